Background: an optimization exercise with open tools, aiming at a short achievable clock period. Do not read the settings as production practice.
RTL that was checked went through simulation tests only; none was proved equivalent to the original.
Order is by start time. A run may have started before the one above it ended, and the first run may already hold edits.
Not every run is shown, and edits may drop behaviour that the tests do not exercise.
The RTL of runs 3 to 5, 11, 16 and 17 was laid out without a check of its function.
No driver is modelled on the clock port, so clocking that relies on it looks cheaper here than on a real chip.
Power figures rest on the tool's default switching activity, not on a simulated workload.

===== design.v =====
module sync_fifo #(parameter WIDTH=32, ADDR=4) (
  input clk, rst,clr,
  input wr_en,
  input [WIDTH-1:0] wdata,
  input rd_en,
  output reg [WIDTH-1:0] rdata,
  output reg fifo_empty, fifo_full
);
  localparam DEPTH = 1<<ADDR ;
  reg [WIDTH-1:0] mem [0:DEPTH-1];
  reg [DEPTH-1:0] wp, rp;        
  reg [DEPTH:0]   cnt;           
  wire wa  = wr_en & ~fifo_full;
  wire ra  = rd_en & ~fifo_empty;
  wire inc = wa & ~ra;
  wire dec = ra & ~wa;
  wire [DEPTH:0] cnt_up = {cnt[DEPTH-1:0], 1'b0};
  wire [DEPTH:0] cnt_dn = {1'b0, cnt[DEPTH:1]};
  wire [DEPTH:0] cnt_nxt = inc ? cnt_up : dec ? cnt_dn : cnt;
  always @(posedge clk, negedge rst)
    if (~rst) begin
      fifo_empty <= 1'b1;
      fifo_full  <= 1'b0;
      cnt        <= {{DEPTH{1'b0}}, 1'b1};
      wp         <= {{(DEPTH-1){1'b0}}, 1'b1};
      rp         <= {{(DEPTH-1){1'b0}}, 1'b1};
    end else if (clr) begin
      fifo_empty <= 1'b1;
      fifo_full  <= 1'b0;
      cnt        <= {{DEPTH{1'b0}}, 1'b1};
      wp         <= {{(DEPTH-1){1'b0}}, 1'b1};
      rp         <= {{(DEPTH-1){1'b0}}, 1'b1};
    end else begin
      fifo_empty <= cnt_nxt[0];
      fifo_full  <= cnt_nxt[DEPTH];
      cnt        <= cnt_nxt;
      if (wa) wp <= {wp[DEPTH-2:0], wp[DEPTH-1]};
      if (ra) rp <= {rp[DEPTH-2:0], rp[DEPTH-1]};
    end
  integer i;
  always @(posedge clk)
    for (i = 0; i < DEPTH; i = i + 1)
      if (wp[i] & ~fifo_full)
        mem[i] <= wdata;
  reg [WIDTH-1:0] head;
  always @* begin
    head = {WIDTH{1'b0}};
    for (i = 0; i < DEPTH; i = i + 1)
      head = head | (mem[i] & {WIDTH{rp[i]}});
  end
  always @(posedge clk, negedge rst)
    if (~rst)
      rdata <= {WIDTH{1'b0}};
    else if (ra)
      rdata <= head;
endmodule

===== run.sh =====
#!/bin/bash
# synth_recipe.tcl (not shown) runs the flow's synth.tcl, then flattens the netlist and writes it again
# the make line also repeats each setting of config.mk as NAME=value (left out here)
make -C /OpenROAD-flow-scripts/flow DESIGN_CONFIG=/design/flow/config.mk WORK_HOME=/design/flow/orfs CLKGATE_MAP_FILE= SYNTH_SCRIPT=/design/flow/synth_recipe.tcl finish

===== config.mk =====
export PLATFORM = sky130hd
export DESIGN_NAME = sync_fifo
export DESIGN_NICKNAME = sync_fifo
export VERILOG_FILES = /design/flow/design.v
export SDC_FILE = /design/flow/constraint.sdc
export NUM_CORES = 4
export LEC_CHECK = 0
export CAP_MARGIN = 20
export CORE_MARGIN = 2
export CORE_UTILIZATION = 40
export SLEW_MARGIN = 20

===== constraint.sdc =====
create_clock -name core_clock -period 4.0 [get_ports {clk}]
set_input_delay 0.8000 -clock core_clock [delete_from_list [all_inputs] [get_ports {clk}]]
set_output_delay 0.8000 -clock core_clock [all_outputs]
set_load 0.01 [all_outputs]

==> results of run 1 <==
-- cells in the final DEF (no fill, tap or decap), types with 2 or more instances in the layout --
cell             instances
edfxtp_1               512
a221oi_1                97
a22o_1                  96
nand2_1                 92
dfrtp_1                 77
clkdlybuf4s50_1         69
a22oi_1                 65
clkbuf_16               59
and3_1                  45
buf_4                   40
a21oi_1                 33
nor2_1                  33
a41oi_1                 32
clkbuf_1                18
nor2b_4                 16
a311oi_1                11
clkinv_2                10
clkinv_1                 7
bufinv_16                5
clkbuf_8                 5
dfstp_2                  3
nand3b_1                 2
inv_1                    2
a211oi_1                 2
-- cell families (layout without fill, tap and decap cells) --
group,Yosys count,after routing,synth area share [%]
DFF,593,593,80.9
AOI/OAI and AO/OA,339,339,12.8
and+or+nand+nor,193,193,4.18
buffers and inverters,93,218,2.03
muxes,1,1,0.0465
-- worst paths after layout --
check / to / cells after the start
setup / recovery: fifo_full / 1
hold / removal: cnt[11] / 1
setup reg to reg: cnt[11] / 4
hold reg to reg: wp[0] / 2
max in group asynchronous: wp[0] / 2
min in group core_clock: wp[0] / 2
-- power by group --
group / switching [uW] / total (uW) / internal, uW / leakage (uW)
registers: 111 / 7000 / 6890 / 0.00566
clock network: 2250 / 5360 / 3110 / 0.000910
logic: 330 / 600 / 270 / 0.00140
total: 2690 / 13000 / 10300 / 0.00798
-- Yosys cell counts --
master    instances
edfxtp_1        512
a221oi_1         97
a22o_1           96
nand2_1          92
dfrtp_1          78
a22oi_1          65
and3_1           45
buf_2            45
clkbuf_1         37
a21oi_1          33
nor2_1           33
a41oi_1          32
nor2b_1          17
a311oi_1         11
buf_4             6
dfstp_2           3
a211oi_1          2
inv_1             2
nand3b_1          2
a21o_1            1
a221o_1           1
and2b_1           1
buf_1             1
buf_6             1
clkbuf_2          1
mux2i_1           1
nand2b_1          1
nor3_1            1
o21bai_1          1
or2b_1            1
-- through the flow --
stage / cells / setup slack (ns)
finish: 2032 / 0.955
CTS: 2032 / 0.919
global route: 2032 / 0.886
detailed placement: 1926 / 1.17
global placement: 1926 / 1.24
floorplan: 1219 / 1.33
-- layer usage --
metal	share of wire (%)	track usage, %	vias to the layer above	wire (um)
met1	42	27.1	6230	23000
met2	49	32.6	457	26600
met5	0.053	0	-	29
met3	7.0	2.87	82	3800
met4	1.8	5.23	4	986
li1	-	-	5144	-
-- registers in the layout (all words and copies together) (netlist names) --
signal,cells
cnt,17
mem,512
rp,16
wp,16
rdata,32
-- layout make-up --
cell class / instances / area (um2) / share of cell area (%)
sequential: 593 / 17400 / 69.8
multi-input combinational: 533 / 3790 / 15.2
clock buffer: 82 / 1610 / 6.47
timing repair buffer: 110 / 1010 / 4.05
tap: 688 / 861 / 3.45
clock inverter: 24 / 243 / 0.973
inverter: 2 / 7.51 / 0.0301
==> impl_metrics.py, run 1 <==
metrics = {
    "run_status": {
        "status": "no timing/DRC/antenna violations",
    },
    "critical_path": {
        "startpoint": "cnt[16]",
        "cp_num_buf_inv": 1,
        "cp_max_fo": 21,
        "regToRegSetupSlack_ns": 1.44,
        "cpLargestDelayFamily": "flip-flops",
        "cp_cell_sequence": "clkdlybuf4s50_1",
        "cp.required_ns": 3.20,
        "timing.rr.start": "cnt[16]",
        "end_kind": "primary output",
        "worstSetupPathType": "reg2out",
        "slowest_stage": "dfrtp_2",
        "max_stage_delay_ns": 0.94,
        "cp-start-kind": "flop",
        "arrival_ns": 2.25,
    },
    "pwr": {
        "p_leak_uw": 0.00798,
        "power.density_mw_per_mm2": 520,
        "power_uw": 13000,
        "ir_drop_mv": 0.341,
    },
    "route": {
        "wire_per_inst_um": 26.8,
        "drt_iter0_markers": 1220,
        "ant_nets": 0,
        "first_pass_iters": 5,
        "wirelength_um": 54400,
        "drt-vias-per-instance": 5.86,
        "route.detailed.drc": 0,
        "route.vias.total": 11917,
    },
    "place": {
        "dpl.hpwl_um": 29800,
        "gp_congestion": 0.754,
        "port_buffers": 70,
        "place_area_mm2": 0.0231,
    },
    "global_routing": {
        "grt-ovfl-total": 0,
        "grt_pass1_wl_um": 81000,
        "grt_max_degree": 64,
        "antenna_found_initial": 2,
        "grt.total_usage_pct": 19.6,
        "grt_pass1_vias": 12124,
    },
    "layout": {
        "nets": 1335,
        "fin_area_mm2": 0.0249,
        "layout-drive-gt1-share_pct": 10.7,
        "diodes": 0,
        "fillers": 4449,
        "synthToLayoutAreaGrowth_pct": 15.9,
        "utilization_pct": 47.2,
    },
    "clocking": {
        "postCtsSetupBuffers": 0,
        "hold_buffers": 0,
        "clockBufferDepth": 3,
        "cts_max_level": 2,
        "cts-root-buf": "clkbuf_16",
        "cts.sinks": 593,
        "cts_resized": 0,
        "cts.clk_slew.worst_paths_ns": 0.06,
        "clock_latency_ns": 0.61,
        "numCtsBuffers": 58,
        "cts_tree": "done",
    },
    "floorplanning": {
        "die_h_um": 236,
        "ios": 71,
        "dieArea_mm2": 0.0556,
        "fp.dieW_um": 236,
        "rows": 84,
        "initial_core_util_pct": 40.7,
        "core_mm2": 0.0529,
    },
    "logic_synthesis": {
        "synth_area_leaders": "edfxtp_1, dfrtp_1, a221oi_1",
        "seq_area_frac_synth_pct": 80.9,
        "ys_warn_count": 2,
        "syn_area_mm2": 0.0215,
        "syn-num-nets": 1256,
        "yosysUniqueCellTypes": 30,
        "syn_area_per_cell_um2": 17.6,
        "syn-instance-count": 1219,
        "yosys.area.top_type": "edfxtp_1",
        "ys_ff_latch": 593,
        "synth_top_area_share_pct": 71.5,
    },
    "worst_hold_path": {
        "worstHoldPathType": "in2async",
    },
    "sta": {
        "holdWs_ns": 0.341,
        "min_period_ns": 3.05,
        "setup_violations": 0,
        "worstMarginPinSlew_ns": 1.22,
        "max_freq_ghz": 0.328,
        "clock_skew_ns": 0.0150,
        "setup_tns_ns": 0,
        "rsz0062_at_grt": "no",
        "period_share_pct": 76.1,
        "relSlewSlack_pct": 18.4,
        "finalHoldViolCount": 0,
        "drv_slew": 0,
    },
    "flow_run": {
        "cap_violations": 0,
    },
}
==> inputs of run 2 (changes only) <==
--- a/config.mk
+++ b/config.mk
@@ -5,7 +5,9 @@
 export SDC_FILE = /design/flow/constraint.sdc
 export NUM_CORES = 4
 export LEC_CHECK = 0
+export ABC_CLOCK_PERIOD_IN_PS = 1200
 export CAP_MARGIN = 20
 export CORE_MARGIN = 2
 export CORE_UTILIZATION = 40
+export SETUP_SLACK_MARGIN = 2.7
 export SLEW_MARGIN = 20
==> impl_metrics.py, run 2 <==
metrics = {
    "critical_path": {
        "max_stage_delay_ns": 0.43,
        "r2r_cells": 9,
        "timing.rr.start": "cnt[16]",
        "slowest_stage": "dfrtp_1",
        "cp_num_buf_inv": 1,
        "cpLargestDelayFamily": "flip-flops",
        "end_kind": "primary output",
        "arrival_ns": 1.26,
        "cp_cell_sequence": "buf_2",
        "cp_max_fo": 2,
        "worstSetupPathType": "reg2out",
        "cp-start-kind": "flop",
        "regToRegSetupSlack_ns": 2.13,
        "r2r-end": "cnt[7]",
        "cp.required_ns": 3.20,
    },
    "floorplanning": {
        "ios": 71,
        "die_h_um": 236,
        "core_mm2": 0.0529,
        "initial_core_util_pct": 40.7,
        "fp.dieW_um": 236,
        "rows": 84,
        "dieArea_mm2": 0.0556,
    },
    "place": {
        "placedCellCount": 1928,
        "port_buffers": 70,
        "gp_congestion": 0.744,
        "dpl.hpwl_um": 29900,
    },
    "route": {
        "route.vias.total": 14403,
        "drt_iter0_markers": 1997,
        "route.detailed.drc": 0,
        "wire_per_inst_um": 32.4,
        "drt-vias-per-instance": 6.29,
        "wirelength_um": 74100,
        "first_pass_iters": 6,
        "ant_nets": 0,
    },
    "pwr": {
        "pwr-share-comb_pct": 7.4,
        "power.density_mw_per_mm2": 436,
        "sw_frac_of_total_pct": 22.8,
        "clock_power_share_pct": 39.6,
        "ir_drop_mv": 0.372,
        "power.internal_uw": 10200,
        "seqPwrFrac_pct": 53.0,
        "p_switching_uw": 3020,
        "p_leak_uw": 0.0104,
    },
    "logic_synthesis": {
        "synth_top_area_share_pct": 71.5,
        "ys_ff_latch": 593,
        "syn-num-nets": 1256,
        "ys_warn_count": 2,
        "seq_area_frac_synth_pct": 80.9,
        "synth_area_leaders": "edfxtp_1, dfrtp_1, a221oi_1",
        "syn_area_mm2": 0.0215,
        "synthTopCellsByCount": "edfxtp_1, a221oi_1, a22o_1, nand2_1, dfrtp_1",
        "synth_edf_count": 512,
        "async_reset_ff_share_pct": 13.7,
        "syn_area_per_cell_um2": 17.6,
        "synth_top_flop_cell": "edfxtp_1",
        "yosys.area.top_type": "edfxtp_1",
        "synth.most_common_cell": "edfxtp_1",
        "yosysUniqueCellTypes": 30,
        "syn-instance-count": 1219,
    },
    "global_routing": {
        "antenna_found_initial": 0,
        "grt_pass1_vias": 13480,
        "grt.total_usage_pct": 23.7,
        "grt-ovfl-total": 0,
        "grt_pass1_wl_um": 95200,
        "grt_max_degree": 50,
    },
    "sta": {
        "setup_violations": 0,
        "relSlewSlack_pct": 53.9,
        "clock_skew_ns": 0.0551,
        "finalHoldViolCount": 0,
        "period_share_pct": 51.5,
        "worstMarginPinSlew_ns": 0.691,
        "setup_tns_ns": 0,
        "drv_slew": 0,
        "max_freq_ghz": 0.486,
        "rsz0062_at_grt": "yes",
        "min_period_ns": 2.06,
    },
    "layout": {
        "mostFrequentLayoutCells": "edfxtp_1, a22o_1, buf_12",
        "fin_cells": 2289,
        "top_register": "mem",
        "synthToLayoutAreaGrowth_pct": 40.7,
        "largest_reg_flops": 512,
        "top_regs": "mem x512, rdata x32, cnt x17",
        "layout-drive-gt1-share_pct": 37.6,
        "nets": 1588,
        "final_common_cell": "edfxtp_1",
    },
    "flow_run": {
        "cap_violations": 0,
    },
    "clocking": {
        "cts.clk_slew.worst_paths_ns": 0.07,
        "numCtsBuffers": 58,
        "cts_max_level": 2,
        "cts.sinks": 593,
        "cts-root-buf": "clkbuf_16",
        "clock_latency_ns": 0.67,
        "cts_tree": "done",
        "clockBufferDepth": 3,
    },
    "run_status": {
        "status": "no timing/DRC/antenna violations",
    },
    "worst_hold_path": {
        "worstHoldPathType": "in2async",
    },
}
-- run 2: how the worst max path moves through the flow --
| stage | from | to | slack (ns) | cells after the start |
|---|---|---|---|---|
| floorplan | wr_en | cnt[15] | 2.23 | 6 |
| global placement | rd_en | rp[1] | 1.36 | 5 |
| detailed placement | rd_en | rdata[22] | 1.32 | 5 |
| CTS | rdata[25] | rdata[25] | 1.93 | 1 |
| global route | rdata[25] | rdata[25] | 1.93 | 1 |
| finish | rdata[25] | rdata[25] | 1.94 | 1 |
-- run 2: per-layer routing --
layer  up-vias  part of all wire, %  GRT usage [%]
met5         -                    0              0
met1      7451                   38           33.2
met2       996                   46           36.8
met3       239                   11           4.10
met4         0                  5.1           9.75
li1       5717                    -              -
-- run 2: repair_timing --
action	CTS	global route
endpoints found under the hold margin	0	0
setup endpoints to repair	627	832
pin swaps	22	88
setup buffers	121	59
gates cloned	44	27
hold buffers	0	0
resized for setup	416	226
-- run 2: cell families after synthesis --
kind of cell | Yosys count | share of synthesized area (%)
flip-flops | 593 | 80.9
buffers and inverters | 93 | 2.03
multiplexers | 1 | 0.0465
AO/OA/AOI/OAI | 339 | 12.8
AND/OR/NAND/NOR | 193 | 4.18
-- run 2: area by class of cell --
type | instances | area (um2)
clock inverter | 27 | 190
clock buffer | 82 | 1620
tap | 688 | 861
antenna | 1 | 2.50
sequential | 593 | 17500
inverter | 2 | 7.51
timing repair buffer | 347 | 5210
fill | 3748 | 22600
multi-input combinational | 549 | 4900
-- run 2: metrics by stage --
stage,util [%],hold WS (ns),cell area [um2],setup slack (ns),total power [uW]
3_5_place_dp,43.8,0.492,23100,1.32,7760
3_3_place_gp,43.8,0.485,23100,1.36,7740
6_report,57.2,0.186,30300,1.94,13200
5_1_grt,57.2,0.223,30300,1.93,13500
4_1_cts,53.0,0.180,28000,1.93,13000
2_1_floorplan,-,0.472,21800,2.23,7360
-- run 2: power by group through the flow --
stage / sequential, uW / combinational, uW / clock (uW)
after global placement: 7130 / 607 / 0
after CTS: 7000 / 773 / 5210
after floorplan: 7110 / 251 / 0
after detailed placement: 7140 / 622 / 0
final: 7000 / 977 / 5220
after global routing: 7010 / 1020 / 5480
==> inputs of run 3 (changes only) <==
==> design.v (replaced) <==
module sync_fifo #(parameter WIDTH=32, ADDR=4) (
  input clk, rst,clr,
  input wr_en,
  input [WIDTH-1:0] wdata,
  input rd_en,
  output reg [WIDTH-1:0] rdata,
  output reg fifo_empty, fifo_full
);
  localparam DEPTH = 1<<ADDR ;
  reg [WIDTH-1:0] mem [0:DEPTH-1];
  reg [DEPTH-1:0] wp, rp;        
  reg [DEPTH-1:1] cnt;           
  reg             ne, nf;        
  wire wa  = wr_en & nf;
  wire ra  = rd_en & ne;
  wire inc = wa & ~ra;
  wire dec = ra & ~wa;
  wire [DEPTH:0] c      = {~nf, cnt, ~ne};
  wire [DEPTH:0] c_up   = {c[DEPTH-1:0], 1'b0};
  wire [DEPTH:0] c_dn   = {1'b0, c[DEPTH:1]};
  wire [DEPTH:0] c_nxt  = inc ? c_up : dec ? c_dn : c;
  always @(posedge clk, negedge rst)
    if (~rst) begin
      fifo_empty <= 1'b1;
      fifo_full  <= 1'b0;
      ne         <= 1'b0;
      nf         <= 1'b1;
      cnt        <= {(DEPTH-1){1'b0}};
      wp         <= {{(DEPTH-1){1'b0}}, 1'b1};
      rp         <= {{(DEPTH-1){1'b0}}, 1'b1};
    end else if (clr) begin
      fifo_empty <= 1'b1;
      fifo_full  <= 1'b0;
      ne         <= 1'b0;
      nf         <= 1'b1;
      cnt        <= {(DEPTH-1){1'b0}};
      wp         <= {{(DEPTH-1){1'b0}}, 1'b1};
      rp         <= {{(DEPTH-1){1'b0}}, 1'b1};
    end else begin
      fifo_empty <= c_nxt[0];
      fifo_full  <= c_nxt[DEPTH];
      ne         <= ~c_nxt[0];
      nf         <= ~c_nxt[DEPTH];
      cnt        <= c_nxt[DEPTH-1:1];
      if (wa) wp <= {wp[DEPTH-2:0], wp[DEPTH-1]};
      if (ra) rp <= {rp[DEPTH-2:0], rp[DEPTH-1]};
    end
  integer i;
  always @(posedge clk)
    for (i = 0; i < DEPTH; i = i + 1)
      if (wp[i] & nf)
        mem[i] <= wdata;
  reg [WIDTH-1:0] head;
  always @* begin
    head = {WIDTH{1'b0}};
    for (i = 0; i < DEPTH; i = i + 1)
      head = head | (mem[i] & {WIDTH{rp[i]}});
  end
  always @(posedge clk, negedge rst)
    if (~rst)
      rdata <= {WIDTH{1'b0}};
    else if (ra)
      rdata <= head;
endmodule
==> impl_metrics.py, run 3 <==
metrics = {
    "critical_path": {
        "startpoint": "fifo_empty",
        "cp_max_fo": 1,
        "path_depth": 1,
        "end_kind": "primary output",
        "worstSetupPathType": "reg2out",
        "slowest_stage": "dfstp_2",
        "timing.rr.start": "nf",
        "max_stage_delay_ns": 0.53,
        "cp_num_buf_inv": 1,
        "cp.required_ns": 3.20,
        "cp-start-kind": "flop",
        "r2r_cells": 7,
        "regToRegSetupSlack_ns": 2.15,
        "arrival_ns": 1.25,
        "cpLargestDelayFamily": "flip-flops",
        "r2r-end": "mem[13][20]",
        "cp_cell_sequence": "buf_6",
        "setup.worst_path.end": "fifo_empty",
    },
    "pwr": {
        "ir_drop_mv": 0.337,
        "power.density_mw_per_mm2": 455,
        "p_leak_uw": 0.0101,
    },
    "layout": {
        "mostFrequentLayoutCells": "edfxtp_1, buf_12, a22o_1",
        "fillers": 3867,
        "top_regs": "mem x512, rdata x32",
        "seqCellArea_mm2": 0.0175,
        "largest_reg_flops": 512,
        "fin_cells": 2287,
        "synthToLayoutAreaGrowth_pct": 38.1,
        "final_common_cell": "edfxtp_1",
        "layout-drive-gt1-share_pct": 40.0,
        "nets": 1577,
        "multi_input_area_mm2": 0.00527,
        "top_register": "mem",
    },
    "floorplanning": {
        "core_mm2": 0.0539,
        "ios": 71,
        "initial_core_util_pct": 40.5,
        "dieArea_mm2": 0.0564,
        "rows": 85,
        "die_h_um": 238,
        "fp.dieW_um": 238,
    },
    "global_routing": {
        "grt.total_usage_pct": 26.1,
        "grt_pass1_vias": 14154,
        "grt_max_degree": 68,
        "grt-ovfl-total": 0,
        "antenna_found_initial": 3,
        "grt_pass1_wl_um": 104000,
    },
    "logic_synthesis": {
        "syn_area_per_cell_um2": 17.8,
        "syn-instance-count": 1224,
        "synthTopCellsByCount": "edfxtp_1, a22o_1, dfrtp_1, a221oi_1, nand2_1",
        "synth_area_leaders": "edfxtp_1, dfrtp_1, a22o_1",
        "seq_area_frac_synth_pct": 80.0,
        "yosysUniqueCellTypes": 32,
        "syn-num-nets": 1261,
        "synth_edf_count": 512,
        "synth_top_flop_cell": "edfxtp_1",
        "async_reset_ff_share_pct": 13.9,
        "syn_area_mm2": 0.0218,
        "ys_ff_latch": 595,
        "synth_top_area_share_pct": 70.5,
        "yosys.area.top_type": "edfxtp_1",
        "ys_warn_count": 2,
        "synth.most_common_cell": "edfxtp_1",
    },
    "sta": {
        "worstMarginPinSlew_ns": 0.842,
        "relSlewSlack_pct": 43.9,
        "min_period_ns": 2.05,
        "setup_violations": 0,
        "rsz0062_at_grt": "yes",
        "drv_slew": 0,
        "period_share_pct": 51.2,
        "finalHoldViolCount": 0,
        "setup_tns_ns": 0,
        "max_freq_ghz": 0.488,
        "clock_skew_ns": 0.0310,
    },
    "flow_run": {
        "cap_violations": 0,
    },
    "clocking": {
        "cts_tree": "done",
        "hold_buffers": 0,
        "numCtsBuffers": 58,
        "clock_latency_ns": 0.64,
        "cts.clk_slew.worst_paths_ns": 0.06,
        "cts_max_level": 2,
        "clockBufferDepth": 3,
        "cts-root-buf": "clkbuf_16",
        "cts.sinks": 595,
    },
    "route": {
        "ant_nets": 0,
        "wire_per_inst_um": 33.2,
        "wirelength_um": 75900,
        "route.detailed.drc": 0,
        "first_pass_iters": 7,
        "drt-vias-per-instance": 6.35,
        "drt_iter0_markers": 2020,
        "route.vias.total": 14528,
    },
    "place": {
        "gp_congestion": 0.739,
        "placedCellCount": 1913,
        "dpl.hpwl_um": 26200,
        "port_buffers": 70,
    },
    "worst_hold_path": {
        "worstHoldPathType": "in2async",
    },
    "run_status": {
        "status": "no timing/DRC/antenna violations",
    },
}
## run 3: changes by cell type in the layout (fill, tap and decap cells not counted), moves of 17 or more
cell	change
buf_16	-17
a211oi_2	+18
nor2b_4	-22
clkbuf_16	-23
buf_12	+25
nand2_1	-27
and2_4	+42
## run 3: cells by family (layout without fill, tap and decap cells)
logic type,after synthesis,in the layout,share of synthesized area [%]
buffers and inverters,97,430,2.46
multiplexers,1,1,0.0459
other,0,2,0
flip-flops,595,595,80.0
AND/OR/NAND/NOR,179,211,3.90
AO/OA/AOI/OAI,352,352,13.6
## run 3: cell type report
class                   instances  share of cell area, %
clock buffers                  77                   5.19
diodes                          2                 0.0166
inverters                       4                 0.0498
well taps                     696                   2.89
clock inverters                32                   1.34
repair buffers                317                   14.9
flip-flops and latches        595                   58.2
multi-input cells             564                   17.5
## run 3: how the worst min path moves through the flow
stage	startpoint	slack, ns	to	cells after the start
after floorplan	wp[0]	0.48	wp[0]	2
after global placement	wp[0]	0.49	wp[0]	2
after detailed placement	wp[0]	0.50	wp[0]	2
after CTS	rst	0.39	rdata[17]	1
after global routing	rst	0.25	rdata[17]	1
final	rst	0.21	rdata[17]	1
## run 3: metrics by stage
step,util (%),area (um2),setup slack [ns],total power (uW),hold WS [ns]
after detailed placement,42.8,23100,1.04,7760,0.495
final,55.9,30100,1.95,13700,0.214
after global placement,42.8,23100,1.06,7740,0.489
after global routing,55.9,30100,1.93,14000,0.253
after CTS,54.4,29300,1.94,13500,0.385
after floorplan,-,22000,2.45,7380,0.476
## run 3: repair_timing
action | 4_1_cts | 5_1_grt
pin swaps | 120 | 77
gates resized for setup | 408 | 118
gates cloned | 44 | 2
setup buffers | 195 | 22
endpoints found under the setup margin | 629 | 719
## run 3: routing by layer
layer,track usage (%),share of wire [%]
met1,34.8,36
met2,40.5,46
met4,11.8,5.2
met3,6.87,13
met5,0.346,0.030
## run 3: power by group
| group | leakage, uW | switching, uW | internal [uW] |
|---|---|---|---|
| Clock | 0.000961 | 2420 | 3340 |
| Combinational | 0.00353 | 500 | 427 |
| Sequential | 0.00566 | 117 | 6910 |
| Total | 0.0101 | 3040 | 10700 |
==> inputs of run 4 (changes only) <==
==> design.v (replaced) <==
module sync_fifo #(parameter WIDTH=32, ADDR=4) (
  input clk, rst,clr,
  input wr_en,
  input [WIDTH-1:0] wdata,
  input rd_en,
  output reg [WIDTH-1:0] rdata,
  output fifo_empty,
  output reg fifo_full
);
  localparam DEPTH = 1<<ADDR ;
  reg [WIDTH-1:0] mem [0:DEPTH-1];
  reg [DEPTH-1:0] wp, rp;        
  reg [DEPTH-1:1] cnt;           
  reg             emp, nf;       
  reg             ne_o;          
  reg [DEPTH-1:0] wen;           
  assign fifo_empty = ~ne_o;
  wire wa  = wr_en & nf;
  wire ra  = rd_en & ~emp;
  wire inc = wa & ~ra;
  wire dec = ra & ~wa;
  wire [DEPTH:0] c      = {~nf, cnt, emp};
  wire [DEPTH:0] c_up   = {c[DEPTH-1:0], 1'b0};
  wire [DEPTH:0] c_dn   = {1'b0, c[DEPTH:1]};
  wire [DEPTH:0] c_nxt  = inc ? c_up : dec ? c_dn : c;
  wire [DEPTH-1:0] wp_nxt = wa ? {wp[DEPTH-2:0], wp[DEPTH-1]} : wp;
  always @(posedge clk, negedge rst)
    if (~rst) begin
      ne_o       <= 1'b0;
      fifo_full  <= 1'b0;
      emp        <= 1'b1;
      nf         <= 1'b1;
      cnt        <= {(DEPTH-1){1'b0}};
      wp         <= {{(DEPTH-1){1'b0}}, 1'b1};
      rp         <= {{(DEPTH-1){1'b0}}, 1'b1};
      wen        <= {{(DEPTH-1){1'b0}}, 1'b1};
    end else if (clr) begin
      ne_o       <= 1'b0;
      fifo_full  <= 1'b0;
      emp        <= 1'b1;
      nf         <= 1'b1;
      cnt        <= {(DEPTH-1){1'b0}};
      wp         <= {{(DEPTH-1){1'b0}}, 1'b1};
      rp         <= {{(DEPTH-1){1'b0}}, 1'b1};
      wen        <= {{(DEPTH-1){1'b0}}, 1'b1};
    end else begin
      ne_o       <= ~c_nxt[0];
      fifo_full  <= c_nxt[DEPTH];
      emp        <= c_nxt[0];
      nf         <= ~c_nxt[DEPTH];
      cnt        <= c_nxt[DEPTH-1:1];
      wp         <= wp_nxt;
      wen        <= wp_nxt & {DEPTH{~c_nxt[DEPTH]}};
      if (ra) rp <= {rp[DEPTH-2:0], rp[DEPTH-1]};
    end
  integer i;
  always @(posedge clk)
    for (i = 0; i < DEPTH; i = i + 1)
      if (wen[i])
        mem[i] <= wdata;
  reg [WIDTH-1:0] head;
  always @* begin
    head = {WIDTH{1'b0}};
    for (i = 0; i < DEPTH; i = i + 1)
      head = head | (mem[i] & {WIDTH{rp[i]}});
  end
  always @(posedge clk, negedge rst)
    if (~rst)
      rdata <= {WIDTH{1'b0}};
    else if (ra)
      rdata <= head;
endmodule
==> flow/run.sh (new file) <==
#!/bin/bash
# Own flow: the standard layout, but the resizer may change a cell's footprint
# (so flip-flops driving ports can be upsized).
set -e
bash standard.sh MATCH_CELL_FOOTPRINT=0 finish > standard.log 2>&1
==> standard.sh (new file) <==
#!/bin/bash
# synth_recipe.tcl (not shown) runs the flow's synth.tcl, then flattens the netlist and writes it again
# the make line also repeats each setting of config.mk as NAME=value (left out here)
make -C /OpenROAD-flow-scripts/flow DESIGN_CONFIG=/design/flow/config.mk WORK_HOME=/design/flow/orfs CLKGATE_MAP_FILE= SYNTH_SCRIPT=/design/flow/synth_recipe.tcl "${@:-finish}"
--- a/config.mk
+++ b/config.mk
@@ -8,6 +8,8 @@
 export ABC_CLOCK_PERIOD_IN_PS = 1200
 export CAP_MARGIN = 20
 export CORE_MARGIN = 2
-export CORE_UTILIZATION = 40
+export CORE_UTILIZATION = 60
+export CTS_CLUSTER_DIAMETER = 100
+export CTS_CLUSTER_SIZE = 25
 export SETUP_SLACK_MARGIN = 2.7
 export SLEW_MARGIN = 20
removed: run.sh
==> impl_metrics.py, run 4 <==
metrics = {
    "place": {
        "port_buffers": 70,
        "dpl.hpwl_um": 27200,
        "place_ws_ns": 1.15,
        "gp_congestion": 0.730,
        "place_area_mm2": 0.0232,
    },
    "layout": {
        "seqCellArea_mm2": 0.0180,
        "top_regs": "mem x512, rdata x32",
        "final_common_cell": "edfxtp_1",
        "synthToLayoutAreaGrowth_pct": 22.9,
        "fin_area_mm2": 0.0272,
        "diodes": 0,
        "multi_input_area_mm2": 0.00507,
        "mostFrequentLayoutCells": "edfxtp_1, a22o_1, a221oi_2",
        "nets": 1435,
        "layout-drive-gt1-share_pct": 34.3,
        "largest_reg_flops": 512,
        "top_register": "mem",
        "fillers": 2097,
    },
    "clocking": {
        "cts_max_level": 1,
        "clockBufferDepth": 3,
        "numCtsBuffers": 28,
        "cts-root-buf": "clkbuf_16",
        "cts_tree": "done",
        "cts.sinks": 611,
        "clock_latency_ns": 0.60,
        "cts.clk_slew.worst_paths_ns": 0.11,
    },
    "floorplanning": {
        "initial_core_util_pct": 60.7,
        "die_h_um": 196,
        "dieArea_mm2": 0.0384,
        "core_mm2": 0.0364,
        "ios": 71,
        "fp.dieW_um": 196,
        "rows": 70,
    },
    "global_routing": {
        "grt_pass1_vias": 12754,
        "grt.total_usage_pct": 33.2,
        "grt-ovfl-total": 0,
        "antenna_found_initial": 0,
        "grt_max_degree": 60,
        "grt_pass1_wl_um": 89500,
    },
    "critical_path": {
        "cpLargestDelayFamily": "flip-flops",
        "cp.required_ns": 3.20,
        "cp-start-kind": "flop",
        "max_stage_delay_ns": 0.44,
        "cp_num_buf_inv": 1,
        "arrival_ns": 1.18,
        "worstSetupPathType": "reg2out",
        "cp_max_fo": 2,
        "slowest_stage": "dfrtp_1",
        "cp_cell_sequence": "clkbuf_2",
        "end_kind": "primary output",
    },
    "route": {
        "drt_iter0_markers": 1827,
        "drt-vias-per-instance": 6.90,
        "first_pass_iters": 6,
        "route.vias.total": 13023,
        "wire_per_inst_um": 33.9,
        "route.detailed.drc": 0,
        "ant_nets": 0,
        "wirelength_um": 63900,
    },
    "logic_synthesis": {
        "async_reset_ff_share_pct": 16.2,
        "ys_warn_count": 2,
        "synth_edf_count": 512,
        "syn-instance-count": 1210,
        "syn_area_per_cell_um2": 18.3,
        "synth_top_area_share_pct": 69.5,
        "synth.most_common_cell": "edfxtp_1",
        "yosys.area.top_type": "edfxtp_1",
        "synth_top_flop_cell": "edfxtp_1",
        "seq_area_frac_synth_pct": 80.7,
        "synthTopCellsByCount": "edfxtp_1, a22o_1, dfrtp_1, a221oi_1, buf_2",
        "syn-num-nets": 1247,
        "yosysUniqueCellTypes": 35,
        "ys_ff_latch": 611,
        "syn_area_mm2": 0.0221,
        "synth_area_leaders": "edfxtp_1, dfrtp_1, a22o_1",
    },
    "flow_run": {
        "cap_violations": 0,
    },
    "sta": {
        "drv_slew": 0,
        "setup_tns_ns": 0,
        "setup_violations": 0,
        "rsz0062_at_grt": "yes",
        "clock_skew_ns": 0.0186,
        "holdWs_ns": 0.314,
        "period_share_pct": 49.4,
        "timing.final.ws_setup_ns": 2.02,
        "max_freq_ghz": 0.506,
        "worstMarginPinSlew_ns": 0.883,
        "min_period_ns": 1.98,
        "finalHoldViolCount": 0,
        "relSlewSlack_pct": 41.1,
    },
    "pwr": {
        "p_leak_uw": 0.00911,
        "ir_drop_mv": 0.500,
        "power.density_mw_per_mm2": 413,
    },
    "run_status": {
        "status": "no timing/DRC/antenna violations",
    },
    "worst_hold_path": {
        "worstHoldPathType": "in2async",
    },
}
==> run 4: kinds of logic (layout without fill, tap and decap cells) <==
family                 Yosys count  count (layout)  share of synthesized area [%]
buffers and inverters           93             294                           2.23
flip-flops                     611             611                           80.7
multiplexers                    36              36                           1.68
AND/OR/NAND/NOR                153             161                           3.18
AO/OA/AOI/OAI                  317             317                           12.2
==> run 4: metrics by stage <==
| stage | utilization (%) | cells | power, uW |
|---|---|---|---|
| after floorplan | - | 1210 | 7530 |
| after global placement | 63.8 | 1688 | 7880 |
| after detailed placement | 63.8 | 1688 | 7900 |
| after CTS | 72.4 | 1860 | 11200 |
| after global routing | 74.7 | 1887 | 11600 |
| final | 74.7 | 1887 | 11200 |
==> run 4: layer usage <==
layer / share of wire, % / up-vias / GRT usage, % / wire length (um)
met1: 39 / 6762 / 47.4 / 25000
met3: 9.8 / 146 / 5.66 / 6250
met5: 0 / - / 0 / 0
li1: - / 5352 / - / -
met2: 47 / 763 / 53.0 / 30200
met4: 3.8 / 0 / 11.3 / 2430
==> run 4: power breakdown <==
group / switching (uW) / leakage [uW] / internal [uW] / total, uW
combinational: 441 / 0.00286 / 362 / 803
sequential: 109 / 0.00586 / 7060 / 7170
clock: 1890 / 0.000389 / 1380 / 3270
==> run 4: area by class of cell <==
class | instances | share of cell area (%)
sequential | 611 | 66.0
multi-input combinational | 514 | 18.6
timing repair buffer | 238 | 10.1
clock buffer | 50 | 2.96
tap | 468 | 2.15
inverter | 5 | 0.0690
clock inverter | 1 | 0.0598
==> run 4: final timing paths <==
kind / end / cells past startpoint / slack [ns] / start
max: rdata[17] / 1 / 2.02 / rdata[17]
min: rp[1] / 1 / 0.31 / rst
max reg2reg: rdata[12] / 5 / 2.38 / rp[9]
min in group core_clock: mem[7][22] / 0 / 0.50 / wen[7]
max in group asynchronous: rp[4] / 2 / 2.89 / rst
min reg2reg: mem[7][22] / 0 / 0.50 / wen[7]
==> run 4: repair_timing <==
item / CTS / global route
gates resized for setup: 302 / 121
hold buffers: 0 / 0
endpoints found under the setup margin: 574 / 232
buffers inserted: 100 / 25
pin swaps: 64 / 64
cloned: 21 / 2
==> inputs of run 5 (changes only) <==
==> run.sh (new file) <==
#!/bin/bash
# synth_recipe.tcl (not shown) runs the flow's synth.tcl, then flattens the netlist and writes it again
# the make line also repeats each setting of config.mk as NAME=value (left out here)
make -C /OpenROAD-flow-scripts/flow DESIGN_CONFIG=/design/flow/config.mk WORK_HOME=/design/flow/orfs CLKGATE_MAP_FILE= SYNTH_SCRIPT=/design/flow/synth_recipe.tcl finish
removed: flow/run.sh
removed: standard.sh
==> impl_metrics.py, run 5 <==
metrics = {
    "run_status": {
        "status": "no timing/DRC/antenna violations",
    },
    "clocking": {
        "clockBufferDepth": 3,
        "cts_max_level": 1,
        "cts.sinks": 611,
        "clock_latency_ns": 0.60,
        "numCtsBuffers": 28,
        "hold_buffers": 0,
        "cts_tree": "done",
        "cts-root-buf": "clkbuf_16",
        "cts.clk_slew.worst_paths_ns": 0.10,
    },
    "logic_synthesis": {
        "seq_area_frac_synth_pct": 80.7,
        "syn-instance-count": 1210,
        "synth_top_flop_cell": "edfxtp_1",
        "synth.most_common_cell": "edfxtp_1",
        "synth_area_leaders": "edfxtp_1, dfrtp_1, a22o_1",
        "yosys.area.top_type": "edfxtp_1",
        "synthTopCellsByCount": "edfxtp_1, a22o_1, dfrtp_1, a221oi_1, buf_2",
        "syn_area_per_cell_um2": 18.3,
        "syn-num-nets": 1247,
        "ys_ff_latch": 611,
        "yosysUniqueCellTypes": 35,
        "async_reset_ff_share_pct": 16.2,
        "synth_top_area_share_pct": 69.5,
        "syn_area_mm2": 0.0221,
        "synth_edf_count": 512,
        "ys_warn_count": 2,
    },
    "layout": {
        "fin_cells": 1918,
        "synthToLayoutAreaGrowth_pct": 26.0,
        "seqCellArea_mm2": 0.0180,
        "top_register": "mem",
        "layout-drive-gt1-share_pct": 35.8,
        "largest_reg_flops": 512,
        "mostFrequentLayoutCells": "edfxtp_1, a22o_1, buf_4",
        "nets": 1465,
        "multi_input_area_mm2": 0.00514,
        "final_common_cell": "edfxtp_1",
        "fillers": 2011,
        "fin_area_mm2": 0.0279,
        "top_regs": "mem x512, rdata x32",
    },
    "sta": {
        "relSlewSlack_pct": 40.1,
        "rsz0062_at_grt": "yes",
        "worstMarginPinSlew_ns": 0.898,
        "finalHoldViolCount": 0,
        "period_share_pct": 49.8,
        "setup_tns_ns": 0,
        "drv_slew": 0,
        "clock_skew_ns": 0.0224,
        "setup_violations": 0,
        "max_freq_ghz": 0.502,
        "min_period_ns": 1.99,
    },
    "route": {
        "ant_nets": 0,
        "drt-vias-per-instance": 6.92,
        "route.vias.total": 13264,
        "route.detailed.drc": 0,
        "drt_iter0_markers": 1695,
        "first_pass_iters": 5,
        "wirelength_um": 65900,
        "wire_per_inst_um": 34.4,
    },
    "floorplanning": {
        "fp.dieW_um": 196,
        "core_mm2": 0.0364,
        "initial_core_util_pct": 60.7,
        "ios": 71,
        "dieArea_mm2": 0.0384,
        "die_h_um": 196,
        "rows": 70,
    },
    "critical_path": {
        "startpoint": "rdata[5]",
        "max_stage_delay_ns": 0.44,
        "worstSetupPathType": "reg2out",
        "slowest_stage": "dfrtp_1",
        "end_kind": "primary output",
        "path_depth": 1,
        "arrival_ns": 1.19,
        "timing.rr.start": "rp[9]",
        "cp.required_ns": 3.20,
        "cp_num_buf_inv": 1,
        "cp_cell_sequence": "buf_2",
        "cpLargestDelayFamily": "flip-flops",
        "r2r_cells": 6,
        "cp_max_fo": 2,
        "cp-start-kind": "flop",
    },
    "global_routing": {
        "grt_max_degree": 56,
        "grt_pass1_wl_um": 89300,
        "grt_pass1_vias": 12824,
        "antenna_found_initial": 0,
        "grt-ovfl-total": 0,
        "grt.total_usage_pct": 33.2,
    },
    "place": {
        "port_buffers": 70,
        "gp_congestion": 0.728,
        "place_area_mm2": 0.0233,
        "dpl.hpwl_um": 27300,
        "placedCellCount": 1690,
    },
    "pwr": {
        "power.density_mw_per_mm2": 405,
        "seqPwrFrac_pct": 63.6,
        "ir_drop_mv": 0.385,
        "clock_power_share_pct": 29.2,
        "p_leak_uw": 0.00934,
        "sw_frac_of_total_pct": 21.9,
        "pwr-share-comb_pct": 7.2,
        "p_switching_uw": 2470,
        "power.internal_uw": 8810,
        "power_uw": 11300,
    },
    "worst_hold_path": {
        "worstHoldPathType": "in2async",
    },
    "flow_run": {
        "cap_violations": 0,
    },
}
## run 5: cell counts after synthesis
Identical to the previous run, type by type.
## run 5: metal layers
layer | vias to the layer above | track usage [%] | wire length [um]
met5 | - | 0 | 0
met1 | 6865 | 46.1 | 25000
met3 | 170 | 5.84 | 6420
met4 | 0 | 12.9 | 2890
met2 | 820 | 53.6 | 31700
li1 | 5409 | - | -
## run 5: worst paths after layout
path	end	slack, ns
min in group core_clock	rdata[4]	0.58
max in group asynchronous	rp[0]	2.92
min reg2reg	rdata[4]	0.58
max reg2reg	rdata[21]	2.33
max	rdata[5]	2.01
min	rdata[6]	0.27
## run 5: per-stage QoR
step / setup slack (ns) / util (%) / hold WS [ns]
3_5_place_dp: 1.15 / 63.9 / 0.542
2_1_floorplan: 2.39 / - / 0.502
3_3_place_gp: 1.23 / 63.9 / 0.531
4_1_cts: 1.99 / 72.8 / 0.294
5_1_grt: 1.97 / 76.5 / 0.325
6_report: 2.01 / 76.5 / 0.273
## run 5: final cells by class
cell class              count  share of cell area, %
flip-flops and latches    611                   64.4
multi-input cells         512                   18.4
repair buffers            270                   12.0
clock buffers              50                   2.89
well taps                 468                   2.10
inverters                   5                 0.0673
clock inverters             1                 0.0583
diodes                      1                0.00897
## run 5: power groups by stage
stage               clock [uW]  sequential (uW)  combinational (uW)
finish                    3290             7180                 810
global route              3500             7190                 855
CTS                       3300             7170                 687
detailed placement           0             7340                 566
global placement             0             7340                 551
floorplan                    0             7310                 215
## run 5: what timing repair did
item | 4_1_cts | 5_1_grt
gates cloned | 16 | 8
setup buffers | 109 | 43
pin swaps | 74 | 90
gates resized for setup | 388 | 156
setup endpoints to repair | 510 | 355
## run 5: kinds of logic after synthesis
| group | share of synthesized area (%) |
|---|---|
| mux | 1.68 |
| compound gates | 12.2 |
| simple gates | 3.18 |
| buf+inv | 2.23 |
| flops | 80.7 |
==> inputs of run 6 (changes only) <==
==> design.v (replaced) <==
module sync_fifo #(parameter WIDTH=32, ADDR=4) (
  input clk, rst,clr,
  input wr_en,
  input [WIDTH-1:0] wdata,
  input rd_en,
  output reg [WIDTH-1:0] rdata,
  output fifo_empty,
  output reg fifo_full
);
  localparam DEPTH = 1<<ADDR ;
  reg [WIDTH-1:0] mem [0:DEPTH-1];
  reg [DEPTH-1:0] wp_q, rp_q, wen_q;
  wire [DEPTH-1:0] flip = {{(DEPTH-1){1'b0}}, 1'b1};
  wire [DEPTH-1:0] wp  = wp_q  ^ flip;
  wire [DEPTH-1:0] rp  = rp_q  ^ flip;
  wire [DEPTH-1:0] wen = wen_q ^ flip;    
  reg [DEPTH-1:1] cnt;           
  reg             ne;            
  assign fifo_empty = ~ne;
  wire wa  = wr_en & ~fifo_full;
  wire ra  = rd_en & ne;
  wire inc = wa & ~ra;
  wire dec = ra & ~wa;
  wire [DEPTH:0] c      = {fifo_full, cnt, ~ne};
  wire [DEPTH:0] c_up   = {c[DEPTH-1:0], 1'b0};
  wire [DEPTH:0] c_dn   = {1'b0, c[DEPTH:1]};
  wire [DEPTH:0] c_nxt  = inc ? c_up : dec ? c_dn : c;
  wire [DEPTH-1:0] wp_nxt = wa ? {wp[DEPTH-2:0], wp[DEPTH-1]} : wp;
  wire [DEPTH-1:0] rp_nxt = ra ? {rp[DEPTH-2:0], rp[DEPTH-1]} : rp;
  always @(posedge clk, negedge rst)
    if (~rst) begin
      ne         <= 1'b0;
      fifo_full  <= 1'b0;
      cnt        <= {(DEPTH-1){1'b0}};
      wp_q       <= {DEPTH{1'b0}};
      rp_q       <= {DEPTH{1'b0}};
      wen_q      <= {DEPTH{1'b0}};
    end else if (clr) begin
      ne         <= 1'b0;
      fifo_full  <= 1'b0;
      cnt        <= {(DEPTH-1){1'b0}};
      wp_q       <= {DEPTH{1'b0}};
      rp_q       <= {DEPTH{1'b0}};
      wen_q      <= {DEPTH{1'b0}};
    end else begin
      ne         <= ~c_nxt[0];
      fifo_full  <= c_nxt[DEPTH];
      cnt        <= c_nxt[DEPTH-1:1];
      wp_q       <= wp_nxt ^ flip;
      rp_q       <= rp_nxt ^ flip;
      wen_q      <= (wp_nxt & {DEPTH{~c_nxt[DEPTH]}}) ^ flip;
    end
  integer i;
  always @(posedge clk)
    for (i = 0; i < DEPTH; i = i + 1)
      if (wen[i])
        mem[i] <= wdata;
  reg [WIDTH-1:0] head;
  always @* begin
    head = {WIDTH{1'b0}};
    for (i = 0; i < DEPTH; i = i + 1)
      head = head | (mem[i] & {WIDTH{rp[i]}});
  end
  always @(posedge clk, negedge rst)
    if (~rst)
      rdata <= {WIDTH{1'b0}};
    else if (ra)
      rdata <= head;
endmodule
--- a/config.mk
+++ b/config.mk
@@ -8,8 +8,6 @@
 export ABC_CLOCK_PERIOD_IN_PS = 1200
 export CAP_MARGIN = 20
 export CORE_MARGIN = 2
-export CORE_UTILIZATION = 60
-export CTS_CLUSTER_DIAMETER = 100
-export CTS_CLUSTER_SIZE = 25
+export CORE_UTILIZATION = 40
 export SETUP_SLACK_MARGIN = 2.7
 export SLEW_MARGIN = 20
==> impl_metrics.py, run 6 <==
metrics = {
    "layout": {
        "final_common_cell": "edfxtp_1",
        "mostFrequentLayoutCells": "edfxtp_1, nand2_1, buf_4",
        "synthToLayoutAreaGrowth_pct": 28.3,
        "nets": 1538,
        "top_register": "mem",
        "top_regs": "mem x512, rdata x32",
        "layout-drive-gt1-share_pct": 32.8,
        "fin_area_mm2": 0.0283,
        "largest_reg_flops": 512,
    },
    "floorplanning": {
        "rows": 86,
        "die_h_um": 239,
        "fp.dieW_um": 239,
        "initial_core_util_pct": 40.3,
        "core_mm2": 0.0548,
        "ios": 71,
        "dieArea_mm2": 0.0570,
    },
    "global_routing": {
        "grt-ovfl-total": 0,
        "grt_max_degree": 65,
        "grt_pass1_wl_um": 86900,
        "antenna_found_initial": 1,
        "grt_pass1_vias": 12958,
        "grt.total_usage_pct": 21.1,
    },
    "route": {
        "drt-vias-per-instance": 5.85,
        "wirelength_um": 62700,
        "route.vias.total": 13189,
        "first_pass_iters": 5,
        "drt_iter0_markers": 1359,
        "wire_per_inst_um": 27.8,
        "ant_nets": 0,
        "route.detailed.drc": 0,
    },
    "logic_synthesis": {
        "synth_top_flop_cell": "edfxtp_1",
        "async_reset_ff_share_pct": 15.9,
        "syn-num-nets": 1340,
        "syn-instance-count": 1303,
        "syn_area_mm2": 0.0221,
        "yosys.area.top_type": "edfxtp_1",
        "synth_top_area_share_pct": 69.7,
        "syn_area_per_cell_um2": 16.9,
        "synthTopCellsByCount": "edfxtp_1, nand2_1, a221oi_1, dfrtp_1",
        "synth.most_common_cell": "edfxtp_1",
        "synth_area_leaders": "edfxtp_1, dfrtp_1, a221oi_1",
        "yosysUniqueCellTypes": 27,
        "synth_edf_count": 512,
        "seq_area_frac_synth_pct": 80.7,
        "ys_ff_latch": 609,
        "ys_warn_count": 2,
    },
    "sta": {
        "finalHoldViolCount": 0,
        "worstMarginPinSlew_ns": 0.822,
        "clock_skew_ns": 0.0242,
        "rsz0062_at_grt": "yes",
        "period_share_pct": 50.6,
        "setup_violations": 0,
        "relSlewSlack_pct": 45.2,
        "drv_slew": 0,
        "max_freq_ghz": 0.494,
        "setup_tns_ns": 0,
        "min_period_ns": 2.02,
    },
    "place": {
        "dpl.hpwl_um": 27700,
        "port_buffers": 70,
        "place_area_mm2": 0.0235,
        "gp_congestion": 0.709,
    },
    "critical_path": {
        "cp_num_buf_inv": 1,
        "worstSetupPathType": "reg2out",
        "cp_cell_sequence": "buf_2",
        "cp.required_ns": 3.20,
        "max_stage_delay_ns": 0.44,
        "path_depth": 1,
        "cpLargestDelayFamily": "flip-flops",
        "slowest_stage": "dfrtp_1",
        "cp-start-kind": "flop",
        "r2r_cells": 6,
        "regToRegSetupSlack_ns": 2.33,
        "timing.rr.start": "rp_q[8]",
        "r2r-end": "rdata[12]",
        "startpoint": "rdata[10]",
        "arrival_ns": 1.22,
        "setup.worst_path.end": "rdata[10]",
        "cp_max_fo": 2,
        "end_kind": "primary output",
    },
    "clocking": {
        "clock_latency_ns": 0.62,
        "cts.clk_slew.worst_paths_ns": 0.06,
        "cts_max_level": 2,
        "cts_tree": "done",
        "cts.sinks": 609,
        "cts-root-buf": "clkbuf_16",
        "clockBufferDepth": 3,
        "hold_buffers": 0,
        "numCtsBuffers": 57,
    },
    "flow_run": {
        "cap_violations": 0,
    },
    "pwr": {
        "ir_drop_mv": 0.311,
        "power.density_mw_per_mm2": 476,
        "p_leak_uw": 0.00968,
    },
    "worst_hold_path": {
        "worstHoldPathType": "in2async",
    },
    "run_status": {
        "status": "no timing/DRC/antenna violations",
    },
}
-- run 6: changes by cell type after synthesis, sizes merged, moves of 14 or more --
cell and delta:
nor3 -15, a22o -33, buf -22, o21ai +32, clkbuf +24, nor2 -22, nand2 +87, inv +30
mux2i -26, a21oi +14, and2 +14
-- run 6: how the worst min path moves through the flow --
stage             start   endpoint  slack [ns]  depth (start not counted)
2_1_floorplan  wp_q[15]    wp_q[0]        0.44                          1
4_1_cts             rst  rdata[17]        0.20                          1
3_5_place_dp    wp_q[0]    wp_q[1]        0.49                          1
6_report            rst  rdata[17]        0.18                          1
5_1_grt             rst  rdata[30]        0.22                          1
3_3_place_gp   wp_q[15]    wp_q[0]        0.48                          1
-- run 6: final cells by class --
type / instances / area, um2
clock buffers: 75 / 1590
flip-flops and latches: 609 / 17900
fillers: 4202 / 26500
multi-input cells: 577 / 4880
well taps: 704 / 881
diodes: 1 / 2.50
clock inverters: 32 / 329
inverters: 35 / 135
repair buffers: 221 / 2590
-- run 6: repair_timing --
action	4_1_cts	5_1_grt
pin swaps	63	125
resized for setup	344	173
cloned	17	6
setup endpoints to repair	642	318
setup buffers	77	36
-- run 6: through the flow --
| step | cells | setup slack [ns] | hold WS, ns | power, uW | util [%] |
|---|---|---|---|---|---|
| floorplan | 1303 | 2.33 | 0.440 | 7500 | - |
| global placement | 2009 | 1.26 | 0.483 | 7860 | 42.8 |
| detailed placement | 2010 | 1.21 | 0.494 | 7880 | 42.8 |
| CTS | 2211 | 1.96 | 0.197 | 13400 | 49.5 |
| global route | 2253 | 1.96 | 0.221 | 13800 | 51.7 |
| finish | 2254 | 1.98 | 0.185 | 13500 | 51.7 |
-- run 6: cell families after synthesis --
group / synth area share (%)
AND/OR/NAND/NOR: 4.63
AO/OA/AOI/OAI: 12.0
flip-flops: 80.7
buffers and inverters: 2.60
-- run 6: power breakdown --
group / leakage (uW) / switching, uW / internal [uW]
Sequential: 0.00584 / 127 / 7040
Clock: 0.000936 / 2350 / 3180
Combinational: 0.00291 / 424 / 351
-- run 6: metal layers --
layer	vias up	share of wire (%)	track usage, %
met5	-	0	0
met4	0	3.2	8.16
met3	111	6.6	2.91
met2	522	51	36.3
met1	6955	39	27.2
li1	5601	-	-
==> inputs of run 7 (changes only) <==
--- a/config.mk
+++ b/config.mk
@@ -8,6 +8,8 @@
 export ABC_CLOCK_PERIOD_IN_PS = 1200
 export CAP_MARGIN = 20
 export CORE_MARGIN = 2
-export CORE_UTILIZATION = 40
+export CORE_UTILIZATION = 60
+export CTS_CLUSTER_DIAMETER = 60
+export CTS_CLUSTER_SIZE = 20
 export SETUP_SLACK_MARGIN = 2.7
 export SLEW_MARGIN = 20
==> impl_metrics.py, run 7 <==
metrics = {
    "layout": {
        "mostFrequentLayoutCells": "edfxtp_1, nand2_1, dfrtp_1",
        "top_regs": "mem x512, rdata x32",
        "utilization_pct": 75.3,
        "top_register": "mem",
        "fillers": 2103,
        "largest_reg_flops": 512,
        "layout-drive-gt1-share_pct": 31.6,
        "fin_cells": 1982,
        "final_common_cell": "edfxtp_1",
        "synthToLayoutAreaGrowth_pct": 24.4,
        "diodes": 0,
        "nets": 1526,
    },
    "route": {
        "wire_per_inst_um": 31.3,
        "drt-vias-per-instance": 6.77,
        "route.detailed.drc": 0,
        "drt_iter0_markers": 1493,
        "wirelength_um": 62000,
        "first_pass_iters": 7,
        "ant_nets": 0,
        "route.vias.total": 13411,
    },
    "logic_synthesis": {
        "async_reset_ff_share_pct": 15.9,
        "syn-num-nets": 1340,
        "seq_area_frac_synth_pct": 80.7,
        "synth_top_area_share_pct": 69.7,
        "synth_top_flop_cell": "edfxtp_1",
        "synth.most_common_cell": "edfxtp_1",
        "synth_area_leaders": "edfxtp_1, dfrtp_1, a221oi_1",
        "syn_area_mm2": 0.0221,
        "yosysUniqueCellTypes": 27,
        "syn_area_per_cell_um2": 16.9,
        "yosys.area.top_type": "edfxtp_1",
        "synth_edf_count": 512,
        "ys_warn_count": 2,
        "synthTopCellsByCount": "edfxtp_1, nand2_1, a221oi_1, dfrtp_1",
        "ys_ff_latch": 609,
        "syn-instance-count": 1303,
    },
    "critical_path": {
        "path_depth": 1,
        "worstSetupPathType": "reg2out",
        "cpLargestDelayFamily": "flip-flops",
        "cp.required_ns": 3.20,
        "r2r_cells": 10,
        "slowest_stage": "dfrtp_1",
        "cp_max_fo": 2,
        "cp_cell_sequence": "buf_2",
        "arrival_ns": 1.17,
        "max_stage_delay_ns": 0.45,
        "cp_num_buf_inv": 1,
        "cp-start-kind": "flop",
        "end_kind": "primary output",
    },
    "clocking": {
        "hold_buffers": 0,
        "cts-root-buf": "clkbuf_16",
        "cts.sinks": 609,
        "cts_tree": "done",
        "clockBufferDepth": 3,
        "clock_latency_ns": 0.56,
        "cts_max_level": 2,
        "numCtsBuffers": 38,
        "cts.clk_slew.worst_paths_ns": 0.08,
    },
    "pwr": {
        "p_leak_uw": 0.00943,
        "ir_drop_mv": 0.338,
        "power.internal_uw": 9440,
        "pwr-share-comb_pct": 6.8,
        "seqPwrFrac_pct": 59.4,
        "p_switching_uw": 2580,
        "clock_power_share_pct": 33.8,
        "sw_frac_of_total_pct": 21.5,
        "power.density_mw_per_mm2": 438,
    },
    "floorplanning": {
        "dieArea_mm2": 0.0383,
        "initial_core_util_pct": 60.5,
        "fp.dieW_um": 196,
        "rows": 70,
        "ios": 71,
        "die_h_um": 196,
        "core_mm2": 0.0364,
    },
    "global_routing": {
        "antenna_found_initial": 2,
        "grt_pass1_vias": 13024,
        "grt.total_usage_pct": 32.0,
        "grt_pass1_wl_um": 86900,
        "grt-ovfl-total": 0,
        "grt_max_degree": 58,
    },
    "run_status": {
        "status": "no timing/DRC/antenna violations",
    },
    "sta": {
        "setup_tns_ns": 0,
        "worstMarginPinSlew_ns": 0.884,
        "drv_slew": 0,
        "min_period_ns": 1.97,
        "period_share_pct": 49.2,
        "rsz0062_at_grt": "yes",
        "setup_violations": 0,
        "clock_skew_ns": 0.0242,
        "relSlewSlack_pct": 41.1,
        "max_freq_ghz": 0.508,
        "finalHoldViolCount": 0,
    },
    "place": {
        "port_buffers": 70,
        "dpl.hpwl_um": 25900,
        "placedCellCount": 1777,
        "gp_congestion": 0.732,
    },
    "worst_hold_path": {
        "worstHoldPathType": "in2async",
    },
    "flow_run": {
        "cap_violations": 0,
    },
}
[run 7: cell types whose count changed in the layout (fill, tap and decap cells not counted), sizes merged, moves of 3 or more]
cell	delta
buf	+8
bufinv	-3
clkbuf	-25
clkdlybuf4s50	-17
clkinv	-16
dlygate4sd2	+6
dlymetal6s2s	+11
[run 7: per-layer routing]
layer / share of wire, % / vias to the layer above / GRT usage, % / routed length, um
met5: 0.040 / - / 0 / 25
met4: 4.0 / 4 / 11.0 / 2510
met3: 9.9 / 162 / 6.12 / 6120
met2: 47 / 728 / 51.0 / 29400
met1: 39 / 6944 / 45.3 / 23900
li1: - / 5573 / - / -
[run 7: cell families (layout without fill, tap and decap cells)]
kind of cell	Yosys count	count (layout)	share of synthesized area, %
flops	609	609	80.7
compound gates	341	341	12.0
simple gates	228	239	4.63
buf+inv	125	325	2.60
[run 7: through the flow]
stage	setup slack (ns)	power (uW)	hold slack [ns]	area, um2
after floorplan	2.33	7500	0.440	22200
after global placement	1.25	7840	0.471	23200
after detailed placement	1.15	7860	0.470	23200
after CTS	2.01	12000	0.351	26600
after global routing	2.01	12300	0.249	27400
final	2.03	12000	0.204	27400
[run 7: worst paths after layout]
kind / startpoint / to / slack [ns]
setup / recovery: rdata[31] / rdata[31] / 2.03
hold / removal: rst / rdata[5] / 0.20
setup reg to reg: fifo_full / wen_q[1] / 2.23
hold reg to reg: wp_q[15] / wp_q[0] / 0.54
max in group asynchronous: rst / rp_q[10] / 2.98
min in group core_clock: wp_q[15] / wp_q[0] / 0.54
[run 7: power groups by stage]
stage	Sequential [uW]	Clock [uW]	Combinational, uW
CTS	7140	4100	718
global placement	7290	0	553
global route	7160	4310	875
detailed placement	7290	0	568
floorplan	7270	0	223
finish	7140	4060	822
[run 7: cell type report]
| class | count | area [um2] | area share [%] |
|---|---|---|---|
| clock buffers | 54 | 1040 | 3.80 |
| clock inverters | 11 | 145 | 0.529 |
| inverters | 35 | 135 | 0.493 |
| multi-input cells | 580 | 5000 | 18.2 |
| flip-flops and latches | 609 | 17900 | 65.2 |
| well taps | 468 | 586 | 2.13 |
| repair buffers | 225 | 2640 | 9.61 |
[run 7: repair_timing]
action / in CTS / in global routing
cloned: 17 / 6
endpoints found under the hold margin: 0 / 0
setup endpoints to repair: 562 / 588
resized for setup: 425 / 117
setup buffers: 89 / 28
pin swaps: 149 / 63
==> inputs of run 8 (changes only) <==
--- a/design.v
+++ b/design.v
@@ -15,13 +15,15 @@
   wire [DEPTH-1:0] rp  = rp_q  ^ flip;
   wire [DEPTH-1:0] wen = wen_q ^ flip;    
   reg [DEPTH-1:1] cnt;           
-  reg             ne;            
-  assign fifo_empty = ~ne;
-  wire wa  = wr_en & ~fifo_full;
-  wire ra  = rd_en & ne;
+  reg             emp;           
+  reg             ne_o;          
+  reg             nf;            
+  assign fifo_empty = ~ne_o;
+  wire wa  = wr_en & nf;
+  wire ra  = rd_en & ~emp;
   wire inc = wa & ~ra;
   wire dec = ra & ~wa;
-  wire [DEPTH:0] c      = {fifo_full, cnt, ~ne};
+  wire [DEPTH:0] c      = {~nf, cnt, emp};
   wire [DEPTH:0] c_up   = {c[DEPTH-1:0], 1'b0};
   wire [DEPTH:0] c_dn   = {1'b0, c[DEPTH:1]};
   wire [DEPTH:0] c_nxt  = inc ? c_up : dec ? c_dn : c;
@@ -29,21 +31,27 @@
   wire [DEPTH-1:0] rp_nxt = ra ? {rp[DEPTH-2:0], rp[DEPTH-1]} : rp;
   always @(posedge clk, negedge rst)
     if (~rst) begin
-      ne         <= 1'b0;
+      emp        <= 1'b1;
+      ne_o       <= 1'b0;
+      nf         <= 1'b1;
       fifo_full  <= 1'b0;
       cnt        <= {(DEPTH-1){1'b0}};
       wp_q       <= {DEPTH{1'b0}};
       rp_q       <= {DEPTH{1'b0}};
       wen_q      <= {DEPTH{1'b0}};
     end else if (clr) begin
-      ne         <= 1'b0;
+      emp        <= 1'b1;
+      ne_o       <= 1'b0;
+      nf         <= 1'b1;
       fifo_full  <= 1'b0;
       cnt        <= {(DEPTH-1){1'b0}};
       wp_q       <= {DEPTH{1'b0}};
       rp_q       <= {DEPTH{1'b0}};
       wen_q      <= {DEPTH{1'b0}};
     end else begin
-      ne         <= ~c_nxt[0];
+      emp        <= c_nxt[0];
+      ne_o       <= ~c_nxt[0];
+      nf         <= ~c_nxt[DEPTH];
       fifo_full  <= c_nxt[DEPTH];
       cnt        <= c_nxt[DEPTH-1:1];
       wp_q       <= wp_nxt ^ flip;
==> impl_metrics.py, run 8 <==
metrics = {
    "run_status": {
        "status": "no timing/DRC/antenna violations",
    },
    "layout": {
        "final_common_cell": "edfxtp_1",
        "largest_reg_flops": 512,
        "mostFrequentLayoutCells": "edfxtp_1, dfrtp_1, a22o_1, a22oi_1, buf_4",
        "synthToLayoutAreaGrowth_pct": 23.0,
        "diodes": 0,
        "top_regs": "mem x512, rdata x32",
        "top_register": "mem",
        "layout-drive-gt1-share_pct": 30.2,
        "nets": 1483,
    },
    "critical_path": {
        "cp_max_fo": 2,
        "cp.required_ns": 3.20,
        "worstSetupPathType": "reg2out",
        "slowest_stage": "dfrtp_1",
        "cpLargestDelayFamily": "flip-flops",
        "end_kind": "primary output",
        "max_stage_delay_ns": 0.44,
        "startpoint": "rdata[13]",
        "cp-start-kind": "flop",
        "cp_cell_sequence": "buf_2",
        "cp_num_buf_inv": 1,
        "arrival_ns": 1.17,
        "timing.rr.start": "rp_q[15]",
    },
    "clocking": {
        "numCtsBuffers": 38,
        "cts_max_level": 2,
        "clockBufferDepth": 3,
        "cts.sinks": 611,
        "cts.clk_slew.worst_paths_ns": 0.09,
        "clock_latency_ns": 0.56,
        "cts-root-buf": "clkbuf_16",
        "hold_buffers": 0,
        "cts_tree": "done",
    },
    "logic_synthesis": {
        "synth_area_leaders": "edfxtp_1, dfrtp_1, a221oi_1",
        "synth_top_area_share_pct": 69.5,
        "yosys.area.top_type": "edfxtp_1",
        "synth_top_flop_cell": "edfxtp_1",
        "synthTopCellsByCount": "edfxtp_1, dfrtp_1, a221oi_1, nand2_1",
        "synth.most_common_cell": "edfxtp_1",
        "seq_area_frac_synth_pct": 80.7,
        "ys_ff_latch": 611,
        "ys_warn_count": 2,
        "syn_area_mm2": 0.0221,
        "synth_edf_count": 512,
        "syn-instance-count": 1290,
        "syn-num-nets": 1327,
        "syn_area_per_cell_um2": 17.1,
        "yosysUniqueCellTypes": 33,
        "async_reset_ff_share_pct": 16.2,
    },
    "route": {
        "route.vias.total": 13406,
        "wire_per_inst_um": 32.4,
        "route.detailed.drc": 0,
        "drt-vias-per-instance": 6.90,
        "wirelength_um": 63000,
        "drt_iter0_markers": 1600,
        "first_pass_iters": 7,
        "ant_nets": 0,
    },
    "floorplanning": {
        "rows": 70,
        "ios": 71,
        "core_mm2": 0.0364,
        "fp.dieW_um": 196,
        "initial_core_util_pct": 60.7,
        "die_h_um": 196,
        "dieArea_mm2": 0.0384,
    },
    "pwr": {
        "ir_drop_mv": 0.466,
        "power.internal_uw": 9350,
        "p_switching_uw": 2610,
        "p_leak_uw": 0.00920,
        "pwr-share-comb_pct": 7.0,
        "power.density_mw_per_mm2": 440,
        "clock_power_share_pct": 33.1,
        "sw_frac_of_total_pct": 21.8,
        "seqPwrFrac_pct": 60.0,
    },
    "global_routing": {
        "grt_max_degree": 56,
        "grt_pass1_vias": 13092,
        "use_met2_pct": 51.5,
        "grt.total_usage_pct": 33.0,
        "grt-ovfl-total": 0,
        "antenna_found_initial": 1,
        "grt_pass1_wl_um": 89500,
        "top_usage_layer": "met2",
        "grt_util_met3_pct": 5.81,
        "met1_usage_pct": 48.6,
    },
    "worst_hold_path": {
        "worstHoldPathType": "in2async",
    },
    "flow_run": {
        "cap_violations": 0,
    },
    "sta": {
        "setup_tns_ns": 0,
        "max_freq_ghz": 0.508,
        "clock_skew_ns": 0.0163,
        "period_share_pct": 49.2,
        "rsz0062_at_grt": "yes",
        "finalHoldViolCount": 0,
        "relSlewSlack_pct": 42.3,
        "min_period_ns": 1.97,
        "holdWs_ns": 0.347,
        "worstMarginPinSlew_ns": 0.865,
        "drv_slew": 0,
        "setup_violations": 0,
    },
    "place": {
        "gp_congestion": 0.731,
        "dpl.hpwl_um": 26600,
        "port_buffers": 70,
    },
}
[run 8: stage by stage]
step	utilization (%)	std cells	setup WS [ns]	total power [uW]	cell area (um2)
2_1_floorplan	-	1290	2.37	7560	22200
3_3_place_gp	63.9	1764	1.34	7930	23300
3_5_place_dp	63.9	1764	1.30	7940	23300
4_1_cts	72.6	1926	2.01	11900	26400
5_1_grt	74.6	1943	2.01	12300	27200
6_report	74.6	1943	2.03	12000	27200
[run 8: repair_timing]
item	4_1_cts	5_1_grt
gates resized for setup	376	120
gates cloned	18	0
pin swaps	113	58
setup endpoints to repair	740	379
buffers inserted	75	17
[run 8: power groups by stage]
stage | logic, uW | registers [uW] | clock network, uW
2_1_floorplan | 243 | 7320 | 0
5_1_grt | 891 | 7180 | 4230
3_5_place_dp | 619 | 7320 | 0
4_1_cts | 753 | 7170 | 4000
3_3_place_gp | 607 | 7320 | 0
6_report | 836 | 7170 | 3950
[run 8: path summary, 6_finish.rpt]
| check | slack (ns) | end | cells after the start |
|---|---|---|---|
| setup / recovery | 2.03 | rdata[13] | 1 |
| hold / removal | 0.35 | rdata[17] | 1 |
| setup reg to reg | 2.34 | rdata[11] | 6 |
| hold reg to reg | 0.49 | wp_q[1] | 1 |
| max in group asynchronous | 2.82 | emp | 2 |
| min in group core_clock | 0.49 | wp_q[1] | 1 |
[run 8: cell type report]
class                      instances  area, um2
timing repair buffer             205       2470
sequential                       611      18000
tap                              468        586
multi-input combinational        554       4890
clock inverter                     9       63.8
inverter                          36        139
fill                            2176       9240
clock buffer                      60       1100
[run 8: logic make-up after synthesis]
| kind of cell | Yosys count | synth area share, % |
|---|---|---|
| AND/OR/NAND/NOR | 209 | 4.23 |
| AO/OA/AOI/OAI | 328 | 11.7 |
| buffers and inverters | 126 | 2.59 |
| multiplexers | 16 | 0.730 |
| flip-flops | 611 | 80.7 |
[run 8: worst reg2reg max path, stage by stage (launching register included)]
cell      delay [ns]
dfrtp_4         0.57
buf_12          0.16
buf_16          0.15
a22o_1          0.19
a221oi_2        0.17
and3_1          0.18
a41oi_1         0.10
[run 8: metal layers]
layer | share of wire (%) | wire (um)
met5 | 0.013 | 8
met4 | 3.5 | 2200
met1 | 39 | 24700
met2 | 47 | 29500
met3 | 10 | 6570
==> inputs of run 9 (changes only) <==
==> flow/run.sh (new file) <==
#!/bin/bash
# Own flow: the standard layout (standard.sh), with two changes:
#  - the resizer may change a cell's footprint (MATCH_CELL_FOOTPRINT=0);
#  - before detailed placement, flow/pre_dp.tcl puts each output port's buffer
#    at its port and the read data flip-flop that drives it next to the buffer.
# The make output goes to standard.log in this folder.
set -e
bash standard.sh MATCH_CELL_FOOTPRINT=0 PRE_DETAIL_PLACE_TCL="$PWD/flow/pre_dp.tcl" finish > standard.log 2>&1
==> flow/pre_dp.tcl (new file) <==
# Before detailed placement: put each output port's buffer at the port and the
# flip-flop that drives it (when it drives little else) right next to the buffer, so the register-to-output
# wires are short.  Detailed placement then legalizes the moved cells.
set block [ord::get_db_block]
set core [$block getCoreArea]
set cx0 [$core xMin]; set cy0 [$core yMin]; set cx1 [$core xMax]; set cy1 [$core yMax]
set dbu [$block getDbUnitsPerMicron]
proc clampv {v lo hi} { expr {$v < $lo ? $lo : ($v > $hi ? $hi : $v)} }
set moved 0
foreach bterm [$block getBTerms] {
  if {[$bterm getIoType] ne "OUTPUT"} { continue }
  set net [$bterm getNet]
  set buf ""
  foreach it [$net getITerms] { if {[$it isOutputSignal]} { set buf [$it getInst] } }
  if {$buf eq ""} { continue }
  set bb [$bterm getBBox]
  set px [expr {([$bb xMin] + [$bb xMax]) / 2}]
  set py [expr {([$bb yMin] + [$bb yMax]) / 2}]
  # direction from the port into the core
  set m [expr {2 * $dbu}]
  set bx [clampv $px [expr {$cx0 + $m}] [expr {$cx1 - 12 * $dbu}]]
  set by [clampv $py [expr {$cy0 + $m}] [expr {$cy1 - 6 * $dbu}]]
  $buf setLocation $bx $by
  $buf setPlacementStatus PLACED
  # the driver of the buffer's input
  set ff ""
  foreach it [$buf getITerms] {
    if {[$it isInputSignal]} {
      set inet [$it getNet]
      if {$inet eq "NULL"} { continue }
      foreach it2 [$inet getITerms] { if {[$it2 isOutputSignal]} { set ff [$it2 getInst] } }
    }
  }
  if {$ff eq ""} { continue }
  # only a flip-flop whose output feeds little else (the read data registers)
  set q [$ff findITerm Q]
  if {$q eq "NULL" || $q eq ""} { continue }
  if {[llength [[$q getNet] getITerms]] > 3} { continue }
  set dx 0; set dy 0
  if {$px <= $cx0} { set dx 1 } elseif {$px >= $cx1} { set dx -1 } elseif {$py <= $cy0} { set dy 1 } else { set dy -1 }
  set fx [clampv [expr {$bx + $dx * 8 * $dbu}] [expr {$cx0 + $m}] [expr {$cx1 - 12 * $dbu}]]
  set fy [clampv [expr {$by + $dy * 6 * $dbu}] [expr {$cy0 + $m}] [expr {$cy1 - 6 * $dbu}]]
  $ff setLocation $fx $fy
  $ff setPlacementStatus PLACED
  incr moved
}
puts "pre_dp: moved $moved output buffer / flip-flop pairs"
==> standard.sh (new file) <==
#!/bin/bash
# synth_recipe.tcl (not shown) runs the flow's synth.tcl, then flattens the netlist and writes it again
# the make line also repeats each setting of config.mk as NAME=value (left out here)
make -C /OpenROAD-flow-scripts/flow DESIGN_CONFIG=/design/flow/config.mk WORK_HOME=/design/flow/orfs CLKGATE_MAP_FILE= SYNTH_SCRIPT=/design/flow/synth_recipe.tcl "${@:-finish}"
removed: run.sh
==> impl_metrics.py, run 9 <==
metrics = {
    "run_status": {
        "status": "no timing/DRC/antenna violations",
    },
    "clocking": {
        "cts.sinks": 611,
        "cts_tree": "done",
        "clockBufferDepth": 3,
        "cts_max_level": 2,
        "clock_latency_ns": 0.56,
        "cts.clk_slew.worst_paths_ns": 0.08,
        "numCtsBuffers": 38,
        "hold_buffers": 0,
        "cts-root-buf": "clkbuf_16",
    },
    "critical_path": {
        "arrival_ns": 1.09,
        "worstSetupPathType": "reg2out",
        "max_stage_delay_ns": 0.41,
        "cp.required_ns": 3.20,
        "slowest_stage": "dfrtp_1",
        "cp_cell_sequence": "clkbuf_2",
        "cpLargestDelayFamily": "flip-flops",
        "cp-start-kind": "flop",
        "cp_max_fo": 2,
        "end_kind": "primary output",
        "cp_num_buf_inv": 1,
    },
    "logic_synthesis": {
        "synth_top_flop_cell": "edfxtp_1",
        "seq_area_frac_synth_pct": 80.7,
        "synth.most_common_cell": "edfxtp_1",
        "synthMuxAreaShare_pct": 0.730,
        "synthSimpleGateAreaFrac_pct": 4.23,
        "synth_compound_area_share_pct": 11.7,
        "synthTopCellsByCount": "edfxtp_1, dfrtp_1, a221oi_1, nand2_1",
        "ys_ff_latch": 611,
        "synth_area_leaders": "edfxtp_1, dfrtp_1, a221oi_1",
        "syn_area_mm2": 0.0221,
        "synth_top_family_by_area": "compound AO/OA/AOI/OAI gates",
        "syn-num-nets": 1327,
        "syn_area_per_cell_um2": 17.1,
        "async_reset_ff_share_pct": 16.2,
        "synthXorXnorAreaFrac_pct": 0,
        "syn-instance-count": 1290,
        "synthAdderAreaFrac_pct": 0,
        "synth_top_area_share_pct": 69.5,
        "yosysUniqueCellTypes": 33,
        "synth_edf_count": 512,
        "yosys.area.top_type": "edfxtp_1",
        "ys_warn_count": 2,
    },
    "layout": {
        "largest_reg_flops": 512,
        "layout-drive-gt1-share_pct": 34.5,
        "nets": 1526,
        "fillers": 2064,
        "final_common_cell": "edfxtp_1",
        "top_register": "mem",
        "top_regs": "mem x512, rdata x32",
        "synthToLayoutAreaGrowth_pct": 25.3,
        "mostFrequentLayoutCells": "edfxtp_1, buf_4, a221oi_2",
    },
    "pwr": {
        "p_leak_uw": 0.00963,
        "ir_drop_mv": 0.376,
        "power_uw": 12200,
        "power.density_mw_per_mm2": 439,
    },
    "sta": {
        "clock_skew_ns": 0.0270,
        "rsz0062_at_grt": "yes",
        "setup_tns_ns": 0,
        "setup_violations": 0,
        "finalHoldViolCount": 0,
        "max_freq_ghz": 0.529,
        "period_share_pct": 47.3,
        "drv_slew": 0,
        "min_period_ns": 1.89,
        "relSlewSlack_pct": 35.6,
        "worstMarginPinSlew_ns": 0.967,
    },
    "flow_run": {
        "cap_violations": 0,
    },
    "place": {
        "gp_congestion": 0.742,
        "dpl.hpwl_um": 27400,
        "port_buffers": 70,
    },
    "floorplanning": {
        "ios": 71,
        "core_mm2": 0.0364,
        "fp.dieW_um": 196,
        "rows": 70,
        "die_h_um": 196,
        "initial_core_util_pct": 60.7,
        "dieArea_mm2": 0.0384,
    },
    "route": {
        "drt_iter0_markers": 1625,
        "drt-vias-per-instance": 6.83,
        "route.vias.total": 13562,
        "route.detailed.drc": 0,
        "wire_per_inst_um": 32.7,
        "first_pass_iters": 5,
        "wirelength_um": 65000,
        "ant_nets": 0,
    },
    "global_routing": {
        "grt_max_degree": 64,
        "grt.total_usage_pct": 32.9,
        "antenna_found_initial": 2,
        "grt_pass1_vias": 12962,
        "grt-ovfl-total": 0,
        "grt_pass1_wl_um": 89000,
    },
    "worst_hold_path": {
        "worstHoldPathType": "in2async",
    },
}
-- run 9: metrics by stage --
step | setup slack, ns | utilization (%) | std cells | instance area [um2] | hold WS [ns]
4_1_cts | 2.10 | 73.3 | 1947 | 26700 | 0.359
6_report | 2.11 | 76.0 | 1985 | 27700 | 0.229
5_1_grt | 2.07 | 76.0 | 1984 | 27700 | 0.256
3_3_place_gp | 1.30 | 63.9 | 1766 | 23300 | 0.465
2_1_floorplan | 2.37 | - | 1290 | 22200 | 0.445
3_5_place_dp | 1.23 | 63.9 | 1766 | 23300 | 0.467
-- run 9: final cells by class --
class                   count  area [um2]  area share (%)
clock buffers              55        1060            3.82
multi-input cells         558        5160            18.6
flip-flops and latches    611       17900            64.8
inverters                  36         139           0.501
well taps                 468         586            2.11
clock inverters            11         123           0.443
repair buffers            244        2690            9.72
diodes                      2        5.00          0.0181
-- run 9: per-layer routing --
| metal | share of wire, % | vias up | track usage [%] | wire length [um] |
|---|---|---|---|---|
| met5 | 0.022 | - | 0 | 14 |
| met4 | 4.4 | 2 | 11.8 | 2880 |
| met3 | 10 | 170 | 4.97 | 6610 |
| li1 | - | 5552 | - | - |
| met1 | 38 | 7022 | 47.2 | 24900 |
| met2 | 47 | 816 | 52.6 | 30600 |
-- run 9: final timing paths --
path	depth (start not counted)	end	slack (ns)	start
min	1	rdata[21]	0.23	rst
min reg2reg	1	wp_q[1]	0.47	wp_q[0]
max	1	rdata[8]	2.11	rdata[8]
max reg2reg	6	rdata[26]	2.29	rp_q[8]
min in group core_clock	1	wp_q[1]	0.47	wp_q[0]
max in group asynchronous	2	rdata[6]	2.98	rst
-- run 9: where the power goes --
group / switching [uW] / leakage (uW) / total, uW / internal (uW)
logic: 517 / 0.00319 / 933 / 415
clock network: 2060 / 0.000581 / 4060 / 2000
registers: 96.9 / 0.00586 / 7160 / 7070
total: 2680 / 0.00963 / 12200 / 9480
-- run 9: kinds of logic after synthesis --
family / count (synthesis)
flops: 611
compound gates: 328
simple gates: 209
buf+inv: 126
mux: 16
-- run 9: what timing repair did --
action,CTS,global route
gates resized for setup,336,140
cloned,15,1
setup buffers,100,35
pin swaps,83,72
endpoints found under the setup margin,696,451
endpoints found under the hold margin,0,0
==> inputs of run 10 (changes only) <==
==> flow/run.sh (replaced) <==
#!/bin/bash
# Own flow: the standard layout (standard.sh), with these changes:
#  - the resizer may change a cell's footprint (MATCH_CELL_FOOTPRINT=0);
#  - the clock is routed on met4 and met5 only (less capacitance per um);
#  - before detailed placement, flow/pre_dp.tcl puts each output port's buffer
#    at its port and the flip-flop (and inverter) that drives it next to it.
# The make output goes to standard.log in this folder.
set -e
bash standard.sh MATCH_CELL_FOOTPRINT=0 MIN_CLK_ROUTING_LAYER=met4 PRE_DETAIL_PLACE_TCL="$PWD/flow/pre_dp.tcl" finish > standard.log 2>&1
==> flow/pre_dp.tcl (replaced) <==
# Before detailed placement: put each output port's buffer at the port, and the
# cells that drive it (an inverter, then the flip-flop, when they drive little
# else) right next to it, further into the core, so the register-to-output
# wires are short.  Detailed placement then legalizes the moved cells.
set block [ord::get_db_block]
set core [$block getCoreArea]
set cx0 [$core xMin]; set cy0 [$core yMin]; set cx1 [$core xMax]; set cy1 [$core yMax]
set dbu [$block getDbUnitsPerMicron]
set row [expr {int(2.72 * $dbu)}]
proc clampv {v lo hi} { expr {$v < $lo ? $lo : ($v > $hi ? $hi : $v)} }
proc driver_of {inst} {
  foreach it [$inst getITerms] {
    if {[$it isInputSignal]} {
      set n [$it getNet]
      if {$n eq "NULL" || $n eq ""} { continue }
      foreach it2 [$n getITerms] { if {[$it2 isOutputSignal]} { return [$it2 getInst] } }
    }
  }
  return ""
}
proc out_fanout {inst} {
  foreach it [$inst getITerms] {
    if {[$it isOutputSignal]} {
      set n [$it getNet]
      if {$n eq "NULL" || $n eq ""} { return 99 }
      return [expr {[llength [$n getITerms]] - 1}]
    }
  }
  return 99
}
proc width_of {inst} { [$inst getMaster] getWidth }
set moved 0
foreach bterm [$block getBTerms] {
  if {[$bterm getIoType] ne "OUTPUT"} { continue }
  set net [$bterm getNet]
  set buf ""
  foreach it [$net getITerms] { if {[$it isOutputSignal]} { set buf [$it getInst] } }
  if {$buf eq ""} { continue }
  set bb [$bterm getBBox]
  set px [expr {([$bb xMin] + [$bb xMax]) / 2}]
  set py [expr {([$bb yMin] + [$bb yMax]) / 2}]
  set dx 0; set dy 0
  if {$px <= $cx0} { set dx 1 } elseif {$px >= $cx1} { set dx -1 } elseif {$py <= $cy0} { set dy 1 } else { set dy -1 }
  set m [expr {2 * $dbu}]
  set x [clampv $px [expr {$cx0 + $m}] [expr {$cx1 - [width_of $buf] - $m}]]
  set y [clampv $py [expr {$cy0 + $m}] [expr {$cy1 - $row - $m}]]
  $buf setLocation $x $y
  $buf setPlacementStatus PLACED
  set prev $buf
  # walk back: at most an inverter, then the flip-flop
  for {set k 0} {$k < 2} {incr k} {
    set d [driver_of $prev]
    if {$d eq ""} { break }
    if {[out_fanout $d] > 2} { break }
    set isff [expr {[$d findITerm Q] ne "NULL" && [$d findITerm Q] ne ""}]
    if {$dx == 1} { set x [expr {$x + [width_of $prev]}] } elseif {$dx == -1} { set x [expr {$x - [width_of $d]}] } else { set y [expr {$y + $dy * $row}] }
    set x [clampv $x [expr {$cx0 + $m}] [expr {$cx1 - [width_of $d] - $m}]]
    set y [clampv $y [expr {$cy0 + $m}] [expr {$cy1 - $row - $m}]]
    $d setLocation $x $y
    $d setPlacementStatus PLACED
    incr moved
    if {$isff} { break }
    set prev $d
  }
}
puts "pre_dp: moved $moved cells next to output buffers"
==> impl_metrics.py, run 10 <==
metrics = {
    "run_status": {
        "status": "no timing/DRC/antenna violations",
    },
    "worst_hold_path": {
        "worstHoldPathType": "in2async",
    },
    "critical_path": {
        "regToRegSetupSlack_ns": 2.29,
        "cp_num_buf_inv": 2,
        "cp_max_fo": 1,
        "cp_cell_sequence": "inv_1 -> buf_2",
        "slowest_stage": "dfrtp_1",
        "timing.rr.start": "rp_q[8]",
        "cp-start-kind": "flop",
        "arrival_ns": 1.13,
        "cpLargestDelayFamily": "flip-flops",
        "r2r-end": "rdata[28]",
        "end_kind": "primary output",
        "max_stage_delay_ns": 0.38,
        "cp.required_ns": 3.20,
        "worstSetupPathType": "reg2out",
        "r2r_cells": 6,
    },
    "layout": {
        "mostFrequentLayoutCells": "edfxtp_1, buf_4, dfrtp_1",
        "top_regs": "mem x512, rdata x32",
        "nets": 1531,
        "top_register": "mem",
        "fillers": 2074,
        "largest_reg_flops": 512,
        "final_common_cell": "edfxtp_1",
        "layout-drive-gt1-share_pct": 33.7,
        "fin_cells": 1990,
        "synthToLayoutAreaGrowth_pct": 25.2,
    },
    "logic_synthesis": {
        "ys_ff_latch": 611,
        "synthTopCellsByCount": "edfxtp_1, dfrtp_1, a221oi_1, nand2_1",
        "synth_edf_count": 512,
        "syn_area_mm2": 0.0221,
        "yosys.area.top_type": "edfxtp_1",
        "async_reset_ff_share_pct": 16.2,
        "syn-num-nets": 1327,
        "synth_top_area_share_pct": 69.5,
        "synth_area_leaders": "edfxtp_1, dfrtp_1, a221oi_1",
        "synth.most_common_cell": "edfxtp_1",
        "syn_area_per_cell_um2": 17.1,
        "yosysUniqueCellTypes": 33,
        "syn-instance-count": 1290,
        "seq_area_frac_synth_pct": 80.7,
        "synth_top_flop_cell": "edfxtp_1",
        "ys_warn_count": 2,
    },
    "route": {
        "drt-vias-per-instance": 6.76,
        "first_pass_iters": 5,
        "wirelength_um": 66000,
        "route.detailed.drc": 0,
        "drt_iter0_markers": 1534,
        "route.vias.total": 13454,
        "ant_nets": 0,
        "wire_per_inst_um": 33.1,
    },
    "global_routing": {
        "grt.total_usage_pct": 35.3,
        "grt_pass1_vias": 13808,
        "grt_pass1_wl_um": 97200,
        "grt_max_degree": 64,
        "antenna_found_initial": 1,
        "grt-ovfl-total": 0,
    },
    "sta": {
        "relSlewSlack_pct": 55.5,
        "min_period_ns": 1.93,
        "max_freq_ghz": 0.519,
        "period_share_pct": 48.2,
        "clock_skew_ns": 0.0150,
        "rsz0062_at_grt": "yes",
        "drv_slew": 0,
        "worstMarginPinSlew_ns": 0.667,
        "setup_tns_ns": 0,
        "finalHoldViolCount": 0,
        "setup_violations": 0,
    },
    "pwr": {
        "ir_drop_mv": 0.518,
        "p_leak_uw": 0.00959,
        "power.density_mw_per_mm2": 440,
        "pwr-share-comb_pct": 7.8,
        "clock_power_share_pct": 33.5,
        "power_uw": 12200,
        "power.internal_uw": 9500,
        "sw_frac_of_total_pct": 22.1,
        "seqPwrFrac_pct": 58.7,
        "p_switching_uw": 2690,
    },
    "clocking": {
        "cts-root-buf": "clkbuf_16",
        "clock_latency_ns": 0.57,
        "cts.sinks": 611,
        "cts.clk_slew.worst_paths_ns": 0.08,
        "numCtsBuffers": 39,
        "cts_tree": "done",
        "clockBufferDepth": 3,
        "cts_max_level": 2,
    },
    "floorplanning": {
        "fp.dieW_um": 196,
        "die_h_um": 196,
        "rows": 70,
        "dieArea_mm2": 0.0384,
        "core_mm2": 0.0364,
        "ios": 71,
        "initial_core_util_pct": 60.7,
    },
    "place": {
        "port_buffers": 70,
        "placedCellCount": 1766,
        "gp_congestion": 0.742,
        "dpl.hpwl_um": 27200,
    },
    "flow_run": {
        "cap_violations": 0,
    },
}
run 10: what timing repair did:
| item | in CTS | in global routing |
|---|---|---|
| hold buffers | 0 | 0 |
| buffers inserted | 103 | 35 |
| resized for setup | 297 | 154 |
| cloned | 12 | 5 |
| endpoints found under the setup margin | 555 | 767 |
| pin swaps | 92 | 81 |
run 10: layer usage:
| metal | up-vias | wire (um) | GRT usage, % |
|---|---|---|---|
| met4 | 6 | 3260 | 17.7 |
| met5 | - | 158 | 9.96 |
| li1 | 5581 | - | - |
| met1 | 6910 | 25100 | 42.1 |
| met3 | 195 | 6250 | 10.7 |
| met2 | 762 | 31200 | 57.9 |
run 10: power by group through the flow:
stage                     sequential, uW  combinational, uW  clock [uW]
final                               7150                948        4080
after global routing                7170               1000        4310
after CTS                           7150                797        4110
after detailed placement            7330                627           0
after global placement              7320                598           0
after floorplan                     7320                243           0
run 10: logic make-up (layout without fill, tap and decap cells):
family	Yosys count	after routing	synth area share, %
other cells	0	1	0
buf+inv	126	352	2.59
flops	611	611	80.7
compound gates	328	328	11.7
simple gates	209	214	4.23
mux	16	16	0.730
run 10: worst max path at each step:
stage             start    endpoint  slack (ns)  depth (start not counted)
6_report           ne_o  fifo_empty        2.07                          2
5_1_grt            ne_o  fifo_empty        2.04                          2
4_1_cts        rdata[6]    rdata[6]        2.08                          1
3_5_place_dp      wr_en     cnt[11]        1.26                          5
3_3_place_gp      wr_en     cnt[11]        1.30                          5
2_1_floorplan     wr_en      cnt[3]        2.37                          5
run 10: final cells by class:
cell class / instances / area (um2) / share of cell area, %
inverter: 36 / 139 / 0.502
antenna: 1 / 2.50 / 0.00904
clock buffer: 55 / 1100 / 3.97
sequential: 611 / 17900 / 64.8
tap: 468 / 586 / 2.11
timing repair buffer: 248 / 2800 / 10.1
clock inverter: 13 / 116 / 0.420
multi-input combinational: 558 / 5010 / 18.1
run 10: through the flow:
step	cell area (um2)	util [%]	setup WS [ns]	hold slack, ns
finish	27700	76.0	2.07	0.206
global route	27700	76.0	2.04	0.252
CTS	26600	72.9	2.08	0.343
detailed placement	23300	63.9	1.26	0.469
global placement	23300	63.9	1.30	0.465
floorplan	22200	-	2.37	0.445
==> inputs of run 11 (changes only) <==
==> design.v (replaced) <==
module sync_fifo #(parameter WIDTH=32, ADDR=4) (
  input clk, rst,clr,
  input wr_en,
  input [WIDTH-1:0] wdata,
  input rd_en,
  output reg [WIDTH-1:0] rdata,
  output fifo_empty,
  output reg fifo_full
);
  localparam DEPTH = 1<<ADDR ;
  reg [WIDTH-1:0] mem [0:DEPTH-1];
  reg [DEPTH-1:0] wp_q, rp_q, wen_q;
  wire [DEPTH-1:0] flip = {{(DEPTH-1){1'b0}}, 1'b1};
  wire [DEPTH-1:0] wp  = wp_q  ^ flip;
  wire [DEPTH-1:0] rp  = rp_q  ^ flip;
  wire [DEPTH-1:0] wen = wen_q ^ flip;    
  reg [DEPTH-1:1] cnt;           
  reg             emp;           
  reg             nf;            
  reg             ne_o;          
  assign fifo_empty = ~ne_o;
  wire [DEPTH:0] c      = {~nf, cnt, emp};
  wire [DEPTH:0] c_up   = {c[DEPTH-1:0], 1'b0};
  wire [DEPTH:0] c_dn   = {1'b0, c[DEPTH:1]};
  wire [DEPTH-1:0] wp_rot = {wp[DEPTH-2:0], wp[DEPTH-1]};
  wire [DEPTH-1:0] rp_rot = {rp[DEPTH-2:0], rp[DEPTH-1]};
  integer i;
  reg [WIDTH-1:0] head;
  always @* begin
    head = {WIDTH{1'b0}};
    for (i = 0; i < DEPTH; i = i + 1)
      head = head | (mem[i] & {WIDTH{rp[i]}});
  end
  wire [DEPTH:0]   c_w   = nf ? c_up : c;                     
  wire [DEPTH:0]   c_r   = emp ? c : c_dn;                    
  wire [DEPTH:0]   c_wr  = emp ? c_up : (nf ? c : c_dn);      
  wire [DEPTH-1:0] wp_w  = nf ? wp_rot : wp;                  
  wire [DEPTH-1:0] rp_r  = emp ? rp : rp_rot;                 
  wire [WIDTH-1:0] rd_r  = emp ? rdata : head;
  reg [DEPTH:0]   c_nxt;
  reg [DEPTH-1:0] wp_nxt, rp_nxt, wen_nxt;
  reg [WIDTH-1:0] rdata_nxt;
  always @* begin
    case ({wr_en, rd_en})
      2'b00: begin c_nxt = c;    wen_nxt = wp   & {DEPTH{nf}}; end
      2'b10: begin c_nxt = c_w;  wen_nxt = wp_w & {DEPTH{~c_w[DEPTH]}}; end
      2'b01: begin c_nxt = c_r;  wen_nxt = wp   & {DEPTH{~c_r[DEPTH]}}; end
      default: begin c_nxt = c_wr; wen_nxt = wp_w & {DEPTH{~c_wr[DEPTH]}}; end
    endcase
    wp_nxt    = wr_en ? wp_w : wp;
    rp_nxt    = rd_en ? rp_r : rp;
    rdata_nxt = rd_en ? rd_r : rdata;
  end
  always @(posedge clk, negedge rst)
    if (~rst) begin
      emp        <= 1'b1;
      nf         <= 1'b1;
      ne_o       <= 1'b0;
      fifo_full  <= 1'b0;
      cnt        <= {(DEPTH-1){1'b0}};
      wp_q       <= {DEPTH{1'b0}};
      rp_q       <= {DEPTH{1'b0}};
      wen_q      <= {DEPTH{1'b0}};
    end else if (clr) begin
      emp        <= 1'b1;
      nf         <= 1'b1;
      ne_o       <= 1'b0;
      fifo_full  <= 1'b0;
      cnt        <= {(DEPTH-1){1'b0}};
      wp_q       <= {DEPTH{1'b0}};
      rp_q       <= {DEPTH{1'b0}};
      wen_q      <= {DEPTH{1'b0}};
    end else begin
      emp        <= c_nxt[0];
      nf         <= ~c_nxt[DEPTH];
      ne_o       <= ~c_nxt[0];
      fifo_full  <= c_nxt[DEPTH];
      cnt        <= c_nxt[DEPTH-1:1];
      wp_q       <= wp_nxt ^ flip;
      rp_q       <= rp_nxt ^ flip;
      wen_q      <= wen_nxt ^ flip;
    end
  always @(posedge clk)
    for (i = 0; i < DEPTH; i = i + 1)
      if (wen[i])
        mem[i] <= wdata;
  always @(posedge clk, negedge rst)
    if (~rst)
      rdata <= {WIDTH{1'b0}};
    else
      rdata <= rdata_nxt;
endmodule
==> impl_metrics.py, run 11 <==
metrics = {
    "sta": {
        "finalHoldViolCount": 0,
        "max_freq_ghz": 0.519,
        "period_share_pct": 48.1,
        "min_period_ns": 1.93,
        "drv_slew": 0,
        "relSlewSlack_pct": 52.7,
        "worstMarginPinSlew_ns": 0.710,
        "rsz0062_at_grt": "yes",
        "setup_tns_ns": 0,
        "clock_skew_ns": 0.0342,
        "timing.final.ws_setup_ns": 2.07,
        "setup_violations": 0,
    },
    "route": {
        "first_pass_iters": 5,
        "drt-vias-per-instance": 7.18,
        "route.vias.total": 14557,
        "drt_iter0_markers": 1850,
        "route.detailed.drc": 0,
        "wirelength_um": 74100,
        "wire_per_inst_um": 36.5,
        "ant_nets": 0,
    },
    "logic_synthesis": {
        "yosysUniqueCellTypes": 33,
        "synth.most_common_cell": "edfxtp_1",
        "synth_area_leaders": "edfxtp_1, dfrtp_1, a22o_1",
        "synthTopCellsByCount": "edfxtp_1, a22o_1, a221oi_1, nand2_1, dfrtp_1",
        "ys_warn_count": 2,
        "syn_area_mm2": 0.0223,
        "syn_area_per_cell_um2": 17.5,
        "syn-num-nets": 1308,
        "synth_edf_count": 512,
        "synth_top_flop_cell": "edfxtp_1",
        "seq_area_frac_synth_pct": 80.2,
        "ys_ff_latch": 611,
        "syn-instance-count": 1271,
        "synth_top_area_share_pct": 69.1,
        "yosys.area.top_type": "edfxtp_1",
        "async_reset_ff_share_pct": 16.2,
    },
    "global_routing": {
        "grt_pass1_vias": 14677,
        "grt_max_degree": 55,
        "grt-ovfl-total": 0,
        "grt.total_usage_pct": 40.3,
        "grt_pass1_wl_um": 110000,
        "antenna_found_initial": 5,
    },
    "floorplanning": {
        "ios": 71,
        "dieArea_mm2": 0.0387,
        "die_h_um": 197,
        "rows": 70,
        "core_mm2": 0.0366,
        "fp.dieW_um": 197,
        "initial_core_util_pct": 60.8,
    },
    "pwr": {
        "pwr-share-comb_pct": 7.5,
        "sw_frac_of_total_pct": 22.4,
        "clock_power_share_pct": 34.1,
        "power.density_mw_per_mm2": 430,
        "p_switching_uw": 2760,
        "p_leak_uw": 0.0101,
        "power.internal_uw": 9530,
        "seqPwrFrac_pct": 58.4,
        "ir_drop_mv": 0.496,
    },
    "critical_path": {
        "worstSetupPathType": "reg2out",
        "cp_max_fo": 2,
        "end_kind": "primary output",
        "timing.rr.start": "emp",
        "regToRegSetupSlack_ns": 2.22,
        "r2r-end": "cnt[6]",
        "max_stage_delay_ns": 0.41,
        "cp.required_ns": 3.20,
        "cp_num_buf_inv": 1,
        "cp_cell_sequence": "clkbuf_2",
        "r2r_cells": 7,
        "cp-start-kind": "flop",
        "slowest_stage": "dfrtp_1",
        "cpLargestDelayFamily": "flip-flops",
        "arrival_ns": 1.13,
    },
    "worst_hold_path": {
        "worstHoldPathType": "in2async",
    },
    "layout": {
        "final_common_cell": "edfxtp_1",
        "top_register": "mem",
        "largest_reg_flops": 512,
        "nets": 1562,
        "top_regs": "mem x512, rdata x32",
        "layout-drive-gt1-share_pct": 35.0,
        "synthToLayoutAreaGrowth_pct": 28.5,
        "mostFrequentLayoutCells": "edfxtp_1, a22o_1, a221oi_2",
        "fillers": 1950,
    },
    "clocking": {
        "cts.sinks": 611,
        "cts-root-buf": "clkbuf_16",
        "numCtsBuffers": 39,
        "hold_buffers": 0,
        "clock_latency_ns": 0.60,
        "cts.clk_slew.worst_paths_ns": 0.08,
        "clockBufferDepth": 3,
        "cts_max_level": 2,
        "cts_tree": "done",
    },
    "place": {
        "port_buffers": 70,
        "place_ws_ns": 1.02,
        "dpl.hpwl_um": 28400,
        "gp_congestion": 0.728,
    },
    "run_status": {
        "status": "no timing/DRC/antenna violations",
    },
    "flow_run": {
        "cap_violations": 0,
    },
}
run 11: metal layers:
| layer | track usage [%] | share of wire [%] |
|---|---|---|
| met2 | 62.9 | 47 |
| met5 | 11.9 | 0.56 |
| met4 | 20.6 | 5.3 |
| met1 | 48.5 | 35 |
| met3 | 15.4 | 12 |
run 11: cell families (layout without fill, tap and decap cells):
family | after synthesis | in the layout | synth area share [%]
AO/OA/AOI/OAI | 380 | 380 | 14.0
buffers and inverters | 103 | 382 | 1.88
flip-flops | 611 | 611 | 80.2
multiplexers | 1 | 1 | 0.0450
other | 0 | 5 | 0
AND/OR/NAND/NOR | 176 | 181 | 3.82
run 11: final cells by class:
| type | instances | area, um2 | share of cell area (%) |
|---|---|---|---|
| multi-input cells | 562 | 5040 | 17.6 |
| clock buffers | 57 | 1090 | 3.80 |
| clock inverters | 14 | 145 | 0.508 |
| flip-flops and latches | 611 | 18000 | 62.8 |
| well taps | 468 | 586 | 2.05 |
| repair buffers | 303 | 3710 | 13.0 |
| inverters | 8 | 42.5 | 0.149 |
| diodes | 5 | 12.5 | 0.0438 |
run 11: repair_timing:
| action | in CTS | in global routing |
|---|---|---|
| gates cloned | 24 | 4 |
| gates resized for setup | 337 | 106 |
| pin swaps | 74 | 79 |
| endpoints found under the setup margin | 477 | 800 |
| buffers inserted | 140 | 43 |
run 11: how the worst max path moves through the flow:
stage               cells after the start        end  startpoint
finish                                  1  rdata[24]   rdata[24]
CTS                                     1  rdata[16]   rdata[16]
global route                            1  rdata[24]   rdata[24]
global placement                        6    cnt[10]       rd_en
floorplan                               6    cnt[14]       rd_en
detailed placement                      6    cnt[10]       rd_en
run 11: power groups by stage:
| stage | sequential, uW | clock [uW] | combinational [uW] |
|---|---|---|---|
| detailed placement | 7340 | 0 | 652 |
| floorplan | 7330 | 0 | 292 |
| CTS | 7170 | 4180 | 810 |
| global placement | 7330 | 0 | 633 |
| finish | 7180 | 4200 | 923 |
| global route | 7190 | 4390 | 981 |
run 11: per-stage QoR:
step / instance area (um2) / instances / util (%) / hold slack, ns / power (uW)
global placement: 23500 / 1741 / 64.1 / 0.462 / 7970
finish: 28600 / 2028 / 78.1 / 0.180 / 12300
floorplan: 22700 / 1271 / - / 0.447 / 7620
global route: 28600 / 2025 / 78.1 / 0.248 / 12600
CTS: 27700 / 1976 / 75.6 / 0.323 / 12200
detailed placement: 23500 / 1741 / 64.1 / 0.468 / 8000
==> inputs of run 12 (changes only) <==
==> design.v (replaced) <==
module sync_fifo #(parameter WIDTH=32, ADDR=4) (
  input clk, rst,clr,
  input wr_en,
  input [WIDTH-1:0] wdata,
  input rd_en,
  output reg [WIDTH-1:0] rdata,
  output fifo_empty,
  output reg fifo_full
);
  localparam DEPTH = 1<<ADDR ;
  reg [WIDTH-1:0] mem [0:DEPTH-1];
  reg [DEPTH-1:0] wp_q, rp_q, wen_q;
  wire [DEPTH-1:0] flip = {{(DEPTH-1){1'b0}}, 1'b1};
  wire [DEPTH-1:0] wp  = wp_q  ^ flip;
  wire [DEPTH-1:0] rp  = rp_q  ^ flip;
  wire [DEPTH-1:0] wen = wen_q ^ flip;    
  reg [DEPTH-1:1] cnt;           
  reg             emp;           
  reg             ne_o;          
  reg             nf;            
  assign fifo_empty = ~ne_o;
  wire wa  = wr_en & nf;
  wire ra  = rd_en & ~emp;
  wire inc = wa & ~ra;
  wire dec = ra & ~wa;
  wire [DEPTH:0] c      = {~nf, cnt, emp};
  wire [DEPTH:0] c_up   = {c[DEPTH-1:0], 1'b0};
  wire [DEPTH:0] c_dn   = {1'b0, c[DEPTH:1]};
  wire [DEPTH:0] c_nxt  = inc ? c_up : dec ? c_dn : c;
  wire [DEPTH-1:0] wp_nxt = wa ? {wp[DEPTH-2:0], wp[DEPTH-1]} : wp;
  wire [DEPTH-1:0] rp_nxt = ra ? {rp[DEPTH-2:0], rp[DEPTH-1]} : rp;
  always @(posedge clk, negedge rst)
    if (~rst) begin
      emp        <= 1'b1;
      ne_o       <= 1'b0;
      nf         <= 1'b1;
      fifo_full  <= 1'b0;
      cnt        <= {(DEPTH-1){1'b0}};
      wp_q       <= {DEPTH{1'b0}};
      rp_q       <= {DEPTH{1'b0}};
      wen_q      <= {DEPTH{1'b0}};
    end else if (clr) begin
      emp        <= 1'b1;
      ne_o       <= 1'b0;
      nf         <= 1'b1;
      fifo_full  <= 1'b0;
      cnt        <= {(DEPTH-1){1'b0}};
      wp_q       <= {DEPTH{1'b0}};
      rp_q       <= {DEPTH{1'b0}};
      wen_q      <= {DEPTH{1'b0}};
    end else begin
      emp        <= c_nxt[0];
      ne_o       <= ~c_nxt[0];
      nf         <= ~c_nxt[DEPTH];
      fifo_full  <= c_nxt[DEPTH];
      cnt        <= c_nxt[DEPTH-1:1];
      wp_q       <= wp_nxt ^ flip;
      rp_q       <= rp_nxt ^ flip;
      wen_q      <= (wp_nxt & {DEPTH{~c_nxt[DEPTH]}}) ^ flip;
    end
  integer i;
  always @(posedge clk)
    for (i = 0; i < DEPTH; i = i + 1)
      if (wen[i])
        mem[i] <= wdata;
  reg [WIDTH-1:0] head;
  always @* begin
    head = {WIDTH{1'b0}};
    for (i = 0; i < DEPTH; i = i + 1)
      head = head | (mem[i] & {WIDTH{rp[i]}});
  end
  always @(posedge clk, negedge rst)
    if (~rst)
      rdata <= {WIDTH{1'b0}};
    else if (ra)
      rdata <= head;
endmodule
==> flow/run.sh (replaced) <==
#!/bin/bash
# Own flow: the standard layout (standard.sh), with these changes:
#  - the resizer may change a cell's footprint (MATCH_CELL_FOOTPRINT=0);
#  - before detailed placement, flow/pre_dp.tcl puts each output port's buffer
#    at its port and the flip-flop (and inverter) that drives it next to it.
# The make output goes to standard.log in this folder.
set -e
bash standard.sh MATCH_CELL_FOOTPRINT=0 PRE_DETAIL_PLACE_TCL="$PWD/flow/pre_dp.tcl" finish > standard.log 2>&1
--- a/config.mk
+++ b/config.mk
@@ -8,8 +8,8 @@
 export ABC_CLOCK_PERIOD_IN_PS = 1200
 export CAP_MARGIN = 20
 export CORE_MARGIN = 2
-export CORE_UTILIZATION = 60
+export CORE_UTILIZATION = 70
 export CTS_CLUSTER_DIAMETER = 60
-export CTS_CLUSTER_SIZE = 20
+export CTS_CLUSTER_SIZE = 25
 export SETUP_SLACK_MARGIN = 2.7
 export SLEW_MARGIN = 20
==> impl_metrics.py, run 12 <==
metrics = {
    "layout": {
        "top_regs": "mem x512, rdata x32",
        "final_common_cell": "edfxtp_1",
        "fin_area_mm2": 0.0275,
        "utilization_pct": 87.7,
        "mostFrequentLayoutCells": "edfxtp_1, buf_4, dfrtp_1",
        "fillers": 1160,
        "top_register": "mem",
        "synthToLayoutAreaGrowth_pct": 24.2,
        "largest_reg_flops": 512,
        "diodes": 0,
        "layout-drive-gt1-share_pct": 33.6,
        "nets": 1509,
    },
    "logic_synthesis": {
        "yosys.area.top_type": "edfxtp_1",
        "syn_area_mm2": 0.0221,
        "synth.most_common_cell": "edfxtp_1",
        "synth_edf_count": 512,
        "yosysUniqueCellTypes": 33,
        "syn-instance-count": 1290,
        "async_reset_ff_share_pct": 16.2,
        "synthTopCellsByCount": "edfxtp_1, dfrtp_1, a221oi_1, nand2_1",
        "ys_warn_count": 2,
        "synth_top_flop_cell": "edfxtp_1",
        "seq_area_frac_synth_pct": 80.7,
        "syn_area_per_cell_um2": 17.1,
        "ys_ff_latch": 611,
        "syn-num-nets": 1327,
        "synth_top_area_share_pct": 69.5,
        "synth_area_leaders": "edfxtp_1, dfrtp_1, a221oi_1",
    },
    "route": {
        "wire_per_inst_um": 35.6,
        "drt_iter0_markers": 2073,
        "route.detailed.drc": 0,
        "ant_nets": 0,
        "first_pass_iters": 5,
        "wirelength_um": 67600,
        "drt-vias-per-instance": 7.43,
        "route.vias.total": 14116,
    },
    "clocking": {
        "numCtsBuffers": 37,
        "cts.clk_slew.worst_paths_ns": 0.09,
        "cts_max_level": 2,
        "cts_tree": "done",
        "cts.sinks": 611,
        "clockBufferDepth": 3,
        "cts-root-buf": "clkbuf_16",
        "clock_latency_ns": 0.56,
    },
    "global_routing": {
        "grt-ovfl-total": 0,
        "grt_pass1_vias": 13517,
        "grt_pass1_wl_um": 89600,
        "antenna_found_initial": 1,
        "grt_max_degree": 64,
        "grt.total_usage_pct": 38.1,
    },
    "floorplanning": {
        "dieArea_mm2": 0.0330,
        "ios": 71,
        "die_h_um": 182,
        "core_mm2": 0.0313,
        "initial_core_util_pct": 70.6,
        "fp.dieW_um": 182,
        "rows": 65,
    },
    "critical_path": {
        "cp_max_fo": 1,
        "arrival_ns": 1.11,
        "setup.worst_path.end": "fifo_empty",
        "cp.required_ns": 3.20,
        "r2r_cells": 6,
        "end_kind": "primary output",
        "r2r-end": "rdata[18]",
        "worstSetupPathType": "reg2out",
        "regToRegSetupSlack_ns": 2.16,
        "startpoint": "ne_o",
        "cp-start-kind": "flop",
        "timing.rr.start": "rp_q[15]",
    },
    "sta": {
        "min_period_ns": 1.91,
        "clock_skew_ns": 0.0395,
        "rsz0062_at_grt": "yes",
        "holdWs_ns": 0.205,
        "relSlewSlack_pct": 50.0,
        "finalHoldViolCount": 0,
        "max_freq_ghz": 0.525,
        "worstMarginPinSlew_ns": 0.750,
        "period_share_pct": 47.7,
        "setup_tns_ns": 0,
        "drv_slew": 0,
        "setup_violations": 0,
    },
    "pwr": {
        "pwr-share-comb_pct": 7.8,
        "clock_power_share_pct": 33.7,
        "power.density_mw_per_mm2": 448,
        "sw_frac_of_total_pct": 23.1,
        "p_switching_uw": 2840,
        "seqPwrFrac_pct": 58.5,
        "power.internal_uw": 9450,
        "ir_drop_mv": 0.418,
        "p_leak_uw": 0.00946,
    },
    "place": {
        "place_area_mm2": 0.0232,
        "gp_congestion": 0.757,
        "port_buffers": 70,
        "dpl.hpwl_um": 27000,
    },
    "flow_run": {
        "cap_violations": 0,
    },
    "worst_hold_path": {
        "worstHoldPathType": "in2async",
    },
    "run_status": {
        "status": "no timing/DRC/antenna violations",
    },
}
==> run 12: worst min path at each step <==
stage	to	cells after the start	slack, ns	from
after global routing	rdata[18]	1	0.25	rst
after floorplan	wp_q[1]	1	0.45	wp_q[0]
after global placement	wp_q[1]	1	0.47	wp_q[0]
final	rdata[18]	1	0.21	rst
after detailed placement	wp_q[1]	1	0.47	wp_q[0]
after CTS	rdata[18]	1	0.33	rst
==> run 12: kinds of logic after synthesis <==
kind of cell,after synthesis,share of synthesized area (%)
compound gates,328,11.7
buf+inv,126,2.59
flops,611,80.7
mux,16,0.730
simple gates,209,4.23
==> run 12: critical path, stage by stage, from the launching register on <==
cell,delay (ns)
dfrtp_1,0.38
inv_1,0.06
buf_2,0.12
==> run 12: timing repair <==
action	CTS	global route
hold buffers	0	0
resized for setup	334	150
cloned	21	2
hold endpoints to repair	0	0
buffers inserted	85	31
pin swaps	107	76
endpoints found under the setup margin	798	462
==> run 12: power by group through the flow <==
stage	clock [uW]	combinational, uW	sequential (uW)
2_1_floorplan	0	243	7320
3_3_place_gp	0	576	7330
3_5_place_dp	0	618	7340
4_1_cts	4070	804	7170
5_1_grt	4340	1000	7200
6_report	4140	958	7190
==> run 12: cell type report <==
cell class | count | area (um2) | area share (%)
flip-flops and latches | 611 | 18000 | 65.4
multi-input cells | 562 | 5130 | 18.7
repair buffers | 224 | 2510 | 9.13
clock buffers | 41 | 963 | 3.51
well taps | 402 | 503 | 1.83
clock inverters | 24 | 254 | 0.925
inverters | 36 | 139 | 0.506
==> run 12: stage by stage <==
step                      std cells  worst slack [ns]  total power, uW
after CTS                      1867              2.12            12000
after floorplan                1290              2.37             7560
final                          1900              2.09            12300
after detailed placement       1696              1.26             7950
after global routing           1900              2.07            12500
after global placement         1694              1.32             7910
==> run 12: routing by layer <==
layer  track usage (%)  vias to the layer above  routed length [um]
met5                 0                        -                   9
met1              55.3                     7128               23400
met3              6.32                      274                8380
met4              12.5                        2                3560
met2              60.9                     1183               32300
li1                  -                     5529                   -
==> inputs of run 13 (changes only) <==
==> flow/run.sh (replaced) <==
#!/bin/bash
# Own flow: the standard layout (standard.sh), with these changes:
#  - the resizer may change a cell's footprint (MATCH_CELL_FOOTPRINT=0);
#  - the clock may also be routed on met2 (less capacitance per um than met3);
#  - before detailed placement, flow/pre_dp.tcl puts each output port's buffer
#    at its port and the flip-flop (and inverter) that drives it next to it.
# The make output goes to standard.log in this folder.
set -e
bash standard.sh MATCH_CELL_FOOTPRINT=0 MIN_CLK_ROUTING_LAYER=met2 PRE_DETAIL_PLACE_TCL="$PWD/flow/pre_dp.tcl" finish > standard.log 2>&1
--- a/config.mk
+++ b/config.mk
@@ -8,8 +8,8 @@
 export ABC_CLOCK_PERIOD_IN_PS = 1200
 export CAP_MARGIN = 20
 export CORE_MARGIN = 2
-export CORE_UTILIZATION = 70
+export CORE_UTILIZATION = 60
 export CTS_CLUSTER_DIAMETER = 60
-export CTS_CLUSTER_SIZE = 25
+export CTS_CLUSTER_SIZE = 20
 export SETUP_SLACK_MARGIN = 2.7
 export SLEW_MARGIN = 20
==> impl_metrics.py, run 13 <==
metrics = {
    "critical_path": {
        "r2r-end": "rdata[1]",
        "setup.worst_path.end": "rdata[6]",
        "slowest_stage": "dfrtp_1",
        "regToRegSetupSlack_ns": 2.29,
        "path_depth": 1,
        "cp_num_buf_inv": 1,
        "startpoint": "rdata[6]",
        "end_kind": "primary output",
        "cp_cell_sequence": "buf_6",
        "arrival_ns": 1.10,
        "cp-start-kind": "flop",
        "cpLargestDelayFamily": "flip-flops",
        "r2r_cells": 6,
        "worstSetupPathType": "reg2out",
        "max_stage_delay_ns": 0.41,
        "cp.required_ns": 3.20,
        "cp_max_fo": 2,
        "timing.rr.start": "rp_q[8]",
    },
    "logic_synthesis": {
        "synthAdderAreaFrac_pct": 0,
        "yosys.area.top_type": "edfxtp_1",
        "syn-instance-count": 1290,
        "synthMuxAreaShare_pct": 0.730,
        "synth_edf_count": 512,
        "synth_top_area_share_pct": 69.5,
        "synthTopCellsByCount": "edfxtp_1, dfrtp_1, a221oi_1, nand2_1",
        "synth.most_common_cell": "edfxtp_1",
        "async_reset_ff_share_pct": 16.2,
        "seq_area_frac_synth_pct": 80.7,
        "synth_compound_area_share_pct": 11.7,
        "ys_warn_count": 2,
        "syn_area_mm2": 0.0221,
        "syn_area_per_cell_um2": 17.1,
        "synth_area_leaders": "edfxtp_1, dfrtp_1, a221oi_1",
        "synthSimpleGateAreaFrac_pct": 4.23,
        "syn-num-nets": 1327,
        "synthXorXnorAreaFrac_pct": 0,
        "ys_ff_latch": 611,
        "synth_top_flop_cell": "edfxtp_1",
        "synth_top_family_by_area": "compound AO/OA/AOI/OAI gates",
        "yosysUniqueCellTypes": 33,
    },
    "global_routing": {
        "grt_pass1_vias": 12677,
        "top_usage_layer": "met2",
        "grt-ovfl-total": 0,
        "grt_util_met3_pct": 4.99,
        "grt_max_degree": 64,
        "grt_pass1_wl_um": 87500,
        "use_met2_pct": 53.9,
        "antenna_found_initial": 1,
        "grt.total_usage_pct": 32.3,
        "met1_usage_pct": 46.4,
    },
    "route": {
        "first_pass_iters": 5,
        "ant_nets": 0,
        "route.detailed.drc": 0,
        "wirelength_um": 62200,
        "wire_per_inst_um": 31.4,
        "route.vias.total": 13190,
        "drt-vias-per-instance": 6.66,
        "drt_iter0_markers": 1736,
    },
    "sta": {
        "min_period_ns": 1.90,
        "worstMarginPinSlew_ns": 0.905,
        "max_freq_ghz": 0.527,
        "relSlewSlack_pct": 39.7,
        "finalHoldViolCount": 0,
        "setup_violations": 0,
        "drv_slew": 0,
        "setup_tns_ns": 0,
        "clock_skew_ns": 0.0184,
        "rsz0062_at_grt": "yes",
        "period_share_pct": 47.4,
    },
    "pwr": {
        "power_uw": 12100,
        "ir_drop_mv": 0.464,
        "power.density_mw_per_mm2": 443,
        "p_leak_uw": 0.00942,
    },
    "layout": {
        "top_regs": "mem x512, rdata x32",
        "synthToLayoutAreaGrowth_pct": 23.7,
        "final_common_cell": "edfxtp_1",
        "mostFrequentLayoutCells": "edfxtp_1, buf_4, dfrtp_1",
        "top_register": "mem",
        "nets": 1521,
        "largest_reg_flops": 512,
        "layout-drive-gt1-share_pct": 32.6,
    },
    "worst_hold_path": {
        "worstHoldPathType": "in2async",
    },
    "floorplanning": {
        "core_mm2": 0.0364,
        "die_h_um": 196,
        "ios": 71,
        "rows": 70,
        "initial_core_util_pct": 60.7,
        "dieArea_mm2": 0.0384,
        "fp.dieW_um": 196,
    },
    "clocking": {
        "cts.clk_slew.worst_paths_ns": 0.08,
        "cts.sinks": 611,
        "cts_tree": "done",
        "cts_max_level": 2,
        "hold_buffers": 0,
        "cts-root-buf": "clkbuf_16",
        "clockBufferDepth": 3,
        "numCtsBuffers": 39,
        "clock_latency_ns": 0.55,
    },
    "place": {
        "dpl.hpwl_um": 27200,
        "gp_congestion": 0.742,
        "port_buffers": 70,
    },
    "run_status": {
        "status": "no timing/DRC/antenna violations",
    },
    "flow_run": {
        "cap_violations": 0,
    },
}
## run 13: layer usage
layer,routed length (um),share of wire [%],up-vias
met4,1450,2.3,0
met2,30500,49,676
li1,-,-,5555
met5,0,0,-
met3,5430,8.7,84
met1,24800,40,6875
## run 13: worst min path at each step
stage,to,slack [ns],cells past startpoint
3_3_place_gp,wp_q[0],0.47,1
6_report,rdata[18],0.22,1
4_1_cts,rdata[18],0.34,1
3_5_place_dp,wp_q[1],0.47,1
5_1_grt,rdata[18],0.25,1
2_1_floorplan,wp_q[1],0.45,1
## run 13: where the power goes
| group | internal, uW | switching (uW) |
|---|---|---|
| logic | 400 | 495 |
| registers | 7060 | 94.7 |
| clock network | 2020 | 2050 |
| total | 9480 | 2640 |
## run 13: cells by family (layout without fill, tap and decap cells)
family	Yosys count	in the layout
buffers and inverters	126	342
other	0	1
and+or+nand+nor	209	214
muxes	16	16
AOI/OAI and AO/OA	328	328
DFF	611	611
## run 13: area by class of cell
class	count	area, um2
antenna	1	2.50
clock buffer	55	1100
clock inverter	13	116
fill	2120	9080
inverter	36	139
multi-input combinational	558	4940
sequential	611	17900
tap	468	586
timing repair buffer	238	2530
## run 13: through the flow
stage	utilization, %	setup slack, ns	cells	hold WS, ns	cell area [um2]
finish	75.1	2.10	1980	0.216	27400
global placement	63.9	1.30	1766	0.465	23300
detailed placement	63.9	1.26	1766	0.469	23300
CTS	72.9	2.08	1949	0.343	26600
floorplan	-	2.37	1290	0.445	22200
global route	75.1	2.06	1980	0.246	27400
## run 13: repair_timing
| action | CTS | global route |
|---|---|---|
| gates resized for setup | 297 | 122 |
| pin swaps | 92 | 81 |
| endpoints found under the setup margin | 555 | 532 |
| cloned | 12 | 2 |
| buffers inserted | 103 | 28 |
==> inputs of run 14 (changes only) <==
==> flow/run.sh (replaced) <==
#!/bin/bash
# Own flow: the standard layout (standard.sh), with these changes:
#  - the resizer may change a cell's footprint (MATCH_CELL_FOOTPRINT=0);
#  - before detailed placement, flow/pre_dp.tcl puts each output port's buffer
#    at its port and the flip-flop (and inverter) that drives it next to it;
#  - before CTS, flow/pre_cts.tcl builds a two-level clock tree (a root buffer
#    driving one buffer per cluster of about 30 flip-flops), and TritonCTS is
#    left only the clock port's net, which it does not change.
# The make output goes to standard.log in this folder.
set -e
bash standard.sh MATCH_CELL_FOOTPRINT=0 CLK_CLUSTER=30 "CTS_ARGS=-clk_nets clk" \
  PRE_DETAIL_PLACE_TCL="$PWD/flow/pre_dp.tcl" PRE_CTS_TCL="$PWD/flow/pre_cts.tcl" finish > standard.log 2>&1
==> flow/pre_cts.tcl (new file) <==
# Before CTS: a two-level clock tree.  One clkbuf_16 at the centre of the
# flip-flops drives one clkbuf_16 per cluster of about CLK_CLUSTER flip-flops
# (k-means on their positions); each of those drives its cluster.  All clock
# pins are on the same two levels, so the tree stays balanced.
set block [ord::get_db_block]
set clknet [$block findNet clk]
set size 20
if {[info exists ::env(CLK_CLUSTER)]} { set size $::env(CLK_CLUSTER) }
set sinks {}
foreach it [$clknet getITerms] {
  set inst [$it getInst]
  lassign [$inst getLocation] x y
  set m [$inst getMaster]
  lappend sinks [list $it [expr {$x + [$m getWidth] / 2}] [expr {$y + [$m getHeight] / 2}]]
}
set n [llength $sinks]
set k [expr {int(ceil(double($n) / $size))}]
# k-means, seeded along a sorted order
set sorted [lsort -real -index 2 [lsort -real -index 1 $sinks]]
set cents {}
for {set i 0} {$i < $k} {incr i} {
  set s [lindex $sinks [expr {int(($i + 0.5) * $n / $k)}]]
  lappend cents [list [lindex $s 1] [lindex $s 2]]
}
# balanced assignment: each centre takes at most cap sinks (greedy by distance)
set cap [expr {int(ceil(double($n) / $k)) + 2}]
for {set iter 0} {$iter < 15} {incr iter} {
  set pairs {}
  set si 0
  foreach s $sinks {
    set ci 0
    foreach c $cents {
      set d [expr {abs([lindex $s 1] - [lindex $c 0]) + abs([lindex $s 2] - [lindex $c 1])}]
      lappend pairs [list $d $si $ci]
      incr ci
    }
    incr si
  }
  set pairs [lsort -integer -index 0 $pairs]
  array unset asg; array unset cnt
  for {set ci 0} {$ci < $k} {incr ci} { set cnt($ci) 0 }
  set left $n
  foreach p $pairs {
    lassign $p d si ci
    if {[info exists asg($si)]} { continue }
    if {$cnt($ci) >= $cap} { continue }
    set asg($si) $ci; incr cnt($ci); incr left -1
    if {$left == 0} { break }
  }
  set newc {}
  for {set ci 0} {$ci < $k} {incr ci} { set sx($ci) 0; set sy($ci) 0 }
  for {set si 0} {$si < $n} {incr si} {
    set ci $asg($si); set s [lindex $sinks $si]
    set sx($ci) [expr {$sx($ci) + [lindex $s 1]}]; set sy($ci) [expr {$sy($ci) + [lindex $s 2]}]
  }
  for {set ci 0} {$ci < $k} {incr ci} {
    if {$cnt($ci) > 0} { lappend newc [list [expr {$sx($ci) / $cnt($ci)}] [expr {$sy($ci) / $cnt($ci)}]] } else { lappend newc [lindex $cents $ci] }
  }
  set cents $newc
}
set lib [ord::get_db]
set bufm [$lib findMaster sky130_fd_sc_hd__clkbuf_16]
# root at the centroid of the leaf buffers
set rx 0; set ry 0
foreach c $cents { set rx [expr {$rx + [lindex $c 0]}]; set ry [expr {$ry + [lindex $c 1]}] }
set rx [expr {$rx / $k}]; set ry [expr {$ry / $k}]
set root [odb::dbInst_create $block $bufm clktree_root]
$root setLocation [expr {int($rx)}] [expr {int($ry)}]
$root setPlacementStatus PLACED
set rootnet [odb::dbNet_create $block clktree_root_net]
$rootnet setSigType CLOCK
[$root findITerm X] connect $rootnet
for {set ci 0} {$ci < $k} {incr ci} {
  set b [odb::dbInst_create $block $bufm clktree_leaf_$ci]
  set c [lindex $cents $ci]
  $b setLocation [expr {int([lindex $c 0])}] [expr {int([lindex $c 1])}]
  $b setPlacementStatus PLACED
  set ln [odb::dbNet_create $block clktree_leaf_net_$ci]
  $ln setSigType CLOCK
  [$b findITerm A] connect $rootnet
  [$b findITerm X] connect $ln
  set leafnet($ci) $ln
}
for {set si 0} {$si < $n} {incr si} {
  set it [lindex [lindex $sinks $si] 0]
  $it disconnect
  $it connect $leafnet($asg($si))
}
[$root findITerm A] connect $clknet
puts "pre_cts: $n clock sinks, $k leaf buffers, root at [expr {$rx/1000.0}] [expr {$ry/1000.0}]"
for {set ci 0} {$ci < $k} {incr ci} { puts -nonewline "$cnt($ci) " }
puts ""
==> impl_metrics.py, run 14 <==
metrics = {
    "route": {
        "route.vias.total": 13192,
        "route.detailed.drc": 0,
        "wire_per_inst_um": 32.6,
        "drt_iter0_markers": 1410,
        "drt-vias-per-instance": 6.79,
        "wirelength_um": 63400,
        "ant_nets": 0,
        "first_pass_iters": 5,
    },
    "critical_path": {
        "slowest_stage": "dfrtp_1",
        "cp-start-kind": "flop",
        "cp_num_buf_inv": 1,
        "cpLargestDelayFamily": "flip-flops",
        "timing.rr.start": "rp_q[8]",
        "cp.required_ns": 3.20,
        "r2r_cells": 6,
        "startpoint": "rdata[6]",
        "cp_cell_sequence": "buf_6",
        "arrival_ns": 1.16,
        "setup.worst_path.end": "rdata[6]",
        "worstSetupPathType": "reg2out",
        "regToRegSetupSlack_ns": 2.23,
        "max_stage_delay_ns": 0.43,
        "end_kind": "primary output",
        "r2r-end": "rdata[5]",
        "cp_max_fo": 2,
        "path_depth": 1,
    },
    "layout": {
        "synthToLayoutAreaGrowth_pct": 21.9,
        "largest_reg_flops": 512,
        "mostFrequentLayoutCells": "edfxtp_1, buf_4, dfrtp_1",
        "top_regs": "mem x512, rdata x32",
        "multi_input_area_mm2": 0.00516,
        "nets": 1512,
        "seqCellArea_mm2": 0.0179,
        "top_register": "mem",
        "final_common_cell": "edfxtp_1",
        "utilization_pct": 74.0,
        "layout-drive-gt1-share_pct": 35.7,
        "fillers": 2152,
    },
    "logic_synthesis": {
        "synth_top_flop_cell": "edfxtp_1",
        "syn-instance-count": 1290,
        "syn-num-nets": 1327,
        "synth_area_leaders": "edfxtp_1, dfrtp_1, a221oi_1",
        "yosysUniqueCellTypes": 33,
        "synth.most_common_cell": "edfxtp_1",
        "syn_area_mm2": 0.0221,
        "ys_warn_count": 2,
        "seq_area_frac_synth_pct": 80.7,
        "synth_top_area_share_pct": 69.5,
        "async_reset_ff_share_pct": 16.2,
        "synth_edf_count": 512,
        "yosys.area.top_type": "edfxtp_1",
        "synthTopCellsByCount": "edfxtp_1, dfrtp_1, a221oi_1, nand2_1",
        "syn_area_per_cell_um2": 17.1,
        "ys_ff_latch": 611,
    },
    "pwr": {
        "ir_drop_mv": 0.410,
        "power.density_mw_per_mm2": 403,
        "p_leak_uw": 0.00906,
    },
    "flow_run": {
        "cap_violations": 0,
    },
    "global_routing": {
        "antenna_found_initial": 2,
        "grt_pass1_wl_um": 83400,
        "grt_max_degree": 64,
        "grt-ovfl-total": 0,
        "grt.total_usage_pct": 30.2,
        "grt_pass1_vias": 12258,
    },
    "floorplanning": {
        "ios": 71,
        "rows": 70,
        "dieArea_mm2": 0.0384,
        "fp.dieW_um": 196,
        "core_mm2": 0.0364,
        "die_h_um": 196,
        "initial_core_util_pct": 60.7,
    },
    "sta": {
        "period_share_pct": 48.9,
        "worstMarginPinSlew_ns": 0.733,
        "setup_violations": 0,
        "clock_skew_ns": 0.0308,
        "max_freq_ghz": 0.511,
        "drv_slew": 0,
        "finalHoldViolCount": 0,
        "timing.final.ws_setup_ns": 2.04,
        "setup_tns_ns": 0,
        "rsz0062_at_grt": "yes",
        "relSlewSlack_pct": 51.1,
        "min_period_ns": 1.96,
    },
    "place": {
        "port_buffers": 70,
        "dpl.hpwl_um": 27200,
        "gp_congestion": 0.742,
        "place_ws_ns": 1.26,
    },
    "worst_hold_path": {
        "worstHoldPathType": "in2async",
    },
    "run_status": {
        "status": "no timing/DRC/antenna violations",
    },
    "clocking": {
        "cts.clk_slew.worst_paths_ns": 0.11,
        "hold_buffers": 0,
        "clock_latency_ns": 0.60,
    },
}
-- run 14: what timing repair did --
item,in CTS,in global routing
setup buffers,61,67
pin swaps,10,113
gates cloned,10,15
gates resized for setup,345,233
endpoints found under the setup margin,1058,281
-- run 14: layer usage --
metal | vias to the layer above | global-route usage (%) | part of all wire [%]
met5 | - | 0 | 0
met4 | 0 | 7.15 | 3.0
met3 | 106 | 3.11 | 9.0
met2 | 686 | 49.0 | 48
met1 | 6892 | 45.3 | 40
li1 | 5508 | - | -
-- run 14: cell type report --
| type | instances | share of cell area (%) |
|---|---|---|
| multi-input combinational | 559 | 19.1 |
| antenna | 2 | 0.0186 |
| timing repair buffer | 245 | 9.54 |
| tap | 468 | 2.17 |
| sequential | 611 | 66.6 |
| buffer | 22 | 2.04 |
| inverter | 36 | 0.515 |
-- run 14: cells by family (layout without fill, tap and decap cells) --
kind of cell / after synthesis / in the layout / share of synthesized area, %
AOI/OAI and AO/OA: 328 / 328 / 11.7
and+or+nand+nor: 209 / 215 / 4.23
muxes: 16 / 16 / 0.730
other: 0 / 2 / 0
buffers and inverters: 126 / 303 / 2.59
DFF: 611 / 611 / 80.7
-- run 14: stage by stage --
stage,hold slack (ns),cells,cell area (um2),total power [uW]
floorplan,0.445,1290,22200,7560
global placement,0.465,1766,23300,7920
detailed placement,0.469,1766,23300,7950
CTS,0.521,1859,24900,10100
global route,0.0788,1943,27000,11100
finish,0.0606,1943,27000,10900
-- run 14: how the worst min path moves through the flow --
stage	start	to	cells past startpoint
finish	rst	rdata[18]	1
detailed placement	wp_q[0]	wp_q[1]	1
global placement	wp_q[15]	wp_q[0]	1
CTS	wp_q[0]	wp_q[1]	1
floorplan	wp_q[0]	wp_q[1]	1
global route	rst	rdata[18]	1
-- run 14: where the power goes --
part | switching (uW) | internal (uW) | leakage (uW)
registers | 86.7 | 7060 | 0.00586
logic | 541 | 433 | 0.00293
clock network | 1750 | 979 | 0.000271
total | 2380 | 8480 | 0.00906
==> inputs of run 15 (changes only) <==
==> flow/run.sh (replaced) <==
#!/bin/bash
# Own flow: the standard layout (standard.sh), with these changes:
#  - the resizer may change a cell's footprint (MATCH_CELL_FOOTPRINT=0);
#  - before detailed placement, flow/pre_dp.tcl puts each output port's buffer
#    at its port and the flip-flop (and inverter) that drives it next to it,
#    and fixes them there.
# The make output goes to standard.log in this folder.
set -e
bash standard.sh MATCH_CELL_FOOTPRINT=0 PRE_DETAIL_PLACE_TCL="$PWD/flow/pre_dp.tcl" finish > standard.log 2>&1
--- a/flow/pre_dp.tcl
+++ b/flow/pre_dp.tcl
@@ -1,7 +1,8 @@
 # Before detailed placement: put each output port's buffer at the port, and the
 # cells that drive it (an inverter, then the flip-flop, when they drive little
 # else) right next to it, further into the core, so the register-to-output
-# wires are short.  Detailed placement then legalizes the moved cells.
+# wires are short.  The moved cells are legalized here and then fixed (FIRM),
+# so that later legalization steps do not move them away again.
 set block [ord::get_db_block]
 set core [$block getCoreArea]
 set cx0 [$core xMin]; set cy0 [$core yMin]; set cx1 [$core xMax]; set cy1 [$core yMax]
@@ -30,6 +31,7 @@
 }
 proc width_of {inst} { [$inst getMaster] getWidth }
 set moved 0
+set fixed {}
 foreach bterm [$block getBTerms] {
   if {[$bterm getIoType] ne "OUTPUT"} { continue }
   set net [$bterm getNet]
@@ -46,6 +48,7 @@
   set y [clampv $py [expr {$cy0 + $m}] [expr {$cy1 - $row - $m}]]
   $buf setLocation $x $y
   $buf setPlacementStatus PLACED
+  lappend fixed $buf
   set prev $buf
   # walk back: at most an inverter, then the flip-flop
   for {set k 0} {$k < 2} {incr k} {
@@ -58,9 +61,12 @@
     set y [clampv $y [expr {$cy0 + $m}] [expr {$cy1 - $row - $m}]]
     $d setLocation $x $y
     $d setPlacementStatus PLACED
+    lappend fixed $d
     incr moved
     if {$isff} { break }
     set prev $d
   }
 }
-puts "pre_dp: moved $moved cells next to output buffers"
+detailed_placement
+foreach inst $fixed { $inst setPlacementStatus FIRM }
+puts "pre_dp: moved $moved cells next to output buffers, fixed [llength $fixed] cells"
removed: flow/pre_cts.tcl
==> impl_metrics.py, run 15 <==
metrics = {
    "floorplanning": {
        "core_mm2": 0.0364,
        "die_h_um": 196,
        "ios": 71,
        "initial_core_util_pct": 60.7,
        "rows": 70,
        "dieArea_mm2": 0.0384,
        "fp.dieW_um": 196,
    },
    "logic_synthesis": {
        "yosysUniqueCellTypes": 33,
        "yosys.area.top_type": "edfxtp_1",
        "syn-instance-count": 1290,
        "syn_area_mm2": 0.0221,
        "syn_area_per_cell_um2": 17.1,
        "synth_area_leaders": "edfxtp_1, dfrtp_1, a221oi_1",
        "synth_top_area_share_pct": 69.5,
        "async_reset_ff_share_pct": 16.2,
        "synthTopCellsByCount": "edfxtp_1, dfrtp_1, a221oi_1, nand2_1",
        "seq_area_frac_synth_pct": 80.7,
        "synth_top_flop_cell": "edfxtp_1",
        "synth.most_common_cell": "edfxtp_1",
        "ys_ff_latch": 611,
        "ys_warn_count": 2,
        "synth_edf_count": 512,
        "syn-num-nets": 1327,
    },
    "route": {
        "drt_iter0_markers": 1512,
        "wire_per_inst_um": 31.7,
        "ant_nets": 0,
        "wirelength_um": 62800,
        "route.vias.total": 13335,
        "route.detailed.drc": 0,
        "drt-vias-per-instance": 6.72,
        "first_pass_iters": 5,
    },
    "critical_path": {
        "cpLargestDelayFamily": "flip-flops",
        "cp-start-kind": "flop",
        "end_kind": "primary output",
        "cp_cell_sequence": "clkbuf_2",
        "worstSetupPathType": "reg2out",
        "regToRegSetupSlack_ns": 2.30,
        "timing.rr.start": "rp_q[8]",
        "cp.required_ns": 3.20,
        "slowest_stage": "dfrtp_1",
        "arrival_ns": 1.10,
        "r2r-end": "rdata[1]",
        "max_stage_delay_ns": 0.41,
        "r2r_cells": 6,
        "path_depth": 1,
        "cp_max_fo": 2,
        "cp_num_buf_inv": 1,
    },
    "sta": {
        "setup_violations": 0,
        "drv_slew": 0,
        "setup_tns_ns": 0,
        "max_freq_ghz": 0.526,
        "clock_skew_ns": 0.0214,
        "rsz0062_at_grt": "yes",
        "period_share_pct": 47.5,
        "relSlewSlack_pct": 39.0,
        "timing.final.ws_setup_ns": 2.10,
        "min_period_ns": 1.90,
        "finalHoldViolCount": 0,
        "worstMarginPinSlew_ns": 0.915,
    },
    "flow_run": {
        "cap_violations": 0,
    },
    "pwr": {
        "p_leak_uw": 0.00958,
        "ir_drop_mv": 0.349,
        "p_switching_uw": 2650,
        "pwr-share-comb_pct": 7.5,
        "power.density_mw_per_mm2": 444,
        "sw_frac_of_total_pct": 21.6,
        "seqPwrFrac_pct": 58.5,
        "power.internal_uw": 9580,
        "clock_power_share_pct": 34.0,
    },
    "global_routing": {
        "grt_pass1_wl_um": 89200,
        "grt-ovfl-total": 0,
        "grt_pass1_vias": 13113,
        "antenna_found_initial": 1,
        "grt.total_usage_pct": 33.0,
        "grt_max_degree": 64,
    },
    "layout": {
        "largest_reg_flops": 512,
        "layout-drive-gt1-share_pct": 33.2,
        "fillers": 2102,
        "seqCellArea_mm2": 0.0179,
        "top_regs": "mem x512, rdata x32",
        "synthToLayoutAreaGrowth_pct": 24.5,
        "top_register": "mem",
        "multi_input_area_mm2": 0.00500,
        "mostFrequentLayoutCells": "edfxtp_1, buf_4, a221oi_2",
        "nets": 1521,
        "final_common_cell": "edfxtp_1",
    },
    "clocking": {
        "cts_tree": "done",
        "numCtsBuffers": 39,
        "cts.sinks": 611,
        "hold_buffers": 0,
        "cts-root-buf": "clkbuf_16",
        "cts.clk_slew.worst_paths_ns": 0.08,
        "clockBufferDepth": 3,
        "cts_max_level": 2,
        "clock_latency_ns": 0.56,
    },
    "place": {
        "dpl.hpwl_um": 27600,
        "place_ws_ns": 1.26,
        "gp_congestion": 0.742,
        "port_buffers": 70,
    },
    "worst_hold_path": {
        "worstHoldPathType": "in2async",
    },
    "run_status": {
        "status": "no timing/DRC/antenna violations",
    },
}
run 15: cell counts after synthesis:
Identical to the previous run, type by type.
run 15: kinds of logic after synthesis:
kind of cell	after synthesis	share of synthesized area, %
buf+inv	126	2.59
simple gates	209	4.23
flops	611	80.7
mux	16	0.730
compound gates	328	11.7
run 15: worst max path at each step:
| stage | from | end | slack (ns) |
|---|---|---|---|
| 2_1_floorplan | wr_en | cnt[3] | 2.37 |
| 6_report | rdata[3] | rdata[3] | 2.10 |
| 3_3_place_gp | wr_en | cnt[11] | 1.30 |
| 5_1_grt | rdata[3] | rdata[3] | 2.08 |
| 4_1_cts | rdata[6] | rdata[6] | 2.09 |
| 3_5_place_dp | wr_en | cnt[11] | 1.26 |
run 15: what timing repair did:
item | 4_1_cts | 5_1_grt
endpoints found under the setup margin | 587 | 432
buffers inserted | 113 | 16
cloned | 15 | 1
endpoints found under the hold margin | 0 | 0
pin swaps | 101 | 51
gates resized for setup | 327 | 96
run 15: cell type report:
cell class | instances | area share [%]
Sequential cell | 611 | 65.2
Multi-Input combinational cell | 558 | 18.2
Timing Repair Buffer | 238 | 9.42
Clock buffer | 59 | 4.08
Tap cell | 468 | 2.13
Inverter | 36 | 0.505
Clock inverter | 12 | 0.486
Antenna cell | 1 | 0.00909
run 15: routing by layer:
metal  track usage (%)  routed length (um)
met5                 0                   0
met3              5.60                6240
met4              12.6                2400
met1              46.9               24300
met2              52.3               29800
run 15: stage by stage:
stage | power, uW | utilization, % | hold slack, ns | area (um2) | cells
after global placement | 7920 | 63.9 | 0.465 | 23300 | 1766
after global routing | 12600 | 75.5 | 0.233 | 27500 | 1983
after floorplan | 7560 | - | 0.445 | 22200 | 1290
final | 12200 | 75.5 | 0.206 | 27500 | 1983
after detailed placement | 7960 | 63.9 | 0.466 | 23300 | 1766
after CTS | 12200 | 73.8 | 0.342 | 26900 | 1965
run 15: power groups by stage:
stage	registers [uW]	logic, uW	clock network, uW
after floorplan	7320	243	0
after global placement	7320	598	0
after detailed placement	7330	634	0
after CTS	7150	842	4190
after global routing	7170	971	4420
final	7160	920	4150
==> inputs of run 16 (changes only) <==
--- a/design.v
+++ b/design.v
@@ -69,9 +69,16 @@
     for (i = 0; i < DEPTH; i = i + 1)
       head = head | (mem[i] & {WIDTH{rp[i]}});
   end
+  reg [WIDTH-1:0] rdata_n;
   always @(posedge clk, negedge rst)
-    if (~rst)
-      rdata <= {WIDTH{1'b0}};
-    else if (ra)
-      rdata <= head;
+    if (~rst) begin
+      rdata   <= {WIDTH{1'b0}};
+      rdata_n <= {WIDTH{1'b1}};
+    end else if (ra) begin
+      rdata   <= head;
+      rdata_n <= ~head;
+    end else begin
+      rdata   <= ~rdata_n;
+      rdata_n <= rdata_n;
+    end
 endmodule
==> impl_metrics.py, run 16 <==
metrics = {
    "run_status": {
        "status": "stopped before the end",
        "failed_stage": "global routing (5_1_grt)",
        "tool.error": "[ERROR DPL-0033] detailed placement checks failed during check placement.",
    },
    "logic_synthesis": {
        "synthXorXnorAreaFrac_pct": 0,
        "synth_edf_count": 512,
        "async_reset_ff_share_pct": 20.4,
        "synthMuxAreaShare_pct": 3.51,
        "synth_area_leaders": "edfxtp_1, dfrtp_1, a22o_1",
        "syn-num-nets": 1299,
        "synthTopCellsByCount": "edfxtp_1, a22o_1, a221oi_1, dfrtp_1, mux2i_1",
        "yosysUniqueCellTypes": 35,
        "ys_warn_count": 2,
        "seq_area_frac_synth_pct": 79.0,
        "synthAdderAreaFrac_pct": 0,
        "synth_compound_area_share_pct": 11.1,
        "syn_area_per_cell_um2": 18.7,
        "syn_area_mm2": 0.0237,
        "ys_ff_latch": 643,
        "syn-instance-count": 1262,
        "synthSimpleGateAreaFrac_pct": 3.19,
        "synth_top_family_by_area": "compound AO/OA/AOI/OAI gates",
        "synth_top_area_share_pct": 65.0,
        "synth_top_flop_cell": "edfxtp_1",
        "yosys.area.top_type": "edfxtp_1",
        "synth.most_common_cell": "edfxtp_1",
    },
    "clocking": {
        "numCtsBuffers": 42,
        "cts-root-buf": "clkbuf_16",
        "clockBufferDepth": 3,
        "cts_max_level": 2,
        "cts.sinks": 643,
    },
    "place": {
        "placedCellCount": 1789,
        "gp_congestion": 0.744,
        "port_buffers": 70,
        "dpl.hpwl_um": 28800,
        "place_ws_ns": 1.20,
    },
    "sta": {
        "worst_endpoint_kind": "output port",
        "worst_endpoint": "fifo_empty",
    },
    "floorplanning": {
        "rows": 72,
        "initial_core_util_pct": 60.9,
        "die_h_um": 203,
        "ios": 71,
        "fp.dieW_um": 203,
    },
    "global_routing": {
        "antenna_found_initial": 3,
        "grt_max_degree": 73,
    },
}
[run 16: worst max path at each step]
| stage | to | slack [ns] | cells after the start |
|---|---|---|---|
| 4_1_cts | fifo_empty | 2.01 | 2 |
| 3_5_place_dp | cnt[15] | 1.20 | 5 |
| 3_3_place_gp | cnt[15] | 1.16 | 5 |
| 2_1_floorplan | wen_q[5] | 2.35 | 5 |
[run 16: kinds of logic after synthesis]
group | Yosys count
muxes | 79
buffers and inverters | 98
AOI/OAI and AO/OA | 305
and+or+nand+nor | 137
DFF | 643
[run 16: repair_timing]
| item | 4_1_cts |
|---|---|
| pin swaps | 91 |
| buffers inserted | 104 |
| setup endpoints to repair | 584 |
| resized for setup | 403 |
| cloned | 30 |
| hold buffers | 0 |
| endpoints found under the hold margin | 0 |
[run 16: stage by stage]
step	utilization (%)	area [um2]	power [uW]
after floorplan	-	23800	8220
after global placement	63.5	24700	8640
after detailed placement	63.5	24700	8690
after CTS	74.7	29000	13300
[run 16: power by group through the flow]
stage	combinational, uW	clock (uW)	sequential [uW]
floorplan	348	0	7870
global placement	790	0	7850
detailed placement	827	0	7860
CTS	995	4610	7720
==> inputs of run 17 (changes only) <==
==> flow/run.sh (replaced) <==
#!/bin/bash
# Own flow: the standard layout (standard.sh), with these changes:
#  - the resizer may change a cell's footprint (MATCH_CELL_FOOTPRINT=0);
#  - before detailed placement, flow/pre_dp.tcl puts each output port's buffer
#    at its port and the flip-flop (and inverter) that drives it next to it,
#    and holds them there through detailed placement; flow/unfix.tcl releases
#    them again before CTS.
# The make output goes to standard.log in this folder.
set -e
bash standard.sh MATCH_CELL_FOOTPRINT=0 PRE_DETAIL_PLACE_TCL="$PWD/flow/pre_dp.tcl" \
  PRE_CTS_TCL="$PWD/flow/unfix.tcl" finish > standard.log 2>&1
==> flow/unfix.tcl (new file) <==
# Before CTS: release the cells that flow/pre_dp.tcl fixed (FIRM), so that later
# resizing and legalization may move them if they must.
set n 0
foreach inst [[ord::get_db_block] getInsts] {
  if {[$inst getPlacementStatus] eq "FIRM"} { $inst setPlacementStatus PLACED; incr n }
}
puts "unfix: released $n cells"
==> impl_metrics.py, run 17 <==
metrics = {
    "run_status": {
        "status": "no timing/DRC/antenna violations",
    },
    "clocking": {
        "numCtsBuffers": 42,
        "cts_tree": "done",
        "clock_latency_ns": 0.61,
        "hold_buffers": 0,
        "cts.sinks": 643,
        "cts.clk_slew.worst_paths_ns": 0.08,
    },
    "logic_synthesis": {
        "synth_top_area_share_pct": 65.0,
        "seq_area_frac_synth_pct": 79.0,
        "synth_edf_count": 512,
        "async_reset_ff_share_pct": 20.4,
        "synth_top_flop_cell": "edfxtp_1",
        "ys_ff_latch": 643,
        "yosys.area.top_type": "edfxtp_1",
        "syn-instance-count": 1262,
        "syn_area_mm2": 0.0237,
        "yosysUniqueCellTypes": 35,
        "syn_area_per_cell_um2": 18.7,
        "ys_warn_count": 2,
        "synth_area_leaders": "edfxtp_1, dfrtp_1, a22o_1",
        "synthTopCellsByCount": "edfxtp_1, a22o_1, a221oi_1, dfrtp_1, mux2i_1",
        "synth.most_common_cell": "edfxtp_1",
        "syn-num-nets": 1299,
    },
    "floorplanning": {
        "rows": 72,
        "dieArea_mm2": 0.0410,
        "ios": 71,
        "core_mm2": 0.0388,
        "fp.dieW_um": 203,
        "die_h_um": 203,
        "initial_core_util_pct": 60.9,
    },
    "route": {
        "drt_iter0_markers": 1785,
        "first_pass_iters": 5,
        "wire_per_inst_um": 34.9,
        "route.detailed.drc": 0,
        "route.vias.total": 13956,
        "wirelength_um": 70800,
        "ant_nets": 0,
        "drt-vias-per-instance": 6.87,
    },
    "flow_run": {
        "cap_violations": 0,
    },
    "layout": {
        "diodes": 0,
        "nets": 1516,
        "largest_reg_flops": 512,
        "final_common_cell": "edfxtp_1",
        "seqCellArea_mm2": 0.0188,
        "multi_input_area_mm2": 0.00578,
        "synthToLayoutAreaGrowth_pct": 26.8,
        "top_regs": "mem x512, rdata x32, rdata_n x32",
        "mostFrequentLayoutCells": "edfxtp_1, a22o_1, a221oi_2",
        "fillers": 2096,
        "layout-drive-gt1-share_pct": 40.7,
        "top_register": "mem",
        "fin_area_mm2": 0.0300,
    },
    "pwr": {
        "ir_drop_mv": 0.484,
        "pwr-share-comb_pct": 8.2,
        "power.internal_uw": 10400,
        "p_leak_uw": 0.0104,
        "clock_power_share_pct": 34.1,
        "power.density_mw_per_mm2": 447,
        "sw_frac_of_total_pct": 22.4,
        "p_switching_uw": 3000,
        "seqPwrFrac_pct": 57.7,
    },
    "sta": {
        "period_share_pct": 48.6,
        "setup_tns_ns": 0,
        "finalHoldViolCount": 0,
        "max_freq_ghz": 0.514,
        "worstMarginPinSlew_ns": 0.818,
        "clock_skew_ns": 0.0401,
        "rsz0062_at_grt": "yes",
        "setup_violations": 0,
        "relSlewSlack_pct": 45.4,
        "drv_slew": 0,
        "min_period_ns": 1.94,
    },
    "critical_path": {
        "cp_cell_sequence": "inv_2 -> buf_6",
        "worstSetupPathType": "reg2out",
        "cp_max_fo": 1,
        "max_stage_delay_ns": 0.39,
        "end_kind": "primary output",
        "slowest_stage": "dfrtp_1",
        "arrival_ns": 1.14,
        "cp-start-kind": "flop",
        "cp.required_ns": 3.20,
    },
    "global_routing": {
        "antenna_found_initial": 2,
        "grt-ovfl-total": 0,
        "grt.total_usage_pct": 34.3,
        "grt_pass1_vias": 13656,
        "grt_max_degree": 73,
        "grt_pass1_wl_um": 97700,
    },
    "place": {
        "dpl.hpwl_um": 28800,
        "gp_congestion": 0.744,
        "port_buffers": 70,
        "place_area_mm2": 0.0247,
    },
    "worst_hold_path": {
        "worstHoldPathType": "in2async",
    },
}
==> run 17: logic make-up (layout without fill, tap and decap cells) <==
kind of cell | count (synthesis) | in the layout | share of synthesized area (%)
AOI/OAI and AO/OA | 305 | 305 | 11.1
buffers and inverters | 98 | 344 | 3.13
DFF | 643 | 643 | 79.0
muxes | 79 | 79 | 3.51
and+or+nand+nor | 137 | 141 | 3.19
==> run 17: path summary, 6_finish.rpt <==
path,from,endpoint,slack (ns),cells past startpoint
max in group asynchronous,rst,rdata_n[8],2.99,2
hold / removal,rst,rdata[1],0.26,1
setup reg to reg,rp_q[1],rdata[11],2.21,6
min in group core_clock,wp_q[0],wp_q[1],0.50,1
setup / recovery,ne_o,fifo_empty,2.06,2
hold reg to reg,wp_q[0],wp_q[1],0.50,1
==> run 17: what timing repair did <==
item | in CTS | in global routing
gates cloned | 30 | 2
gates resized for setup | 403 | 130
pin swaps | 91 | 47
buffers inserted | 104 | 28
setup endpoints to repair | 584 | 390
==> run 17: worst max-delay path, delay by kind of cell, from the launching register on <==
kind                   cells  cell delay (ns)
flip-flops                 1             0.39
buffers and inverters      2             0.15
==> run 17: final cells by class <==
type,instances,area share [%]
inverters,6,0.100
clock inverters,22,0.880
clock buffers,55,3.77
multi-input cells,525,19.3
well taps,518,2.16
flip-flops and latches,643,62.6
repair buffers,260,11.2
repair inverters,1,0.0250
==> run 17: power by group through the flow <==
stage	clock [uW]	sequential (uW)	combinational (uW)
floorplan	0	7870	348
global placement	0	7850	790
detailed placement	0	7860	827
CTS	4610	7720	995
global route	4850	7760	1160
finish	4570	7730	1100
==> run 17: through the flow <==
step           hold slack [ns]  utilization [%]  setup WS, ns  total power [uW]  instances
3_5_place_dp             0.464             63.5          1.20              8690       1789
2_1_floorplan            0.444                -          2.35              8220       1262
5_1_grt                  0.304             77.3          2.02             13800       2030
6_report                 0.259             77.3          2.06             13400       2030
3_3_place_gp             0.460             63.5          1.16              8640       1789
4_1_cts                  0.258             74.7          2.01             13300       2000
==> run 17: per-layer routing <==
metal | GRT usage, % | share of wire, %
met5 | 0 | 0.038
met1 | 47.7 | 37
met3 | 8.11 | 11
met2 | 53.5 | 48
met4 | 13.1 | 3.9

==> separate check: timing with driven ports <==
Ports are ideal in the flow. The routed layouts listed here were re-timed in OpenROAD.
Step 1 assumes that a clkbuf_16 drives the clock port and a buf_2 every other input.
Step 2 also shifts input and output timing later by t, the mid clock arrival at the registers, as if the neighbouring blocks saw the same clock.
Slacks: ideal / step 1 / step 2; pairs: ideal / step 1.
run | shift t [ns] | setup slack, ns | worst hold slack (ns) | pins driven straight from the clock port
run 1 | 0.658 | 0.955 / 0.898 / 1.136 | 0.341 / 0.314 / 0.506 | 1
run 2 | 0.699 | 1.941 / 1.882 / 1.741 | 0.186 / 0.154 / 0.527 | 1
run 3 | 0.676 | 1.953 / 1.898 / 1.799 | 0.214 / 0.197 / 0.584 | 1
run 4 | 0.645 | 2.022 / 1.964 / 1.937 | 0.314 / 0.287 / 0.501 | 1
run 5 | 0.645 | 2.007 / 1.952 / 1.955 | 0.273 / 0.249 / 0.583 | 1
run 6 | 0.673 | 1.975 / 1.916 / 1.871 | 0.185 / 0.180 / 0.559 | 1
run 7 | 0.603 | 2.032 / 1.980 / 1.722 | 0.204 / 0.191 / 0.539 | 1
run 8 | 0.602 | 2.032 / 1.978 / 1.843 | 0.347 / 0.318 / 0.493 | 1
run 9 | 0.601 | 2.109 / 2.055 / 1.868 | 0.229 / 0.214 / 0.466 | 1
run 10 | 0.608 | 2.073 / 2.020 / 1.885 | 0.206 / 0.191 / 0.536 | 1
run 11 | 0.629 | 2.074 / 2.024 / 1.724 | 0.180 / 0.170 / 0.492 | 1
run 12 | 0.597 | 2.094 / 2.037 / 1.884 | 0.205 / 0.187 / 0.558 | 1
run 13 | 0.595 | 2.103 / 2.052 / 1.901 | 0.216 / 0.203 / 0.534 | 1
run 14 | 0.635 | 2.044 / 1.992 / 1.992 | 0.061 / 0.073 / 0.541 | 1
run 15 | 0.605 | 2.100 / 2.045 / 1.800 | 0.206 / 0.190 / 0.468 | 1
run 17 | 0.649 | 2.055 / 1.998 / 1.761 | 0.259 / 0.241 / 0.502 | 1
After both steps setup and hold are still met in every run listed. For run 11, which loses most, drivers alone change the setup slack by -0.050 ns; drivers and shift together by -0.350 ns.
